Context: an optimization exercise on an open-source flow, tuned for small area and a short achievable clock period. The choices shown serve that exercise and are no tape-out recipe.
At most, simulation tests tie the RTL to the original design; equivalence was not proved.
Order is by start time. A run may have started before the one above it ended, and the first run may already hold edits.
Not every run is shown, and edits may drop behaviour that the tests do not exercise.
Function not checked in runs 1 to 7, 16, 18, 20 and 21: the RTL went through the layout flow alone.
The flow treats the clock pin as an ideal source. Dropping or thinning the clock tree relies on that and would not hold on a real chip.

<file path="flow/run.sh">
#!/bin/bash
# synth_recipe.tcl (not shown) runs the flow's synth.tcl, then flattens the netlist and writes it again
# the make line also repeats each setting of config.mk as NAME=value (left out here)
make -C /OpenROAD-flow-scripts/flow DESIGN_CONFIG=/design/flow/config.mk WORK_HOME=/design/flow/orfs CLKGATE_MAP_FILE= SYNTH_SCRIPT=/design/flow/synth_recipe.tcl finish
</file>
<file path="flow/constraint.sdc">
create_clock -name core_clock -period 6.5 [get_ports {clk_i}]
set_input_delay 1.3000 -clock core_clock [delete_from_list [all_inputs] [get_ports {clk_i}]]
set_output_delay 1.3000 -clock core_clock [all_outputs]
set_load 0.01 [all_outputs]
</file>
<file path="flow/config.mk">
export PLATFORM = sky130hd
export DESIGN_NAME = axis_fifo
export DESIGN_NICKNAME = axis_fifo
export VERILOG_FILES = /design/flow/design.v
export SDC_FILE = /design/flow/constraint.sdc
export NUM_CORES = 4
export LEC_CHECK = 0
export CAP_MARGIN = 20
export CORE_MARGIN = 2
export CORE_UTILIZATION = 40
export SETUP_SLACK_MARGIN = 0.2
export SLEW_MARGIN = 20
</file>
<file path="flow/design.v">
module axis_fifo
#(
    parameter DATA_WIDTH  = 32,  
    parameter FIFO_DEPTH  = 32   
)
(
    input  logic                      clk_i,
    input  logic                      arstn_i,
    input  logic [DATA_WIDTH   - 1:0] s_axis_tdata_i,
    input  logic                      s_axis_tvalid_i,
    input  logic                      s_axis_tlast_i,
    input  logic [DATA_WIDTH/8 - 1:0] s_axis_tuser_i,
    input  logic [DATA_WIDTH/8 - 1:0] s_axis_tkeep_i,
    output logic                      s_axis_tready_o,
    input  logic                      m_axis_tready_i,
    output logic [DATA_WIDTH   - 1:0] m_axis_tdata_o,
    output logic                      m_axis_tvalid_o,
    output logic                      m_axis_tlast_o
    ,
    output logic [DATA_WIDTH/8 - 1:0] m_axis_tuser_o
    ,
    output logic [DATA_WIDTH/8 - 1:0] m_axis_tkeep_o
);
    localparam ADDR_WIDTH = $clog2(FIFO_DEPTH);  
    logic [DATA_WIDTH   - 1:0] fifo_tdata_mem [FIFO_DEPTH - 1:0];
    logic                      fifo_tlast_mem [FIFO_DEPTH - 1:0];
    logic [DATA_WIDTH/8 - 1:0] fifo_tuser_mem [FIFO_DEPTH - 1:0];
    logic [DATA_WIDTH/8 - 1:0] fifo_tkeep_mem [FIFO_DEPTH - 1:0];
    logic [ADDR_WIDTH  - 1:0] fifo_write_ptr_s;
    logic [ADDR_WIDTH  - 1:0] fifo_read_ptr_s;
    logic                     fifo_full_s;
    logic                     fifo_empty_s;
    always_ff @(posedge clk_i or negedge arstn_i) begin
        if (!arstn_i) begin
            fifo_write_ptr_s <= '0;
        end else if (s_axis_tvalid_i & s_axis_tready_o) begin
            fifo_tdata_mem[fifo_write_ptr_s] <= s_axis_tdata_i;
            fifo_tlast_mem[fifo_write_ptr_s] <= s_axis_tlast_i;
            fifo_tuser_mem[fifo_write_ptr_s] <= s_axis_tuser_i;
            fifo_tkeep_mem[fifo_write_ptr_s] <= s_axis_tkeep_i;
            fifo_write_ptr_s <= fifo_write_ptr_s + {{(ADDR_WIDTH - 1){1'b0}}, 1'b1};
        end
    end
    always_ff @(posedge clk_i or negedge arstn_i) begin
        if (!arstn_i) begin
            fifo_read_ptr_s <= '0;
        end else if (m_axis_tready_i & m_axis_tvalid_o) begin
            fifo_read_ptr_s <= fifo_read_ptr_s + {{(ADDR_WIDTH - 1){1'b0}}, 1'b1};
        end
    end
    assign fifo_empty_s = (fifo_read_ptr_s == fifo_write_ptr_s);
    assign fifo_full_s  = (fifo_write_ptr_s + {{(ADDR_WIDTH - 1){1'b0}}, 1'b1} == fifo_read_ptr_s);
    assign s_axis_tready_o = !fifo_full_s;
    assign m_axis_tdata_o  = fifo_tdata_mem[fifo_read_ptr_s];
    assign m_axis_tuser_o  = fifo_tuser_mem[fifo_read_ptr_s];
    assign m_axis_tkeep_o  = fifo_tkeep_mem[fifo_read_ptr_s];
    assign m_axis_tvalid_o = !fifo_empty_s;
    assign m_axis_tlast_o  = fifo_tlast_mem[fifo_read_ptr_s];
    logic [ADDR_WIDTH:0] fifo_count_s;
    always_comb begin
        if (fifo_write_ptr_s >= fifo_read_ptr_s) begin
            fifo_count_s = fifo_write_ptr_s - fifo_read_ptr_s;
        end else begin
            fifo_count_s = FIFO_DEPTH - (fifo_read_ptr_s - fifo_write_ptr_s);
        end
    end
endmodule
</file>
==> notes.md, run 1 <==
Critical path
The endpoint identified for the worst register-to-register timing path is fifo_tdata_mem[22][7]. The slack of the worst reg-to-reg path is 1.77 ns. The slowest stage of the critical path is the and3b_1 cell.

Of all nets on the critical path, the largest fanout is 40. Data arrives at the worst endpoint at 4.92 ns. In this design, the critical path's most frequently occurring cell is buf_4. The family with the most delay on the worst path is buffers and inverters. The startpoint identified for the worst register-to-register timing path is fifo_read_ptr_s[3].

STA puts the critical path data required time at 5.20 ns. The critical path start-end classification is flip-flop to primary output. Traced cell by cell, the critical path runs through buf_4 -> buf_4 -> and3b_1 -> buf_4 -> a22o_1 -> a221oi_1 -> a31oi_1 -> clkdlybuf4s50_1. For the worst flop-to-flop path, the logic depth is 7.

The largest incremental delay on the critical path is 1.05 ns. Together, buffers and inverters on the worst path number 4. The kind of start point of the critical path is a flip-flop. The worst setup path is captured at a primary output.

Final layout
The commonest non-fill, non-tap cell in the layout is edfxtp_1. For this run, the number of standard cells in the final layout without fillers is 4731. The fill cell instance count of the final layout is 10470.

The area added between synthesis and finish is 15.74%. The net count of the finished layout is 3048. The library cells used most frequently in the layout, excluding fill and tap cells, are edfxtp_1 (1312), a22oi_1 (282), buf_4 (137). The ratio of cells with drive above 1 in the final layout is 0.1621.

Global route
Entering global routing, the biggest net connects 47 pins. The number of global-route vias before repair is 30170. In the global route stage, overall resource usage came out at 0.2884. The first global-routing pass estimated 251100 um of wire.

The aggregate global routing overflow is 0. The number of antenna violations at the first check in global routing was 9.

Clock network
The H-tree generated during clock tree synthesis spans 4 levels. The total of hold buffers inserted after clock tree synthesis is 0. The clock latency of the later-clocked register in the worst-skew pair is 0.76 ns.

The TritonCTS buffer count is 135. The CTS tree is yes. The maximum number of buffers from clock root to sink is 3. After clock tree synthesis, the clock-pin slew on the worst setup and hold paths is 0.06 ns. The root buffer cell chosen for the clock tree is clkbuf_16.

The total clock sinks is 1322.

Timing
Timing would allow up to 160.9 MHz. Hold timing on the final database bottoms out at a slack of 0.6048 ns. For the pin with the worst max-slew slack, the measured transition is 1.230 ns. Once routing completed, OpenROAD measured the worst setup slack at 0.2834 ns.

Setup violations remaining at the end of the flow were counted as 0. The sum of negative setup slack is 0 ns. Counting I/O delays and the setup requirement, the final critical path takes 6.217 ns. The number of max-slew violations in the final report came to 0. Setup repair after global routing left no endpoint under its margin. The worst-case clock skew is 0.02685 ns. The number of endpoints with negative hold slack in the final report is 0. In this run the tightest slew margin relative to its limit is 0.1800. The fraction of the cycle the final worst path needs is 0.9564.

Die
The floorplan die height is 357.6 um. The die covers 0.1279 sq mm. The region available for standard cell placement spans 0.1240 sq mm. The starting density of the core is 0.4035.

The number of top-level pins is 88. The floorplan has 129 rows. The die span in x is 357.6 um.

Routing
The via count is 31650. For this run, design rule violations remaining after detail routing come to 0. The average via count per standard cell is 6.691. The violation count after the first detailed-route iteration is 5695. Dividing the detail-routed wire length by the instance count gives 39.40 um.

The length of the first detailed-routing pass in iterations is 7. Summed over all layers, the routed wires come to 186400 um. The detail route stage leaves a number of antenna-violating nets equal to 0.

Place
In this run, placement finished with an instance count of 4491. Timing analysis after detailed placement gives a worst setup slack of 1.177 ns. In this run the tool buffered the top-level ports with 87 buffer cells.

The half-perimeter wire length after detailed placement is 106000 um. The congestion estimate from routability-driven global placement came to 0.8662.

Min path
The launch point of the worst hold path is fifo_read_ptr_s[0]. Counting instances, the worst hold path has a depth of 1. For hold timing, the worst endpoint is fifo_read_ptr_s[0]. The type of the worst min-delay path is flip-flop to flip-flop.

Logic synthesis
The synthesis warning total is 5. The synthesized design contains 1322 register bits. The net count after synthesis is 2860. The netlist uses 68 different library cells. The per-instance average area after synthesis is 17.84 sq um. The combined area of all synthesized cells is 0.05002 sq mm. After synthesis, the share of flip-flops with an asynchronous set or reset is 0.007564.

The primary flip-flop cell chosen by synthesis mapping is edfxtp_1. The cell count after synthesis came out at 2803. The sequential cell area fraction in the yosys report is 0.7927. The number of enable-type register cells in the synthesized netlist is 1312.

Run status
The flow ran to the end and the layout has no timing, DRC or antenna violations.

Flow run
The number of maximum-capacitance violations is 0.
==> kinds of logic after synthesis <==
group | count (synthesis) | synth area share
buffers and inverters | 195 | 0.01653
muxes | 172 | 0.03767
DFF | 1322 | 0.7927
adders and majority gates | 12 | 0.003002
AOI/OAI and AO/OA | 673 | 0.1031
and+or+nand+nor | 414 | 0.04413
xor gates and xnor gates | 15 | 0.002927
==> Yosys cell counts, types with 26 or more instances <==
cell,n,area share
o22ai_1,26,0.0033
a21oi_1,39,0.0039
nor2_1,86,0.0065
mux2i_1,60,0.012
a22oi_1,282,0.042
a221oi_1,33,0.0058
nand4_1,39,0.0049
o21ai_0,35,0.0035
buf_2,49,0.0049
a22o_1,63,0.011
clkbuf_1,118,0.0089
nand3_1,46,0.0046
mux2_1,39,0.0088
a222oi_1,31,0.0062
mux2_2,71,0.016
edfxtp_1,1312,0.79
a32oi_1,30,0.0053
nand2_1,117,0.0088
==> state kept, by name, summed over array words and instances (netlist names) <==
register and cells:
fifo_tlast_mem 32, fifo_tuser_mem 128, fifo_write_ptr_s 5, fifo_tdata_mem 1024, fifo_tkeep_mem 128, fifo_read_ptr_s 5
==> worst register-to-register path, stage by stage, from the launching register on <==
cell and delay, ns:
dfrtp_4 0.84, buf_4 0.63, xnor2_1 0.22, xnor2_1 0.18, a21oi_1 0.34, nand3b_1 0.67, nor2_4 0.93, buf_4 0.52
==> what timing repair did <==
| item | in CTS | in global routing |
|---|---|---|
| gates resized for setup | 0 | 1 |
| buffers inserted | 0 | 0 |
| hold endpoints to repair | 0 | 0 |
| endpoints found under the setup margin | 0 | 1 |
==> worst max-delay path by stage <==
stage / startpoint / end / slack [ns] / depth (start not counted)
floorplan: fifo_read_ptr_s[2] / m_axis_tdata_o[6] / 2.09 / 15
global placement: fifo_read_ptr_s[3] / m_axis_tuser_o[2] / 1.17 / 8
detailed placement: fifo_read_ptr_s[0] / m_axis_tdata_o[4] / 1.18 / 9
CTS: fifo_read_ptr_s[1] / m_axis_tdata_o[17] / 0.37 / 9
global route: fifo_read_ptr_s[3] / m_axis_tdata_o[6] / 0.27 / 9
finish: fifo_read_ptr_s[3] / m_axis_tuser_o[2] / 0.28 / 8
==> area by class of cell <==
class	count	area, sq um	share of cell area
antenna	4	10.01	0.0001729
clock buffer	167	3520	0.06080
clock inverter	69	556.8	0.009617
inverter	9	33.78	0.0005835
multi-input combinational	1286	10040	0.1734
sequential	1322	39660	0.6850
tap	1637	2048	0.03538
timing repair buffer	237	2029	0.03506
==> stage by stage <==
step             util  cell area (sq um)
4_1_cts        0.4678              57990
6_report       0.4670              57890
5_1_grt        0.4670              57890
3_3_place_gp   0.4349              53900
3_5_place_dp   0.4349              53910
2_1_floorplan       -              50020
==> metal layers <==
metal / track usage / up-vias / routed length, um
met5: 0 / - / 78
met4: 0.1460 / 10 / 10590
met3: 0.08672 / 606 / 27160
met2: 0.4434 / 2822 / 83960
met1: 0.3724 / 16190 / 64630
li1: - / 12020 / -
Power of run 1 is not shown: the default activity estimate is doubtful for this run.
==> run 2, diff against run 1 <==
==> flow/design.v (replaced) <==
module axis_fifo
#(
    parameter DATA_WIDTH  = 32,  
    parameter FIFO_DEPTH  = 32   
)
(
    input  logic                      clk_i,
    input  logic                      arstn_i,
    input  logic [DATA_WIDTH   - 1:0] s_axis_tdata_i,
    input  logic                      s_axis_tvalid_i,
    input  logic                      s_axis_tlast_i,
    input  logic [DATA_WIDTH/8 - 1:0] s_axis_tuser_i,
    input  logic [DATA_WIDTH/8 - 1:0] s_axis_tkeep_i,
    output logic                      s_axis_tready_o,
    input  logic                      m_axis_tready_i,
    output logic [DATA_WIDTH   - 1:0] m_axis_tdata_o,
    output logic                      m_axis_tvalid_o,
    output logic                      m_axis_tlast_o
    ,
    output logic [DATA_WIDTH/8 - 1:0] m_axis_tuser_o
    ,
    output logic [DATA_WIDTH/8 - 1:0] m_axis_tkeep_o
);
    localparam ADDR_WIDTH = $clog2(FIFO_DEPTH);
    localparam NSTORE     = FIFO_DEPTH - 2;      
    localparam UW = DATA_WIDTH/8;
    localparam KW = DATA_WIDTH/8;
    localparam W = DATA_WIDTH + 1 + UW + KW;     
    logic [W - 1:0] in_s;
    logic [W - 1:0] head_q;
    assign in_s[DATA_WIDTH - 1:0] = s_axis_tdata_i;
    assign in_s[DATA_WIDTH]       = s_axis_tlast_i;
    assign m_axis_tdata_o         = head_q[DATA_WIDTH - 1:0];
    assign m_axis_tlast_o         = head_q[DATA_WIDTH];
    assign in_s[DATA_WIDTH + 1 +: UW] = s_axis_tuser_i;
    assign m_axis_tuser_o             = head_q[DATA_WIDTH + 1 +: UW];
    assign in_s[DATA_WIDTH + 1 + UW +: KW] = s_axis_tkeep_i;
    assign m_axis_tkeep_o                  = head_q[DATA_WIDTH + 1 + UW +: KW];
    logic                    valid_q;    
    logic                    nfull_q;    
    logic                    full_q;     
    logic                    le1_q;      
    logic [ADDR_WIDTH - 1:0] idx_q;      
    logic                    par_q;
    logic wr_s, rd_s, eq2_s, eq30_s, nfull_d;
    logic sh_s, hold_s;
    assign wr_s   = s_axis_tvalid_i & nfull_q;
    assign rd_s   = m_axis_tready_i & valid_q;
    assign eq2_s  = (idx_q == ADDR_WIDTH'(0));
    assign eq30_s = (idx_q == ADDR_WIDTH'(FIFO_DEPTH - 4));
    assign nfull_d = rd_s | (nfull_q & ~(eq30_s & wr_s));
    assign sh_s   = s_axis_tvalid_i & nfull_q;
    assign hold_s = ~s_axis_tvalid_i | full_q;
    assign s_axis_tready_o = nfull_q;
    assign m_axis_tvalid_o = valid_q;
    always_ff @(posedge clk_i or negedge arstn_i) begin
        if (!arstn_i) begin
            valid_q <= 1'b0;
            nfull_q <= 1'b1;
            full_q  <= 1'b0;
            le1_q   <= 1'b1;
            idx_q   <= ADDR_WIDTH'(-2);
            par_q   <= 1'b0;
        end else begin
            valid_q <= wr_s | (valid_q & ~(m_axis_tready_i & le1_q));
            nfull_q <= nfull_d;
            full_q  <= ~nfull_d;
            le1_q   <= ~valid_q | (le1_q & ~(wr_s & ~m_axis_tready_i))
                                | (eq2_s & m_axis_tready_i & ~wr_s);
            if (wr_s & ~rd_s)
                idx_q <= idx_q + ADDR_WIDTH'(1);
            else if (rd_s & ~wr_s)
                idx_q <= idx_q - ADDR_WIDTH'(1);
            par_q   <= ~par_q;
        end
    end
    logic [W - 1:0] store_q [NSTORE];
    logic [W - 1:0] enc_s;
    assign enc_s = in_s ^ {W{par_q}};
    always_ff @(posedge clk_i) begin
        store_q[0] <= ~((enc_s | {W{hold_s}}) & (store_q[0] | {W{sh_s}}));
        for (int i = 1; i < NSTORE; i++)
            store_q[i] <= ~((store_q[i - 1] | {W{hold_s}}) & (store_q[i] | {W{sh_s}}));
    end
    logic [W - 1:0] rdmux_s;
    always_comb begin
        rdmux_s = '0;
        for (int i = 0; i < NSTORE; i++)
            rdmux_s = rdmux_s | (store_q[i] & {W{idx_q == ADDR_WIDTH'(i)}});
    end
    always_ff @(posedge clk_i) begin
        if (~valid_q | m_axis_tready_i)
            head_q <= le1_q ? in_s : (rdmux_s ^ {W{par_q}});
    end
endmodule
==> run 2 against run 1 <==
Net effect: synthesized cell count is 53% higher; routed wire length is 1.9% lower; core utilization is 0.64 points lower; worst setup slack better by 2.1 ns; sequential cell count is 41 lower; synthesized area is 7.9% lower; critical path depth stayed put; clock-buffer cell count is 47 higher; global-route usage is 1.0 points higher; cell count is 23% higher; largest cell class unchanged; fmax is 50% higher; first-iteration DRC count is 7.3% higher.
==> notes.md, run 2 <==
Global route
The met3 layer usage reported by global route is 0.07112 (was 0.08672). The most used routing layer is met2 (unchanged). The aggregate global routing overflow is 0 (unchanged). The pin count of the biggest net entering global routing is 238 (was 47). The met2 demand-to-capacity share in global routing is 0.4319 (was 0.4434). The met1 track demand over resource is 0.3987 (was 0.3724). The number of global-route vias before repair was 36550 (was 30170). The number of antenna violations at the first check in global routing is 9 (unchanged). The wire length of the first global-routing pass is 259200 um (was 251100 um).

The total track usage was 0.2987 (was 0.2884).

Place
The half-perimeter wire length after detailed placement is 114800 um (was 106000 um). The quantity of I/O buffers inserted on ports is 87 (unchanged). The global placement routability congestion is 0.9331 (was 0.8662).

Clock network
The number of setup buffers added after CTS was 0 (unchanged). The total clock sinks is 1281 (was 1322). The maximum number of buffers from clock root to sink is 3 (unchanged).

The number of H-tree levels is 4 (unchanged). The root buffer cell is clkbuf_16 (unchanged). The total of hold buffers inserted after clock tree synthesis came to 0 (unchanged). The post-CTS resize count is 0 (unchanged).

The TritonCTS buffer count is 134 (was 135). The CTS tree was yes (unchanged). The clock latency of the later-clocked register in the worst-skew pair is 0.76 ns (about the same). The clock slew seen by the registers of the worst setup and hold paths is 0.07 ns (was 0.06 ns).

Timing
The number of endpoints with negative hold slack in the final report is 0 (unchanged). The post-route worst hold slack is 0.4397 ns (was 0.6048 ns). The actual transition at the worst max-transition pin came to 1.371 ns (was 1.230 ns).

The headroom to the max-slew limit is 0.08570 (was 0.1800). The worst-case clock skew was 0.03222 ns (was 0.02685 ns). Setup repair after global routing missed its margin: no (unchanged). The minimum period implied by the final worst setup slack was 4.153 ns (was 6.217 ns). The sum of negative setup slack came to 0 ns (unchanged). The fraction of the cycle the final worst path needs is 0.6390 (was 0.9564). The total of endpoints with negative setup slack in the final report is 0 (unchanged).

The number of max-slew violations in the final report is 0 (unchanged). The highest attainable clock frequency is 240.8 MHz (was 160.9 MHz).

Routing
The total DRC errors in the routed layout was 0 (unchanged). The average via count per standard cell is 6.848 (was 6.691). The violation count after the first detailed-route iteration came to 6111 (was 5695). The count of nets left with antenna violations after detail routing is 0 (unchanged). The routed length per instance is 31.50 um (was 39.40 um). The length of the first detailed-routing pass in iterations is 6 (was 7). The aggregate routed wire length was 182900 um (was 186400 um).

The via count was 39740 (was 31650).

Final layout
The ratio of cells with drive above 1 in the final layout is 0.1117 (was 0.1621). Most frequent cells in the layout: o22ai_1 (1284), dfxtp_1 (1230), a22oi_1 (269) (was edfxtp_1 (1312), a22oi_1 (282), buf_4 (137)). The commonest non-fill, non-tap cell in the layout is o22ai_1 (was edfxtp_1). The storage element area came to 0.02613 sq mm (was 0.03966 sq mm). The area added between synthesis and finish is 14.33% (was 15.74%). The final core utilization is 0.4607 (was 0.4670). The fill cell instance count of the final layout is 10500 (was 10470). The area used by multi-input combinational logic is 0.01822 sq mm (was 0.01004 sq mm). The net total in the final layout is 4232 (was 3048). Leading registers by flop count: store_q: 1230 flops, head_q: 41 flops, idx_q: 5 flops (was fifo_tdata_mem: 1024 flops, fifo_tkeep_mem: 128 flops, fifo_tuser_mem: 128 flops). The register containing the most flip-flops in the final layout is store_q (was fifo_tdata_mem). The number of flip-flops in the largest register is 1230 (was 1024).

Logic synthesis
Area contributors post-synth: dfxtp_1 (53%), o22ai_1 (17%), a22oi_1 (4.4%) (was edfxtp_1 (79%), a22oi_1 (4.2%), mux2_2 (1.6%)). The synthesized-area fraction occupied by adder cells is 0.001901 (was 0.003002). The fraction of synthesized cell area taken by the top area cell type was 0.5344 (was 0.7877). The synthesis warning total was 2 (was 5). The synthesized-area fraction occupied by and/or/nand/nor cells is 0.05627 (was 0.04413). The sequential cell area fraction in the yosys report is 0.5668 (was 0.7927). The number of instances in the synthesized netlist came to 4302 (was 2803). The combined area of all synthesized cells is 0.04607 sq mm (was 0.05002 sq mm). The primary flip-flop cell chosen by synthesis mapping is dfxtp_1 (was edfxtp_1).

The number of distinct library cell variants in the gate-level netlist after synthesis came to 92 (was 68). The register bit total from synthesis was 1281 (was 1322). The area fraction in compound gates after synthesis was 0.2774 (was 0.1031). The most numerous cell in the Yosys netlist is o22ai_1 (was edfxtp_1).

The per-instance average area after synthesis is 10.71 sq um (was 17.84 sq um). The portion of netlist area occupied by mux cells was 0.04494 (was 0.03767). The main combinational cell family by area after synthesis is compound AO/OA/AOI/OAI gates (unchanged). The net count after synthesis was 4354 (was 2860). The number of enable-type register cells in the synthesized netlist is 41 (was 1312). Ranking of synthesized cells by instance count: o22ai_1 (1284), dfxtp_1 (1230), clkbuf_1 (332) (was edfxtp_1 (1312), a22oi_1 (282), clkbuf_1 (118)). The share of synthesized flip-flops with an asynchronous set or reset was 0.007806 (was 0.007564). The XOR/XNOR share of the synthesized area was 0.008935 (was 0.002927). The cell type with the largest total area after synthesis is dfxtp_1 (was edfxtp_1).

Critical path
The logic depth of the worst path, buffers included is 8 (unchanged). The arrival time of the worst setup path is 4.64 ns (was 4.92 ns). The kind of start point of the critical path is a flip-flop (unchanged). The worst reg2reg path startpoint is idx_q[3] (was fifo_read_ptr_s[3]). The slack of the worst reg-to-reg path came to 2.35 ns (was 1.77 ns). The endpoint required time on the critical path was 6.99 ns (was 5.20 ns).

The slowest cell on the critical path is dfstp_4 (was and3b_1). The path depth of the worst reg2reg path is 8 (was 7). The count of buffering cells on the critical path with inverters included came to 2 (was 4). The family with the most delay on the worst path is simple AND/OR/NAND/NOR gates (was buffers and inverters). The largest incremental delay on the critical path was 1.18 ns (was 1.05 ns).

The maximum fanout along the worst path is 81 (was 40). The element type at the critical path end is a flip-flop (was primary output). The critical path start-end classification is flip-flop to flip-flop (was flip-flop to primary output). Ordered list of cells on the worst path: buf_12 -> and4b_1 -> buf_4 -> a22oi_1 -> nand4b_1 -> nor4_1 -> nand2_1 -> o221a_2 (was buf_4 -> buf_4 -> and3b_1 -> buf_4 -> a22o_1 -> a221oi_1 -> a31oi_1 -> clkdlybuf4s50_1). The reg-to-reg endpoint was head_q[38] (was fifo_tdata_mem[22][7]).

Min path
The type of the worst min-delay path is flip-flop to flip-flop (unchanged). The cell depth of the worst hold path is 1 (unchanged). The launch point of the worst hold path is store_q[14][1] (was fifo_read_ptr_s[0]). The destination of the worst hold path is store_q[15][1] (was fifo_read_ptr_s[0]).

Flow run
The number of maximum-capacitance violations is 0 (unchanged).

Die
The floorplan die height is 343.4 um (was 357.6 um). The full die area came to 0.1179 sq mm (was 0.1279 sq mm). The core region area is 0.1143 sq mm (was 0.1240 sq mm). The floorplan row count is 124 (was 129). The number of top-level pins is 88 (unchanged). The die span in x is 343.4 um (was 357.6 um). The starting density of the core is 0.4029 (was 0.4035).

Run status
Run status: timing/DRC/antenna clean (unchanged).
==> run 2: cells by family after synthesis <==
logic type | Yosys count
compound gates | 1897
xor+xnor | 47
fa+ha+maj | 7
buf+inv | 468
flops | 1281
mux | 178
simple gates | 424
==> run 2: per-layer routing <==
metal	up-vias	wire length, um
met5	-	68
met4	10	13150
met3	626	20340
met2	2528	76750
met1	19490	72540
li1	17090	-
==> run 2: metrics by stage <==
step | instance area (sq um) | setup slack (ns) | cells
floorplan | 46070 | 3.384 | 4302
global placement | 48170 | 2.536 | 5556
detailed placement | 48170 | 2.453 | 5556
CTS | 52660 | 2.432 | 5801
global route | 52670 | 2.336 | 5801
finish | 52670 | 2.347 | 5804
==> run 2: final cells by class <==
class	count	share of cell area
antenna	3	0.0001425
clock buffer	214	0.07993
clock inverter	31	0.005463
inverter	13	0.0009264
multi-input combinational	2553	0.3458
sequential	1281	0.4960
tap	1512	0.03592
timing repair buffer	197	0.03577
==> run 2: how the worst max path moves through the flow <==
stage,start,slack [ns],to
2_1_floorplan,s_axis_tvalid_i,3.38,idx_q[3]
3_3_place_gp,idx_q[3],2.54,head_q[17]
3_5_place_dp,idx_q[3],2.45,head_q[38]
4_1_cts,idx_q[3],2.43,head_q[38]
5_1_grt,idx_q[3],2.34,head_q[38]
6_report,idx_q[3],2.35,head_q[38]
Power of run 2 is not shown: the default activity estimate is doubtful for this run.
==> run 3, diff against run 2 <==
--- a/flow/design.v
+++ b/flow/design.v
@@ -40,15 +40,15 @@
     logic                    nfull_q;    
     logic                    full_q;     
     logic                    le1_q;      
-    logic [ADDR_WIDTH - 1:0] idx_q;      
+    logic [NSTORE - 1:0]     sel_q;      
     logic                    par_q;
-    logic wr_s, rd_s, eq2_s, eq30_s, nfull_d;
+    logic wr_s, rd_s, up_s, dn_s, nfull_d;
     logic sh_s, hold_s;
-    assign wr_s   = s_axis_tvalid_i & nfull_q;
-    assign rd_s   = m_axis_tready_i & valid_q;
-    assign eq2_s  = (idx_q == ADDR_WIDTH'(0));
-    assign eq30_s = (idx_q == ADDR_WIDTH'(FIFO_DEPTH - 4));
-    assign nfull_d = rd_s | (nfull_q & ~(eq30_s & wr_s));
+    assign wr_s = s_axis_tvalid_i & nfull_q;
+    assign rd_s = m_axis_tready_i & valid_q;
+    assign up_s = wr_s & ~rd_s;
+    assign dn_s = rd_s & ~wr_s;
+    assign nfull_d = rd_s | (nfull_q & ~(sel_q[NSTORE - 2] & wr_s));
     assign sh_s   = s_axis_tvalid_i & nfull_q;
     assign hold_s = ~s_axis_tvalid_i | full_q;
     assign s_axis_tready_o = nfull_q;
@@ -59,18 +59,17 @@
             nfull_q <= 1'b1;
             full_q  <= 1'b0;
             le1_q   <= 1'b1;
-            idx_q   <= ADDR_WIDTH'(-2);
+            sel_q   <= '0;
             par_q   <= 1'b0;
         end else begin
             valid_q <= wr_s | (valid_q & ~(m_axis_tready_i & le1_q));
             nfull_q <= nfull_d;
             full_q  <= ~nfull_d;
-            le1_q   <= ~valid_q | (le1_q & ~(wr_s & ~m_axis_tready_i))
-                                | (eq2_s & m_axis_tready_i & ~wr_s);
-            if (wr_s & ~rd_s)
-                idx_q <= idx_q + ADDR_WIDTH'(1);
-            else if (rd_s & ~wr_s)
-                idx_q <= idx_q - ADDR_WIDTH'(1);
+            le1_q   <= ~valid_q | (le1_q & ~up_s) | (sel_q[0] & dn_s);
+            if (up_s)
+                sel_q <= {sel_q[NSTORE - 2:0], valid_q & le1_q};
+            else if (dn_s)
+                sel_q <= {1'b0, sel_q[NSTORE - 1:1]};
             par_q   <= ~par_q;
         end
     end
@@ -86,7 +85,7 @@
     always_comb begin
         rdmux_s = '0;
         for (int i = 0; i < NSTORE; i++)
-            rdmux_s = rdmux_s | (store_q[i] & {W{idx_q == ADDR_WIDTH'(i)}});
+            rdmux_s = rdmux_s | (store_q[i] & {W{sel_q[i]}});
     end
     always_ff @(posedge clk_i) begin
         if (~valid_q | m_axis_tready_i)
==> run 3 against run 2 <==
Net effect: first-iteration DRC count fell by 30%; routed wire length fell by 22%; critical path type is now input port to flip-flop; clock-buffer cell count fell by 7; synthesized area fell by 4.1%; largest cell class unchanged; clock skew fell by 0.0089 ns; die area fell by 4.1%.
==> notes.md, run 3 <==
Timing
Setup repair after global routing missed its margin: no (unchanged). The worst-case clock skew is 0.02330 ns (was 0.03222 ns). The sum of negative setup slack is 0 ns (unchanged). The total of endpoints with negative setup slack in the final report is 0 (unchanged). The highest attainable clock frequency is 283.7 MHz (was 240.8 MHz).

The fraction of the cycle the final worst path needs is 0.5422 (was 0.6390). The number of max-slew violations in the final report was 0 (unchanged). The minimum period implied by the final worst setup slack is 3.524 ns (was 4.153 ns).

The number of endpoints with negative hold slack in the final report is 0 (unchanged). The headroom to the max-slew limit is 0.1898 (was 0.08570). The actual transition at the worst max-transition pin is 1.215 ns (was 1.371 ns).

Critical path
The element type at the critical path end is a flip-flop (unchanged). The critical path capture point is store_q[27][21] (was head_q[38]). The maximum fanout along the worst path is 145 (was 81). The critical path start-end classification is input port to flip-flop (was flip-flop to flip-flop).

The slack of the worst reg-to-reg path is 3.21 ns (was 2.35 ns). The arrival time of the worst setup path is 4.09 ns (was 4.64 ns). The reg-to-reg endpoint is head_q[29] (was head_q[38]).

The family with the most delay on the worst path is buffers and inverters (was simple AND/OR/NAND/NOR gates). The path depth of the worst reg2reg path is 4 (was 8). The slowest cell on the critical path is buf_12 (was dfstp_4). The origin of the worst setup path is s_axis_tvalid_i (was idx_q[3]). Ordered list of cells on the worst path: clkdlybuf4s50_1 -> nand2_1 -> inv_8 -> buf_12 -> buf_12 -> o22ai_1 (was buf_12 -> and4b_1 -> buf_4 -> a22oi_1 -> nand4b_1 -> nor4_1 -> nand2_1 -> o221a_2). The logic depth of the worst path, buffers included was 6 (was 8).

The kind of start point of the critical path is an input port (was flip-flop). The endpoint required time on the critical path is 7.07 ns (was 6.99 ns). The most numerous cell type found on the critical path is buf_12. The largest incremental delay on the critical path is 0.55 ns (was 1.18 ns). The count of buffering cells on the critical path with inverters included is 4 (was 2). The worst reg2reg path startpoint is le1_q (was idx_q[3]).

Clock network
The total clock sinks is 1306 (was 1281). The root buffer cell is clkbuf_16 (unchanged). The number of H-tree levels is 4 (unchanged).

The maximum number of buffers from clock root to sink is 3 (unchanged). The clock latency of the later-clocked register in the worst-skew pair is 0.72 ns (was 0.76 ns). The post-CTS resize count is 0 (unchanged). The number of setup buffers added after CTS is 0 (unchanged). The total of hold buffers inserted after clock tree synthesis is 0 (unchanged). The clock slew seen by the registers of the worst setup and hold paths was 0.06 ns (was 0.07 ns).

The TritonCTS buffer count came to 131 (was 134). The CTS tree was yes (unchanged).

Routing
The violation count after the first detailed-route iteration is 4283 (was 6111). The length of the first detailed-routing pass in iterations is 6 (unchanged). The count of nets left with antenna violations after detail routing is 0 (unchanged). The routed length per instance is 25.92 um (was 31.50 um). The via count is 35670 (was 39740).

The total DRC errors in the routed layout is 0 (unchanged). The average via count per standard cell is 6.467 (was 6.848). The aggregate routed wire length is 143000 um (was 182900 um).

Place
The number of placed instances, taps included was 5283 (was 5556). The placed cell area came to 0.04568 sq mm (was 0.04817 sq mm). The global placement routability congestion is 0.7663 (was 0.9331).

The half-perimeter wire length after detailed placement is 68620 um (was 114800 um). The quantity of I/O buffers inserted on ports was 87 (unchanged).

Logic synthesis
The number of distinct library cell variants in the gate-level netlist after synthesis is 33 (was 92). The primary flip-flop cell chosen by synthesis mapping is dfxtp_1 (unchanged). The sequential cell area fraction in the yosys report is 0.6052 (was 0.5668). The net count after synthesis is 4176 (was 4354). The fraction of synthesized cell area taken by the top area cell type is 0.5574 (was 0.5344).

The combined area of all synthesized cells came to 0.04417 sq mm (was 0.04607 sq mm). The cell type with the largest total area after synthesis is dfxtp_1 (unchanged). Area contributors post-synth: dfxtp_1 (56%), o22ai_1 (17%), a22oi_1 (9.1%) (was dfxtp_1 (53%), o22ai_1 (17%), a22oi_1 (4.4%)). The number of instances in the synthesized netlist is 4129 (was 4302).

The register bit total from synthesis came to 1306 (was 1281). Ranking of synthesized cells by instance count: dfxtp_1 (1230), o22ai_1 (1230), a22oi_1 (535) (was o22ai_1 (1284), dfxtp_1 (1230), clkbuf_1 (332)). The number of enable-type register cells in the synthesized netlist is 41 (unchanged). The per-instance average area after synthesis is 10.70 sq um (was 10.71 sq um).

The synthesis warning total is 2 (unchanged). The share of synthesized flip-flops with an asynchronous set or reset is 0.02680 (was 0.007806).

Run status
Run status: timing/DRC/antenna clean (unchanged).

Global route
The number of antenna violations at the first check in global routing is 0 (was 9). The wire length of the first global-routing pass is 210700 um (was 259200 um). The pin count of the biggest net entering global routing is 256 (was 238). The aggregate global routing overflow is 0 (unchanged). The total track usage is 0.2434 (was 0.2987). The number of global-route vias before repair is 32840 (was 36550).

Die
The full die area was 0.1131 sq mm (was 0.1179 sq mm). The number of top-level pins is 88 (unchanged). The core region area is 0.1092 sq mm (was 0.1143 sq mm).

The die span in x was 336.3 um (was 343.4 um). The starting density of the core came to 0.4047 (was 0.4029). The floorplan die height came to 336.3 um (was 343.4 um). The floorplan row count is 121 (was 124).

Final layout
Leading registers by flop count: store_q: 1230 flops, head_q: 41 flops, sel_q: 30 flops (was store_q: 1230 flops, head_q: 41 flops, idx_q: 5 flops). The ratio of cells with drive above 1 in the final layout is 0.07946 (was 0.1117). The register containing the most flip-flops in the final layout was store_q (unchanged).

The final standard cell count with taps included and fillers excluded is 5516 (was 5804). The net total in the final layout is 3987 (was 4232). The final core utilization came to 0.4581 (was 0.4607). The final standard cell area without fillers is 0.05000 sq mm (was 0.05267 sq mm). The storage element area came to 0.02685 sq mm (was 0.02613 sq mm).

The fill cell instance count of the final layout came to 10200 (was 10500). The number of diodes is 0 (was 3). The area added between synthesis and finish is 13.19% (was 14.33%). The number of flip-flops in the largest register is 1230 (unchanged).

The area used by multi-input combinational logic is 0.01561 sq mm (was 0.01822 sq mm). Most frequent cells in the layout: o22ai_1 (1230), dfxtp_1 (1230), a22oi_1 (535) (was o22ai_1 (1284), dfxtp_1 (1230), a22oi_1 (269)).

Flow run
The number of maximum-capacitance violations is 0 (unchanged).

Min path
The type of the worst min-delay path is flip-flop to flip-flop (unchanged).
[run 3: cell types whose count changed after synthesis, moves of 31 or more]
cell / change
a22oi_1: +266
clkbuf_1: +56
mux2_2: -61
mux2i_1: -72
nand3b_1: -31
nand4_1: +45
o22ai_1: -54
[run 3: kinds of logic after synthesis]
kind of cell             count (synthesis)  share of synthesized area
flip-flops                            1306                     0.6052
AO/OA/AOI/OAI                         1948                     0.2999
XOR/XNOR                                41                   0.008129
adder cells (fa/ha/maj)                  2                  0.0005664
multiplexers                            28                   0.006345
buffers and inverters                  457                    0.04217
AND/OR/NAND/NOR                        347                    0.03767
[run 3: worst min-delay path by stage]
stage,start,to,slack [ns],cells after the start
final,store_q[8][32],store_q[9][32],0.44,1
after global routing,store_q[13][12],store_q[14][12],0.46,1
after CTS,store_q[17][31],store_q[18][31],0.44,1
after detailed placement,store_q[5][40],store_q[6][40],0.44,1
after global placement,store_q[24][33],store_q[25][33],0.43,1
after floorplan,store_q[9][13],store_q[10][13],0.42,1
[run 3: routing by layer]
layer	vias to the layer above	GRT usage	share of wire
li1	16200	-	-
met1	17820	0.3541	0.45
met2	1411	0.3746	0.45
met3	246	0.03339	0.077
met4	0	0.07137	0.024
met5	-	0	0
[run 3: cell type report]
class	instances	area share
Clock buffer	207	0.08195
Clock inverter	26	0.004504
Inverter	5	0.0005255
Multi-Input combinational cell	2366	0.3121
Sequential cell	1306	0.5370
Tap cell	1476	0.03693
Timing Repair Buffer	130	0.02702
[run 3: worst register-to-register path: stages, from the launching register on]
cell	delay (ns)
dfstp_2	0.47
inv_2	0.68
buf_4	0.57
nand2_4	0.72
o221a_2	0.59
[run 3: through the flow]
stage	setup slack [ns]	hold slack [ns]
after global routing	2.823	0.4565
after floorplan	3.355	0.4238
after CTS	3.054	0.4376
after detailed placement	2.304	0.4379
after global placement	2.336	0.4298
final	2.976	0.4426
Power of run 3 is not shown: the default activity estimate is doubtful for this run.
==> run 4, diff against run 3 <==
--- a/flow/design.v
+++ b/flow/design.v
@@ -38,7 +38,8 @@
     assign m_axis_tkeep_o                  = head_q[DATA_WIDTH + 1 + UW +: KW];
     logic                    valid_q;    
     logic                    nfull_q;    
-    logic                    full_q;     
+    logic                    snfull_q;   
+    logic                    sfull_q;    
     logic                    le1_q;      
     logic [NSTORE - 1:0]     sel_q;      
     logic                    par_q;
@@ -49,22 +50,24 @@
     assign up_s = wr_s & ~rd_s;
     assign dn_s = rd_s & ~wr_s;
     assign nfull_d = rd_s | (nfull_q & ~(sel_q[NSTORE - 2] & wr_s));
-    assign sh_s   = s_axis_tvalid_i & nfull_q;
-    assign hold_s = ~s_axis_tvalid_i | full_q;
+    assign sh_s   = s_axis_tvalid_i & snfull_q;
+    assign hold_s = ~s_axis_tvalid_i | sfull_q;
     assign s_axis_tready_o = nfull_q;
     assign m_axis_tvalid_o = valid_q;
     always_ff @(posedge clk_i or negedge arstn_i) begin
         if (!arstn_i) begin
             valid_q <= 1'b0;
             nfull_q <= 1'b1;
-            full_q  <= 1'b0;
+            snfull_q <= 1'b1;
+            sfull_q  <= 1'b0;
             le1_q   <= 1'b1;
             sel_q   <= '0;
             par_q   <= 1'b0;
         end else begin
             valid_q <= wr_s | (valid_q & ~(m_axis_tready_i & le1_q));
             nfull_q <= nfull_d;
-            full_q  <= ~nfull_d;
+            snfull_q <= rd_s | (~sfull_q & ~(sel_q[NSTORE - 2] & wr_s));
+            sfull_q  <= ~nfull_d;
             le1_q   <= ~valid_q | (le1_q & ~up_s) | (sel_q[0] & dn_s);
             if (up_s)
                 sel_q <= {sel_q[NSTORE - 2:0], valid_q & le1_q};
--- a/flow/config.mk
+++ b/flow/config.mk
@@ -8,5 +8,7 @@
 export CAP_MARGIN = 20
 export CORE_MARGIN = 2
 export CORE_UTILIZATION = 40
-export SETUP_SLACK_MARGIN = 0.2
+export CTS_CLUSTER_DIAMETER = 60
+export CTS_CLUSTER_SIZE = 30
+export SETUP_SLACK_MARGIN = 4.2
 export SLEW_MARGIN = 20
==> run 4 against run 3 <==
Net effect: global-route usage increased by 2.6 points; final area increased by 1.6%; routed wire length increased by 17%; critical path depth decreased by 5; worst hold slack improved by 0.0036 ns; synthesized area about the same; register-to-register slack improved by 1.0 ns; synthesized cell count decreased by 0.46%; clock-buffer cell count decreased by 117; still clean on timing, DRC and antenna.
==> notes.md, run 4 <==
Logic synthesis
The net count after synthesis is 4157 (was 4176). The share of synthesized flip-flops with an asynchronous set or reset is 0.02754 (was 0.02680). Area contributors post-synth: dfxtp_1 (56%), o22ai_1 (17%), a22oi_1 (8.4%) (was dfxtp_1 (56%), o22ai_1 (17%), a22oi_1 (9.1%)). The area fraction in compound gates after synthesis is 0.3005 (was 0.2999). The fraction of synthesized cell area taken by the top area cell type was 0.5572 (was 0.5574). The synthesized-area fraction occupied by and/or/nand/nor cells was 0.03663 (was 0.03767).

The register bit total from synthesis is 1307 (was 1306). The sequential cell area fraction in the yosys report is 0.6055 (was 0.6052). The primary flip-flop cell chosen by synthesis mapping is dfxtp_1 (unchanged). The synthesis warning total is 2 (unchanged).

The per-instance average area after synthesis is 10.75 sq um (was 10.70 sq um). The combined area of all synthesized cells came to 0.04419 sq mm (was 0.04417 sq mm). The XOR/XNOR share of the synthesized area is 0.008125 (was 0.008129). The cell type with the largest total area after synthesis is dfxtp_1 (unchanged). The portion of netlist area occupied by mux cells is 0.006342 (was 0.006345).

The synthesized-area fraction occupied by adder cells is 0.0005662 (was 0.0005665). The number of instances in the synthesized netlist is 4110 (was 4129). Ranking of synthesized cells by instance count: dfxtp_1 (1230), o22ai_1 (1230), a22oi_1 (495) (was dfxtp_1 (1230), o22ai_1 (1230), a22oi_1 (535)).

The number of enable-type register cells in the synthesized netlist was 41 (unchanged). The number of distinct library cell variants in the gate-level netlist after synthesis was 31 (was 33). The main combinational cell family by area after synthesis is compound AO/OA/AOI/OAI gates (unchanged).

Timing
The final critical-path setup slack came to 3.741 ns (was 2.976 ns). The headroom to the max-slew limit is 0.2819 (was 0.1898). The sum of negative setup slack came to 0 ns (unchanged). The worst-case clock skew was 0.02470 ns (was 0.02330 ns). The actual transition at the worst max-transition pin is 1.077 ns (was 1.215 ns).

Setup repair after global routing missed its margin: yes (was no). The number of max-slew violations in the final report was 0 (unchanged). The number of endpoints with negative hold slack in the final report came to 0 (unchanged). The highest attainable clock frequency was 362.5 MHz (was 283.7 MHz). The total of endpoints with negative setup slack in the final report is 0 (unchanged).

The minimum period implied by the final worst setup slack is 2.759 ns (was 3.524 ns). The fraction of the cycle the final worst path needs came to 0.4245 (was 0.5422).

Final layout
Most frequent cells in the layout: o22ai_1 (1230), dfxtp_1 (1230), a22oi_1 (495) (was o22ai_1 (1230), dfxtp_1 (1230), a22oi_1 (535)). The register containing the most flip-flops in the final layout is store_q (unchanged). The number of flip-flops in the largest register was 1230 (unchanged). Leading registers by flop count: store_q: 1230 flops, head_q: 41 flops, sel_q: 30 flops (unchanged). The area added between synthesis and finish was 14.97% (was 13.19%). The net total in the final layout is 4048 (was 3987). The ratio of cells with drive above 1 in the final layout came to 0.1171 (was 0.07946). The fill cell instance count of the final layout was 10040 (was 10200).

The final core utilization is 0.4655 (was 0.4581).

Critical path
The critical path start-end classification is flip-flop to primary output (was input port to flip-flop). The slowest cell on the critical path is edfxtp_1 (was buf_12). The arrival time of the worst setup path is 1.46 ns (was 4.09 ns). The kind of start point of the critical path is a flip-flop (was input port). The endpoint required time on the critical path is 5.20 ns (was 7.07 ns). The largest incremental delay on the critical path is 0.57 ns (was 0.55 ns).

The element type at the critical path end is a primary output (was flip-flop). The count of buffering cells on the critical path with inverters included is 1 (was 4). The family with the most delay on the worst path was flip-flops (was buffers and inverters).

The maximum fanout along the worst path came to 1 (was 145). Ordered list of cells on the worst path: buf_2 (was clkdlybuf4s50_1 -> nand2_1 -> inv_8 -> buf_12 -> buf_12 -> o22ai_1).

Die
The starting density of the core was 0.4049 (was 0.4047). The floorplan row count is 121 (unchanged). The number of top-level pins is 88 (unchanged).

The full die area is 0.1132 sq mm (was 0.1131 sq mm). The floorplan die height is 336.4 um (was 336.3 um). The die span in x is 336.4 um (was 336.3 um). The core region area is 0.1092 sq mm (unchanged).

Clock network
The maximum number of buffers from clock root to sink is 3 (unchanged). The total clock sinks is 1307 (was 1306). The number of H-tree levels is 3 (was 4).

The clock latency of the later-clocked register in the worst-skew pair was 0.67 ns (was 0.72 ns). The root buffer cell is clkbuf_16 (unchanged). The TritonCTS buffer count came to 78 (was 131). The CTS tree is yes (unchanged). The total of hold buffers inserted after clock tree synthesis was 0 (unchanged). The clock slew seen by the registers of the worst setup and hold paths is 0.10 ns (was 0.06 ns).

Run status
Run status: timing/DRC/antenna clean (unchanged).

Routing
The amount of wire on met3 after detailed routing came to 18510 um (was 11000 um). The highest layer used for signal routing is met5 (was met4). The routed length per instance is 30.08 um (was 25.92 um). The met1 routed wirelength after detailed routing is 68950 um (was 64480 um). The aggregate routed wire length is 166800 um (was 143000 um).

The met2 wire length was 72090 um (was 64070 um). The via count is 37400 (was 35670). The total DRC errors in the routed layout is 0 (unchanged). The count of nets left with antenna violations after detail routing was 0 (unchanged).

The average via count per standard cell is 6.745 (was 6.467). The length of the first detailed-routing pass in iterations is 8 (was 6). The violation count after the first detailed-route iteration came to 5556 (was 4283).

Global route
The number of antenna violations at the first check in global routing is 5 (was 0). The total track usage came to 0.2691 (was 0.2434). The pin count of the biggest net entering global routing is 163 (was 256).

The aggregate global routing overflow is 0 (unchanged). The number of global-route vias before repair is 32940 (was 32840). The wire length of the first global-routing pass is 227400 um (was 210700 um).

Place
The setup slack after placement is 2.759 ns (was 2.304 ns). The global placement routability congestion is 0.7832 (was 0.7663). The half-perimeter wire length after detailed placement is 69950 um (was 68620 um). The quantity of I/O buffers inserted on ports is 87 (unchanged).

Flow run
The number of maximum-capacitance violations was 0 (unchanged).

Min path
The type of the worst min-delay path is flip-flop to flip-flop (unchanged).
## run 4: cell count changes in the layout (fill, tap and decap cells not counted), moves of 14 or more
cell,previous run,this run
buf_2,1,40
a22oi_1,535,495
buf_12,13,48
buf_4,30,71
a221oi_2,0,20
buf_16,0,29
clkbuf_1,35,2
a22o_1,40,60
clkdlybuf4s50_1,86,41
clkbuf_8,30,4
nand2_1,133,117
clkinv_2,17,3
clkbuf_16,142,88
## run 4: worst paths after layout
check / slack [ns] / startpoint / to / depth (start not counted)
min in group asynchronous: 0.77 / arstn_i / sel_q[15] / 1
max in group asynchronous: 5.05 / arstn_i / sel_q[17] / 1
worst min-delay path: 0.45 / store_q[16][26] / store_q[17][26] / 1
worst max-delay path: 3.74 / head_q[34] / m_axis_tuser_o[1] / 1
worst max register to register: 4.21 / sel_q[18] / head_q[18] / 6
worst min register to register: 0.45 / store_q[16][26] / store_q[17][26] / 1
## run 4: cell type report
class                           instances  area [sq um]  area share
Multi-Input combinational cell       2352         15840      0.3118
Timing Repair Buffer                  257          3347     0.06587
Sequential cell                      1307         26880      0.5290
Clock inverter                         54         700.7     0.01379
Inverter                                5         18.77   0.0003694
Antenna cell                            4         10.01   0.0001970
Tap cell                             1476          1847     0.03635
Clock buffer                           90          2165     0.04260
## run 4: metrics by stage
step           instance area, sq um  hold slack (ns)  cells
6_report                      50810           0.4461   5545
5_1_grt                       50800           0.4564   5541
4_1_cts                       49840           0.4433   5492
3_5_place_dp                  45780           0.4386   5270
3_3_place_gp                  45780           0.4286   5270
2_1_floorplan                 44430           0.4238   4110
## run 4: repair_timing
action,4_1_cts,5_1_grt
buffers inserted,69,44
gates cloned,9,5
pin swaps,2,9
gates resized for setup,223,53
setup endpoints to repair,1343,553
## run 4: layer usage
layer,vias to the layer above,GRT usage
met2,2145,0.4078
met3,346,0.04573
met5,-,0
met4,6,0.1035
li1,16310,-
met1,18590,0.3818
## run 4: kinds of logic (layout without fill, tap and decap cells)
family          count (synthesis)  count (layout)
xor+xnor                       41              41
other cells                     0               4
buf+inv                       457             406
flops                        1307            1307
fa+ha+maj                       2               2
simple gates                  331             337
mux                            28              28
compound gates               1944            1944
Power of run 4 is not shown: the default activity estimate is doubtful for this run.
==> run 5, diff against run 4 <==
--- a/flow/config.mk
+++ b/flow/config.mk
@@ -5,6 +5,7 @@
 export SDC_FILE = /design/flow/constraint.sdc
 export NUM_CORES = 4
 export LEC_CHECK = 0
+export ABC_AREA = 1
 export CAP_MARGIN = 20
 export CORE_MARGIN = 2
 export CORE_UTILIZATION = 40
==> run 5 against run 4 <==
Net effect: register-to-register slack improved by 0.03 ns; synthesized cell count grew 42%; sequential share of layout area fell by 2.4 points; first-iteration DRC count decreased by 29%; worst hold slack worse by 0.022 ns; sequential cell count did not move; still clean on timing, DRC and antenna; critical path type unchanged; via count grew 7.8%; non-clock buffer count down 95; core utilization down 2.9 points; clock skew up 0.011 ns.
==> notes.md, run 5 <==
Critical path
The largest incremental delay on the critical path is 0.60 ns (was 0.57 ns). The kind of start point of the critical path is a flip-flop (unchanged). The arrival time of the worst setup path is 1.39 ns (was 1.46 ns). The family with the most delay on the worst path is flip-flops (unchanged). The slowest cell on the critical path was dfstp_2 (was edfxtp_1).

The count of buffering cells on the critical path with inverters included is 1 (unchanged). The critical path start-end classification was flip-flop to primary output (unchanged). The maximum fanout along the worst path is 2 (was 1). The endpoint required time on the critical path is 5.20 ns (about the same).

The element type at the critical path end was a primary output (unchanged). Ordered list of cells on the worst path: buf_6 (was buf_2).

Logic synthesis
The sequential cell area fraction in the yosys report came to 0.5445 (was 0.6055). The primary flip-flop cell chosen by synthesis mapping is dfxtp_1 (unchanged). The per-instance average area after synthesis is 8.410 sq um (was 10.75 sq um). The number of instances in the synthesized netlist is 5844 (was 4110). The number of distinct library cell variants in the gate-level netlist after synthesis came to 30 (was 31).

The number of enable-type register cells in the synthesized netlist is 41 (unchanged). The register bit total from synthesis was 1307 (unchanged). The net count after synthesis was 5891 (was 4157).

The fraction of synthesized cell area taken by the top area cell type was 0.5010 (was 0.5572). The synthesis warning total is 2 (unchanged). Ranking of synthesized cells by instance count: nand2_1 (2144), dfxtp_1 (1230), o22ai_1 (1229) (was dfxtp_1 (1230), o22ai_1 (1230), a22oi_1 (495)). Area contributors post-synth: dfxtp_1 (50%), nand2_1 (16%), o22ai_1 (16%) (was dfxtp_1 (56%), o22ai_1 (17%), a22oi_1 (8.4%)). The combined area of all synthesized cells came to 0.04915 sq mm (was 0.04419 sq mm). The cell type with the largest total area after synthesis was dfxtp_1 (unchanged). The share of synthesized flip-flops with an asynchronous set or reset is 0.02754 (unchanged). The most numerous cell in the Yosys netlist is nand2_1.

Final layout
The final core utilization came to 0.4364 (was 0.4655). The number of diodes came to 0 (was 4). The commonest non-fill, non-tap cell in the layout is nand2_1. The area added between synthesis and finish is 8.218% (was 14.97%). Leading registers by flop count: store_q: 1230 flops, head_q: 41 flops, sel_q: 30 flops (unchanged). Most frequent cells in the layout: nand2_1 (2140), dfxtp_1 (1230), o22ai_1 (1229) (was o22ai_1 (1230), dfxtp_1 (1230), a22oi_1 (495)).

The number of flip-flops in the largest register was 1230 (unchanged). The ratio of cells with drive above 1 in the final layout is 0.07857 (was 0.1171). The net total in the final layout was 5684 (was 4048). The register containing the most flip-flops in the final layout is store_q (unchanged).

Min path
The type of the worst min-delay path is flip-flop to flip-flop (unchanged).

Global route
The met2 demand-to-capacity share in global routing was 0.3466 (was 0.4078). The total track usage is 0.2192 (was 0.2691). The aggregate global routing overflow is 0 (unchanged). The wire length of the first global-routing pass was 216600 um (was 227400 um). The met1 track demand over resource was 0.3191 (was 0.3818). The number of global-route vias before repair came to 35300 (was 32940). The pin count of the biggest net entering global routing is 156 (was 163). The number of antenna violations at the first check in global routing is 6 (was 5). The met3 layer usage reported by global route came to 0.02946 (was 0.04573). The most used routing layer is met2 (unchanged).

Timing
The sum of negative setup slack was 0 ns (unchanged). The minimum period implied by the final worst setup slack was 2.686 ns (was 2.759 ns). The worst-case clock skew is 0.03555 ns (was 0.02470 ns). The actual transition at the worst max-transition pin was 1.011 ns (was 1.077 ns). The fraction of the cycle the final worst path needs is 0.4133 (was 0.4245). The number of max-slew violations in the final report was 0 (unchanged). Setup repair after global routing missed its margin: yes (unchanged). The number of endpoints with negative hold slack in the final report is 0 (unchanged). The total of endpoints with negative setup slack in the final report is 0 (unchanged). The highest attainable clock frequency came to 372.3 MHz (was 362.5 MHz). The headroom to the max-slew limit is 0.3263 (was 0.2819).

Die
The full die area is 0.1257 sq mm (was 0.1132 sq mm). The number of top-level pins is 88 (unchanged). The floorplan row count came to 128 (was 121). The starting density of the core was 0.4033 (was 0.4049). The core region area is 0.1219 sq mm (was 0.1092 sq mm). The floorplan die height is 354.5 um (was 336.4 um). The die span in x was 354.5 um (was 336.4 um).

Flow run
The number of maximum-capacitance violations is 0 (unchanged).

Clock network
The clock latency of the later-clocked register in the worst-skew pair is 0.69 ns (was 0.67 ns). The maximum number of buffers from clock root to sink is 3 (unchanged). The clock slew seen by the registers of the worst setup and hold paths is 0.11 ns (was 0.10 ns).

The total clock sinks is 1307 (unchanged). The total of hold buffers inserted after clock tree synthesis is 0 (unchanged). The number of H-tree levels is 3 (unchanged). The TritonCTS buffer count is 81 (was 78). The CTS tree is yes (unchanged). The root buffer cell is clkbuf_16 (unchanged).

Routing
The total DRC errors in the routed layout is 0 (unchanged). The violation count after the first detailed-route iteration came to 3936 (was 5556). The routed length per instance is 20.76 um (was 30.08 um).

The length of the first detailed-routing pass in iterations came to 6 (was 8). The count of nets left with antenna violations after detail routing is 0 (unchanged). The aggregate routed wire length was 152100 um (was 166800 um).

The average via count per standard cell was 5.502 (was 6.745). The via count is 40310 (was 37400).

Run status
Run status: timing/DRC/antenna clean (unchanged).

Place
The global placement routability congestion is 0.7593 (was 0.7832). The half-perimeter wire length after detailed placement came to 70420 um (was 69950 um). The quantity of I/O buffers inserted on ports is 87 (unchanged).
==> run 5: cell types whose count changed after synthesis, sizes merged, moves of 28 or more <==
| cell | delta |
|---|---|
| a221oi | -60 |
| a22o | -60 |
| a22oi | -495 |
| buf | +351 |
| clkbuf | -346 |
| inv | +74 |
| mux2i | -28 |
| nand2 | +2088 |
| nand3 | +42 |
| nand4 | -82 |
| nor2 | +346 |
| nor3 | -41 |
| o211ai | +29 |
| o221a | -41 |
==> run 5: stage by stage <==
stage / hold WS [ns] / area (sq um) / std cells / worst slack [ns]
6_report: 0.4238 / 53190 / 7327 / 3.814
2_1_floorplan: 0.4034 / 49170 / 5844 / 4.185
5_1_grt: 0.4612 / 53190 / 7327 / 3.771
3_3_place_gp: 0.4233 / 49460 / 7137 / 2.592
3_5_place_dp: 0.4310 / 49460 / 7137 / 2.575
4_1_cts: 0.4169 / 52650 / 7302 / 3.788
==> run 5: metal layers <==
| metal | part of all wire | vias up |
|---|---|---|
| li1 | - | 19630 |
| met1 | 0.47 | 19230 |
| met2 | 0.44 | 1255 |
| met3 | 0.066 | 195 |
| met4 | 0.019 | 8 |
| met5 | 0.00036 | - |
==> run 5: repair_timing <==
| action | in CTS | in global routing |
|---|---|---|
| setup buffers | 8 | 22 |
| pin swaps | 1 | 2 |
| endpoints found under the setup margin | 1344 | 653 |
| resized for setup | 217 | 21 |
| gates cloned | 9 | 3 |
| endpoints found under the hold margin | 0 | 0 |
==> run 5: final cells by class <==
class / instances / area, sq um
multi-input combinational: 4002 / 18990
inverter: 80 / 326.6
timing repair buffer: 162 / 2044
tap: 1625 / 2033
clock buffer: 100 / 2265
clock inverter: 48 / 629.4
timing repair inverter: 3 / 26.28
fill: 12000 / 68690
sequential: 1307 / 26870
==> run 5: cell families after synthesis <==
| logic type | Yosys count | synth area share |
|---|---|---|
| xor+xnor | 40 | 0.007128 |
| buf+inv | 537 | 0.07082 |
| flops | 1307 | 0.5445 |
| fa+ha+maj | 2 | 0.0005091 |
| simple gates | 2665 | 0.2125 |
| compound gates | 1293 | 0.1646 |
==> run 5: path summary, 6_finish.rpt <==
check	start	to	slack [ns]	cells past startpoint
worst max-delay path	nfull_q	s_axis_tready_o	3.81	1
worst min-delay path	sfull_q	snfull_q	0.42	1
worst max register to register	sel_q[27]	head_q[11]	4.24	9
worst min register to register	sfull_q	snfull_q	0.42	1
max in group asynchronous	arstn_i	sel_q[10]	5.08	1
min in group asynchronous	arstn_i	sel_q[29]	0.73	1
Power of run 5 is not shown: the default activity estimate is doubtful for this run.
==> run 6, diff against run 5 <==
--- a/flow/config.mk
+++ b/flow/config.mk
@@ -5,11 +5,11 @@
 export SDC_FILE = /design/flow/constraint.sdc
 export NUM_CORES = 4
 export LEC_CHECK = 0
-export ABC_AREA = 1
 export CAP_MARGIN = 20
 export CORE_MARGIN = 2
-export CORE_UTILIZATION = 40
+export CORE_UTILIZATION = 65
 export CTS_CLUSTER_DIAMETER = 60
 export CTS_CLUSTER_SIZE = 30
+export PLACE_DENSITY = 0.75
 export SETUP_SLACK_MARGIN = 4.2
 export SLEW_MARGIN = 20
==> run 6 against run 5 <==
Net effect: global-route usage grew 17 points; register-to-register slack worse by 0.13 ns; still clean on timing, DRC and antenna; routed wire length is 2.9% lower; core utilization increased by 29 points; die area is 44% lower; sequential cell count unchanged; fmax grew 1.0%; critical endpoint is now m_axis_tdata_o[8].
==> notes.md, run 6 <==
Final layout
The number of diodes is 0 (unchanged). The area added between synthesis and finish is 11.11% (was 8.218%). The net total in the final layout is 4015 (was 5684).

The ratio of cells with drive above 1 in the final layout is 0.1045 (was 0.07857). Leading registers by flop count: store_q: 1230 flops, head_q: 41 flops, sel_q: 30 flops (unchanged). The register containing the most flip-flops in the final layout is store_q (unchanged). The number of flip-flops in the largest register is 1230 (unchanged). The fill cell instance count of the final layout is 4639 (was 12000).

Most frequent cells in the layout: o22ai_1 (1230), dfxtp_1 (1230), a22oi_1 (495) (was nand2_1 (2140), dfxtp_1 (1230), o22ai_1 (1229)).

Place
The global placement routability congestion was 0.8984 (was 0.7593). The quantity of I/O buffers inserted on ports is 87 (unchanged). The half-perimeter wire length after detailed placement came to 72170 um (was 70420 um).

Die
The die span in x is 264.8 um (was 354.5 um). The starting density of the core is 0.6569 (was 0.4033). The number of top-level pins came to 88 (unchanged). The floorplan row count is 95 (was 128).

The core region area is 0.06728 sq mm (was 0.1219 sq mm). The full die area is 0.07010 sq mm (was 0.1257 sq mm). The floorplan die height is 264.8 um (was 354.5 um).

Critical path
The element type at the critical path end is a primary output (unchanged). The largest incremental delay on the critical path is 0.51 ns (was 0.60 ns). The origin of the worst setup path is head_q[8] (was nfull_q). The worst reg2reg path startpoint is sel_q[29] (was sel_q[27]).

The slowest cell on the critical path was edfxtp_1 (was dfstp_2). The arrival time of the worst setup path is 1.36 ns (was 1.39 ns). The endpoint required time on the critical path is 5.20 ns (about the same). The count of buffering cells on the critical path with inverters included is 1 (unchanged). The family with the most delay on the worst path is flip-flops (unchanged). The maximum fanout along the worst path is 1 (was 2). Ordered list of cells on the worst path: buf_2 (was buf_6). The kind of start point of the critical path is a flip-flop (unchanged). The critical path start-end classification is flip-flop to primary output (unchanged).

Timing
The worst-case clock skew is 0.02369 ns (was 0.03555 ns). The minimum period implied by the final worst setup slack is 2.659 ns (was 2.686 ns). The sum of negative setup slack came to 0 ns (unchanged). The highest attainable clock frequency is 376.1 MHz (was 372.3 MHz). The fraction of the cycle the final worst path needs is 0.4091 (was 0.4133). The total of endpoints with negative setup slack in the final report came to 0 (unchanged).

The number of endpoints with negative hold slack in the final report is 0 (unchanged). The actual transition at the worst max-transition pin is 1.084 ns (was 1.011 ns). Setup repair after global routing missed its margin: yes (unchanged). The headroom to the max-slew limit came to 0.2773 (was 0.3263). The number of max-slew violations in the final report was 0 (unchanged).

Logic synthesis
Ranking of synthesized cells by instance count: dfxtp_1 (1230), o22ai_1 (1230), a22oi_1 (495) (was nand2_1 (2144), dfxtp_1 (1230), o22ai_1 (1229)). The sequential cell area fraction in the yosys report is 0.6055 (was 0.5445). The per-instance average area after synthesis is 10.75 sq um (was 8.410 sq um). The number of enable-type register cells in the synthesized netlist was 41 (unchanged).

The synthesis warning total is 2 (unchanged). The primary flip-flop cell chosen by synthesis mapping is dfxtp_1 (unchanged). The number of distinct library cell variants in the gate-level netlist after synthesis is 31 (was 30). Area contributors post-synth: dfxtp_1 (56%), o22ai_1 (17%), a22oi_1 (8.4%) (was dfxtp_1 (50%), nand2_1 (16%), o22ai_1 (16%)). The cell type with the largest total area after synthesis is dfxtp_1 (unchanged). The net count after synthesis came to 4157 (was 5891). The combined area of all synthesized cells is 0.04419 sq mm (was 0.04915 sq mm). The register bit total from synthesis is 1307 (unchanged). The number of instances in the synthesized netlist was 4110 (was 5844).

The fraction of synthesized cell area taken by the top area cell type is 0.5572 (was 0.5010). The share of synthesized flip-flops with an asynchronous set or reset was 0.02754 (unchanged).

Routing
The aggregate routed wire length is 147600 um (was 152100 um). The count of nets left with antenna violations after detail routing came to 0 (unchanged). The total DRC errors in the routed layout is 0 (unchanged). The length of the first detailed-routing pass in iterations was 7 (was 6).

The via count is 38150 (was 40310). The routed length per instance is 30.17 um (was 20.76 um). The violation count after the first detailed-route iteration was 6264 (was 3936). The average via count per standard cell was 7.794 (was 5.502).

Min path
The launch point of the worst hold path is store_q[22][5] (was sfull_q). The type of the worst min-delay path is flip-flop to flip-flop (unchanged).

Clock network
The clock slew seen by the registers of the worst setup and hold paths is 0.11 ns (about the same). The root buffer cell is clkbuf_16 (unchanged). The CTS tree is yes (unchanged). The maximum number of buffers from clock root to sink is 3 (unchanged). The number of H-tree levels came to 3 (unchanged). The total of hold buffers inserted after clock tree synthesis came to 0 (unchanged).

The total clock sinks came to 1307 (unchanged). The TritonCTS buffer count came to 66 (was 81). The clock latency of the later-clocked register in the worst-skew pair came to 0.66 ns (was 0.69 ns).

Global route
The total track usage was 0.3886 (was 0.2192). The number of global-route vias before repair is 34530 (was 35300). The aggregate global routing overflow is 0 (unchanged). The number of antenna violations at the first check in global routing was 1 (was 6). The wire length of the first global-routing pass is 210400 um (was 216600 um). The pin count of the biggest net entering global routing is 180 (was 156).

Run status
Run status: timing/DRC/antenna clean (unchanged).

Flow run
The number of maximum-capacitance violations is 0 (unchanged).
[run 6: cell count changes after synthesis, moves of 42 or more]
cell | before | now
a221oi_1 | 0 | 60
a22o_1 | 0 | 60
a22oi_1 | 0 | 495
buf_2 | 269 | 33
buf_6 | 128 | 15
clkbuf_1 | 35 | 384
inv_1 | 77 | 4
nand2_1 | 2144 | 121
nand2_2 | 65 | 0
nand3_1 | 83 | 41
nand4_1 | 0 | 82
nor2_1 | 304 | 26
nor2_2 | 68 | 0
[run 6: worst paths after layout]
| kind | cells after the start | end | slack [ns] |
|---|---|---|---|
| min reg2reg | 1 | store_q[23][5] | 0.45 |
| max reg2reg | 5 | head_q[27] | 4.11 |
| max in group asynchronous | 2 | sel_q[10] | 5.03 |
| min | 1 | store_q[23][5] | 0.45 |
| max | 1 | m_axis_tdata_o[8] | 3.84 |
| min in group asynchronous | 2 | sfull_q | 1.07 |
[run 6: cell type report]
cell class	instances	area, sq um	area share
Multi-Input combinational cell	2351	15760	0.3209
Clock inverter	43	563.0	0.01147
Sequential cell	1307	26860	0.5470
Inverter	5	26.28	0.0005351
Tap cell	873	1092	0.02224
Clock buffer	78	1887	0.03842
Timing Repair Buffer	237	2918	0.05942
[run 6: layer usage]
| metal | share of wire | wire, um | track usage | vias to the layer above |
|---|---|---|---|---|
| met5 | 0.000088 | 13 | 0 | - |
| met3 | 0.12 | 17790 | 0.08054 | 641 |
| li1 | - | - | - | 16220 |
| met1 | 0.38 | 56110 | 0.5260 | 18570 |
| met2 | 0.44 | 64600 | 0.5897 | 2717 |
| met4 | 0.062 | 9119 | 0.2066 | 2 |
[run 6: metrics by stage]
stage	setup slack, ns	hold slack [ns]	area (sq um)	cells	utilization
finish	3.841	0.4542	49110	4894	0.7299
global route	3.815	0.4683	49110	4894	0.7299
detailed placement	2.720	0.4400	45160	4689	0.6713
global placement	2.799	0.4296	45160	4689	0.6713
CTS	3.821	0.4543	48310	4859	0.7181
floorplan	3.989	0.4238	44430	4110	-
[run 6: cell families after synthesis]
group	synth area share
xor+xnor	0.008125
buf+inv	0.04230
compound gates	0.3005
flops	0.6055
mux	0.006342
simple gates	0.03663
fa+ha+maj	0.0005661
[run 6: what timing repair did]
action / 4_1_cts / 5_1_grt
gates resized for setup: 257 / 59
pin swaps: 1 / 4
hold endpoints to repair: 0 / 0
cloned: 7 / 12
setup buffers: 42 / 23
endpoints found under the setup margin: 1375 / 891
Power of run 6 is not shown: the default activity estimate is doubtful for this run.
==> run 7, diff against run 6 <==
--- a/flow/design.v
+++ b/flow/design.v
@@ -90,8 +90,10 @@
         for (int i = 0; i < NSTORE; i++)
             rdmux_s = rdmux_s | (store_q[i] & {W{sel_q[i]}});
     end
-    always_ff @(posedge clk_i) begin
-        if (~valid_q | m_axis_tready_i)
+    always_ff @(posedge clk_i or negedge arstn_i) begin
+        if (!arstn_i)
+            head_q <= '0;
+        else if (~valid_q | m_axis_tready_i)
             head_q <= le1_q ? in_s : (rdmux_s ^ {W{par_q}});
     end
 endmodule
==> run 7 against run 6 <==
Net effect: still clean on timing, DRC and antenna; clock-buffer cell count up 3; global-route usage down 2.4 points; cell count rose by 2.3%; critical path depth unchanged; sequential cell count is the same; non-clock buffer count decreased by 60; routed wire length fell by 4.6%; die area is 3.2% higher; first-iteration DRC count shrank 13%; fmax increased by 1.8%; via count decreased by 1.9%; worst setup slack improved by 0.047 ns; critical path type unchanged; critical endpoint is now s_axis_tready_o; largest cell class unchanged.
==> notes.md, run 7 <==
Die
The floorplan row count is 97 (was 95). The full die area is 0.07233 sq mm (was 0.07010 sq mm). The core region area is 0.06979 sq mm (was 0.06728 sq mm). The starting density of the core is 0.6539 (was 0.6569). The number of top-level pins is 88 (unchanged).

The floorplan die height is 269.0 um (was 264.8 um). The die span in x is 269.0 um (was 264.8 um).

Routing
The length of the first detailed-routing pass in iterations came to 7 (unchanged). The via count was 37400 (was 38150). The routed length per instance is 28.13 um (was 30.17 um).

The aggregate routed wire length is 140900 um (was 147600 um). The violation count after the first detailed-route iteration was 5446 (was 6264). The average via count per standard cell was 7.467 (was 7.794).

The total DRC errors in the routed layout is 0 (unchanged). The count of nets left with antenna violations after detail routing is 0 (unchanged).

Critical path
The slowest cell on the critical path is dfstp_2 (was edfxtp_1). The kind of start point of the critical path was a flip-flop (unchanged). The largest incremental delay on the critical path is 0.57 ns (was 0.51 ns).

The element type at the critical path end is a primary output (unchanged). Ordered list of cells on the worst path: buf_6 (was buf_2). The arrival time of the worst setup path came to 1.31 ns (was 1.36 ns). The maximum fanout along the worst path was 3 (was 1). The critical path start-end classification is flip-flop to primary output (unchanged). The count of buffering cells on the critical path with inverters included is 1 (unchanged).

The endpoint required time on the critical path is 5.20 ns (about the same). The family with the most delay on the worst path is flip-flops (unchanged).

Run status
Run status: timing/DRC/antenna clean (unchanged).

Logic synthesis
The number of instances in the synthesized netlist is 4222 (was 4110). Ranking of synthesized cells by instance count: dfxtp_1 (1230), o22ai_1 (1230), a22oi_1 (605) (was dfxtp_1 (1230), o22ai_1 (1230), a22oi_1 (495)). The register bit total from synthesis is 1307 (unchanged). The synthesized-area fraction occupied by adder cells is 0.0005484 (was 0.0005662).

The XOR/XNOR share of the synthesized area is 0.007870 (was 0.008125). The fraction of synthesized cell area taken by the top area cell type is 0.5396 (was 0.5572). The synthesis warning total came to 2 (unchanged). The cell type with the largest total area after synthesis is dfxtp_1 (unchanged).

The share of synthesized flip-flops with an asynchronous set or reset was 0.05891 (was 0.02754). The net count after synthesis is 4269 (was 4157). The per-instance average area after synthesis is 10.81 sq um (was 10.75 sq um). The primary flip-flop cell chosen by synthesis mapping is dfxtp_1 (unchanged). Area contributors post-synth: dfxtp_1 (54%), o22ai_1 (17%), a22oi_1 (10%) (was dfxtp_1 (56%), o22ai_1 (17%), a22oi_1 (8.4%)). The sequential cell area fraction in the yosys report came to 0.5819 (was 0.6055).

The portion of netlist area occupied by mux cells was 0.006142 (was 0.006342). The main combinational cell family by area after synthesis is compound AO/OA/AOI/OAI gates (unchanged). The area fraction in compound gates after synthesis is 0.2833 (was 0.3005). The number of distinct library cell variants in the gate-level netlist after synthesis is 33 (was 31). The number of enable-type register cells in the synthesized netlist came to 0 (was 41).

The synthesized-area fraction occupied by and/or/nand/nor cells is 0.05640 (was 0.03663). The combined area of all synthesized cells is 0.04563 sq mm (was 0.04419 sq mm).

Global route
The number of global-route vias before repair is 32910 (was 34530). The number of antenna violations at the first check in global routing is 0 (was 1). The pin count of the biggest net entering global routing is 194 (was 180). The wire length of the first global-routing pass is 201700 um (was 210400 um). The aggregate global routing overflow was 0 (unchanged). The total track usage was 0.3641 (was 0.3886).

Final layout
Leading registers by flop count: store_q: 1230 flops, head_q: 41 flops, sel_q: 30 flops (unchanged). The area added between synthesis and finish is 6.828% (was 11.11%). The number of flip-flops in the largest register is 1230 (unchanged).

The final standard cell count with taps included and fillers excluded was 5009 (was 4894). The area used by multi-input combinational logic is 0.01628 sq mm (was 0.01576 sq mm). The fill cell instance count of the final layout is 5298 (was 4639). The net total in the final layout is 4062 (was 4015).

The register containing the most flip-flops in the final layout was store_q (unchanged). Most frequent cells in the layout: o22ai_1 (1230), dfxtp_1 (1230), a22oi_1 (605) (was o22ai_1 (1230), dfxtp_1 (1230), a22oi_1 (495)). The ratio of cells with drive above 1 in the final layout is 0.08776 (was 0.1045). The storage element area came to 0.02665 sq mm (was 0.02686 sq mm).

Clock network
The total of hold buffers inserted after clock tree synthesis was 0 (unchanged). The clock latency of the later-clocked register in the worst-skew pair was 0.67 ns (was 0.66 ns). The total clock sinks came to 1307 (unchanged). The root buffer cell is clkbuf_16 (unchanged). The maximum number of buffers from clock root to sink is 3 (unchanged). The clock slew seen by the registers of the worst setup and hold paths came to 0.11 ns (about the same). The number of H-tree levels is 3 (unchanged). The CTS tree is yes (unchanged).

The TritonCTS buffer count is 69 (was 66).

Timing
The minimum period implied by the final worst setup slack is 2.612 ns (was 2.659 ns). The sum of negative setup slack came to 0 ns (unchanged). The headroom to the max-slew limit came to 0.2164 (was 0.2773). The total of endpoints with negative setup slack in the final report is 0 (unchanged).

The worst-case clock skew is 0.04095 ns (was 0.02369 ns). The highest attainable clock frequency is 382.9 MHz (was 376.1 MHz). The actual transition at the worst max-transition pin is 1.175 ns (was 1.084 ns).

Setup repair after global routing missed its margin: yes (unchanged). The post-route worst hold slack is 0.4416 ns (was 0.4542 ns). The number of max-slew violations in the final report came to 0 (unchanged). The fraction of the cycle the final worst path needs was 0.4018 (was 0.4091). The number of endpoints with negative hold slack in the final report was 0 (unchanged). The final critical-path setup slack is 3.888 ns (was 3.841 ns).

Place
The half-perimeter wire length after detailed placement is 65760 um (was 72170 um). The setup slack after placement is 2.471 ns (was 2.720 ns). The number of placed instances, taps included is 4837 (was 4689). The quantity of I/O buffers inserted on ports is 87 (unchanged).

The global placement routability congestion is 0.7888 (was 0.8984).

Min path
The type of the worst min-delay path is flip-flop to flip-flop (unchanged).

Flow run
The number of maximum-capacitance violations is 0 (unchanged).
-- run 7: changes by cell type in the layout (fill, tap and decap cells not counted), moves of 42 or more --
| cell | previous run | this run |
|---|---|---|
| nand2_1 | 119 | 41 |
| a22o_1 | 60 | 0 |
| a22oi_1 | 495 | 605 |
| nand3b_1 | 0 | 42 |
| nor2_1 | 26 | 79 |
-- run 7: worst paths after layout --
check	cells after the start	slack, ns	to	start
min	1	0.44	store_q[29][6]	store_q[28][6]
min reg2reg	1	0.44	store_q[29][6]	store_q[28][6]
max reg2reg	6	4.18	head_q[31]	sel_q[3]
max in group asynchronous	2	4.39	sel_q[2]	arstn_i
min in group asynchronous	1	0.64	head_q[33]	arstn_i
max	1	3.89	s_axis_tready_o	nfull_q
-- run 7: through the flow --
stage	instance area, sq um	util
2_1_floorplan	45640	-
4_1_cts	48220	0.6910
5_1_grt	48740	0.6985
3_5_place_dp	45440	0.6512
3_3_place_gp	45440	0.6512
6_report	48750	0.6985
-- run 7: cell type report --
class	instances	area share
Clock buffer	81	0.03825
Multi-Input combinational cell	2456	0.3339
Timing Repair Buffer	177	0.04356
Tap cell	940	0.02413
Antenna cell	1	0.00005134
Sequential cell	1307	0.5466
Inverter	4	0.0003080
Clock inverter	43	0.01317
-- run 7: what timing repair did --
action / 4_1_cts / 5_1_grt
pin swaps: 1 / 1
setup endpoints to repair: 1345 / 977
hold endpoints to repair: 0 / 0
buffers inserted: 22 / 5
cloned: 7 / 13
gates resized for setup: 212 / 34
-- run 7: cell families after synthesis --
kind of cell / after synthesis
AOI/OAI and AO/OA: 1958
and+or+nand+nor: 420
buffers and inverters: 466
muxes: 28
xor gates and xnor gates: 41
DFF: 1307
adders and majority gates: 2
-- run 7: metal layers --
layer / global-route usage / wire length [um] / part of all wire / up-vias
met4: 0.1270 / 5644 / 0.040 / 0
met5: 0 / 0 / 0 / -
met1: 0.5408 / 57720 / 0.41 / 18270
met3: 0.06365 / 16690 / 0.12 / 401
li1: - / - / - / 16400
met2: 0.5350 / 60850 / 0.43 / 2336
Power of run 7 is not shown: the default activity estimate is doubtful for this run.
==> run 8, diff against run 7 <==
--- a/flow/design.v
+++ b/flow/design.v
@@ -40,6 +40,8 @@
     logic                    nfull_q;    
     logic                    snfull_q;   
     logic                    sfull_q;    
+    logic                    ofull_q;    
+    logic                    ovalid_q;   
     logic                    le1_q;      
     logic [NSTORE - 1:0]     sel_q;      
     logic                    par_q;
@@ -52,14 +54,16 @@
     assign nfull_d = rd_s | (nfull_q & ~(sel_q[NSTORE - 2] & wr_s));
     assign sh_s   = s_axis_tvalid_i & snfull_q;
     assign hold_s = ~s_axis_tvalid_i | sfull_q;
-    assign s_axis_tready_o = nfull_q;
-    assign m_axis_tvalid_o = valid_q;
+    assign s_axis_tready_o = ~ofull_q;
+    assign m_axis_tvalid_o = ovalid_q;
     always_ff @(posedge clk_i or negedge arstn_i) begin
         if (!arstn_i) begin
             valid_q <= 1'b0;
             nfull_q <= 1'b1;
             snfull_q <= 1'b1;
             sfull_q  <= 1'b0;
+            ofull_q  <= 1'b0;
+            ovalid_q <= 1'b0;
             le1_q   <= 1'b1;
             sel_q   <= '0;
             par_q   <= 1'b0;
@@ -68,6 +72,8 @@
             nfull_q <= nfull_d;
             snfull_q <= rd_s | (~sfull_q & ~(sel_q[NSTORE - 2] & wr_s));
             sfull_q  <= ~nfull_d;
+            ofull_q  <= ~rd_s & (ofull_q | (sel_q[NSTORE - 2] & wr_s));
+            ovalid_q <= wr_s | (ovalid_q & ~(m_axis_tready_i & le1_q));
             le1_q   <= ~valid_q | (le1_q & ~up_s) | (sel_q[0] & dn_s);
             if (up_s)
                 sel_q <= {sel_q[NSTORE - 2:0], valid_q & le1_q};
==> flow/flow/run.sh (new file) <==
#!/bin/bash
set -euo pipefail
work=$(pwd)
bash standard.sh \
  "PRE_CTS_TCL=$work/flow/pre_cts.tcl" \
  "CTS_ARGS=-sink_clustering_enable -repair_clock_nets -dont_use_dummy_load -sink_clustering_size 30 -sink_clustering_max_diameter 60" \
  finish > "$work/standard.log" 2>&1
==> flow/flow/pre_cts.tcl (new file) <==
# Sourced by ORFS's cts.tcl before clock tree synthesis (PRE_CTS_TCL).
#
# TritonCTS builds an H-tree with a root buffer and an intermediate level
# above the leaf buffers that drive the flip-flops. This wraps
# clock_tree_synthesis so that, once TritonCTS is done, the leaf buffers are
# split into NROOT groups by their angle around the die centre and each group
# is driven by its own clkbuf_16 placed at the group's centroid, fed straight
# from the clock port. The port then drives NROOT buffer inputs, and every
# flip-flop still sees the same number of buffer stages (root, leaf), so the
# tree stays balanced; it is just one level shallower.

set ::flatten_nroot 4

proc flatten_clock_tree { nroot } {
  set db [ord::get_db]
  set block [ord::get_db_block]
  set clknet [$block findNet clk_i]
  set master [$db findMaster sky130_fd_sc_hd__clkbuf_16]
  set leaves {}
  set others {}
  foreach inst [$block getInsts] {
    set n [$inst getName]
    if {![string match "clkbuf_*" $n]} continue
    if {[string match "clkbuf_leaf_*" $n]} { lappend leaves $inst } else { lappend others $inst }
  }
  puts "flatten_clock_tree: [llength $leaves] leaf buffers, removing [llength $others] upper buffers"
  if {[llength $leaves] == 0} { return }
  set die [$block getDieArea]
  set cx [expr {([$die xMin] + [$die xMax]) / 2.0}]
  set cy [expr {([$die yMin] + [$die yMax]) / 2.0}]
  set items {}
  foreach l $leaves {
    set loc [$l getLocation]
    lappend items [list [expr {atan2([lindex $loc 1] - $cy, [lindex $loc 0] - $cx)}] $l]
  }
  set items [lsort -real -index 0 $items]
  set per [expr {int(ceil([llength $items] / double($nroot)))}]
  foreach inst $others {
    set outnet ""
    foreach it [$inst getITerms] {
      if {[$it isOutputSignal] && [$it getNet] ne "NULL"} { set outnet [$it getNet] }
    }
    odb::dbInst_destroy $inst
    if {$outnet ne "" && [$outnet getName] ne "clk_i"} { odb::dbNet_destroy $outnet }
  }
  for {set g 0} {$g < $nroot} {incr g} {
    set grp [lrange $items [expr {$g * $per}] [expr {($g + 1) * $per - 1}]]
    if {[llength $grp] == 0} continue
    set sx 0
    set sy 0
    foreach it $grp {
      set loc [[lindex $it 1] getLocation]
      set sx [expr {$sx + [lindex $loc 0]}]
      set sy [expr {$sy + [lindex $loc 1]}]
    }
    set sx [expr {int($sx / [llength $grp])}]
    set sy [expr {int($sy / [llength $grp])}]
    set root [odb::dbInst_create $block $master "clkbuf_root_$g"]
    $root setLocation $sx $sy
    $root setPlacementStatus PLACED
    set rnet [odb::dbNet_create $block "clknet_root_$g"]
    $rnet setSigType CLOCK
    [$root findITerm A] connect $clknet
    [$root findITerm X] connect $rnet
    foreach it $grp {
      set a [[lindex $it 1] findITerm A]
      $a disconnect
      $a connect $rnet
    }
    puts "flatten_clock_tree: root $g at ($sx, $sy) drives [llength $grp] leaf buffers"
  }
}

rename clock_tree_synthesis tritoncts_clock_tree_synthesis
proc clock_tree_synthesis { args } {
  tritoncts_clock_tree_synthesis {*}$args
  flatten_clock_tree $::flatten_nroot
}
==> flow/standard.sh (new file) <==
#!/bin/bash
# synth_recipe.tcl (not shown) runs the flow's synth.tcl, then flattens the netlist and writes it again
# the make line also repeats each setting of config.mk as NAME=value (left out here)
make -C /OpenROAD-flow-scripts/flow DESIGN_CONFIG=/design/flow/config.mk WORK_HOME=/design/flow/orfs CLKGATE_MAP_FILE= SYNTH_SCRIPT=/design/flow/synth_recipe.tcl "${@:-finish}"
--- a/flow/config.mk
+++ b/flow/config.mk
@@ -11,5 +11,5 @@
 export CTS_CLUSTER_DIAMETER = 60
 export CTS_CLUSTER_SIZE = 30
 export PLACE_DENSITY = 0.75
-export SETUP_SLACK_MARGIN = 4.2
+export SETUP_SLACK_MARGIN = 4.0
 export SLEW_MARGIN = 20
removed: flow/run.sh
==> run 8 against run 7 <==
Net effect: sequential cell count is 2 higher; first-iteration DRC count is 3.3% lower; worst hold slack worse by 0.031 ns; critical path type is now input port to flip-flop; final area is 2.0% lower; critical endpoint is now store_q[8][13]; cell count is 1.5% lower; core utilization is 1.7 points lower; synthesized cell count is 0.12% higher; critical path depth is 4 higher; via count is 2.4% lower.
==> notes.md, run 8 <==
Run status
Run status: timing/DRC/antenna clean (unchanged).

Logic synthesis
The number of distinct library cell variants in the gate-level netlist after synthesis is 31 (was 33). The combined area of all synthesized cells is 0.04615 sq mm (was 0.04563 sq mm). The net count after synthesis is 4274 (was 4269). The synthesis warning total is 2 (unchanged). The number of instances in the synthesized netlist is 4227 (was 4222). The sequential cell area fraction in the yosys report is 0.5764 (was 0.5819). The fraction of synthesized cell area taken by the top area cell type is 0.5335 (was 0.5396).

Area contributors post-synth: dfxtp_1 (53%), o22ai_1 (17%), a22oi_1 (9.1%) (was dfxtp_1 (54%), o22ai_1 (17%), a22oi_1 (10%)). The share of synthesized flip-flops with an asynchronous set or reset is 0.06035 (was 0.05891). The register bit total from synthesis is 1309 (was 1307). The cell type with the largest total area after synthesis is dfxtp_1 (unchanged).

The primary flip-flop cell chosen by synthesis mapping is dfxtp_1 (unchanged). The per-instance average area after synthesis came to 10.92 sq um (was 10.81 sq um). The number of enable-type register cells in the synthesized netlist came to 0 (unchanged). Ranking of synthesized cells by instance count: dfxtp_1 (1230), o22ai_1 (1230), a22oi_1 (558) (was dfxtp_1 (1230), o22ai_1 (1230), a22oi_1 (605)).

Timing
The actual transition at the worst max-transition pin came to 1.242 ns (was 1.175 ns). The highest attainable clock frequency came to 395.1 MHz (was 382.9 MHz). The total of endpoints with negative setup slack in the final report came to 0 (unchanged). The fraction of the cycle the final worst path needs came to 0.3894 (was 0.4018).

The worst-case clock skew is 0.06052 ns (was 0.04095 ns). The sum of negative setup slack was 0 ns (unchanged). The headroom to the max-slew limit is 0.1720 (was 0.2164). The number of endpoints with negative hold slack in the final report is 0 (unchanged).

The minimum period implied by the final worst setup slack is 2.531 ns (was 2.612 ns). Setup repair after global routing missed its margin: yes (unchanged). The number of max-slew violations in the final report came to 0 (unchanged).

Final layout
The area added between synthesis and finish was 3.538% (was 6.828%). The register containing the most flip-flops in the final layout is store_q (unchanged). The net total in the final layout was 4040 (was 4062). Leading registers by flop count: store_q: 1230 flops, head_q: 41 flops, sel_q: 30 flops (unchanged). The number of flip-flops in the largest register is 1230 (unchanged).

The ratio of cells with drive above 1 in the final layout is 0.07342 (was 0.08776). Most frequent cells in the layout: o22ai_1 (1230), dfxtp_1 (1230), a22oi_1 (558) (was o22ai_1 (1230), dfxtp_1 (1230), a22oi_1 (605)).

Critical path
The critical path start-end classification is input port to flip-flop (was flip-flop to primary output). The element type at the critical path end is a flip-flop (was primary output). The path depth of the worst reg2reg path came to 5 (was 6). The maximum fanout along the worst path is 181 (was 3). The kind of start point of the critical path is an input port (was flip-flop).

The arrival time of the worst setup path is 2.83 ns (was 1.31 ns). The endpoint required time on the critical path is 6.80 ns (was 5.20 ns).

Die
The number of top-level pins is 88 (unchanged). The die span in x was 270.5 um (was 269.0 um). The full die area is 0.07315 sq mm (was 0.07233 sq mm).

The starting density of the core is 0.6579 (was 0.6539). The floorplan die height came to 270.5 um (was 269.0 um). The floorplan row count is 97 (unchanged). The core region area was 0.07015 sq mm (was 0.06979 sq mm).

Min path
The type of the worst min-delay path is flip-flop to flip-flop (unchanged). The cell depth of the worst hold path came to 1 (unchanged).

Routing
The routed length per instance was 27.84 um (was 28.13 um). The via count is 36510 (was 37400). The aggregate routed wire length is 137400 um (was 140900 um). The count of nets left with antenna violations after detail routing is 0 (unchanged). The length of the first detailed-routing pass in iterations came to 6 (was 7). The average via count per standard cell is 7.399 (was 7.467). The total DRC errors in the routed layout is 0 (unchanged).

The violation count after the first detailed-route iteration was 5266 (was 5446).

Global route
The pin count of the biggest net entering global routing is 182 (was 194). The wire length of the first global-routing pass is 203700 um (was 201700 um). The total track usage came to 0.3575 (was 0.3641).

The number of antenna violations at the first check in global routing was 3 (was 0). The number of global-route vias before repair came to 33210 (was 32910). The aggregate global routing overflow was 0 (unchanged).

Place
The quantity of I/O buffers inserted on ports was 87 (unchanged). The half-perimeter wire length after detailed placement is 65360 um (was 65760 um). The global placement routability congestion is 0.7924 (was 0.7888).

Clock network
The total clock sinks is 1309 (was 1307). The clock slew seen by the registers of the worst setup and hold paths is 0.09 ns (was 0.11 ns). The total of hold buffers inserted after clock tree synthesis is 0 (unchanged). The clock latency of the later-clocked register in the worst-skew pair is 0.50 ns (was 0.67 ns).

Flow run
The number of maximum-capacitance violations is 0 (unchanged).
[run 8: cell types whose count changed after synthesis, moves of 5 or more]
| cell | change |
|---|---|
| buf_1 | -5 |
| clkbuf_1 | -22 |
| buf_4 | +10 |
| a22oi_2 | +47 |
| a22oi_1 | -47 |
| buf_2 | -12 |
| buf_6 | +32 |
[run 8: area by class of cell, clock buffers not listed]
| type | count | area, sq um |
|---|---|---|
| antenna | 3 | 7.507 |
| buffer | 4 | 100.1 |
| fill | 5561 | 22360 |
| inverter | 5 | 18.77 |
| multi-input combinational | 2458 | 16510 |
| sequential | 1309 | 26700 |
| tap | 940 | 1176 |
| timing repair buffer | 153 | 1718 |
[run 8: kinds of logic after synthesis]
| logic type | after synthesis | synth area share |
|---|---|---|
| and+or+nand+nor | 420 | 0.05560 |
| buffers and inverters | 467 | 0.06815 |
| AOI/OAI and AO/OA | 1960 | 0.2854 |
| DFF | 1309 | 0.5764 |
| adders and majority gates | 2 | 0.0005421 |
| muxes | 28 | 0.006072 |
| xor gates and xnor gates | 41 | 0.007780 |
[run 8: worst max-delay path, cell delays in order]
cell and delay (ns):
clkdlybuf4s15_2 0.34, and2_4 0.24, buf_12 0.15, buf_16 0.45, o22ai_1 0.17
[run 8: metal layers]
metal  vias up  share of wire  GRT usage
li1      16300              -          -
met1     17820           0.41     0.5049
met2      1992           0.44     0.5481
met3       395           0.10    0.05538
met4         0          0.047     0.1528
met5         -              0          0
[run 8: metrics by stage]
step	area (sq um)	instances	utilization	hold WS (ns)	setup WS [ns]
2_1_floorplan	46150	4227	-	0.4239	4.127
3_3_place_gp	45780	4841	0.6526	0.4283	2.555
3_5_place_dp	45780	4841	0.6526	0.4387	2.515
4_1_cts	47740	4929	0.6805	0.3979	4.001
5_1_grt	47780	4932	0.6811	0.4222	3.921
6_report	47790	4934	0.6812	0.4104	3.969
[run 8: worst paths after layout]
path                                  from               to  slack, ns
max in group asynchronous          arstn_i        sel_q[15]       4.27
min in group asynchronous          arstn_i       head_q[33]       0.86
hold / removal             store_q[26][26]  store_q[27][26]       0.41
setup reg to reg                     par_q        head_q[5]       4.00
setup / recovery           s_axis_tvalid_i   store_q[8][13]       3.97
hold reg to reg            store_q[26][26]  store_q[27][26]       0.41
[run 8: what timing repair did]
item,4_1_cts,5_1_grt
resized for setup,88,18
gates cloned,7,1
endpoints found under the setup margin,1311,379
buffers inserted,15,1
pin swaps,3,1
Power of run 8 is not shown: the default activity estimate is doubtful for this run.
==> run 9, diff against run 8 <==
==> flow/run.sh (new file) <==
#!/bin/bash
# synth_recipe.tcl (not shown) runs the flow's synth.tcl, then flattens the netlist and writes it again
# the make line also repeats each setting of config.mk as NAME=value (left out here)
make -C /OpenROAD-flow-scripts/flow DESIGN_CONFIG=/design/flow/config.mk WORK_HOME=/design/flow/orfs CLKGATE_MAP_FILE= SYNTH_SCRIPT=/design/flow/synth_recipe.tcl finish
removed: flow/flow/run.sh
removed: flow/flow/pre_cts.tcl
removed: flow/standard.sh
==> run 9 against run 8 <==
Net effect: still clean; sequential share of layout area shrank 0.90 points; sequential cell count stayed put; die area is the same; critical path type is now flip-flop to primary output; critical endpoint is now m_axis_tdata_o[6]; largest cell class unchanged.
==> notes.md, run 9 <==
Critical path
The family with the most delay on the worst path is flip-flops (was buffers and inverters). Ordered list of cells on the worst path: buf_2 (was clkdlybuf4s15_2 -> and2_4 -> buf_12 -> buf_16 -> o22ai_1). The maximum fanout along the worst path is 2 (was 181). The arrival time of the worst setup path is 1.27 ns (was 2.83 ns). The critical path start-end classification is flip-flop to primary output (was input port to flip-flop). The count of buffering cells on the critical path with inverters included is 1 (was 3). The element type at the critical path end is a primary output (was flip-flop).

The largest incremental delay on the critical path came to 0.46 ns (was 0.45 ns). The endpoint required time on the critical path is 5.20 ns (was 6.80 ns). The slowest cell on the critical path was dfrtp_1 (was buf_16).

The kind of start point of the critical path is a flip-flop (was input port).

Die
The starting density of the core is 0.6579 (unchanged). The number of top-level pins came to 88 (unchanged). The floorplan die height was 270.5 um (unchanged).

The floorplan row count is 97 (unchanged). The core region area is 0.07015 sq mm (unchanged). The die span in x is 270.5 um (unchanged). The full die area is 0.07315 sq mm (unchanged).

Logic synthesis
The register bit total from synthesis is 1309 (unchanged). Ranking of synthesized cells by instance count: dfxtp_1 (1230), o22ai_1 (1230), a22oi_1 (558) (unchanged). The fraction of synthesized cell area taken by the top area cell type is 0.5335 (unchanged).

Area contributors post-synth: dfxtp_1 (53%), o22ai_1 (17%), a22oi_1 (9.1%) (unchanged). The portion of netlist area occupied by mux cells is 0.006072 (unchanged). The main combinational cell family by area after synthesis is compound AO/OA/AOI/OAI gates (unchanged).

The per-instance average area after synthesis came to 10.92 sq um (unchanged). The synthesized-area fraction occupied by adder cells is 0.0005422 (unchanged). The XOR/XNOR share of the synthesized area is 0.007780 (unchanged). The share of synthesized flip-flops with an asynchronous set or reset is 0.06035 (unchanged). The primary flip-flop cell chosen by synthesis mapping is dfxtp_1 (unchanged).

The area fraction in compound gates after synthesis came to 0.2854 (unchanged). The number of distinct library cell variants in the gate-level netlist after synthesis was 31 (unchanged). The sequential cell area fraction in the yosys report is 0.5764 (unchanged). The combined area of all synthesized cells came to 0.04615 sq mm (unchanged). The synthesis warning total came to 2 (unchanged).

The net count after synthesis is 4274 (unchanged). The number of enable-type register cells in the synthesized netlist was 0 (unchanged). The cell type with the largest total area after synthesis is dfxtp_1 (unchanged).

The number of instances in the synthesized netlist is 4227 (unchanged). The synthesized-area fraction occupied by and/or/nand/nor cells is 0.05560 (unchanged).

Timing
The number of max-slew violations in the final report is 0 (unchanged). The headroom to the max-slew limit is 0.1557 (was 0.1720). The number of endpoints with negative hold slack in the final report was 0 (unchanged). The worst-case clock skew is 0.02844 ns (was 0.06052 ns). Setup repair after global routing missed its margin: yes (unchanged). The fraction of the cycle the final worst path needs is 0.3960 (was 0.3894). The total of endpoints with negative setup slack in the final report is 0 (unchanged). The minimum period implied by the final worst setup slack is 2.574 ns (was 2.531 ns).

The sum of negative setup slack is 0 ns (unchanged). The actual transition at the worst max-transition pin is 1.266 ns (was 1.242 ns). The highest attainable clock frequency came to 388.5 MHz (was 395.1 MHz).

Clock network
The total clock sinks is 1309 (unchanged). The number of H-tree levels is 3. The TritonCTS buffer count is 71.

The clock latency of the later-clocked register in the worst-skew pair is 0.65 ns (was 0.50 ns). Clock tree synthesis selected as its root buffer the cell clkbuf_16. The longest clock path from root to sink contains 3 buffers.

TritonCTS built the clock tree. The clock slew seen by the registers of the worst setup and hold paths is 0.10 ns (was 0.09 ns).

Global route
The number of global-route vias before repair is 33420 (was 33210). The wire length of the first global-routing pass is 204700 um (was 203700 um). The total track usage is 0.3602 (was 0.3575).

The met3 layer usage reported by global route is 0.06284 (was 0.05538). The most used routing layer is met2 (unchanged). The met1 track demand over resource was 0.5101 (was 0.5049). The aggregate global routing overflow is 0 (unchanged).

The met2 demand-to-capacity share in global routing is 0.5456 (was 0.5481). The pin count of the biggest net entering global routing came to 182 (unchanged). The number of antenna violations at the first check in global routing is 2 (was 3).

Final layout
The net total in the final layout came to 4049 (was 4040). Leading registers by flop count: store_q: 1230 flops, head_q: 41 flops, sel_q: 30 flops (unchanged). The ratio of cells with drive above 1 in the final layout came to 0.09467 (was 0.07342). The fill cell instance count of the final layout was 5458 (was 5561). Most frequent cells in the layout: o22ai_1 (1230), dfxtp_1 (1230), a22oi_1 (558) (unchanged). The area added between synthesis and finish is 5.232% (was 3.538%). The register containing the most flip-flops in the final layout is store_q (unchanged). The number of flip-flops in the largest register came to 1230 (unchanged).

Flow run
The number of maximum-capacitance violations came to 0 (unchanged).

Place
The half-perimeter wire length after detailed placement is 65360 um (unchanged). The global placement routability congestion was 0.7924 (unchanged). The quantity of I/O buffers inserted on ports is 87 (unchanged).

Routing
The aggregate routed wire length came to 138700 um (was 137400 um). The average via count per standard cell is 7.375 (was 7.399). The count of nets left with antenna violations after detail routing is 0 (unchanged). The total DRC errors in the routed layout is 0 (unchanged). The routed length per instance is 27.76 um (was 27.84 um). The via count was 36860 (was 36510). The length of the first detailed-routing pass in iterations is 9 (was 6). The violation count after the first detailed-route iteration is 5556 (was 5266).

Min path
The type of the worst min-delay path is flip-flop to flip-flop (unchanged).

Run status
Run status: timing/DRC/antenna clean (unchanged).
==> run 9: logic make-up (layout without fill, tap and decap cells) <==
family	after synthesis	count (layout)
and+or+nand+nor	420	427
DFF	1309	1309
adders and majority gates	2	2
AOI/OAI and AO/OA	1960	1960
xor gates and xnor gates	41	41
buffers and inverters	467	289
muxes	28	28
other	0	1
==> run 9: path summary, 6_finish.rpt <==
path / from / endpoint / slack (ns) / cells after the start
setup / recovery: head_q[6] / m_axis_tdata_o[6] / 3.93 / 1
hold reg to reg: store_q[23][17] / store_q[24][17] / 0.45 / 1
hold / removal: store_q[23][17] / store_q[24][17] / 0.45 / 1
setup reg to reg: sel_q[6] / head_q[39] / 4.09 / 6
min in group asynchronous: arstn_i / head_q[32] / 0.71 / 1
max in group asynchronous: arstn_i / sel_q[3] / 4.45 / 2
==> run 9: area by class of cell <==
class	instances	area (sq um)	share of cell area
flip-flops and latches	1309	26700	0.5498
multi-input cells	2458	16510	0.3400
clock buffers	81	1877	0.03864
repair buffers	157	1699	0.03498
well taps	940	1176	0.02422
clock inverters	46	578.1	0.01190
inverters	5	18.77	0.0003864
diodes	1	2.502	0.00005152
==> run 9: what timing repair did <==
action                     in CTS  in global routing
resized for setup             196                 16
pin swaps                       3                  0
setup buffers                  17                  1
hold buffers                    0                  0
gates cloned                    7                  3
setup endpoints to repair    1302                 96
hold endpoints to repair        0                  0
==> run 9: stage by stage <==
step | area (sq um) | instances | setup slack, ns | hold slack [ns] | utilization
2_1_floorplan | 46150 | 4227 | 4.127 | 0.4239 | -
3_3_place_gp | 45780 | 4841 | 2.555 | 0.4283 | 0.6526
3_5_place_dp | 45780 | 4841 | 2.515 | 0.4387 | 0.6526
4_1_cts | 48410 | 4992 | 3.905 | 0.4460 | 0.6901
5_1_grt | 48570 | 4996 | 3.907 | 0.4662 | 0.6923
6_report | 48570 | 4997 | 3.926 | 0.4509 | 0.6924
==> run 9: per-layer routing <==
| metal | wire [um] | up-vias |
|---|---|---|
| li1 | - | 16360 |
| met1 | 57140 | 18010 |
| met2 | 60800 | 2059 |
| met3 | 13840 | 426 |
| met4 | 6927 | 0 |
| met5 | 0 | - |
Power of run 9 is not shown: the default activity estimate is doubtful for this run.
==> run 10, diff against run 9 <==
==> flow/flow/run.sh (new file) <==
#!/bin/bash
set -euo pipefail
work=$(pwd)
bash standard.sh \
  "PRE_CTS_TCL=$work/flow/pre_cts.tcl" \
  "CTS_ARGS=-sink_clustering_enable -repair_clock_nets -dont_use_dummy_load -sink_clustering_size 30 -sink_clustering_max_diameter 60" \
  "BUFFER_PORTS_ARGS=-buffer_cell sky130_fd_sc_hd__buf_4" \
  finish > "$work/standard.log" 2>&1
==> flow/flow/pre_cts.tcl: back to that of run 8 <==
==> flow/standard.sh (new file) <==
#!/bin/bash
# synth_recipe.tcl (not shown) runs the flow's synth.tcl, then flattens the netlist and writes it again
# the make line also repeats each setting of config.mk as NAME=value (left out here)
make -C /OpenROAD-flow-scripts/flow DESIGN_CONFIG=/design/flow/config.mk WORK_HOME=/design/flow/orfs CLKGATE_MAP_FILE= SYNTH_SCRIPT=/design/flow/synth_recipe.tcl "${@:-finish}"
--- a/flow/config.mk
+++ b/flow/config.mk
@@ -11,5 +11,5 @@
 export CTS_CLUSTER_DIAMETER = 60
 export CTS_CLUSTER_SIZE = 30
 export PLACE_DENSITY = 0.75
-export SETUP_SLACK_MARGIN = 4.0
+export SETUP_SLACK_MARGIN = 4.2
 export SLEW_MARGIN = 20
removed: flow/run.sh
==> run 10 against run 9 <==
Net effect: still clean on timing, DRC and antenna; sequential share of layout area increased by 0.85 points; routed wire length increased by 0.32%; synthesized cell count did not move; clock skew up 0.019 ns; critical path depth did not move; sequential cell count is the same; worst hold slack got worse by 0.036 ns; fmax up 6.6%; global-route usage decreased by 0.17 points; die area did not move; core utilization shrank 0.99 points.
==> notes.md, run 10 <==
Run status
Run status: timing/DRC/antenna clean (unchanged).

Logic synthesis
The number of instances in the synthesized netlist is 4227 (unchanged). The share of synthesized flip-flops with an asynchronous set or reset is 0.06035 (unchanged). The combined area of all synthesized cells came to 0.04615 sq mm (unchanged).

The number of distinct library cell variants in the gate-level netlist after synthesis was 31 (unchanged). The synthesis warning total is 2 (unchanged). The per-instance average area after synthesis is 10.92 sq um (unchanged). The primary flip-flop cell chosen by synthesis mapping is dfxtp_1 (unchanged). The cell type with the largest total area after synthesis is dfxtp_1 (unchanged). Ranking of synthesized cells by instance count: dfxtp_1 (1230), o22ai_1 (1230), a22oi_1 (558) (unchanged).

The fraction of synthesized cell area taken by the top area cell type is 0.5335 (unchanged). Area contributors post-synth: dfxtp_1 (53%), o22ai_1 (17%), a22oi_1 (9.1%) (unchanged). The sequential cell area fraction in the yosys report was 0.5764 (unchanged). The net count after synthesis is 4274 (unchanged).

The number of enable-type register cells in the synthesized netlist is 0 (unchanged). The register bit total from synthesis came to 1309 (unchanged).

Die
The number of top-level pins came to 88 (unchanged). The die span in x came to 270.5 um (unchanged). The starting density of the core is 0.6579 (unchanged). The full die area is 0.07315 sq mm (unchanged).

The core region area was 0.07015 sq mm (unchanged). The floorplan row count came to 97 (unchanged). The floorplan die height is 270.5 um (unchanged).

Clock network
The total of hold buffers inserted after clock tree synthesis is 0 (unchanged). The clock slew seen by the registers of the worst setup and hold paths was 0.10 ns (about the same). The total clock sinks is 1309 (unchanged). The clock latency of the later-clocked register in the worst-skew pair was 0.49 ns (was 0.65 ns).

Critical path
The family with the most delay on the worst path is flip-flops (unchanged). The maximum fanout along the worst path came to 2 (unchanged). The slowest cell on the critical path is dfrtp_2 (was dfrtp_1). Ordered list of cells on the worst path: buf_6 (was buf_2).

The origin of the worst setup path is head_q[6] (unchanged). The element type at the critical path end was a primary output (unchanged). The worst reg2reg path startpoint was sel_q[13] (was sel_q[6]). The count of buffering cells on the critical path with inverters included is 1 (unchanged). The arrival time of the worst setup path was 1.11 ns (was 1.27 ns). The endpoint required time on the critical path was 5.20 ns (about the same).

The kind of start point of the critical path is a flip-flop (unchanged). The largest incremental delay on the critical path was 0.48 ns (was 0.46 ns). The critical path start-end classification is flip-flop to primary output (unchanged).

Final layout
The number of flip-flops in the largest register was 1230 (unchanged). The net total in the final layout is 4039 (was 4049). The final core utilization is 0.6825 (was 0.6924).

The fill cell instance count of the final layout is 5488 (was 5458). Leading registers by flop count: store_q: 1230 flops, head_q: 41 flops, sel_q: 30 flops (unchanged). The register containing the most flip-flops in the final layout is store_q (unchanged). The final standard cell count with taps included and fillers excluded is 4930 (was 4997).

The ratio of cells with drive above 1 in the final layout was 0.09248 (was 0.09467). The number of diodes is 0 (was 1). Most frequent cells in the layout: o22ai_1 (1230), dfxtp_1 (1230), a22oi_1 (558) (unchanged). The area added between synthesis and finish is 3.728% (was 5.232%).

Routing
The count of nets left with antenna violations after detail routing is 0 (unchanged). The average via count per standard cell was 7.460 (was 7.375). The aggregate routed wire length came to 139100 um (was 138700 um). The via count came to 36780 (was 36860). The total DRC errors in the routed layout is 0 (unchanged). The length of the first detailed-routing pass in iterations was 7 (was 9). The violation count after the first detailed-route iteration came to 5121 (was 5556). The routed length per instance came to 28.22 um (was 27.76 um).

Place
The global placement routability congestion is 0.7895 (was 0.7924). The number of placed instances, taps included is 4829 (was 4841). The quantity of I/O buffers inserted on ports came to 87 (unchanged). The half-perimeter wire length after detailed placement was 65250 um (was 65360 um).

Min path
The type of the worst min-delay path is flip-flop to flip-flop (unchanged). The launch point of the worst hold path is store_q[3][10] (was store_q[23][17]).

Global route
The number of global-route vias before repair was 33270 (was 33420). The aggregate global routing overflow is 0 (unchanged). The number of antenna violations at the first check in global routing is 0 (was 2).

The wire length of the first global-routing pass is 204700 um (about the same). The pin count of the biggest net entering global routing is 232 (was 182). The total track usage came to 0.3585 (was 0.3602).

Timing
The headroom to the max-slew limit is 0.1708 (was 0.1557). The total of endpoints with negative setup slack in the final report is 0 (unchanged). The minimum period implied by the final worst setup slack came to 2.414 ns (was 2.574 ns). The worst-case clock skew is 0.04755 ns (was 0.02844 ns). Setup repair after global routing missed its margin: yes (unchanged).

The number of endpoints with negative hold slack in the final report is 0 (unchanged). The highest attainable clock frequency is 414.2 MHz (was 388.5 MHz). The actual transition at the worst max-transition pin is 1.244 ns (was 1.266 ns).

The fraction of the cycle the final worst path needs is 0.3714 (was 0.3960). The sum of negative setup slack is 0 ns (unchanged). The number of max-slew violations in the final report is 0 (unchanged).

Flow run
The number of maximum-capacitance violations was 0 (unchanged).
run 10: cell counts after synthesis:
Identical to the previous run, type by type.
run 10: area by class of cell, clock buffers not listed:
class | count | area, sq um | share of cell area
tap | 940 | 1176 | 0.02457
buffer | 4 | 100.1 | 0.002091
inverter | 5 | 18.77 | 0.0003920
sequential | 1309 | 26730 | 0.5583
multi-input combinational | 2456 | 16490 | 0.3445
timing repair buffer | 158 | 1908 | 0.03986
run 10: cell families (layout without fill, tap and decap cells):
| group | after synthesis | in the layout | synth area share |
|---|---|---|---|
| simple gates | 420 | 425 | 0.05560 |
| flops | 1309 | 1309 | 0.5764 |
| xor+xnor | 41 | 41 | 0.007780 |
| mux | 28 | 28 | 0.006072 |
| compound gates | 1960 | 1960 | 0.2854 |
| fa+ha+maj | 2 | 2 | 0.0005421 |
| buf+inv | 467 | 225 | 0.06815 |
run 10: worst reg2reg max path, cell delays in order, from the launching register on:
cell and delay, ns:
dfrtp_2 0.92, buf_6 0.53, a22oi_1 0.22, nand3_1 0.15, nor2_1 0.07, and3b_1 0.18
nor3_2 0.16
run 10: final timing paths:
kind / endpoint / slack, ns / cells past startpoint
min: store_q[4][10] / 0.42 / 1
max: m_axis_tdata_o[6] / 4.09 / 1
min reg2reg: store_q[4][10] / 0.42 / 1
max in group asynchronous: sel_q[7] / 4.56 / 2
max reg2reg: head_q[18] / 4.23 / 6
min in group asynchronous: head_q[32] / 0.90 / 1
run 10: routing by layer:
layer,global-route usage,up-vias,routed length [um]
met2,0.5577,1955,62760
met3,0.05565,419,13060
met1,0.5009,18130,56850
met4,0.1489,0,6481
li1,-,16280,-
met5,0,-,0
run 10: metrics by stage:
| step | hold slack, ns | setup slack (ns) | instance area [sq um] |
|---|---|---|---|
| after floorplan | 0.4239 | 4.156 | 46170 |
| after global placement | 0.4285 | 2.937 | 45440 |
| after detailed placement | 0.4381 | 2.858 | 45440 |
| after CTS | 0.4071 | 4.083 | 47620 |
| after global routing | 0.4218 | 4.069 | 47870 |
| final | 0.4153 | 4.086 | 47870 |
run 10: timing repair:
action / 4_1_cts / 5_1_grt
buffers inserted: 19 / 8
pin swaps: 3 / 2
resized for setup: 68 / 14
endpoints found under the setup margin: 1258 / 566
cloned: 8 / 4
Power of run 10 is not shown: the default activity estimate is doubtful for this run.
==> run 11, diff against run 10 <==
--- a/flow/config.mk
+++ b/flow/config.mk
@@ -11,5 +11,5 @@
 export CTS_CLUSTER_DIAMETER = 60
 export CTS_CLUSTER_SIZE = 30
 export PLACE_DENSITY = 0.75
-export SETUP_SLACK_MARGIN = 4.2
+export SETUP_SLACK_MARGIN = 4.4
 export SLEW_MARGIN = 20
==> run 11 against run 10 <==
Net effect: worst hold slack better by 0.0047 ns; routed wire length up 11%; via count up 4.1%; synthesized area unchanged; synthesized cell count unchanged; global-route usage up 2.2 points; worst setup slack better by 0.00056 ns; die area unchanged; sequential share of layout area down 2.0 points; cell count up 1.3%; core utilization up 2.5 points.
==> notes.md, run 11 <==
Logic synthesis
Area contributors post-synth: dfxtp_1 (53%), o22ai_1 (17%), a22oi_1 (9.1%) (unchanged). The primary flip-flop cell chosen by synthesis mapping is dfxtp_1 (unchanged). The sequential cell area fraction in the yosys report was 0.5764 (unchanged). The combined area of all synthesized cells is 0.04615 sq mm (unchanged). The number of distinct library cell variants in the gate-level netlist after synthesis was 31 (unchanged). Ranking of synthesized cells by instance count: dfxtp_1 (1230), o22ai_1 (1230), a22oi_1 (558) (unchanged). The number of instances in the synthesized netlist is 4227 (unchanged).

The cell type with the largest total area after synthesis is dfxtp_1 (unchanged). The synthesis warning total is 2 (unchanged). The number of enable-type register cells in the synthesized netlist is 0 (unchanged). The per-instance average area after synthesis is 10.92 sq um (unchanged). The net count after synthesis is 4274 (unchanged). The fraction of synthesized cell area taken by the top area cell type is 0.5335 (unchanged). The register bit total from synthesis is 1309 (unchanged). The share of synthesized flip-flops with an asynchronous set or reset is 0.06035 (unchanged).

Final layout
The register containing the most flip-flops in the final layout is store_q (unchanged). The ratio of cells with drive above 1 in the final layout is 0.1113 (was 0.09248). Leading registers by flop count: store_q: 1230 flops, head_q: 41 flops, sel_q: 30 flops (unchanged). The number of flip-flops in the largest register is 1230 (unchanged). The net total in the final layout came to 4102 (was 4039). The area added between synthesis and finish was 7.577% (was 3.728%). Most frequent cells in the layout: o22ai_1 (1230), dfxtp_1 (1230), a22oi_1 (558) (unchanged).

Clock network
The clock latency of the later-clocked register in the worst-skew pair is 0.50 ns (was 0.49 ns). The total of hold buffers inserted after clock tree synthesis was 0 (unchanged). The clock slew seen by the registers of the worst setup and hold paths is 0.10 ns (about the same). The total clock sinks is 1309 (unchanged).

Global route
The number of global-route vias before repair is 35160 (was 33270). The total track usage is 0.3808 (was 0.3585). The number of antenna violations at the first check in global routing is 2 (was 0). The pin count of the biggest net entering global routing was 116 (was 232). The wire length of the first global-routing pass was 216100 um (was 204700 um). The aggregate global routing overflow is 0 (unchanged).

Timing
The number of max-slew violations in the final report is 0 (unchanged). The number of endpoints with negative hold slack in the final report is 0 (unchanged). The sum of negative setup slack came to 0 ns (unchanged).

The fraction of the cycle the final worst path needs is 0.3713 (was 0.3714). The worst-case clock skew came to 0.04615 ns (was 0.04755 ns). The total of endpoints with negative setup slack in the final report was 0 (unchanged). The actual transition at the worst max-transition pin is 1.126 ns (was 1.244 ns). The headroom to the max-slew limit was 0.2491 (was 0.1708). The highest attainable clock frequency is 414.3 MHz (was 414.2 MHz). Setup repair after global routing missed its margin: yes (unchanged). The minimum period implied by the final worst setup slack was 2.414 ns (about the same).

Die
The die span in x is 270.5 um (unchanged). The core region area is 0.07015 sq mm (unchanged). The floorplan die height is 270.5 um (unchanged).

The number of top-level pins came to 88 (unchanged). The floorplan row count came to 97 (unchanged). The starting density of the core is 0.6579 (unchanged). The full die area is 0.07315 sq mm (unchanged).

Place
The half-perimeter wire length after detailed placement is 65200 um (was 65250 um). The global placement routability congestion was 0.7974 (was 0.7895). The quantity of I/O buffers inserted on ports came to 87 (unchanged).

Critical path
The arrival time of the worst setup path was 1.11 ns (about the same). The family with the most delay on the worst path is flip-flops (unchanged). Ordered list of cells on the worst path: buf_6 (unchanged). The slowest cell on the critical path is dfrtp_2 (unchanged). The critical path start-end classification is flip-flop to primary output (unchanged).

The count of buffering cells on the critical path with inverters included was 1 (unchanged). The endpoint required time on the critical path is 5.20 ns (about the same). The element type at the critical path end is a primary output (unchanged). The largest incremental delay on the critical path is 0.47 ns (was 0.48 ns). The maximum fanout along the worst path was 2 (unchanged).

The kind of start point of the critical path was a flip-flop (unchanged).

Routing
The violation count after the first detailed-route iteration was 5626 (was 5121). The count of nets left with antenna violations after detail routing was 0 (unchanged). The via count is 38270 (was 36780). The length of the first detailed-routing pass in iterations was 7 (unchanged).

The routed length per instance is 30.80 um (was 28.22 um). The total DRC errors in the routed layout is 0 (unchanged). The aggregate routed wire length is 153800 um (was 139100 um). The average via count per standard cell is 7.664 (was 7.460).

Flow run
The number of maximum-capacitance violations is 0 (unchanged).

Min path
The type of the worst min-delay path was flip-flop to flip-flop (unchanged).

Run status
Run status: timing/DRC/antenna clean (unchanged).
-- run 11: cell counts after synthesis --
No cell type changed its count.
-- run 11: area by class of cell, clock buffers not listed --
type,count,area [sq um]
Antenna cell,1,2.502
Buffer,4,100.1
Fill cell,5209,20500
Inverter,5,21.27
Multi-Input combinational cell,2456,16590
Sequential cell,1309,26710
Tap cell,940,1176
Timing Repair Buffer,217,3498
-- run 11: final timing paths --
path                                      from            endpoint  slack [ns]  cells after the start
worst max-delay path                head_q[21]  m_axis_tdata_o[21]        4.09                      1
worst min-delay path            store_q[24][7]      store_q[25][7]        0.42                      1
worst max register to register           par_q          head_q[25]        4.36                      4
worst min register to register  store_q[24][7]      store_q[25][7]        0.42                      1
max in group asynchronous              arstn_i           sel_q[22]        4.56                      2
min in group asynchronous              arstn_i          head_q[33]        0.82                      1
-- run 11: routing by layer --
metal | global-route usage | wire [um] | up-vias
met4 | 0.1832 | 10020 | 4
met3 | 0.06887 | 18840 | 594
met2 | 0.5922 | 66900 | 2647
met1 | 0.5158 | 58010 | 18630
met5 | 0 | 23 | -
li1 | - | - | 16400
-- run 11: repair_timing --
item                                    4_1_cts  5_1_grt
resized for setup                           116       44
buffers inserted                             29       21
pin swaps                                     1       12
cloned                                       34       13
endpoints found under the setup margin     1341      875
-- run 11: logic make-up after synthesis --
| family | Yosys count | share of synthesized area |
|---|---|---|
| xor gates and xnor gates | 41 | 0.007780 |
| buffers and inverters | 467 | 0.06815 |
| muxes | 28 | 0.006072 |
| and+or+nand+nor | 420 | 0.05560 |
| DFF | 1309 | 0.5764 |
| AOI/OAI and AO/OA | 1960 | 0.2854 |
| adders and majority gates | 2 | 0.0005421 |
-- run 11: per-stage QoR --
step | hold WS (ns) | cells | area, sq um | utilization | setup slack [ns]
finish | 0.4200 | 4994 | 49650 | 0.7078 | 4.086
detailed placement | 0.4395 | 4830 | 45460 | 0.6480 | 3.155
global route | 0.4194 | 4993 | 49650 | 0.7078 | 4.075
global placement | 0.4274 | 4830 | 45450 | 0.6480 | 3.190
floorplan | 0.4239 | 4227 | 46490 | - | 4.316
CTS | 0.4155 | 4959 | 48800 | 0.6956 | 4.099
Power of run 11 is not shown: the default activity estimate is doubtful for this run.
==> run 12, diff against run 11 <==
--- a/flow/config.mk
+++ b/flow/config.mk
@@ -7,9 +7,9 @@
 export LEC_CHECK = 0
 export CAP_MARGIN = 20
 export CORE_MARGIN = 2
-export CORE_UTILIZATION = 65
+export CORE_UTILIZATION = 75
 export CTS_CLUSTER_DIAMETER = 60
 export CTS_CLUSTER_SIZE = 30
-export PLACE_DENSITY = 0.75
-export SETUP_SLACK_MARGIN = 4.4
+export PLACE_DENSITY = 0.85
+export SETUP_SLACK_MARGIN = 4.2
 export SLEW_MARGIN = 20
==> run 12 against run 11 <==
Net effect: worst hold slack gained 0.0020 ns; die area shrank 13%; largest cell class unchanged; fmax grew 1.0%.
==> notes.md, run 12 <==
Logic synthesis
The combined area of all synthesized cells is 0.04615 sq mm (unchanged). The share of synthesized flip-flops with an asynchronous set or reset is 0.06035 (unchanged). Area contributors post-synth: dfxtp_1 (53%), o22ai_1 (17%), a22oi_1 (9.1%) (unchanged). The synthesis warning total is 2 (unchanged). The fraction of synthesized cell area taken by the top area cell type is 0.5335 (unchanged).

The cell type with the largest total area after synthesis is dfxtp_1 (unchanged). The net count after synthesis is 4274 (unchanged). The primary flip-flop cell chosen by synthesis mapping was dfxtp_1 (unchanged). The number of distinct library cell variants in the gate-level netlist after synthesis is 31 (unchanged). The number of instances in the synthesized netlist is 4227 (unchanged). Ranking of synthesized cells by instance count: dfxtp_1 (1230), o22ai_1 (1230), a22oi_1 (558) (unchanged). The per-instance average area after synthesis is 10.92 sq um (unchanged). The register bit total from synthesis is 1309 (unchanged). The number of enable-type register cells in the synthesized netlist is 0 (unchanged). The sequential cell area fraction in the yosys report is 0.5764 (unchanged).

Timing
The minimum period implied by the final worst setup slack is 2.389 ns (was 2.414 ns). The worst-case clock skew came to 0.04226 ns (was 0.04615 ns). The total of endpoints with negative setup slack in the final report came to 0 (unchanged). The sum of negative setup slack came to 0 ns (unchanged). The number of max-slew violations in the final report was 0 (unchanged). The headroom to the max-slew limit is 0.1927 (was 0.2491). The highest attainable clock frequency is 418.6 MHz (was 414.3 MHz). The fraction of the cycle the final worst path needs is 0.3675 (was 0.3713). Setup repair after global routing missed its margin: yes (unchanged).

The actual transition at the worst max-transition pin is 1.211 ns (was 1.126 ns). The number of endpoints with negative hold slack in the final report is 0 (unchanged).

Die
The floorplan die height is 252.1 um (was 270.5 um). The floorplan row count is 90 (was 97). The number of top-level pins is 88 (unchanged). The starting density of the core is 0.7618 (was 0.6579).

The full die area is 0.06354 sq mm (was 0.07315 sq mm). The die span in x is 252.1 um (was 270.5 um). The core region area came to 0.06058 sq mm (was 0.07015 sq mm).

Critical path
The largest incremental delay on the critical path is 0.48 ns (was 0.47 ns). The kind of start point of the critical path is a flip-flop (unchanged). The endpoint required time on the critical path was 5.20 ns (about the same).

The arrival time of the worst setup path is 1.09 ns (was 1.11 ns). The family with the most delay on the worst path is flip-flops (unchanged). The count of buffering cells on the critical path with inverters included was 1 (unchanged). Ordered list of cells on the worst path: buf_6 (unchanged). The slowest cell on the critical path is dfrtp_2 (unchanged).

The critical path start-end classification is flip-flop to primary output (unchanged). The element type at the critical path end is a primary output (unchanged). The maximum fanout along the worst path is 2 (unchanged).

Routing
The average via count per standard cell is 7.927 (was 7.664). The count of nets left with antenna violations after detail routing is 0 (unchanged). The via count is 37800 (was 38270). The total DRC errors in the routed layout is 0 (unchanged). The aggregate routed wire length is 137900 um (was 153800 um). The length of the first detailed-routing pass in iterations is 7 (unchanged). The violation count after the first detailed-route iteration is 6079 (was 5626).

The routed length per instance was 28.92 um (was 30.80 um).

Final layout
The ratio of cells with drive above 1 in the final layout is 0.09109 (was 0.1113). The fill cell instance count of the final layout is 3932 (was 5209). The number of flip-flops in the largest register is 1230 (unchanged). The register containing the most flip-flops in the final layout is store_q (unchanged). Most frequent cells in the layout: o22ai_1 (1230), dfxtp_1 (1230), a22oi_1 (558) (unchanged). The area added between synthesis and finish came to 2.819% (was 7.577%). Leading registers by flop count: store_q: 1230 flops, head_q: 41 flops, sel_q: 30 flops (unchanged). The net total in the final layout is 4034 (was 4102).

Min path
The type of the worst min-delay path is flip-flop to flip-flop (unchanged).

Clock network
The clock latency of the later-clocked register in the worst-skew pair is 0.48 ns (was 0.50 ns). The total of hold buffers inserted after clock tree synthesis is 0 (unchanged). The total clock sinks is 1309 (unchanged). The clock slew seen by the registers of the worst setup and hold paths came to 0.11 ns (was 0.10 ns).

Place
The quantity of I/O buffers inserted on ports is 87 (unchanged). The half-perimeter wire length after detailed placement was 68780 um (was 65200 um). The global placement routability congestion is 0.8465 (was 0.7974).

Global route
The wire length of the first global-routing pass is 203300 um (was 216100 um). The total track usage came to 0.4124 (was 0.3808). The pin count of the biggest net entering global routing is 166 (was 116).

The aggregate global routing overflow is 0 (unchanged). The number of antenna violations at the first check in global routing was 1 (was 2). The number of global-route vias before repair is 34510 (was 35160).

Flow run
The number of maximum-capacitance violations is 0 (unchanged).

Run status
Run status: timing/DRC/antenna clean (unchanged).
run 12: repair_timing:
action	CTS	global route
gates resized for setup	70	24
endpoints found under the setup margin	1315	219
cloned	12	3
pin swaps	1	1
buffers inserted	10	3
run 12: area by class of cell, clock buffers not listed:
| cell class | instances | area, sq um | area share |
|---|---|---|---|
| sequential | 1309 | 26680 | 0.5622 |
| multi-input combinational | 2457 | 16490 | 0.3474 |
| tap | 782 | 978.4 | 0.02062 |
| timing repair buffer | 159 | 1907 | 0.04018 |
| inverter | 5 | 18.77 | 0.0003955 |
| antenna | 2 | 5.005 | 0.0001055 |
| buffer | 4 | 100.1 | 0.002109 |
run 12: worst paths after layout:
check / from / end / slack [ns] / depth (start not counted)
worst max-delay path: head_q[30] / m_axis_tdata_o[30] / 4.11 / 1
worst min-delay path: store_q[14][12] / store_q[15][12] / 0.42 / 1
worst max register to register: sel_q[22] / head_q[39] / 4.15 / 6
worst min register to register: store_q[14][12] / store_q[15][12] / 0.42 / 1
max in group asynchronous: arstn_i / par_q / 4.31 / 2
min in group asynchronous: arstn_i / head_q[37] / 0.90 / 1
run 12: metal layers:
metal	track usage	wire length, um
met5	0	0
met1	0.5716	52540
met3	0.08656	17330
met4	0.2015	7237
met2	0.6189	60820
run 12: stage by stage:
step | cell area (sq um) | worst slack [ns] | instances | utilization | hold slack [ns]
3_3_place_gp | 45240 | 3.143 | 4684 | 0.7467 | 0.4281
6_report | 47460 | 4.111 | 4769 | 0.7833 | 0.4220
4_1_cts | 47270 | 4.124 | 4761 | 0.7802 | 0.4342
2_1_floorplan | 46170 | 4.156 | 4227 | - | 0.4239
5_1_grt | 47450 | 4.103 | 4767 | 0.7832 | 0.4403
3_5_place_dp | 45240 | 3.063 | 4684 | 0.7467 | 0.4393
run 12: kinds of logic after synthesis:
| kind of cell | share of synthesized area |
|---|---|
| mux | 0.006072 |
| xor+xnor | 0.007780 |
| compound gates | 0.2854 |
| fa+ha+maj | 0.0005421 |
| simple gates | 0.05560 |
| flops | 0.5764 |
| buf+inv | 0.06815 |
Power of run 12 is not shown: the default activity estimate is doubtful for this run.
==> run 13, diff against run 12 <==
==> flow/flow/run.sh (replaced) <==
#!/bin/bash
set -euo pipefail
work=$(pwd)
bash standard.sh \
  "PRE_DETAIL_PLACE_TCL=$work/flow/pre_detail_place.tcl" \
  "PRE_CTS_TCL=$work/flow/pre_cts.tcl" \
  "CTS_ARGS=-sink_clustering_enable -repair_clock_nets -dont_use_dummy_load -sink_clustering_size 30 -sink_clustering_max_diameter 60" \
  "BUFFER_PORTS_ARGS=-buffer_cell sky130_fd_sc_hd__buf_4" \
  finish > "$work/standard.log" 2>&1
==> flow/flow/pre_detail_place.tcl (new file) <==
# Sourced by ORFS's detail_place.tcl before detailed placement
# (PRE_DETAIL_PLACE_TCL). buffer_ports puts each output port's buffer at the
# port, so the register behind it drives the whole wire to the die edge.
# Moving the buffer next to the cell that drives it (detailed placement then
# legalizes it) leaves the register a short net and lets the buffer drive
# the long wire instead.

proc move_output_buffers { } {
  set block [ord::get_db_block]
  set n 0
  foreach bt [$block getBTerms] {
    if {[$bt getIoType] ne "OUTPUT"} continue
    set net [$bt getNet]
    if {$net eq "NULL"} continue
    set buf ""
    foreach it [$net getITerms] {
      if {[$it isOutputSignal]} { set buf [$it getInst] }
    }
    if {$buf eq ""} continue
    set drv ""
    foreach it [$buf getITerms] {
      if {[$it isInputSignal] && [$it getNet] ne "NULL"} {
        foreach jt [[$it getNet] getITerms] {
          if {[$jt isOutputSignal]} { set drv [$jt getInst] }
        }
      }
    }
    if {$drv eq ""} continue
    set loc [$drv getLocation]
    $buf setLocation [lindex $loc 0] [lindex $loc 1]
    incr n
  }
  puts "move_output_buffers: moved $n output buffers next to their drivers"
}

move_output_buffers
--- a/flow/config.mk
+++ b/flow/config.mk
@@ -7,9 +7,9 @@
 export LEC_CHECK = 0
 export CAP_MARGIN = 20
 export CORE_MARGIN = 2
-export CORE_UTILIZATION = 75
+export CORE_UTILIZATION = 65
 export CTS_CLUSTER_DIAMETER = 60
 export CTS_CLUSTER_SIZE = 30
-export PLACE_DENSITY = 0.85
-export SETUP_SLACK_MARGIN = 4.2
+export PLACE_DENSITY = 0.75
+export SETUP_SLACK_MARGIN = 4.35
 export SLEW_MARGIN = 20
==> run 13 against run 12 <==
Net effect: core utilization is 8.3 points lower; synthesized cell count did not move; first-iteration DRC count up 0.33%; highest routed layer is now met5; routed wire length up 9.3%; sequential cell count did not move; worst hold slack worse by 0.0055 ns; die area increased by 15%; worst setup slack better by 0.036 ns; critical path type unchanged; register-to-register slack better by 0.20 ns.
==> notes.md, run 13 <==
Critical path
Ordered list of cells on the worst path: buf_6 (unchanged). The family with the most delay on the worst path is flip-flops (unchanged). The count of buffering cells on the critical path with inverters included is 1 (unchanged).

The origin of the worst setup path is head_q[30] (unchanged). The element type at the critical path end is a primary output (unchanged). The kind of start point of the critical path is a flip-flop (unchanged). The arrival time of the worst setup path is 1.05 ns (was 1.09 ns). The largest incremental delay on the critical path is 0.41 ns (was 0.48 ns).

The path depth of the worst reg2reg path is 6 (unchanged). The slack of the worst reg-to-reg path is 4.35 ns (was 4.15 ns). The reg-to-reg endpoint is head_q[8] (was head_q[39]). The slowest cell on the critical path was dfrtp_1 (was dfrtp_2). The endpoint required time on the critical path was 5.20 ns (about the same). The maximum fanout along the worst path is 2 (unchanged). The critical path start-end classification is flip-flop to primary output (unchanged).

The worst reg2reg path startpoint is sel_q[5] (was sel_q[22]).

Timing
The headroom to the max-slew limit came to 0.2149 (was 0.1927). The final critical-path setup slack is 4.148 ns (was 4.111 ns). The fraction of the cycle the final worst path needs came to 0.3619 (was 0.3675). The actual transition at the worst max-transition pin came to 1.178 ns (was 1.211 ns). The number of endpoints with negative hold slack in the final report came to 0 (unchanged). The number of max-slew violations in the final report is 0 (unchanged). The total of endpoints with negative setup slack in the final report is 0 (unchanged). The highest attainable clock frequency is 425.1 MHz (was 418.6 MHz). The sum of negative setup slack came to 0 ns (unchanged). The minimum period implied by the final worst setup slack is 2.352 ns (was 2.389 ns).

The worst-case clock skew is 0.05966 ns (was 0.04226 ns). Setup repair after global routing missed its margin: yes (unchanged).

Routing
The length of the first detailed-routing pass in iterations is 8 (was 7). The violation count after the first detailed-route iteration is 6099 (was 6079). The via count came to 37900 (was 37800). The aggregate routed wire length was 150700 um (was 137900 um).

The routed length per instance is 30.25 um (was 28.92 um). The count of nets left with antenna violations after detail routing was 0 (unchanged). The average via count per standard cell is 7.608 (was 7.927). The total DRC errors in the routed layout is 0 (unchanged).

Place
The setup slack after placement is 3.062 ns (was 3.063 ns). The quantity of I/O buffers inserted on ports was 87 (unchanged). The half-perimeter wire length after detailed placement is 67570 um (was 68780 um).

The global placement routability congestion is 0.8032 (was 0.8465).

Logic synthesis
The number of distinct library cell variants in the gate-level netlist after synthesis is 31 (unchanged). The number of enable-type register cells in the synthesized netlist came to 0 (unchanged). The fraction of synthesized cell area taken by the top area cell type is 0.5335 (unchanged). The area fraction in compound gates after synthesis is 0.2854 (unchanged). The per-instance average area after synthesis is 10.92 sq um (unchanged). The synthesized-area fraction occupied by and/or/nand/nor cells is 0.05560 (unchanged). The main combinational cell family by area after synthesis was compound AO/OA/AOI/OAI gates (unchanged). The number of instances in the synthesized netlist is 4227 (unchanged). Ranking of synthesized cells by instance count: dfxtp_1 (1230), o22ai_1 (1230), a22oi_1 (558) (unchanged). Area contributors post-synth: dfxtp_1 (53%), o22ai_1 (17%), a22oi_1 (9.1%) (unchanged).

The cell type with the largest total area after synthesis is dfxtp_1 (unchanged). The combined area of all synthesized cells was 0.04615 sq mm (unchanged). The register bit total from synthesis is 1309 (unchanged). The net count after synthesis was 4274 (unchanged). The portion of netlist area occupied by mux cells is 0.006072 (unchanged). The synthesis warning total was 2 (unchanged).

The share of synthesized flip-flops with an asynchronous set or reset is 0.06035 (unchanged). The sequential cell area fraction in the yosys report is 0.5764 (unchanged). The synthesized-area fraction occupied by adder cells was 0.0005422 (unchanged). The primary flip-flop cell chosen by synthesis mapping is dfxtp_1 (unchanged). The XOR/XNOR share of the synthesized area is 0.007780 (unchanged).

Flow run
The number of maximum-capacitance violations is 0 (unchanged).

Final layout
The number of flip-flops in the largest register came to 1230 (unchanged). Most frequent cells in the layout: o22ai_1 (1230), dfxtp_1 (1230), a22oi_1 (558) (unchanged). The storage element area is 0.02670 sq mm (was 0.02668 sq mm). The fill cell instance count of the final layout is 5350 (was 3932).

The register containing the most flip-flops in the final layout was store_q (unchanged). Leading registers by flop count: store_q: 1230 flops, head_q: 41 flops, sel_q: 30 flops (unchanged). The net total in the final layout came to 4090 (was 4034). The area added between synthesis and finish is 6.417% (was 2.819%). The ratio of cells with drive above 1 in the final layout came to 0.1049 (was 0.09109). The area used by multi-input combinational logic is 0.01657 sq mm (was 0.01649 sq mm).

Min path
The launch point of the worst hold path is store_q[4][36] (was store_q[14][12]). The cell depth of the worst hold path is 1 (unchanged). The type of the worst min-delay path is flip-flop to flip-flop (unchanged). The destination of the worst hold path is store_q[5][36] (was store_q[15][12]).

Clock network
The total of hold buffers inserted after clock tree synthesis was 0 (unchanged). The total clock sinks is 1309 (unchanged). The clock latency of the later-clocked register in the worst-skew pair is 0.50 ns (was 0.48 ns). The clock slew seen by the registers of the worst setup and hold paths came to 0.11 ns (about the same).

Global route
The number of global-route vias before repair was 34490 (was 34510). The wire length of the first global-routing pass is 211500 um (was 203300 um). The aggregate global routing overflow is 0 (unchanged). The total track usage is 0.3722 (was 0.4124).

The number of antenna violations at the first check in global routing is 5 (was 1). The pin count of the biggest net entering global routing is 157 (was 166).

Die
The full die area is 0.07315 sq mm (was 0.06354 sq mm). The die span in x is 270.5 um (was 252.1 um). The core region area came to 0.07015 sq mm (was 0.06058 sq mm). The starting density of the core is 0.6579 (was 0.7618). The floorplan die height is 270.5 um (was 252.1 um). The number of top-level pins came to 88 (unchanged).

The floorplan row count came to 97 (was 90).

Run status
Run status: timing/DRC/antenna clean (unchanged).
==> run 13: how the worst max path moves through the flow <==
stage,to,cells past startpoint
2_1_floorplan,store_q[15][0],6
3_3_place_gp,store_q[8][20],5
3_5_place_dp,head_q[15],7
4_1_cts,m_axis_tdata_o[19],1
5_1_grt,m_axis_tdata_o[5],1
6_report,m_axis_tdata_o[30],1
==> run 13: kinds of logic (layout without fill, tap and decap cells) <==
| logic type | Yosys count | after routing |
|---|---|---|
| muxes | 28 | 28 |
| buffers and inverters | 467 | 274 |
| and+or+nand+nor | 420 | 427 |
| adders and majority gates | 2 | 2 |
| other | 0 | 1 |
| AOI/OAI and AO/OA | 1960 | 1960 |
| xor gates and xnor gates | 41 | 41 |
| DFF | 1309 | 1309 |
==> run 13: final cells by class, clock buffers not listed <==
| cell class | instances | share of cell area |
|---|---|---|
| Buffer | 4 | 0.002038 |
| Sequential cell | 1309 | 0.5435 |
| Tap cell | 940 | 0.02395 |
| Inverter | 5 | 0.0004331 |
| Timing Repair Buffer | 206 | 0.06264 |
| Antenna cell | 1 | 0.00005095 |
| Multi-Input combinational cell | 2458 | 0.3373 |
==> run 13: per-stage QoR <==
step	util	instance area (sq um)	hold slack, ns	instances
6_report	0.7002	49120	0.4165	4982
5_1_grt	0.7001	49110	0.4271	4981
4_1_cts	0.6887	48310	0.4115	4947
3_5_place_dp	0.6489	45520	0.4383	4839
3_3_place_gp	0.6489	45520	0.4282	4839
2_1_floorplan	-	46430	0.4239	4227
==> run 13: metal layers <==
metal	part of all wire	wire length, um	GRT usage
met1	0.38	56940	0.5066
met2	0.44	66750	0.5742
met3	0.12	18000	0.06781
met4	0.060	8978	0.1822
met5	0.00016	24	0
==> run 13: what timing repair did <==
item | in CTS | in global routing
resized for setup | 111 | 33
endpoints found under the setup margin | 1334 | 933
pin swaps | 2 | 13
cloned | 25 | 13
endpoints found under the hold margin | 0 | 0
buffers inserted | 20 | 21
Power of run 13 is not shown: the default activity estimate is doubtful for this run.
==> run 14, diff against run 13 <==
--- a/flow/config.mk
+++ b/flow/config.mk
@@ -11,5 +11,5 @@
 export CTS_CLUSTER_DIAMETER = 60
 export CTS_CLUSTER_SIZE = 30
 export PLACE_DENSITY = 0.75
-export SETUP_SLACK_MARGIN = 4.35
+export SETUP_SLACK_MARGIN = 4.2
 export SLEW_MARGIN = 20
==> run 14 against run 13 <==
Net effect: fmax down 0.18%; sequential cell count stayed put; sequential share of layout area rose by 1.5 points; worst setup slack got worse by 0.0042 ns; cell count is 1.1% lower; critical path depth is the same; critical path type unchanged; critical endpoint is now m_axis_tdata_o[0].
==> notes.md, run 14 <==
Run status
Run status: timing/DRC/antenna clean (unchanged).

Clock network
The clock latency of the later-clocked register in the worst-skew pair was 0.49 ns (was 0.50 ns). The total clock sinks is 1309 (unchanged). The clock slew seen by the registers of the worst setup and hold paths is 0.11 ns (about the same).

Timing
The sum of negative setup slack was 0 ns (unchanged). The number of max-slew violations in the final report is 0 (unchanged). The highest attainable clock frequency came to 424.3 MHz (was 425.1 MHz). The number of endpoints with negative hold slack in the final report is 0 (unchanged). The minimum period implied by the final worst setup slack is 2.357 ns (was 2.352 ns). The actual transition at the worst max-transition pin came to 1.222 ns (was 1.178 ns). The fraction of the cycle the final worst path needs was 0.3626 (was 0.3619). The worst-case clock skew is 0.05699 ns (was 0.05966 ns). The total of endpoints with negative setup slack in the final report is 0 (unchanged).

The headroom to the max-slew limit came to 0.1852 (was 0.2149). Setup repair after global routing missed its margin: yes (unchanged).

Critical path
The element type at the critical path end is a primary output (unchanged). The kind of start point of the critical path is a flip-flop (unchanged). The arrival time of the worst setup path is 1.06 ns (was 1.05 ns). The endpoint required time on the critical path was 5.20 ns (about the same). Ordered list of cells on the worst path: buf_6 (unchanged). The slowest cell on the critical path is dfrtp_1 (unchanged). The largest incremental delay on the critical path is 0.42 ns (was 0.41 ns).

The path depth of the worst reg2reg path is 6 (unchanged). The slack of the worst reg-to-reg path came to 4.20 ns (was 4.35 ns). The count of buffering cells on the critical path with inverters included came to 1 (unchanged). The critical path start-end classification is flip-flop to primary output (unchanged).

The maximum fanout along the worst path is 2 (unchanged). The logic depth of the worst path, buffers included is 1 (unchanged). The family with the most delay on the worst path is flip-flops (unchanged).

Final layout
The net total in the final layout came to 4038 (was 4090). The number of flip-flops in the largest register is 1230 (unchanged). The register containing the most flip-flops in the final layout is store_q (unchanged). The area added between synthesis and finish is 3.641% (was 6.417%). The fill cell instance count of the final layout was 5514 (was 5350). The area used by multi-input combinational logic is 0.01649 sq mm (was 0.01657 sq mm). The ratio of cells with drive above 1 in the final layout is 0.09050 (was 0.1049). Leading registers by flop count: store_q: 1230 flops, head_q: 41 flops, sel_q: 30 flops (unchanged). The storage element area was 0.02672 sq mm (was 0.02670 sq mm).

The number of diodes is 0 (was 1). Most frequent cells in the layout: o22ai_1 (1230), dfxtp_1 (1230), a22oi_1 (558) (unchanged). The final standard cell area without fillers came to 0.04783 sq mm (was 0.04912 sq mm).

Logic synthesis
The register bit total from synthesis is 1309 (unchanged). The cell type with the largest total area after synthesis is dfxtp_1 (unchanged). The combined area of all synthesized cells is 0.04615 sq mm (unchanged). Area contributors post-synth: dfxtp_1 (53%), o22ai_1 (17%), a22oi_1 (9.1%) (unchanged). The number of enable-type register cells in the synthesized netlist is 0 (unchanged). The fraction of synthesized cell area taken by the top area cell type is 0.5335 (unchanged). Ranking of synthesized cells by instance count: dfxtp_1 (1230), o22ai_1 (1230), a22oi_1 (558) (unchanged). The number of distinct library cell variants in the gate-level netlist after synthesis is 31 (unchanged). The number of instances in the synthesized netlist is 4227 (unchanged). The net count after synthesis is 4274 (unchanged). The share of synthesized flip-flops with an asynchronous set or reset is 0.06035 (unchanged).

The primary flip-flop cell chosen by synthesis mapping is dfxtp_1 (unchanged). The sequential cell area fraction in the yosys report is 0.5764 (unchanged). The synthesis warning total was 2 (unchanged). The per-instance average area after synthesis is 10.92 sq um (unchanged).

Die
The core region area was 0.07015 sq mm (unchanged). The full die area is 0.07315 sq mm (unchanged). The floorplan row count is 97 (unchanged). The die span in x was 270.5 um (unchanged). The floorplan die height is 270.5 um (unchanged).

The number of top-level pins is 88 (unchanged). The starting density of the core is 0.6579 (unchanged).

Routing
The total DRC errors in the routed layout is 0 (unchanged). The violation count after the first detailed-route iteration came to 5342 (was 6099). The average via count per standard cell came to 7.534 (was 7.608). The length of the first detailed-routing pass in iterations came to 6 (was 8). The count of nets left with antenna violations after detail routing is 0 (unchanged).

The routed length per instance is 28.39 um (was 30.25 um). The via count is 37130 (was 37900). The aggregate routed wire length came to 140000 um (was 150700 um).

Global route
The aggregate global routing overflow is 0 (unchanged). The total track usage was 0.3629 (was 0.3722). The wire length of the first global-routing pass is 207200 um (was 211500 um). The number of antenna violations at the first check in global routing is 2 (was 5).

The number of global-route vias before repair came to 33300 (was 34490). The pin count of the biggest net entering global routing was 139 (was 157).

Place
The quantity of I/O buffers inserted on ports is 87 (unchanged). The global placement routability congestion was 0.7895 (was 0.8032). The half-perimeter wire length after detailed placement came to 65620 um (was 67570 um). The placed cell area came to 0.04544 sq mm (was 0.04552 sq mm).

Min path
The type of the worst min-delay path is flip-flop to flip-flop (unchanged). The cell depth of the worst hold path came to 1 (unchanged).

Flow run
The number of maximum-capacitance violations is 0 (unchanged).
run 14: cell count changes in the layout (fill, tap and decap cells not counted), moves of 5 or more:
cell       before  now
a21oi_1        37   43
a21oi_2         5    0
buf_12         24   14
buf_16         31    8
buf_4          66   73
buf_6          63   54
clkbuf_16      75   65
dfrtp_2        10    2
dfrtp_4        21   29
run 14: logic make-up (layout without fill, tap and decap cells):
group | after synthesis | count (layout) | synth area share
flops | 1309 | 1309 | 0.5764
fa+ha+maj | 2 | 2 | 0.0005421
buf+inv | 467 | 224 | 0.06815
simple gates | 420 | 425 | 0.05560
mux | 28 | 28 | 0.006072
compound gates | 1960 | 1960 | 0.2854
xor+xnor | 41 | 41 | 0.007780
run 14: repair_timing:
item / 4_1_cts / 5_1_grt
resized for setup: 61 / 12
hold buffers: 0 / 0
hold endpoints to repair: 0 / 0
pin swaps: 3 / 1
setup endpoints to repair: 1257 / 234
setup buffers: 19 / 7
gates cloned: 9 / 2
run 14: metrics by stage:
step | util | hold slack [ns] | cells | worst slack [ns]
3_3_place_gp | 0.6477 | 0.4285 | 4829 | 2.937
4_1_cts | 0.6791 | 0.4032 | 4920 | 4.134
3_5_place_dp | 0.6477 | 0.4388 | 4829 | 2.858
6_report | 0.6819 | 0.3971 | 4929 | 4.143
5_1_grt | 0.6819 | 0.4079 | 4929 | 4.113
2_1_floorplan | - | 0.4239 | 4227 | 4.156
run 14: area by class of cell, clock buffers not listed:
type / instances / share of cell area
Buffer: 4 / 0.002093
Inverter: 5 / 0.0003924
Multi-Input combinational cell: 2456 / 0.3448
Sequential cell: 1309 / 0.5586
Tap cell: 940 / 0.02459
Timing Repair Buffer: 156 / 0.03871
run 14: path summary, 6_finish.rpt:
path / startpoint / to
worst min register to register: store_q[17][32] / store_q[18][32]
max in group asynchronous: arstn_i / sel_q[8]
worst max-delay path: head_q[0] / m_axis_tdata_o[0]
worst min-delay path: store_q[17][32] / store_q[18][32]
min in group asynchronous: arstn_i / head_q[32]
worst max register to register: sel_q[2] / head_q[28]
run 14: per-layer routing:
metal  global-route usage  vias to the layer above  wire [um]
met5                    0                        -         16
met2               0.5630                     2105      63100
met3              0.05831                      393      14190
met1               0.5071                    18330      56140
li1                     -                    16300          -
met4               0.1505                        2       6502
Power of run 14 is not shown: the default activity estimate is doubtful for this run.
==> run 15, diff against run 14 <==
--- a/flow/config.mk
+++ b/flow/config.mk
@@ -7,9 +7,9 @@
 export LEC_CHECK = 0
 export CAP_MARGIN = 20
 export CORE_MARGIN = 2
-export CORE_UTILIZATION = 65
+export CORE_UTILIZATION = 75
 export CTS_CLUSTER_DIAMETER = 60
 export CTS_CLUSTER_SIZE = 30
-export PLACE_DENSITY = 0.75
+export PLACE_DENSITY = 0.85
 export SETUP_SLACK_MARGIN = 4.2
 export SLEW_MARGIN = 20
==> run 15 against run 14 <==
Net effect: die area decreased by 13%; core utilization is 10 points higher; sequential share of layout area is 0.22 points higher; synthesized cell count unchanged; synthesized area stayed put; fmax is 0.73% lower; register-to-register slack got worse by 0.07 ns; cell count shrank 3.0%; critical path type is now flip-flop to flip-flop; critical endpoint is now head_q[3].
==> notes.md, run 15 <==
Min path
The type of the worst min-delay path is flip-flop to flip-flop (unchanged). The launch point of the worst hold path is store_q[12][40] (was store_q[17][32]). The cell depth of the worst hold path is 1 (unchanged). The destination of the worst hold path is store_q[13][40] (was store_q[18][32]).

Logic synthesis
The fraction of synthesized cell area taken by the top area cell type is 0.5335 (unchanged). The number of instances in the synthesized netlist is 4227 (unchanged). Ranking of synthesized cells by instance count: dfxtp_1 (1230), o22ai_1 (1230), a22oi_1 (558) (unchanged). The per-instance average area after synthesis was 10.92 sq um (unchanged). The share of synthesized flip-flops with an asynchronous set or reset came to 0.06035 (unchanged). The register bit total from synthesis is 1309 (unchanged). The sequential cell area fraction in the yosys report came to 0.5764 (unchanged). The cell type with the largest total area after synthesis was dfxtp_1 (unchanged). The number of distinct library cell variants in the gate-level netlist after synthesis came to 31 (unchanged). The primary flip-flop cell chosen by synthesis mapping was dfxtp_1 (unchanged). The net count after synthesis was 4274 (unchanged). The combined area of all synthesized cells is 0.04615 sq mm (unchanged). The synthesis warning total was 2 (unchanged). Area contributors post-synth: dfxtp_1 (53%), o22ai_1 (17%), a22oi_1 (9.1%) (unchanged). The number of enable-type register cells in the synthesized netlist came to 0 (unchanged).

Routing
The via count is 38050 (was 37130). The count of nets left with antenna violations after detail routing is 0 (unchanged). The violation count after the first detailed-route iteration is 6300 (was 5342). The routed length per instance came to 29.29 um (was 28.39 um). The length of the first detailed-routing pass in iterations came to 7 (was 6).

The average via count per standard cell is 7.962 (was 7.534). The aggregate routed wire length was 140000 um (about the same). The total DRC errors in the routed layout came to 0 (unchanged).

Flow run
The number of maximum-capacitance violations came to 0 (unchanged).

Critical path
The critical path start-end classification is flip-flop to flip-flop (was flip-flop to primary output). The maximum fanout along the worst path is 25 (was 2). The arrival time of the worst setup path is 2.74 ns (was 1.06 ns). The reg-to-reg endpoint was head_q[3] (was head_q[28]). The path depth of the worst reg2reg path is 6 (unchanged). The count of buffering cells on the critical path with inverters included is 1 (unchanged).

The origin of the worst setup path is sel_q[28] (was head_q[0]). The endpoint required time on the critical path came to 6.87 ns (was 5.20 ns). The slowest cell on the critical path is dfrtp_2 (was dfrtp_1). The family with the most delay on the worst path is flip-flops (unchanged). The element type at the critical path end is a flip-flop (was primary output).

The worst reg2reg path startpoint is sel_q[28] (was sel_q[2]). The slack of the worst reg-to-reg path is 4.13 ns (was 4.20 ns). Ordered list of cells on the worst path: buf_4 -> a22oi_1 -> nand4_1 -> nor2_1 -> and3b_1 -> nor3_2 (was buf_6). The kind of start point of the critical path is a flip-flop (unchanged). The logic depth of the worst path, buffers included was 6 (was 1). The largest incremental delay on the critical path is 0.86 ns (was 0.42 ns).

Clock network
The total clock sinks is 1309 (unchanged). The clock latency of the later-clocked register in the worst-skew pair is 0.48 ns (was 0.49 ns). The clock slew seen by the registers of the worst setup and hold paths is 0.12 ns (was 0.11 ns).

Global route
The total track usage is 0.4112 (was 0.3629). The wire length of the first global-routing pass came to 203200 um (was 207200 um). The number of antenna violations at the first check in global routing came to 1 (was 2). The aggregate global routing overflow is 0 (unchanged).

The number of global-route vias before repair came to 34320 (was 33300). The pin count of the biggest net entering global routing is 214 (was 139).

Final layout
Most frequent cells in the layout: o22ai_1 (1230), dfxtp_1 (1230), a22oi_1 (558) (unchanged). The area added between synthesis and finish is 3.063% (was 3.641%). Leading registers by flop count: store_q: 1230 flops, head_q: 41 flops, sel_q: 30 flops (unchanged).

The net total in the final layout is 4045 (was 4038). The number of flip-flops in the largest register came to 1230 (unchanged). The register containing the most flip-flops in the final layout was store_q (unchanged). The ratio of cells with drive above 1 in the final layout is 0.09209 (was 0.09050). The final core utilization was 0.7852 (was 0.6819).

Die
The core region area is 0.06058 sq mm (was 0.07015 sq mm). The full die area came to 0.06354 sq mm (was 0.07315 sq mm). The floorplan die height is 252.1 um (was 270.5 um). The floorplan row count is 90 (was 97).

The number of top-level pins came to 88 (unchanged). The starting density of the core came to 0.7618 (was 0.6579). The die span in x is 252.1 um (was 270.5 um).

Place
The half-perimeter wire length after detailed placement is 69360 um (was 65620 um). The global placement routability congestion is 0.8465 (was 0.7895). The quantity of I/O buffers inserted on ports is 87 (unchanged).

Timing
The minimum period implied by the final worst setup slack is 2.374 ns (was 2.357 ns). The total of endpoints with negative setup slack in the final report is 0 (unchanged). The sum of negative setup slack is 0 ns (unchanged).

The number of endpoints with negative hold slack in the final report was 0 (unchanged). The headroom to the max-slew limit is 0.1761 (was 0.1852). The actual transition at the worst max-transition pin is 1.236 ns (was 1.222 ns). The highest attainable clock frequency came to 421.2 MHz (was 424.3 MHz). The post-route worst hold slack is 0.4285 ns (was 0.3971 ns). The fraction of the cycle the final worst path needs is 0.3652 (was 0.3626).

The number of max-slew violations in the final report was 0 (unchanged). Setup repair after global routing missed its margin: yes (unchanged). The worst-case clock skew was 0.04342 ns (was 0.05699 ns).

Run status
Run status: timing/DRC/antenna clean (unchanged).
-- run 15: cell counts after synthesis --
No cell type changed its count.
-- run 15: layer usage --
metal  vias to the layer above  global-route usage  share of wire
met5                         -                   0              0
met4                         0              0.2108          0.067
met3                       668             0.08955           0.13
met2                      2677              0.6146           0.43
met1                     18420              0.5657           0.37
li1                      16290                   -              -
-- run 15: worst max-delay path by stage --
stage | endpoint | slack (ns)
5_1_grt | head_q[3] | 4.14
3_5_place_dp | head_q[30] | 3.07
4_1_cts | store_q[16][29] | 4.05
6_report | head_q[3] | 4.13
2_1_floorplan | sel_q[10] | 4.16
3_3_place_gp | store_q[16][12] | 3.14
-- run 15: layout make-up, clock buffers not listed --
class | instances | area, sq um
flip-flops and latches | 1309 | 26680
multi-input cells | 2457 | 16490
fillers | 3936 | 13020
repair buffers | 170 | 2026
well taps | 782 | 978.4
plain buffers | 4 | 100.1
inverters | 5 | 18.77
diodes | 1 | 2.502
-- run 15: metrics by stage --
stage | instance area [sq um] | cells | worst slack (ns)
6_report | 47570 | 4779 | 4.126
5_1_grt | 47570 | 4778 | 4.135
4_1_cts | 47150 | 4761 | 4.049
3_5_place_dp | 45240 | 4684 | 3.065
3_3_place_gp | 45240 | 4684 | 3.143
2_1_floorplan | 46170 | 4227 | 4.156
-- run 15: cell families (layout without fill, tap and decap cells) --
kind of cell / after synthesis / in the layout / share of synthesized area
AO/OA/AOI/OAI: 1960 / 1960 / 0.2854
XOR/XNOR: 41 / 41 / 0.007780
adder cells (fa/ha/maj): 2 / 2 / 0.0005421
buffers and inverters: 467 / 230 / 0.06815
flip-flops: 1309 / 1309 / 0.5764
multiplexers: 28 / 28 / 0.006072
other: 0 / 1 / 0
AND/OR/NAND/NOR: 420 / 426 / 0.05560
-- run 15: timing repair --
item                       in CTS  in global routing
resized for setup              52                 34
setup buffers                  14                  9
setup endpoints to repair    1314                977
pin swaps                       1                  1
cloned                          8                  8
hold buffers                    0                  0
Power of run 15 is not shown: the default activity estimate is doubtful for this run.
==> run 16, diff against run 15 <==
--- a/flow/design.v
+++ b/flow/design.v
@@ -96,10 +96,8 @@
         for (int i = 0; i < NSTORE; i++)
             rdmux_s = rdmux_s | (store_q[i] & {W{sel_q[i]}});
     end
-    always_ff @(posedge clk_i or negedge arstn_i) begin
-        if (!arstn_i)
-            head_q <= '0;
-        else if (~valid_q | m_axis_tready_i)
+    always_ff @(posedge clk_i) begin
+        if (~valid_q | m_axis_tready_i)
             head_q <= le1_q ? in_s : (rdmux_s ^ {W{par_q}});
     end
 endmodule
--- a/flow/config.mk
+++ b/flow/config.mk
@@ -7,9 +7,9 @@
 export LEC_CHECK = 0
 export CAP_MARGIN = 20
 export CORE_MARGIN = 2
-export CORE_UTILIZATION = 75
+export CORE_UTILIZATION = 65
 export CTS_CLUSTER_DIAMETER = 60
 export CTS_CLUSTER_SIZE = 30
-export PLACE_DENSITY = 0.85
+export PLACE_DENSITY = 0.75
 export SETUP_SLACK_MARGIN = 4.2
 export SLEW_MARGIN = 20
==> run 16 against run 15 <==
Net effect: still clean; cell count is 1.2% higher; clock skew grew 0.00062 ns; sequential share of layout area decreased by 0.34 points; worst hold slack got worse by 0.0011 ns; register-to-register slack improved by 0.04 ns; critical path depth down 5; via count fell by 1.5%.
==> notes.md, run 16 <==
Critical path
The largest incremental delay on the critical path is 0.41 ns (was 0.86 ns). The element type at the critical path end is a primary output (was flip-flop). The count of buffering cells on the critical path with inverters included was 1 (unchanged). The slack of the worst reg-to-reg path is 4.17 ns (was 4.13 ns).

The arrival time of the worst setup path is 1.04 ns (was 2.74 ns). The origin of the worst setup path is head_q[5] (was sel_q[28]). The slowest cell on the critical path is edfxtp_1 (was dfrtp_2). The critical path start-end classification is flip-flop to primary output (was flip-flop to flip-flop).

Ordered list of cells on the worst path: buf_6 (was buf_4 -> a22oi_1 -> nand4_1 -> nor2_1 -> and3b_1 -> nor3_2). The maximum fanout along the worst path is 1 (was 25). The logic depth of the worst path, buffers included is 1 (was 6). The worst reg2reg path startpoint is sel_q[19] (was sel_q[28]). The endpoint required time on the critical path is 5.20 ns (was 6.87 ns). The path depth of the worst reg2reg path was 6 (unchanged). The family with the most delay on the worst path is flip-flops (unchanged). The reg-to-reg endpoint is head_q[15] (was head_q[3]). The kind of start point of the critical path is a flip-flop (unchanged).

Routing
The via count came to 37500 (was 38050). The routed length per instance is 30.27 um (was 29.29 um). The violation count after the first detailed-route iteration is 5611 (was 6300). The aggregate routed wire length was 146400 um (was 140000 um). The average via count per standard cell came to 7.750 (was 7.962). The count of nets left with antenna violations after detail routing is 0 (unchanged). The length of the first detailed-routing pass in iterations is 9 (was 7). The total DRC errors in the routed layout was 0 (unchanged).

Logic synthesis
The main combinational cell family by area after synthesis is compound AO/OA/AOI/OAI gates (unchanged). The per-instance average area after synthesis was 10.75 sq um (was 10.92 sq um). The combined area of all synthesized cells is 0.04426 sq mm (was 0.04615 sq mm).

The cell type with the largest total area after synthesis is dfxtp_1 (unchanged). Ranking of synthesized cells by instance count: dfxtp_1 (1230), o22ai_1 (1230), a22oi_1 (495) (was dfxtp_1 (1230), o22ai_1 (1230), a22oi_1 (558)). The number of instances in the synthesized netlist is 4115 (was 4227).

The synthesis warning total is 2 (unchanged). The portion of netlist area occupied by mux cells came to 0.006333 (was 0.006072). The area fraction in compound gates after synthesis is 0.3004 (was 0.2854).

The fraction of synthesized cell area taken by the top area cell type is 0.5564 (was 0.5335). The sequential cell area fraction in the yosys report was 0.6058 (was 0.5764). The synthesized-area fraction occupied by adder cells was 0.0005654 (was 0.0005422). The XOR/XNOR share of the synthesized area was 0.008114 (was 0.007780). The number of enable-type register cells in the synthesized netlist was 41 (was 0).

The net count after synthesis is 4162 (was 4274). The primary flip-flop cell chosen by synthesis mapping is dfxtp_1 (unchanged). Area contributors post-synth: dfxtp_1 (56%), o22ai_1 (17%), a22oi_1 (8.4%) (was dfxtp_1 (53%), o22ai_1 (17%), a22oi_1 (9.1%)). The synthesized-area fraction occupied by and/or/nand/nor cells is 0.03658 (was 0.05560).

The number of distinct library cell variants in the gate-level netlist after synthesis is 32 (was 31). The share of synthesized flip-flops with an asynchronous set or reset came to 0.02903 (was 0.06035). The register bit total from synthesis is 1309 (unchanged).

Die
The starting density of the core is 0.6578 (was 0.7618). The die span in x is 264.9 um (was 252.1 um). The floorplan row count is 95 (was 90). The number of top-level pins is 88 (unchanged).

The core region area was 0.06728 sq mm (was 0.06058 sq mm). The floorplan die height came to 264.9 um (was 252.1 um). The full die area came to 0.07019 sq mm (was 0.06354 sq mm).

Timing
The sum of negative setup slack is 0 ns (unchanged). The number of endpoints with negative hold slack in the final report is 0 (unchanged). The minimum period implied by the final worst setup slack was 2.342 ns (was 2.374 ns). The actual transition at the worst max-transition pin is 0.9568 ns (was 1.236 ns). The number of max-slew violations in the final report is 0 (unchanged).

The highest attainable clock frequency is 427.0 MHz (was 421.2 MHz). The post-route worst hold slack is 0.4274 ns (was 0.4285 ns). The headroom to the max-slew limit came to 0.3621 (was 0.1761). The total of endpoints with negative setup slack in the final report is 0 (unchanged). The worst-case clock skew is 0.04404 ns (was 0.04342 ns). Setup repair after global routing missed its margin: yes (unchanged). The fraction of the cycle the final worst path needs came to 0.3603 (was 0.3652).

Min path
The destination of the worst hold path is store_q[8][9] (was store_q[13][40]). The cell depth of the worst hold path is 1 (unchanged). The type of the worst min-delay path is flip-flop to flip-flop (unchanged). The launch point of the worst hold path was store_q[7][9] (was store_q[12][40]).

Flow run
The number of maximum-capacitance violations is 0 (unchanged).

Final layout
The final core utilization is 0.7179 (was 0.7852). Most frequent cells in the layout: o22ai_1 (1230), dfxtp_1 (1230), a22oi_1 (494) (was o22ai_1 (1230), dfxtp_1 (1230), a22oi_1 (558)). The register containing the most flip-flops in the final layout is store_q (unchanged). The area added between synthesis and finish is 9.140% (was 3.063%).

Leading registers by flop count: store_q: 1230 flops, head_q: 41 flops, sel_q: 30 flops (unchanged). The fill cell instance count of the final layout is 4697 (was 3936). The ratio of cells with drive above 1 in the final layout is 0.1024 (was 0.09209). The number of flip-flops in the largest register is 1230 (unchanged). The net total in the final layout was 4012 (was 4045).

Global route
The wire length of the first global-routing pass is 209600 um (was 203200 um). The number of global-route vias before repair is 34230 (was 34320). The number of antenna violations at the first check in global routing was 2 (was 1). The aggregate global routing overflow came to 0 (unchanged). The total track usage is 0.3889 (was 0.4112). The pin count of the biggest net entering global routing is 214 (unchanged).

Clock network
The total of hold buffers inserted after clock tree synthesis is 0 (unchanged). The clock latency of the later-clocked register in the worst-skew pair was 0.49 ns (was 0.48 ns). The total clock sinks is 1309 (unchanged). The clock slew seen by the registers of the worst setup and hold paths is 0.09 ns (was 0.12 ns).

Place
The half-perimeter wire length after detailed placement came to 71660 um (was 69360 um). The quantity of I/O buffers inserted on ports is 87 (unchanged). The global placement routability congestion is 0.8519 (was 0.8465).

Run status
Run status: timing/DRC/antenna clean (unchanged).
==> run 16: area by class of cell, clock buffers not listed <==
cell class	count	area, sq um	area share
antenna	2	5.005	0.0001036
buffer	4	100.1	0.002072
inverter	6	27.53	0.0005699
multi-input combinational	2353	15810	0.3273
sequential	1309	26920	0.5574
tap	873	1092	0.02261
timing repair buffer	232	2870	0.05942
==> run 16: worst max path at each step <==
stage                                     to  slack (ns)
after CTS                 m_axis_tdata_o[20]        4.16
after detailed placement      store_q[8][26]        3.15
after global routing              head_q[15]        4.12
after global placement        store_q[0][26]        3.18
final                      m_axis_tdata_o[5]        4.16
after floorplan               store_q[15][0]        3.99
==> run 16: per-layer routing <==
layer | share of wire | global-route usage
met5 | 0.000089 | 0
met1 | 0.38 | 0.5205
met3 | 0.12 | 0.07887
met4 | 0.056 | 0.2034
met2 | 0.45 | 0.5993
==> run 16: cells by family (layout without fill, tap and decap cells) <==
family | count (synthesis) | count (layout)
compound gates | 1946 | 1946
flops | 1309 | 1309
buf+inv | 458 | 301
simple gates | 331 | 336
xor+xnor | 41 | 41
mux | 28 | 28
fa+ha+maj | 2 | 2
other cells | 0 | 2
==> run 16: metrics by stage <==
step	cells	instance area (sq um)	setup WS (ns)
4_1_cts	4792	47500	4.156
3_3_place_gp	4678	44800	3.184
3_5_place_dp	4678	44800	3.147
6_report	4838	48300	4.158
2_1_floorplan	4115	44500	3.989
5_1_grt	4836	48300	4.118
==> run 16: timing repair <==
| action | in CTS | in global routing |
|---|---|---|
| setup buffers | 41 | 37 |
| gates cloned | 10 | 7 |
| gates resized for setup | 124 | 64 |
| endpoints found under the setup margin | 1281 | 947 |
| pin swaps | 1 | 5 |
Power of run 16 is not shown: the default activity estimate is doubtful for this run.
==> run 17, diff against run 16 <==
--- a/flow/design.v
+++ b/flow/design.v
@@ -96,8 +96,10 @@
         for (int i = 0; i < NSTORE; i++)
             rdmux_s = rdmux_s | (store_q[i] & {W{sel_q[i]}});
     end
-    always_ff @(posedge clk_i) begin
-        if (~valid_q | m_axis_tready_i)
+    always_ff @(posedge clk_i or negedge arstn_i) begin
+        if (!arstn_i)
+            head_q <= '0;
+        else if (~valid_q | m_axis_tready_i)
             head_q <= le1_q ? in_s : (rdmux_s ^ {W{par_q}});
     end
 endmodule
--- a/flow/config.mk
+++ b/flow/config.mk
@@ -11,5 +11,5 @@
 export CTS_CLUSTER_DIAMETER = 60
 export CTS_CLUSTER_SIZE = 30
 export PLACE_DENSITY = 0.75
-export SETUP_SLACK_MARGIN = 4.2
+export SETUP_SLACK_MARGIN = 4.12
 export SLEW_MARGIN = 20
==> run 17 against run 16 <==
Net effect: still clean; worst hold slack lost 0.033 ns; routed wire length shrank 5.7%; synthesized area grew 4.3%; worst setup slack lost 0.077 ns; clock skew grew 0.046 ns; highest routed layer is now met4; final area shrank 1.4%; sequential share of layout area grew 0.35 points.
==> notes.md, run 17 <==
Run status
Run status: timing/DRC/antenna clean (unchanged).

Timing
Setup repair after global routing missed its margin: yes (unchanged). The worst-case clock skew is 0.09044 ns (was 0.04404 ns). The sum of negative setup slack was 0 ns (unchanged). The final critical-path setup slack is 4.081 ns (was 4.158 ns). The headroom to the max-slew limit came to 0.1805 (was 0.3621). The fraction of the cycle the final worst path needs is 0.3722 (was 0.3603). The number of endpoints with negative hold slack in the final report is 0 (unchanged). The actual transition at the worst max-transition pin is 1.229 ns (was 0.9568 ns). The minimum period implied by the final worst setup slack is 2.419 ns (was 2.342 ns).

The highest attainable clock frequency was 413.3 MHz (was 427.0 MHz). The total of endpoints with negative setup slack in the final report came to 0 (unchanged). The number of max-slew violations in the final report is 0 (unchanged).

Place
The setup slack after placement is 3.186 ns (was 3.147 ns). The half-perimeter wire length after detailed placement is 65510 um (was 71660 um). The global placement routability congestion is 0.7849 (was 0.8519). The quantity of I/O buffers inserted on ports is 87 (unchanged).

Global route
The number of antenna violations at the first check in global routing was 1 (was 2). The pin count of the biggest net entering global routing is 222 (was 214). The aggregate global routing overflow was 0 (unchanged). The wire length of the first global-routing pass is 202800 um (was 209600 um).

The total track usage is 0.3560 (was 0.3889). The number of global-route vias before repair came to 32960 (was 34230).

Final layout
The ratio of cells with drive above 1 in the final layout was 0.08888 (was 0.1024). The net total in the final layout was 4032 (was 4012). The number of flip-flops in the largest register was 1230 (unchanged). Most frequent cells in the layout: o22ai_1 (1230), dfxtp_1 (1230), a22oi_1 (558) (was o22ai_1 (1230), dfxtp_1 (1230), a22oi_1 (494)). The number of diodes is 0 (was 2). Leading registers by flop count: store_q: 1230 flops, head_q: 41 flops, sel_q: 30 flops (unchanged). The register containing the most flip-flops in the final layout is store_q (unchanged).

The area added between synthesis and finish came to 3.161% (was 9.140%).

Die
The die span in x came to 270.5 um (was 264.9 um). The floorplan die height was 270.5 um (was 264.9 um). The full die area was 0.07315 sq mm (was 0.07019 sq mm).

The core region area was 0.07015 sq mm (was 0.06728 sq mm). The starting density of the core is 0.6579 (was 0.6578). The number of top-level pins is 88 (unchanged). The floorplan row count is 97 (was 95).

Critical path
The element type at the critical path end is a flip-flop (was primary output). The maximum fanout along the worst path came to 70 (was 1). The kind of start point of the critical path is an input port (was flip-flop). The arrival time of the worst setup path is 2.75 ns (was 1.04 ns). The endpoint required time on the critical path came to 6.83 ns (was 5.20 ns).

The critical path start-end classification is input port to flip-flop (was flip-flop to primary output).

Logic synthesis
The number of distinct library cell variants in the gate-level netlist after synthesis is 31 (was 32). The cell type with the largest total area after synthesis is dfxtp_1 (unchanged). The net count after synthesis is 4274 (was 4162). The register bit total from synthesis is 1309 (unchanged). The share of synthesized flip-flops with an asynchronous set or reset is 0.06035 (was 0.02903). The sequential cell area fraction in the yosys report was 0.5764 (was 0.6058). Ranking of synthesized cells by instance count: dfxtp_1 (1230), o22ai_1 (1230), a22oi_1 (558) (was dfxtp_1 (1230), o22ai_1 (1230), a22oi_1 (495)). Area contributors post-synth: dfxtp_1 (53%), o22ai_1 (17%), a22oi_1 (9.1%) (was dfxtp_1 (56%), o22ai_1 (17%), a22oi_1 (8.4%)). The number of instances in the synthesized netlist was 4227 (was 4115).

The primary flip-flop cell chosen by synthesis mapping was dfxtp_1 (unchanged). The synthesis warning total was 2 (unchanged). The combined area of all synthesized cells is 0.04615 sq mm (was 0.04426 sq mm). The number of enable-type register cells in the synthesized netlist is 0 (was 41).

The fraction of synthesized cell area taken by the top area cell type is 0.5335 (was 0.5564). The per-instance average area after synthesis is 10.92 sq um (was 10.75 sq um).

Routing
The total DRC errors in the routed layout was 0 (unchanged). The aggregate routed wire length was 138000 um (was 146400 um). The routed length per instance is 28.04 um (was 30.27 um).

The count of nets left with antenna violations after detail routing was 0 (unchanged). The average via count per standard cell was 7.428 (was 7.750). The length of the first detailed-routing pass in iterations is 8 (was 9).

The violation count after the first detailed-route iteration is 5117 (was 5611). The via count was 36570 (was 37500).

Min path
The type of the worst min-delay path is flip-flop to flip-flop (unchanged).

Clock network
The total clock sinks came to 1309 (unchanged). The clock slew seen by the registers of the worst setup and hold paths is 0.09 ns (about the same). The clock latency of the later-clocked register in the worst-skew pair is 0.51 ns (was 0.49 ns).

Flow run
The number of maximum-capacitance violations is 0 (unchanged).
## run 17: cell count changes after synthesis, moves of 63 or more
cell / previous run / this run
a22oi_1: 495 / 558
clkbuf_1: 397 / 45
nand2_1: 121 / 42
buf_6: 15 / 131
buf_2: 31 / 252
## run 17: metal layers
metal / vias to the layer above / wire [um] / GRT usage
li1: 16270 / - / -
met1: 17960 / 55070 / 0.4949
met2: 1922 / 62860 / 0.5601
met3: 415 / 13470 / 0.05316
met4: 0 / 6606 / 0.1439
met5: - / 0 / 0
## run 17: what timing repair did
action	in CTS	in global routing
pin swaps	1	2
hold buffers	0	0
setup buffers	0	13
endpoints found under the setup margin	1129	706
resized for setup	25	15
gates cloned	7	3
## run 17: kinds of logic (layout without fill, tap and decap cells)
| logic type | Yosys count | after routing | synth area share |
|---|---|---|---|
| compound gates | 1960 | 1960 | 0.2854 |
| flops | 1309 | 1309 | 0.5764 |
| buf+inv | 467 | 219 | 0.06815 |
| simple gates | 420 | 424 | 0.05560 |
| xor+xnor | 41 | 41 | 0.007780 |
| mux | 28 | 28 | 0.006072 |
| fa+ha+maj | 2 | 2 | 0.0005421 |
## run 17: worst paths after layout
path,depth (start not counted),slack (ns),startpoint,endpoint
min,1,0.39,store_q[19][23],store_q[20][23]
max in group asynchronous,2,4.46,arstn_i,sel_q[14]
max,6,4.08,s_axis_tvalid_i,store_q[19][12]
min reg2reg,1,0.39,store_q[19][23],store_q[20][23]
min in group asynchronous,1,0.89,arstn_i,head_q[37]
max reg2reg,6,4.11,sel_q[20],head_q[27]
## run 17: area by class of cell, clock buffers not listed
cell class | instances | area, sq um
fillers | 5575 | 22540
repair buffers | 149 | 1614
plain buffers | 4 | 100.1
flip-flops and latches | 1309 | 26700
well taps | 940 | 1176
multi-input cells | 2455 | 16470
inverters | 5 | 18.77
## run 17: worst max-delay path: stages
cell and delay [ns]:
buf_4 0.17, and2_4 0.29, buf_12 0.16, buf_16 0.29
buf_16 0.30, o22ai_1 0.13
## run 17: metrics by stage
step           cells  hold WS (ns)  utilization  instance area [sq um]
2_1_floorplan   4227        0.4239            -                  46150
3_3_place_gp    4835        0.4278       0.6480                  45460
3_5_place_dp    4835        0.4395       0.6480                  45460
4_1_cts         4907        0.3849       0.6744                  47310
5_1_grt         4923        0.3959       0.6787                  47610
6_report        4923        0.3949       0.6787                  47610
Power of run 17 is not shown: the default activity estimate is doubtful for this run.
==> run 18, diff against run 17 <==
--- a/flow/design.v
+++ b/flow/design.v
@@ -96,10 +96,11 @@
         for (int i = 0; i < NSTORE; i++)
             rdmux_s = rdmux_s | (store_q[i] & {W{sel_q[i]}});
     end
-    always_ff @(posedge clk_i or negedge arstn_i) begin
-        if (!arstn_i)
-            head_q <= '0;
-        else if (~valid_q | m_axis_tready_i)
-            head_q <= le1_q ? in_s : (rdmux_s ^ {W{par_q}});
+    logic [W - 1:0] hcopy_q, hnext_s;
+    assign hnext_s = le1_q ? in_s : (rdmux_s ^ {W{par_q}});
+    always_ff @(posedge clk_i) begin
+        if (~valid_q | m_axis_tready_i)
+            hcopy_q <= hnext_s;
+        head_q <= (~ovalid_q | m_axis_tready_i) ? hnext_s : hcopy_q;
     end
 endmodule
--- a/flow/config.mk
+++ b/flow/config.mk
@@ -11,5 +11,5 @@
 export CTS_CLUSTER_DIAMETER = 60
 export CTS_CLUSTER_SIZE = 30
 export PLACE_DENSITY = 0.75
-export SETUP_SLACK_MARGIN = 4.12
+export SETUP_SLACK_MARGIN = 4.2
 export SLEW_MARGIN = 20
==> run 18 against run 17 <==
Net effect: still clean; routed wire length up 10%; sequential cell count up 41; worst hold slack better by 0.026 ns; register-to-register slack better by 0.06 ns; fmax up 2.4%; synthesized area up 1.5%; via count up 6.1%; die area up 1.5%; largest cell class unchanged.
==> notes.md, run 18 <==
Run status
Run status: timing/DRC/antenna clean (unchanged).

Die
The core region area is 0.07136 sq mm (was 0.07015 sq mm). The number of top-level pins is 88 (unchanged). The floorplan die height came to 272.5 um (was 270.5 um).

The starting density of the core came to 0.6565 (was 0.6579). The floorplan row count was 98 (was 97). The full die area was 0.07424 sq mm (was 0.07315 sq mm).

The die span in x was 272.5 um (was 270.5 um).

Global route
The pin count of the biggest net entering global routing is 207 (was 222). The total track usage came to 0.3788 (was 0.3560). The aggregate global routing overflow is 0 (unchanged). The number of antenna violations at the first check in global routing is 1 (unchanged). The number of global-route vias before repair is 34460 (was 32960). The wire length of the first global-routing pass is 216100 um (was 202800 um).

Clock network
The total of hold buffers inserted after clock tree synthesis came to 0 (unchanged). The clock latency of the later-clocked register in the worst-skew pair was 0.49 ns (was 0.51 ns). The clock slew seen by the registers of the worst setup and hold paths came to 0.10 ns (was 0.09 ns).

The total clock sinks came to 1350 (was 1309).

Routing
The via count was 38800 (was 36570). The total DRC errors in the routed layout is 0 (unchanged). The count of nets left with antenna violations after detail routing is 0 (unchanged). The aggregate routed wire length is 151900 um (was 138000 um). The routed length per instance is 29.67 um (was 28.04 um). The average via count per standard cell is 7.578 (was 7.428). The violation count after the first detailed-route iteration is 6358 (was 5117).

The length of the first detailed-routing pass in iterations is 6 (was 8).

Logic synthesis
The synthesis warning total is 2 (unchanged). Area contributors post-synth: dfxtp_1 (54%), o22ai_1 (16%), a22oi_1 (9.9%) (was dfxtp_1 (53%), o22ai_1 (17%), a22oi_1 (9.1%)). The cell type with the largest total area after synthesis was dfxtp_1 (unchanged).

The number of distinct library cell variants in the gate-level netlist after synthesis is 32 (was 31). Ranking of synthesized cells by instance count: dfxtp_1 (1271), o22ai_1 (1230), a22oi_1 (615) (was dfxtp_1 (1230), o22ai_1 (1230), a22oi_1 (558)). The combined area of all synthesized cells came to 0.04685 sq mm (was 0.04615 sq mm). The number of instances in the synthesized netlist is 4403 (was 4227). In the post-synthesis netlist, the cell with the most instances is dfxtp_1.

The number of enable-type register cells in the synthesized netlist is 41 (was 0). The fraction of synthesized cell area taken by the top area cell type is 0.5431 (was 0.5335). The share of synthesized flip-flops with an asynchronous set or reset is 0.02815 (was 0.06035). The per-instance average area after synthesis is 10.64 sq um (was 10.92 sq um). The primary flip-flop cell chosen by synthesis mapping is dfxtp_1 (unchanged).

The net count after synthesis was 4450 (was 4274). The register bit total from synthesis is 1350 (was 1309). The sequential cell area fraction in the yosys report is 0.5897 (was 0.5764).

Timing
The number of max-slew violations in the final report is 0 (unchanged). Setup repair after global routing missed its margin: yes (unchanged). The number of endpoints with negative hold slack in the final report came to 0 (unchanged). The minimum period implied by the final worst setup slack came to 2.363 ns (was 2.419 ns).

The sum of negative setup slack is 0 ns (unchanged). The fraction of the cycle the final worst path needs came to 0.3635 (was 0.3722). The highest attainable clock frequency is 423.2 MHz (was 413.3 MHz). The headroom to the max-slew limit came to 0.2031 (was 0.1805). The actual transition at the worst max-transition pin is 1.195 ns (was 1.229 ns). The worst-case clock skew is 0.05919 ns (was 0.09044 ns). The total of endpoints with negative setup slack in the final report was 0 (unchanged).

Min path
The type of the worst min-delay path is flip-flop to flip-flop (unchanged). The destination of the worst hold path is store_q[11][32] (was store_q[20][23]). The launch point of the worst hold path is store_q[10][32] (was store_q[19][23]). The cell depth of the worst hold path is 1 (unchanged).

Final layout
The commonest non-fill, non-tap cell in the layout is dfxtp_1. The net total in the final layout was 4216 (was 4032). The area added between synthesis and finish was 5.493% (was 3.161%). The register containing the most flip-flops in the final layout is store_q (unchanged).

Most frequent cells in the layout: dfxtp_1 (1267), o22ai_1 (1230), a22oi_1 (615) (was o22ai_1 (1230), dfxtp_1 (1230), a22oi_1 (558)). The number of flip-flops in the largest register is 1230 (unchanged). The ratio of cells with drive above 1 in the final layout is 0.08663 (was 0.08888). Leading registers by flop count: store_q: 1230 flops, hcopy_q: 41 flops, head_q: 41 flops (was store_q: 1230 flops, head_q: 41 flops, sel_q: 30 flops).

Critical path
The worst reg2reg path startpoint was sel_q[0] (was sel_q[20]). The largest incremental delay on the critical path is 0.39 ns (was 0.30 ns). The reg-to-reg endpoint is hcopy_q[10] (was head_q[27]). The endpoint required time on the critical path is 6.84 ns (was 6.83 ns).

Ordered list of cells on the worst path: buf_4 -> and2_4 -> buf_4 -> buf_16 -> o22ai_1 (was buf_4 -> and2_4 -> buf_12 -> buf_16 -> buf_16 -> o22ai_1). The path depth of the worst reg2reg path is 5 (was 6). The element type at the critical path end is a flip-flop (unchanged).

The arrival time of the worst setup path is 2.70 ns (was 2.75 ns). The critical path start-end classification was input port to flip-flop (unchanged). The kind of start point of the critical path was an input port (unchanged). The maximum fanout along the worst path is 120 (was 70). The slowest cell on the critical path was buf_16 (unchanged). The slack of the worst reg-to-reg path was 4.17 ns (was 4.11 ns).

The most frequent cell on the critical path is buf_4 (was buf_16).

Flow run
The number of maximum-capacitance violations is 0 (unchanged).

Place
The quantity of I/O buffers inserted on ports was 87 (unchanged). The half-perimeter wire length after detailed placement is 69160 um (was 65510 um). The global placement routability congestion came to 0.8007 (was 0.7849).
==> run 18: cell count changes after synthesis, sizes merged <==
cell / previous run / this run
a21oi: 43 / 84
a311oi: 0 / 41
buf: 417 / 253
clkbuf: 45 / 219
dfrtp: 76 / 35
dfxtp: 1230 / 1271
edfxtp: 0 / 41
nand2: 42 / 83
nand2b: 4 / 7
nand3b: 42 / 0
nor2b: 1 / 42
==> run 18: worst max-delay path, delay by kind of cell <==
kind                   cells  cell delay [ns]
buffers and inverters      3             0.86
AND/OR/NAND/NOR            1             0.28
AO/OA/AOI/OAI              1             0.15
==> run 18: layout make-up, clock buffers not listed <==
cell class	instances	area [sq um]
plain buffers	4	100.1
multi-input cells	2586	16960
well taps	950	1189
repair buffers	160	1846
inverters	5	18.77
diodes	3	7.507
fillers	5551	21940
flip-flops and latches	1350	27750
==> run 18: logic make-up (layout without fill, tap and decap cells) <==
logic type / after synthesis / count (layout) / synth area share
compound gates: 2042 / 2042 / 0.2871
xor+xnor: 41 / 41 / 0.007664
fa+ha+maj: 2 / 2 / 0.0005340
buf+inv: 477 / 231 / 0.05189
flops: 1350 / 1350 / 0.5897
mux: 28 / 28 / 0.005982
other cells: 0 / 3 / 0
simple gates: 463 / 473 / 0.05704
==> run 18: repair_timing <==
action | in CTS | in global routing
gates cloned | 11 | 3
endpoints found under the setup margin | 1257 | 490
buffers inserted | 14 | 23
resized for setup | 26 | 23
pin swaps | 2 | 1
==> run 18: worst max path at each step <==
stage                          startpoint         endpoint
after detailed placement  m_axis_tready_i       head_q[38]
after floorplan           s_axis_tvalid_i        sel_q[10]
after global routing              ofull_q  s_axis_tready_o
final                     s_axis_tvalid_i  store_q[16][18]
after global placement    m_axis_tready_i       head_q[34]
after CTS                         ofull_q  s_axis_tready_o
==> run 18: metal layers <==
metal / share of wire / vias up / track usage
met5: 0 / - / 0
met4: 0.048 / 0 / 0.1437
met3: 0.12 / 473 / 0.07141
met2: 0.43 / 2345 / 0.5733
met1: 0.40 / 18990 / 0.5401
li1: - / 16990 / -
==> run 18: metrics by stage <==
stage / instances / area [sq um] / setup WS [ns] / hold WS, ns / util
2_1_floorplan: 4403 / 46950 / 4.128 / 0.4239 / -
3_3_place_gp: 5000 / 46860 / 3.207 / 0.4282 / 0.6567
3_5_place_dp: 5000 / 46860 / 3.157 / 0.4380 / 0.6567
4_1_cts: 5091 / 48930 / 4.133 / 0.4173 / 0.6856
5_1_grt: 5117 / 49420 / 4.125 / 0.4377 / 0.6925
6_report: 5120 / 49420 / 4.137 / 0.4209 / 0.6926
Power of run 18 is not shown: the default activity estimate is doubtful for this run.
==> run 19, diff against run 18 <==
--- a/flow/design.v
+++ b/flow/design.v
@@ -96,11 +96,10 @@
         for (int i = 0; i < NSTORE; i++)
             rdmux_s = rdmux_s | (store_q[i] & {W{sel_q[i]}});
     end
-    logic [W - 1:0] hcopy_q, hnext_s;
-    assign hnext_s = le1_q ? in_s : (rdmux_s ^ {W{par_q}});
-    always_ff @(posedge clk_i) begin
-        if (~valid_q | m_axis_tready_i)
-            hcopy_q <= hnext_s;
-        head_q <= (~ovalid_q | m_axis_tready_i) ? hnext_s : hcopy_q;
+    always_ff @(posedge clk_i or negedge arstn_i) begin
+        if (!arstn_i)
+            head_q <= '0;
+        else if (~valid_q | m_axis_tready_i)
+            head_q <= le1_q ? in_s : (rdmux_s ^ {W{par_q}});
     end
 endmodule
==> flow/flow/run.sh (replaced) <==
#!/bin/bash
set -euo pipefail
work=$(pwd)
bash standard.sh \
  "PRE_DETAIL_PLACE_TCL=$work/flow/pre_detail_place.tcl" \
  "PRE_CTS_TCL=$work/flow/pre_cts.tcl" \
  "CTS_ARGS=-sink_clustering_enable -repair_clock_nets -dont_use_dummy_load -sink_clustering_size 30 -sink_clustering_max_diameter 120" \
  "BUFFER_PORTS_ARGS=-buffer_cell sky130_fd_sc_hd__buf_4" \
  finish > "$work/standard.log" 2>&1
==> run 19 against run 18 <==
Net effect: synthesized cell count decreased by 4.0%; worst hold slack improved by 0.0074 ns; first-iteration DRC count shrank 18%; critical endpoint is now store_q[17][22]; core utilization decreased by 1.5 points; still clean; worst setup slack lost 0.097 ns; global-route usage down 1.8 points.
==> notes.md, run 19 <==
Final layout
The area added between synthesis and finish is 3.034% (was 5.493%). The ratio of cells with drive above 1 in the final layout was 0.08775 (was 0.08663). The final standard cell area without fillers came to 0.04755 sq mm (was 0.04942 sq mm).

Most frequent cells in the layout: o22ai_1 (1230), dfxtp_1 (1230), a22oi_1 (558) (was dfxtp_1 (1267), o22ai_1 (1230), a22oi_1 (615)). The net total in the final layout is 4026 (was 4216). The final standard cell count with taps included and fillers excluded is 4918 (was 5120). The final core utilization was 0.6779 (was 0.6926). Leading registers by flop count: store_q: 1230 flops, head_q: 41 flops, sel_q: 30 flops (was store_q: 1230 flops, hcopy_q: 41 flops, head_q: 41 flops). The number of flip-flops in the largest register is 1230 (unchanged). The register containing the most flip-flops in the final layout is store_q (unchanged).

Die
The starting density of the core is 0.6579 (was 0.6565). The core region area is 0.07015 sq mm (was 0.07136 sq mm). The floorplan row count is 97 (was 98).

The full die area was 0.07315 sq mm (was 0.07424 sq mm). The floorplan die height is 270.5 um (was 272.5 um). The die span in x came to 270.5 um (was 272.5 um). The number of top-level pins came to 88 (unchanged).

Global route
The pin count of the biggest net entering global routing is 232 (was 207). The number of global-route vias before repair is 33320 (was 34460). The number of antenna violations at the first check in global routing is 2 (was 1).

The wire length of the first global-routing pass was 206300 um (was 216100 um). The total track usage came to 0.3606 (was 0.3788). The aggregate global routing overflow is 0 (unchanged).

Clock network
The total clock sinks is 1309 (was 1350). The total of hold buffers inserted after clock tree synthesis is 0 (unchanged). The clock latency of the later-clocked register in the worst-skew pair is 0.45 ns (was 0.49 ns). The clock slew seen by the registers of the worst setup and hold paths is 0.11 ns (was 0.10 ns).

Logic synthesis
The sequential cell area fraction in the yosys report is 0.5764 (was 0.5897). The combined area of all synthesized cells is 0.04615 sq mm (was 0.04685 sq mm). The register bit total from synthesis is 1309 (was 1350).

Ranking of synthesized cells by instance count: dfxtp_1 (1230), o22ai_1 (1230), a22oi_1 (558) (was dfxtp_1 (1271), o22ai_1 (1230), a22oi_1 (615)). The number of enable-type register cells in the synthesized netlist came to 0 (was 41). The per-instance average area after synthesis is 10.92 sq um (was 10.64 sq um). The fraction of synthesized cell area taken by the top area cell type is 0.5335 (was 0.5431). The number of instances in the synthesized netlist is 4227 (was 4403).

The primary flip-flop cell chosen by synthesis mapping is dfxtp_1 (unchanged). The share of synthesized flip-flops with an asynchronous set or reset was 0.06035 (was 0.02815). The cell type with the largest total area after synthesis was dfxtp_1 (unchanged). The net count after synthesis is 4274 (was 4450). Area contributors post-synth: dfxtp_1 (53%), o22ai_1 (17%), a22oi_1 (9.1%) (was dfxtp_1 (54%), o22ai_1 (16%), a22oi_1 (9.9%)).

The number of distinct library cell variants in the gate-level netlist after synthesis is 31 (was 32). The synthesis warning total is 2 (unchanged).

Critical path
The arrival time of the worst setup path is 2.75 ns (was 2.70 ns). Ordered list of cells on the worst path: buf_4 -> and2_4 -> buf_16 -> o22ai_1 (was buf_4 -> and2_4 -> buf_4 -> buf_16 -> o22ai_1). The largest incremental delay on the critical path is 0.49 ns (was 0.39 ns).

The slowest cell on the critical path is buf_16 (unchanged). The slack of the worst reg-to-reg path is 4.20 ns (was 4.17 ns). The endpoint required time on the critical path is 6.79 ns (was 6.84 ns). The reg-to-reg endpoint is head_q[31] (was hcopy_q[10]). The path depth of the worst reg2reg path is 6 (was 5). The worst reg2reg path startpoint was sel_q[2] (was sel_q[0]). The critical path start-end classification is input port to flip-flop (unchanged). The element type at the critical path end is a flip-flop (unchanged).

The maximum fanout along the worst path came to 231 (was 120). The kind of start point of the critical path is an input port (unchanged).

Place
The global placement routability congestion is 0.7895 (was 0.8007). The number of placed instances, taps included was 4829 (was 5000). The half-perimeter wire length after detailed placement is 65620 um (was 69160 um). The placed cell area was 0.04544 sq mm (was 0.04686 sq mm). The quantity of I/O buffers inserted on ports was 87 (unchanged).

Flow run
The number of maximum-capacitance violations is 0 (unchanged).

Min path
The destination of the worst hold path is store_q[16][35] (was store_q[11][32]). The cell depth of the worst hold path is 1 (unchanged). The type of the worst min-delay path is flip-flop to flip-flop (unchanged).

The launch point of the worst hold path is store_q[15][35] (was store_q[10][32]).

Timing
The worst-case clock skew is 0.02857 ns (was 0.05919 ns). The headroom to the max-slew limit came to 0.1877 (was 0.2031). The total of endpoints with negative setup slack in the final report was 0 (unchanged).

The fraction of the cycle the final worst path needs is 0.3785 (was 0.3635). The actual transition at the worst max-transition pin is 1.218 ns (was 1.195 ns). The minimum period implied by the final worst setup slack was 2.460 ns (was 2.363 ns). The highest attainable clock frequency was 406.5 MHz (was 423.2 MHz). The sum of negative setup slack is 0 ns (unchanged). The number of endpoints with negative hold slack in the final report is 0 (unchanged). The number of max-slew violations in the final report is 0 (unchanged).

Setup repair after global routing missed its margin: yes (unchanged).

Routing
The violation count after the first detailed-route iteration is 5217 (was 6358). The count of nets left with antenna violations after detail routing is 0 (unchanged). The average via count per standard cell is 7.511 (was 7.578). The length of the first detailed-routing pass in iterations came to 9 (was 6). The routed length per instance came to 28.48 um (was 29.67 um). The via count is 36940 (was 38800). The total DRC errors in the routed layout is 0 (unchanged). The aggregate routed wire length came to 140100 um (was 151900 um).

Run status
Run status: timing/DRC/antenna clean (unchanged).
run 19: cell count changes in the layout (fill, tap and decap cells not counted), sizes merged, moves of 8 or more:
| cell | delta |
|---|---|
| a21oi | -41 |
| a311oi | -41 |
| clkbuf | -16 |
| dfrtp | +41 |
| dfxtp | -41 |
| edfxtp | -41 |
| nand2 | -41 |
| nand2b | -8 |
| nand3b | +42 |
| nor2b | -41 |
run 19: layout make-up, clock buffers not listed:
cell class / count / area (sq um)
Tap cell: 940 / 1176
Fill cell: 5512 / 22600
Sequential cell: 1309 / 26720
Inverter: 5 / 18.77
Buffer: 4 / 100.1
Timing Repair Buffer: 159 / 1942
Antenna cell: 1 / 2.502
Multi-Input combinational cell: 2456 / 16490
run 19: worst max path at each step:
stage	slack, ns	cells after the start	startpoint	to
after floorplan	4.16	6	s_axis_tvalid_i	sel_q[10]
after global placement	2.94	6	m_axis_tready_i	head_q[5]
after detailed placement	2.86	6	m_axis_tready_i	head_q[31]
after CTS	4.17	5	s_axis_tvalid_i	store_q[8][12]
after global routing	4.01	4	s_axis_tvalid_i	store_q[28][22]
final	4.04	4	s_axis_tvalid_i	store_q[17][22]
run 19: per-layer routing:
metal	share of wire	vias up	global-route usage
met5	0.00020	-	0
met4	0.045	4	0.1436
met3	0.10	413	0.05964
met2	0.45	2097	0.5596
met1	0.40	18170	0.5051
li1	-	16260	-
run 19: through the flow:
step | setup WS, ns | hold slack, ns
after detailed placement | 2.858 | 0.4388
after global placement | 2.937 | 0.4285
after floorplan | 4.156 | 0.4239
after global routing | 4.011 | 0.4650
after CTS | 4.173 | 0.4330
final | 4.040 | 0.4283
run 19: timing repair:
item / in CTS / in global routing
pin swaps: 2 / 1
setup buffers: 22 / 6
cloned: 8 / 4
gates resized for setup: 56 / 18
endpoints found under the setup margin: 1276 / 813
run 19: cell families after synthesis:
family | share of synthesized area
AO/OA/AOI/OAI | 0.2854
AND/OR/NAND/NOR | 0.05560
multiplexers | 0.006072
adder cells (fa/ha/maj) | 0.0005421
flip-flops | 0.5764
buffers and inverters | 0.06815
XOR/XNOR | 0.007780
run 19: worst max-delay path, delay by kind of cell:
kind / cells / cell delay [ns]
AND/OR/NAND/NOR: 1 / 0.28
buffers and inverters: 2 / 0.66
AO/OA/AOI/OAI: 1 / 0.18
Power of run 19 is not shown: the default activity estimate is doubtful for this run.
==> run 20, diff against run 19 <==
--- a/flow/design.v
+++ b/flow/design.v
@@ -26,6 +26,7 @@
     localparam UW = DATA_WIDTH/8;
     localparam KW = DATA_WIDTH/8;
     localparam W = DATA_WIDTH + 1 + UW + KW;     
+    localparam NGRP = 4;                         
     logic [W - 1:0] in_s;
     logic [W - 1:0] head_q;
     assign in_s[DATA_WIDTH - 1:0] = s_axis_tdata_i;
@@ -38,30 +39,30 @@
     assign m_axis_tkeep_o                  = head_q[DATA_WIDTH + 1 + UW +: KW];
     logic                    valid_q;    
     logic                    nfull_q;    
-    logic                    snfull_q;   
-    logic                    sfull_q;    
+    logic [NGRP - 1:0]       snfull_q;   
+    logic [NGRP - 1:0]       sfull_q;    
     logic                    ofull_q;    
     logic                    ovalid_q;   
     logic                    le1_q;      
     logic [NSTORE - 1:0]     sel_q;      
     logic                    par_q;
     logic wr_s, rd_s, up_s, dn_s, nfull_d;
-    logic sh_s, hold_s;
+    logic [NGRP - 1:0] sh_s, hold_s;
     assign wr_s = s_axis_tvalid_i & nfull_q;
     assign rd_s = m_axis_tready_i & valid_q;
     assign up_s = wr_s & ~rd_s;
     assign dn_s = rd_s & ~wr_s;
     assign nfull_d = rd_s | (nfull_q & ~(sel_q[NSTORE - 2] & wr_s));
-    assign sh_s   = s_axis_tvalid_i & snfull_q;
-    assign hold_s = ~s_axis_tvalid_i | sfull_q;
+    assign sh_s   = {NGRP{s_axis_tvalid_i}} & snfull_q;
+    assign hold_s = {NGRP{~s_axis_tvalid_i}} | sfull_q;
     assign s_axis_tready_o = ~ofull_q;
     assign m_axis_tvalid_o = ovalid_q;
     always_ff @(posedge clk_i or negedge arstn_i) begin
         if (!arstn_i) begin
             valid_q <= 1'b0;
             nfull_q <= 1'b1;
-            snfull_q <= 1'b1;
-            sfull_q  <= 1'b0;
+            snfull_q <= '1;
+            sfull_q  <= '0;
             ofull_q  <= 1'b0;
             ovalid_q <= 1'b0;
             le1_q   <= 1'b1;
@@ -70,8 +71,10 @@
         end else begin
             valid_q <= wr_s | (valid_q & ~(m_axis_tready_i & le1_q));
             nfull_q <= nfull_d;
-            snfull_q <= rd_s | (~sfull_q & ~(sel_q[NSTORE - 2] & wr_s));
-            sfull_q  <= ~nfull_d;
+            for (int g = 0; g < NGRP; g++) begin
+                snfull_q[g] <= rd_s | (snfull_q[g] & ~(sel_q[NSTORE - 2] & wr_s));
+                sfull_q[g]  <= ~rd_s & (sfull_q[g] | (sel_q[NSTORE - 2] & wr_s));
+            end
             ofull_q  <= ~rd_s & (ofull_q | (sel_q[NSTORE - 2] & wr_s));
             ovalid_q <= wr_s | (ovalid_q & ~(m_axis_tready_i & le1_q));
             le1_q   <= ~valid_q | (le1_q & ~up_s) | (sel_q[0] & dn_s);
@@ -86,9 +89,10 @@
     logic [W - 1:0] enc_s;
     assign enc_s = in_s ^ {W{par_q}};
     always_ff @(posedge clk_i) begin
-        store_q[0] <= ~((enc_s | {W{hold_s}}) & (store_q[0] | {W{sh_s}}));
+        store_q[0] <= ~((enc_s | {W{hold_s[0]}}) & (store_q[0] | {W{sh_s[0]}}));
         for (int i = 1; i < NSTORE; i++)
-            store_q[i] <= ~((store_q[i - 1] | {W{hold_s}}) & (store_q[i] | {W{sh_s}}));
+            store_q[i] <= ~((store_q[i - 1] | {W{hold_s[i * NGRP / NSTORE]}})
+                            & (store_q[i] | {W{sh_s[i * NGRP / NSTORE]}}));
     end
     logic [W - 1:0] rdmux_s;
     always_comb begin
==> flow/flow/run.sh (replaced) <==
#!/bin/bash
set -euo pipefail
work=$(pwd)
bash standard.sh \
  "PRE_DETAIL_PLACE_TCL=$work/flow/pre_detail_place.tcl" \
  "PRE_CTS_TCL=$work/flow/pre_cts.tcl" \
  "CTS_ARGS=-sink_clustering_enable -repair_clock_nets -dont_use_dummy_load -sink_clustering_size 30 -sink_clustering_max_diameter 60" \
  "BUFFER_PORTS_ARGS=-buffer_cell sky130_fd_sc_hd__buf_4" \
  finish > "$work/standard.log" 2>&1
==> run 20 against run 19 <==
Net effect: global-route usage rose by 2.7 points; via count grew 3.4%; fmax grew 3.7%; largest cell class unchanged; critical endpoint is now m_axis_tkeep_o[1].
==> notes.md, run 20 <==
Min path
The type of the worst min-delay path is flip-flop to flip-flop (unchanged).

Die
The full die area is 0.07378 sq mm (was 0.07315 sq mm). The die span in x came to 271.6 um (was 270.5 um). The starting density of the core was 0.6535 (was 0.6579).

The core region area is 0.07124 sq mm (was 0.07015 sq mm). The floorplan die height is 271.6 um (was 270.5 um). The floorplan row count is 98 (was 97). The number of top-level pins was 88 (unchanged).

Timing
Setup repair after global routing missed its margin: yes (unchanged). The sum of negative setup slack is 0 ns (unchanged). The minimum period implied by the final worst setup slack came to 2.372 ns (was 2.460 ns). The actual transition at the worst max-transition pin is 1.260 ns (was 1.218 ns).

The fraction of the cycle the final worst path needs is 0.3649 (was 0.3785). The number of max-slew violations in the final report is 0 (unchanged). The number of endpoints with negative hold slack in the final report came to 0 (unchanged). The total of endpoints with negative setup slack in the final report is 0 (unchanged).

The headroom to the max-slew limit is 0.1601 (was 0.1877). The highest attainable clock frequency came to 421.6 MHz (was 406.5 MHz). The worst-case clock skew was 0.06034 ns (was 0.02857 ns).

Routing
The count of nets left with antenna violations after detail routing is 0 (unchanged). The length of the first detailed-routing pass in iterations is 8 (was 9). The average via count per standard cell is 7.655 (was 7.511). The total DRC errors in the routed layout is 0 (unchanged). The violation count after the first detailed-route iteration came to 5962 (was 5217).

The via count came to 38200 (was 36940). The routed length per instance came to 30.12 um (was 28.48 um). The aggregate routed wire length is 150300 um (was 140100 um).

Clock network
The total of hold buffers inserted after clock tree synthesis is 0 (unchanged). The total clock sinks is 1315 (was 1309). The clock slew seen by the registers of the worst setup and hold paths was 0.11 ns (about the same).

The clock latency of the later-clocked register in the worst-skew pair was 0.50 ns (was 0.45 ns).

Place
The global placement routability congestion is 0.8167 (was 0.7895). The placed cell area was 0.04591 sq mm (was 0.04544 sq mm). The half-perimeter wire length after detailed placement came to 73540 um (was 65620 um).

The quantity of I/O buffers inserted on ports is 87 (unchanged).

Critical path
Ordered list of cells on the worst path: buf_6 (was buf_4 -> and2_4 -> buf_16 -> o22ai_1). The largest incremental delay on the critical path is 0.42 ns (was 0.49 ns). The kind of start point of the critical path is a flip-flop (was input port).

The slowest cell on the critical path is dfrtp_1 (was buf_16). The endpoint required time on the critical path was 5.20 ns (was 6.79 ns). The element type at the critical path end was a primary output (was flip-flop).

The slack of the worst reg-to-reg path is 4.18 ns (was 4.20 ns). The count of buffering cells on the critical path with inverters included is 1 (was 2). The critical path start-end classification is flip-flop to primary output (was input port to flip-flop). The family with the most delay on the worst path is flip-flops (was buffers and inverters). The maximum fanout along the worst path is 2 (was 231).

The arrival time of the worst setup path is 1.07 ns (was 2.75 ns).

Global route
The number of global-route vias before repair is 35520 (was 33320). The met1 track demand over resource is 0.5248 (was 0.5051). The met2 demand-to-capacity share in global routing is 0.5961 (was 0.5596). The wire length of the first global-routing pass is 219900 um (was 206300 um).

The most used routing layer is met2 (unchanged). The total track usage is 0.3881 (was 0.3606). The number of antenna violations at the first check in global routing is 6 (was 2). The met3 layer usage reported by global route is 0.08023 (was 0.05964).

The aggregate global routing overflow is 0 (unchanged). The pin count of the biggest net entering global routing is 120 (was 232).

Final layout
Most frequent cells in the layout: o22ai_1 (1230), dfxtp_1 (1230), a22oi_1 (524) (was o22ai_1 (1230), dfxtp_1 (1230), a22oi_1 (558)). The ratio of cells with drive above 1 in the final layout came to 0.1053 (was 0.08775). The final standard cell area without fillers is 0.04841 sq mm (was 0.04755 sq mm). The number of flip-flops in the largest register is 1230 (unchanged). The register containing the most flip-flops in the final layout is store_q (unchanged).

The area added between synthesis and finish is 3.980% (was 3.034%). Leading registers by flop count: store_q: 1230 flops, head_q: 41 flops, sel_q: 30 flops (unchanged). The net total in the final layout was 4086 (was 4026).

Logic synthesis
The net count after synthesis is 4303 (was 4274). The cell type with the largest total area after synthesis is dfxtp_1 (unchanged). Area contributors post-synth: dfxtp_1 (53%), o22ai_1 (17%), a22oi_1 (8.5%) (was dfxtp_1 (53%), o22ai_1 (17%), a22oi_1 (9.1%)).

The number of distinct library cell variants in the gate-level netlist after synthesis is 35 (was 31). The number of enable-type register cells in the synthesized netlist was 0 (unchanged). The combined area of all synthesized cells is 0.04655 sq mm (was 0.04615 sq mm). Ranking of synthesized cells by instance count: dfxtp_1 (1230), o22ai_1 (1230), a22oi_1 (524) (was dfxtp_1 (1230), o22ai_1 (1230), a22oi_1 (558)).

The synthesized-area fraction occupied by adder cells is 0.0005375 (was 0.0005422). The main combinational cell family by area after synthesis is compound AO/OA/AOI/OAI gates (unchanged). The fraction of synthesized cell area taken by the top area cell type is 0.5289 (was 0.5335).

The share of synthesized flip-flops with an asynchronous set or reset is 0.06464 (was 0.06035). The XOR/XNOR share of the synthesized area is 0.007714 (was 0.007780). The number of instances in the synthesized netlist came to 4256 (was 4227). The synthesis warning total is 2 (unchanged). The sequential cell area fraction in the yosys report was 0.5748 (was 0.5764). The area fraction in compound gates after synthesis was 0.2865 (was 0.2854). The synthesized-area fraction occupied by and/or/nand/nor cells is 0.05730 (was 0.05560). The portion of netlist area occupied by mux cells was 0.006020 (was 0.006072).

The primary flip-flop cell chosen by synthesis mapping is dfxtp_1 (unchanged). The per-instance average area after synthesis is 10.94 sq um (was 10.92 sq um). The register bit total from synthesis was 1315 (was 1309).

Flow run
The number of maximum-capacitance violations is 0 (unchanged).

Run status
Run status: timing/DRC/antenna clean (unchanged).
==> run 20: area by class of cell, clock buffers not listed <==
cell class                      instances  area, sq um
Antenna cell                            3        7.507
Buffer                                  4        100.1
Fill cell                            5505        22830
Inverter                                4        15.01
Multi-Input combinational cell       2486        16850
Sequential cell                      1315        26840
Tap cell                              950         1189
Timing Repair Buffer                  170         1949
==> run 20: cells by family (layout without fill, tap and decap cells) <==
logic type               Yosys count  after routing
other                              0              3
adder cells (fa/ha/maj)            2              2
AO/OA/AOI/OAI                   1959           1959
buffers and inverters            468            236
XOR/XNOR                          41             41
multiplexers                      28             28
flip-flops                      1315           1315
AND/OR/NAND/NOR                  443            456
==> run 20: timing repair <==
item,CTS,global route
cloned,14,5
buffers inserted,19,6
resized for setup,88,19
pin swaps,5,2
endpoints found under the setup margin,1181,762
==> run 20: final timing paths <==
kind,cells after the start,to,start
setup reg to reg,6,head_q[20],sel_q[0]
max in group asynchronous,2,sel_q[18],arstn_i
setup / recovery,1,m_axis_tkeep_o[1],head_q[38]
hold reg to reg,1,store_q[16][10],store_q[15][10]
min in group asynchronous,1,head_q[1],arstn_i
hold / removal,1,store_q[16][10],store_q[15][10]
==> run 20: worst reg2reg max path, stage by stage (launching register included) <==
cell	delay, ns
dfrtp_2	0.89
buf_6	0.54
a22oi_1	0.18
nand4_1	0.13
nor2_1	0.07
and3b_1	0.19
nor3_2	0.18
==> run 20: through the flow <==
| stage | utilization | setup slack, ns | instances | hold slack [ns] |
|---|---|---|---|---|
| final | 0.6795 | 4.128 | 4990 | 0.4168 |
| after global routing | 0.6794 | 4.118 | 4988 | 0.4277 |
| after CTS | 0.6768 | 4.088 | 4976 | 0.4116 |
| after detailed placement | 0.6444 | 2.996 | 4881 | 0.4379 |
| after global placement | 0.6444 | 3.050 | 4881 | 0.4300 |
| after floorplan | - | 4.150 | 4256 | 0.4239 |
==> run 20: layer usage <==
metal | vias up | wire length, um
met1 | 18630 | 57650
met5 | - | 0
met4 | 0 | 8503
met3 | 565 | 18840
met2 | 2591 | 65310
li1 | 16410 | -
Power of run 20 is not shown: the default activity estimate is doubtful for this run.
==> run 21, diff against run 20 <==
==> flow/flow/run.sh (replaced) <==
#!/bin/bash
set -euo pipefail
work=$(pwd)
bash standard.sh \
  "PRE_DETAIL_PLACE_TCL=$work/flow/pre_detail_place.tcl" \
  "PRE_CTS_TCL=$work/flow/pre_cts.tcl" \
  "CTS_ARGS=-sink_clustering_enable -repair_clock_nets -dont_use_dummy_load -sink_clustering_size 30 -sink_clustering_max_diameter 120" \
  "BUFFER_PORTS_ARGS=-buffer_cell sky130_fd_sc_hd__buf_4" \
  finish > "$work/standard.log" 2>&1
==> run 21 against run 20 <==
Net effect: via count shrank 0.22%; critical path type is now flip-flop to flip-flop; synthesized cell count did not move; routed wire length up 0.18%; register-to-register slack worse by 0.02 ns; core utilization fell by 0.44 points.
==> notes.md, run 21 <==
Run status
Run status: timing/DRC/antenna clean (unchanged).

Final layout
The area used by multi-input combinational logic is 0.01686 sq mm (was 0.01685 sq mm). The register containing the most flip-flops in the final layout was store_q (unchanged). The storage element area came to 0.02684 sq mm (unchanged).

The net total in the final layout is 4073 (was 4086). The number of flip-flops in the largest register is 1230 (unchanged). Most frequent cells in the layout: o22ai_1 (1230), dfxtp_1 (1230), a22oi_1 (524) (unchanged). The fill cell instance count of the final layout is 5566 (was 5505).

The ratio of cells with drive above 1 in the final layout is 0.1024 (was 0.1053). Leading registers by flop count: store_q: 1230 flops, head_q: 41 flops, sel_q: 30 flops (unchanged). The area added between synthesis and finish is 3.301% (was 3.980%).

Routing
The length of the first detailed-routing pass in iterations came to 6 (was 8). The via count is 38120 (was 38200). The routed length per instance was 30.25 um (was 30.12 um). The count of nets left with antenna violations after detail routing is 0 (unchanged). The total DRC errors in the routed layout came to 0 (unchanged). The aggregate routed wire length was 150600 um (was 150300 um). The violation count after the first detailed-route iteration was 5686 (was 5962). The average via count per standard cell was 7.657 (was 7.655).

Global route
The aggregate global routing overflow was 0 (unchanged). The total track usage is 0.3870 (was 0.3881). The pin count of the biggest net entering global routing is 120 (unchanged). The number of global-route vias before repair is 35190 (was 35520). The wire length of the first global-routing pass is 219200 um (was 219900 um). The number of antenna violations at the first check in global routing was 4 (was 6).

Logic synthesis
The net count after synthesis is 4303 (unchanged). Area contributors post-synth: dfxtp_1 (53%), o22ai_1 (17%), a22oi_1 (8.5%) (unchanged). The fraction of synthesized cell area taken by the top area cell type came to 0.5289 (unchanged).

Ranking of synthesized cells by instance count: dfxtp_1 (1230), o22ai_1 (1230), a22oi_1 (524) (unchanged). The share of synthesized flip-flops with an asynchronous set or reset was 0.06464 (unchanged). The cell type with the largest total area after synthesis is dfxtp_1 (unchanged).

The primary flip-flop cell chosen by synthesis mapping is dfxtp_1 (unchanged). The sequential cell area fraction in the yosys report is 0.5748 (unchanged). The per-instance average area after synthesis is 10.94 sq um (unchanged). The synthesis warning total is 2 (unchanged). The number of instances in the synthesized netlist is 4256 (unchanged).

The number of enable-type register cells in the synthesized netlist is 0 (unchanged). The register bit total from synthesis came to 1315 (unchanged). The number of distinct library cell variants in the gate-level netlist after synthesis is 35 (unchanged). The combined area of all synthesized cells is 0.04655 sq mm (unchanged).

Critical path
The reg-to-reg endpoint is head_q[20] (unchanged). The origin of the worst setup path is sel_q[11] (was head_q[38]). The slowest cell on the critical path is buf_4 (was dfrtp_1). The largest incremental delay on the critical path came to 0.73 ns (was 0.42 ns). Ordered list of cells on the worst path: buf_4 -> a22oi_1 -> nand3_1 -> nor2_1 -> and3b_1 -> nor3_2 (was buf_6).

The slack of the worst reg-to-reg path is 4.16 ns (was 4.18 ns). The endpoint required time on the critical path was 6.87 ns (was 5.20 ns). The critical path start-end classification is flip-flop to flip-flop (was flip-flop to primary output). The arrival time of the worst setup path is 2.71 ns (was 1.07 ns).

The worst reg2reg path startpoint is sel_q[11] (was sel_q[0]). The element type at the critical path end is a flip-flop (was primary output). The kind of start point of the critical path is a flip-flop (unchanged). The family with the most delay on the worst path was buffers and inverters (was flip-flops). The path depth of the worst reg2reg path came to 6 (unchanged). The maximum fanout along the worst path is 30 (was 2). The count of buffering cells on the critical path with inverters included is 1 (unchanged).

Min path
The destination of the worst hold path is store_q[17][38] (was store_q[16][10]). The type of the worst min-delay path is flip-flop to flip-flop (unchanged). The launch point of the worst hold path is store_q[16][38] (was store_q[15][10]).

The cell depth of the worst hold path is 1 (unchanged).

Die
The floorplan row count is 98 (unchanged). The core region area is 0.07124 sq mm (unchanged). The full die area is 0.07378 sq mm (unchanged). The die span in x is 271.6 um (unchanged). The starting density of the core is 0.6535 (unchanged). The number of top-level pins was 88 (unchanged). The floorplan die height was 271.6 um (unchanged).

Timing
The sum of negative setup slack is 0 ns (unchanged). The number of endpoints with negative hold slack in the final report is 0 (unchanged). The actual transition at the worst max-transition pin is 1.251 ns (was 1.260 ns). The total of endpoints with negative setup slack in the final report is 0 (unchanged). The highest attainable clock frequency is 428.0 MHz (was 421.6 MHz).

The fraction of the cycle the final worst path needs came to 0.3595 (was 0.3649). The minimum period implied by the final worst setup slack is 2.337 ns (was 2.372 ns). The worst-case clock skew came to 0.02118 ns (was 0.06034 ns).

Setup repair after global routing missed its margin: yes (unchanged). The headroom to the max-slew limit is 0.1660 (was 0.1601). The post-route worst hold slack was 0.4529 ns (was 0.4168 ns).

The number of max-slew violations in the final report came to 0 (unchanged).

Flow run
The number of maximum-capacitance violations is 0 (unchanged).

Place
The quantity of I/O buffers inserted on ports was 87 (unchanged). The half-perimeter wire length after detailed placement is 73540 um (unchanged). The global placement routability congestion was 0.8167 (unchanged).

Clock network
The clock slew seen by the registers of the worst setup and hold paths was 0.11 ns (about the same). The total clock sinks was 1315 (unchanged). The total of hold buffers inserted after clock tree synthesis is 0 (unchanged). The clock latency of the later-clocked register in the worst-skew pair is 0.46 ns (was 0.50 ns).
## run 21: changes by cell type in the layout (fill, tap and decap cells not counted), sizes merged
cell / before / now
clkbuf: 63 / 49
bufbuf: 2 / 3
diode: 3 / 4
buf: 167 / 166
nand2b: 14 / 15
## run 21: logic make-up (layout without fill, tap and decap cells)
kind of cell	after synthesis	count (layout)	synth area share
AO/OA/AOI/OAI	1959	1959	0.2865
flip-flops	1315	1315	0.5748
buffers and inverters	468	222	0.06711
AND/OR/NAND/NOR	443	457	0.05730
XOR/XNOR	41	41	0.007714
multiplexers	28	28	0.006020
adder cells (fa/ha/maj)	2	2	0.0005374
other	0	4	0
## run 21: through the flow
| stage | std cells | worst slack [ns] | instance area [sq um] | utilization |
|---|---|---|---|---|
| after global routing | 4974 | 4.157 | 48080 | 0.6749 |
| after detailed placement | 4881 | 2.996 | 45910 | 0.6444 |
| after global placement | 4881 | 3.050 | 45910 | 0.6444 |
| after floorplan | 4256 | 4.150 | 46570 | - |
| final | 4978 | 4.163 | 48090 | 0.6750 |
| after CTS | 4960 | 4.063 | 47840 | 0.6716 |
## run 21: how the worst max path moves through the flow
stage | depth (start not counted) | to
2_1_floorplan | 6 | sel_q[10]
3_3_place_gp | 6 | head_q[7]
3_5_place_dp | 6 | head_q[20]
4_1_cts | 4 | store_q[13][34]
5_1_grt | 1 | m_axis_tdata_o[27]
6_report | 6 | head_q[20]
## run 21: routing by layer
| metal | vias up | part of all wire | track usage |
|---|---|---|---|
| li1 | 16360 | - | - |
| met1 | 18560 | 0.39 | 0.5204 |
| met2 | 2656 | 0.44 | 0.5943 |
| met3 | 541 | 0.12 | 0.08076 |
| met4 | 0 | 0.057 | 0.1949 |
| met5 | - | 0 | 0 |
## run 21: final cells by class, clock buffers not listed
type	instances	area share
tap	950	0.02472
buffer	4	0.002081
multi-input combinational	2487	0.3507
sequential	1315	0.5581
timing repair buffer	170	0.04100
inverter	4	0.0003122
antenna	4	0.0002081
## run 21: worst register-to-register path: stages, from the launching register on
cell	delay (ns)
dfrtp_2	0.71
buf_4	0.74
a22oi_1	0.23
nand3_1	0.13
nor2_1	0.07
and3b_1	0.18
nor3_2	0.20
## run 21: what timing repair did
| action | 4_1_cts | 5_1_grt |
|---|---|---|
| pin swaps | 5 | 3 |
| buffers inserted | 17 | 7 |
| setup endpoints to repair | 1179 | 913 |
| cloned | 14 | 7 |
| resized for setup | 81 | 27 |
Power of run 21 is not shown: the default activity estimate is doubtful for this run.
==> run 22, diff against run 21 <==
==> flow/design.v: back to that of run 8 <==
==> flow/flow/run.sh (replaced) <==
#!/bin/bash
set -euo pipefail
work=$(pwd)
bash standard.sh \
  "PRE_DETAIL_PLACE_TCL=$work/flow/pre_detail_place.tcl" \
  "PRE_CTS_TCL=$work/flow/pre_cts.tcl" \
  "CTS_ARGS=-sink_clustering_enable -repair_clock_nets -dont_use_dummy_load -sink_clustering_size 30 -sink_clustering_max_diameter 60" \
  "BUFFER_PORTS_ARGS=-buffer_cell sky130_fd_sc_hd__buf_4" \
  finish > "$work/standard.log" 2>&1
--- a/flow/config.mk
+++ b/flow/config.mk
@@ -10,6 +10,7 @@
 export CORE_UTILIZATION = 65
 export CTS_CLUSTER_DIAMETER = 60
 export CTS_CLUSTER_SIZE = 30
+export GPL_ROUTABILITY_DRIVEN = 0
 export PLACE_DENSITY = 0.75
 export SETUP_SLACK_MARGIN = 4.2
 export SLEW_MARGIN = 20
==> run 22 against run 21 <==
Net effect: core utilization rose by 0.69 points; sequential share of layout area barely moved; die area fell by 0.84%; register-to-register slack improved by 0.04 ns; worst hold slack got worse by 0.056 ns; critical path type is now flip-flop to primary output; critical path depth fell by 5; clock skew rose by 0.036 ns; final area fell by 0.53%; worst setup slack got worse by 0.020 ns.
==> notes.md, run 22 <==
Run status
Run status: timing/DRC/antenna clean (unchanged).

Logic synthesis
The per-instance average area after synthesis is 10.92 sq um (was 10.94 sq um). The register bit total from synthesis is 1309 (was 1315). The fraction of synthesized cell area taken by the top area cell type was 0.5335 (was 0.5289). The number of instances in the synthesized netlist came to 4227 (was 4256).

The number of enable-type register cells in the synthesized netlist came to 0 (unchanged). The cell type with the largest total area after synthesis is dfxtp_1 (unchanged). Area contributors post-synth: dfxtp_1 (53%), o22ai_1 (17%), a22oi_1 (9.1%) (was dfxtp_1 (53%), o22ai_1 (17%), a22oi_1 (8.5%)). Ranking of synthesized cells by instance count: dfxtp_1 (1230), o22ai_1 (1230), a22oi_1 (558) (was dfxtp_1 (1230), o22ai_1 (1230), a22oi_1 (524)). The primary flip-flop cell chosen by synthesis mapping is dfxtp_1 (unchanged). The share of synthesized flip-flops with an asynchronous set or reset came to 0.06035 (was 0.06464). The synthesis warning total was 2 (unchanged).

The sequential cell area fraction in the yosys report is 0.5764 (was 0.5748). The number of distinct library cell variants in the gate-level netlist after synthesis is 31 (was 35). The net count after synthesis is 4274 (was 4303). The combined area of all synthesized cells came to 0.04615 sq mm (was 0.04655 sq mm).

Critical path
Ordered list of cells on the worst path: buf_6 (was buf_4 -> a22oi_1 -> nand3_1 -> nor2_1 -> and3b_1 -> nor3_2). The slowest cell on the critical path was dfrtp_1 (was buf_4). The endpoint required time on the critical path is 5.20 ns (was 6.87 ns).

The logic depth of the worst path, buffers included is 1 (was 6). The kind of start point of the critical path is a flip-flop (unchanged). The origin of the worst setup path is head_q[0] (was sel_q[11]).

The worst reg2reg path startpoint is sel_q[2] (was sel_q[11]). The element type at the critical path end is a primary output (was flip-flop). The path depth of the worst reg2reg path is 6 (unchanged). The arrival time of the worst setup path was 1.06 ns (was 2.71 ns). The maximum fanout along the worst path was 2 (was 30). The family with the most delay on the worst path is flip-flops (was buffers and inverters). The largest incremental delay on the critical path is 0.42 ns (was 0.73 ns).

The critical path start-end classification is flip-flop to primary output (was flip-flop to flip-flop). The count of buffering cells on the critical path with inverters included is 1 (unchanged).

Global route
The aggregate global routing overflow came to 0 (unchanged). The number of antenna violations at the first check in global routing is 2 (was 4). The met3 layer usage reported by global route is 0.05831 (was 0.08076). The total track usage is 0.3629 (was 0.3870). The wire length of the first global-routing pass is 207200 um (was 219200 um). The number of global-route vias before repair is 33300 (was 35190).

The pin count of the biggest net entering global routing is 139 (was 120). The met1 track demand over resource is 0.5071 (was 0.5204). The met2 demand-to-capacity share in global routing is 0.5630 (was 0.5943). The most used routing layer is met2 (unchanged).

Die
The floorplan die height came to 270.5 um (was 271.6 um). The floorplan row count came to 97 (was 98). The starting density of the core is 0.6579 (was 0.6535).

The number of top-level pins came to 88 (unchanged). The core region area came to 0.07015 sq mm (was 0.07124 sq mm). The die span in x is 270.5 um (was 271.6 um).

The full die area is 0.07315 sq mm (was 0.07378 sq mm).

Final layout
The ratio of cells with drive above 1 in the final layout is 0.09050 (was 0.1024). The register containing the most flip-flops in the final layout is store_q (unchanged). The number of flip-flops in the largest register is 1230 (unchanged). The number of diodes was 0 (was 4).

Leading registers by flop count: store_q: 1230 flops, head_q: 41 flops, sel_q: 30 flops (unchanged). The net total in the final layout is 4038 (was 4073). The area added between synthesis and finish is 3.641% (was 3.301%).

Most frequent cells in the layout: o22ai_1 (1230), dfxtp_1 (1230), a22oi_1 (558) (was o22ai_1 (1230), dfxtp_1 (1230), a22oi_1 (524)).

Clock network
The total of hold buffers inserted after clock tree synthesis is 0 (unchanged). The clock slew seen by the registers of the worst setup and hold paths is 0.11 ns (about the same). The clock latency of the later-clocked register in the worst-skew pair is 0.49 ns (was 0.46 ns). The total clock sinks is 1309 (was 1315).

Timing
The highest attainable clock frequency came to 424.3 MHz (was 428.0 MHz). Setup repair after global routing missed its margin: yes (unchanged). The total of endpoints with negative setup slack in the final report was 0 (unchanged). The fraction of the cycle the final worst path needs is 0.3626 (was 0.3595). The headroom to the max-slew limit is 0.1852 (was 0.1660). The actual transition at the worst max-transition pin is 1.222 ns (was 1.251 ns). The worst-case clock skew is 0.05699 ns (was 0.02118 ns). The number of endpoints with negative hold slack in the final report is 0 (unchanged). The number of max-slew violations in the final report is 0 (unchanged). The minimum period implied by the final worst setup slack came to 2.357 ns (was 2.337 ns). The sum of negative setup slack is 0 ns (unchanged).

Place
The quantity of I/O buffers inserted on ports is 87 (unchanged). The half-perimeter wire length after detailed placement is 65620 um (was 73540 um).

Routing
The routed length per instance is 28.39 um (was 30.25 um). The average via count per standard cell is 7.534 (was 7.657). The count of nets left with antenna violations after detail routing was 0 (unchanged). The length of the first detailed-routing pass in iterations is 6 (unchanged).

The total DRC errors in the routed layout was 0 (unchanged). The via count is 37130 (was 38120). The aggregate routed wire length is 140000 um (was 150600 um). The violation count after the first detailed-route iteration came to 5342 (was 5686).

Min path
The cell depth of the worst hold path is 1 (unchanged). The type of the worst min-delay path was flip-flop to flip-flop (unchanged). The launch point of the worst hold path is store_q[17][32] (was store_q[16][38]).

Flow run
The number of maximum-capacitance violations is 0 (unchanged).
run 22: per-stage QoR:
step | hold WS [ns] | utilization | worst slack, ns | cell area (sq um) | std cells
global placement | 0.4285 | 0.6477 | 2.937 | 45440 | 4829
global route | 0.4079 | 0.6819 | 4.113 | 47830 | 4929
CTS | 0.4032 | 0.6791 | 4.134 | 47640 | 4920
finish | 0.3971 | 0.6819 | 4.143 | 47830 | 4929
detailed placement | 0.4388 | 0.6477 | 2.858 | 45440 | 4829
floorplan | 0.4239 | - | 4.156 | 46170 | 4227
run 22: area by class of cell, clock buffers not listed:
cell class	instances	area, sq um
sequential	1309	26720
fill	5514	22320
multi-input combinational	2456	16490
timing repair buffer	156	1852
tap	940	1176
buffer	4	100.1
inverter	5	18.77
run 22: path summary, 6_finish.rpt:
kind | endpoint | slack, ns
min in group asynchronous | head_q[32] | 0.91
max in group asynchronous | sel_q[8] | 4.54
worst max register to register | head_q[28] | 4.20
worst max-delay path | m_axis_tdata_o[0] | 4.14
worst min-delay path | store_q[18][32] | 0.40
worst min register to register | store_q[18][32] | 0.40
run 22: what timing repair did:
| item | 4_1_cts | 5_1_grt |
|---|---|---|
| gates resized for setup | 61 | 12 |
| setup endpoints to repair | 1257 | 234 |
| pin swaps | 3 | 1 |
| gates cloned | 9 | 2 |
| setup buffers | 19 | 7 |
run 22: cells by family (layout without fill, tap and decap cells):
family          Yosys count  count (layout)  share of synthesized area
mux                      28              28                   0.006072
fa+ha+maj                 2               2                  0.0005421
flops                  1309            1309                     0.5764
simple gates            420             425                    0.05560
compound gates         1960            1960                     0.2854
buf+inv                 467             224                    0.06815
xor+xnor                 41              41                   0.007780
run 22: per-layer routing:
metal,vias up,share of wire
met5,-,0.00011
met4,2,0.046
met3,393,0.10
met2,2105,0.45
met1,18330,0.40
li1,16300,-
Power of run 22 is not shown: the default activity estimate is doubtful for this run.

==> separate check: timing with driven ports <==
No port has a modelled driver above. Below, the same layouts with a new extraction and two added sets of constraints.
Step 1, drivers: a clkbuf_16 drives clk_i and a buf_2 each remaining input, both assumed.
Step 2 also shifts input and output timing later by t, the mid clock arrival at the registers, as if the neighbouring blocks saw the same clock.
Three values: ideal, step 1, step 2; two values: the first two.
run	t, ns	slack for setup (ns)	hold slack, ns	latest minus earliest clock arrival (ns)
run 1	0.819	0.283 / 0.208 / 1.027	0.605 / 0.605 / 0.605	0.027 / 0.027
run 2	0.819	2.347 / 2.347 / 2.347	0.440 / 0.440 / 0.440	0.035 / 0.035
run 3	0.774	2.976 / 3.018 / 2.243	0.443 / 0.443 / 0.443	0.027 / 0.027
run 4	0.726	3.741 / 3.669 / 3.529	0.446 / 0.446 / 0.446	0.035 / 0.035
run 5	0.737	3.814 / 3.743 / 3.624	0.424 / 0.424 / 0.424	0.038 / 0.038
run 6	0.708	3.841 / 3.773 / 3.525	0.454 / 0.454 / 0.454	0.031 / 0.031
run 7	0.710	3.888 / 3.822 / 3.583	0.442 / 0.442 / 0.442	0.044 / 0.044
run 8	0.617	3.969 / 3.872 / 3.460	0.410 / 0.410 / 0.410	0.064 / 0.064
run 9	0.710	3.926 / 3.860 / 3.289	0.451 / 0.451 / 0.451	0.035 / 0.035
run 10	0.615	4.086 / 3.940 / 3.701	0.415 / 0.415 / 0.415	0.061 / 0.061
run 11	0.621	4.086 / 3.943 / 3.870	0.420 / 0.420 / 0.420	0.056 / 0.055
run 12	0.590	4.111 / 3.974 / 3.652	0.422 / 0.422 / 0.422	0.049 / 0.048
run 13	0.617	4.148 / 4.005 / 3.816	0.417 / 0.417 / 0.417	0.065 / 0.065
run 14	0.609	4.143 / 4.001 / 3.738	0.397 / 0.397 / 0.397	0.057 / 0.057
run 15	0.594	4.126 / 4.024 / 3.702	0.429 / 0.429 / 0.429	0.050 / 0.050
run 16	0.613	4.158 / 4.017 / 3.670	0.427 / 0.428 / 0.428	0.054 / 0.055
run 17	0.608	4.081 / 3.991 / 3.591	0.395 / 0.395 / 0.395	0.092 / 0.092
run 18	0.617	4.137 / 3.999 / 3.640	0.421 / 0.421 / 0.421	0.080 / 0.080
run 19	0.583	4.040 / 4.040 / 3.576	0.428 / 0.428 / 0.428	0.034 / 0.033
run 20	0.618	4.128 / 3.985 / 3.657	0.417 / 0.417 / 0.417	0.076 / 0.076
run 21	0.585	4.163 / 4.037 / 3.652	0.453 / 0.453 / 0.453	0.023 / 0.023
run 22	0.609	4.143 / 4.001 / 3.738	0.397 / 0.397 / 0.397	0.057 / 0.057
After both steps setup and hold are still met in every run listed. The setup slack of run 3, which loses most, moves by +0.042 ns with the drivers and by -0.733 ns with both steps.
